Context: an optimization exercise on an open-source flow, tuned for a short achievable clock period and few clock cycles per item. The choices shown serve that exercise and are no tape-out recipe.
Only simulation tests tie the RTL to the original design; equivalence was not proved.
The runs stand in the order in which they began. Some may have run side by side, so a run need not build on the results above it, and the first need not be the original design.
Not every run is shown, and edits may drop behaviour that the tests do not exercise.
Power and IR drop assume default switching activity.

File: run.sh
#!/bin/bash
# synth_recipe.tcl (not shown) runs the flow's synth.tcl, then flattens the netlist and writes it again
# the make line also repeats each setting of config.mk as NAME=value (left out here)
make -C /OpenROAD-flow-scripts/flow DESIGN_CONFIG=/design/flow/config.mk WORK_HOME=/design/flow/orfs CLKGATE_MAP_FILE= SYNTH_SCRIPT=/design/flow/synth_recipe.tcl finish
File: config.mk
export PLATFORM = sky130hd
export DESIGN_NAME = top
export DESIGN_NICKNAME = top
export VERILOG_FILES = /design/flow/design.v
export SDC_FILE = /design/flow/constraint.sdc
export NUM_CORES = 4
export LEC_CHECK = 0
export CAP_MARGIN = 20
export CORE_MARGIN = 2
export CORE_UTILIZATION = 40
export SLEW_MARGIN = 20
File: constraint.sdc
create_clock -name core_clock -period 10.0 [get_ports {clk}]
set_input_delay 2.0000 -clock core_clock [delete_from_list [all_inputs] [get_ports {clk}]]
set_output_delay 2.0000 -clock core_clock [all_outputs]
set_load 0.01 [all_outputs]
File: design.v
module regfile(
  input   wire    clk   ,
  input   wire    rstn  ,
  input   wire    [4:0]   index_rs1   ,
  input   wire    [4:0]   index_rs2   ,
  output  wire    [63:0]  gpr_data_rs1   ,
  output  wire    [63:0]  gpr_data_rs2   ,
  input   wire               wr_en    ,
  input   wire    [4:0]   index_rd    ,
  input   wire    [63:0]   data_rd    
);
  reg  [63:0]  gpr [31:0] ;
  integer i;
  always@(posedge clk) begin
    if(!rstn) begin
      for( i=0; i<32; i=i+1) begin
        gpr[i] <= 64'b0;
      end
    end
    else if( wr_en && (index_rd != 0) ) begin
      gpr[index_rd] <= data_rd;
    end
  end
  assign  gpr_data_rs1 = gpr[index_rs1];
  assign  gpr_data_rs2 = gpr[index_rs2];
endmodule
module imm_gen (
  input   wire  [31:0]  instr  ,
  input   wire          I_type ,
  input   wire          S_type ,
  input   wire          U_type ,
  input   wire          B_type ,
  input   wire          J_type ,
  output  wire  [63:0]  imm   
);
  assign imm = ( {64{I_type}} & { {53{instr[31]}},instr[30:20] } ) | 
               ( {64{S_type}} & { {53{instr[31]}},instr[30:25],instr[11:7] } ) |
               ( {64{B_type}} & { {52{instr[31]}},instr[7], instr[30:25],instr[11:8],1'b0 } ) |
               ( {64{U_type}} & { {33{instr[31]}},instr[30:12], 12'b0 } ) |
               ( {64{J_type}} & { {44{instr[31]}},instr[19:12], instr[20], instr[30:21], 1'b0 } ) ; 
endmodule
module decoder (
  input   wire    [31:0]  instr         ,
  output  wire            I_type        ,
  output  wire            S_type        ,
  output  wire            B_type        ,
  output  wire            U_type        ,
  output  wire            J_type        ,
  output  wire            need_rs1      ,
  output  wire            need_rs2      ,
  output  wire            add_pc_en     ,
  output  wire            add_rs1_en    ,
  output  wire            add_zero_en   ,
  output  wire            imm_en    ,
  output  wire            rs2_en    ,
  output  wire            addop_en      ,
  output  wire              iop_en      ,
  output  wire             iwop_en      ,
  output  wire              rop_en      ,
  output  wire             rwop_en      ,
  output  wire              mop_en      ,
  output  wire             mwop_en      ,
  output  wire              jal_en      ,
  output  wire             jalr_en      ,
  output  wire            branch_en     ,
  output  wire            load_en       ,
  output  wire            store_en      ,
  output  wire            wb_alu_en     ,
  output  wire            ebreak_en
);
  wire  [6:0]   opcode  =   instr[6:0]    ;
  wire  [2:0]   funct3  =   instr[14:12]  ;
  wire  [6:0]   funct7  =   instr[31:25]  ;
  wire  opcode1_0__11  = ( opcode[1:0]== 2'b11  ) ;
  wire  opcode4_2__000 = ( opcode[4:2]== 3'b000 ) ;
  wire  opcode4_2__001 = ( opcode[4:2]== 3'b001 ) ;
  wire  opcode4_2__010 = ( opcode[4:2]== 3'b010 ) ;
  wire  opcode4_2__011 = ( opcode[4:2]== 3'b011 ) ;
  wire  opcode4_2__100 = ( opcode[4:2]== 3'b100 ) ;
  wire  opcode4_2__101 = ( opcode[4:2]== 3'b101 ) ;
  wire  opcode4_2__110 = ( opcode[4:2]== 3'b110 ) ;
  wire  opcode4_2__111 = ( opcode[4:2]== 3'b111 ) ;
  wire  opcode6_5__00  = ( opcode[6:5]== 2'b00 ) ;
  wire  opcode6_5__01  = ( opcode[6:5]== 2'b01 ) ;
  wire  opcode6_5__10  = ( opcode[6:5]== 2'b10 ) ;
  wire  opcode6_5__11  = ( opcode[6:5]== 2'b11 ) ;
  wire       lui_en  = opcode6_5__01 & opcode4_2__101 & opcode1_0__11 ;
  wire     auipc_en  = opcode6_5__00 & opcode4_2__101 & opcode1_0__11 ;
assign       jal_en  = opcode6_5__11 & opcode4_2__011 & opcode1_0__11 ;
assign      jalr_en  = opcode6_5__11 & opcode4_2__001 & opcode1_0__11 ;
assign    branch_en  = opcode6_5__11 & opcode4_2__000 & opcode1_0__11 ;
assign      load_en  = opcode6_5__00 & opcode4_2__000 & opcode1_0__11 ;
assign     store_en  = opcode6_5__01 & opcode4_2__000 & opcode1_0__11 ;
  wire      addi_en  = opcode6_5__00 & opcode4_2__100 & opcode1_0__11 & ( funct3 == 3'b000 );
  wire       add_en  = opcode6_5__01 & opcode4_2__100 & opcode1_0__11 & ( funct3 == 3'b000 ) & ( funct7[5] == 1'b0 ) & ( funct7[0] == 1'b0 ) ;
assign       iop_en  = opcode6_5__00 & opcode4_2__100 & opcode1_0__11 & ( funct3 != 3'b000 );
assign       rop_en  = opcode6_5__01 & opcode4_2__100 & opcode1_0__11 & ( funct7[0] == 1'b0) & !add_en  ;
assign       mop_en  = opcode6_5__01 & opcode4_2__100 & opcode1_0__11 & ( funct7[0] == 1'b1);
assign      iwop_en  = opcode6_5__00 & opcode4_2__110 & opcode1_0__11 ;
assign      rwop_en  = opcode6_5__01 & opcode4_2__110 & opcode1_0__11 & ( funct7[0] == 1'b0 );
assign      mwop_en  = opcode6_5__01 & opcode4_2__110 & opcode1_0__11 & ( funct7[0] == 1'b1 );
assign    ebreak_en  = opcode6_5__11 & opcode4_2__100 & opcode1_0__11 & instr[20] & ( {instr[31:21], instr[19:7]} == 0 ) ;
assign  add_pc_en = auipc_en | jal_en | branch_en;
assign  add_rs1_en = jalr_en | load_en | store_en | addi_en | add_en;
assign  add_zero_en = lui_en ;
assign  imm_en = lui_en | auipc_en | jal_en  | jalr_en | branch_en | 
                load_en | store_en | addi_en | iop_en  | iwop_en   ;
assign  rs2_en = add_en | rop_en | rwop_en ;
assign addop_en = add_pc_en | add_rs1_en | add_zero_en ;
  wire     op_en =  rop_en |  iop_en ;
  wire    wop_en = rwop_en | iwop_en ;
  assign  wb_alu_en = lui_en  | auipc_en | addi_en |  add_en | 
                      iop_en  | rop_en   | mop_en  | iwop_en | 
                      rwop_en | mwop_en  ;
assign  need_rs1 = jalr_en | branch_en | load_en | store_en | addi_en | iop_en  |
                   add_en  | rop_en    | iwop_en | rwop_en  | mop_en  | mwop_en ;
assign  need_rs2 = branch_en | store_en | add_en  | rop_en | 
                     rwop_en | mop_en   | mwop_en ;
  assign  U_type = lui_en | auipc_en ;
  assign  J_type = jal_en ;
  assign  I_type = jalr_en | load_en | iop_en | iwop_en | addi_en ;
  assign  B_type = branch_en ;
  assign  S_type = store_en  ;
endmodule
module alu(
  input   wire              add_pc_en    ,
  input   wire              add_rs1_en   ,
  input   wire              add_zero_en  ,
  input   wire              imm_en       ,
  input   wire              rs2_en       ,
  input   wire    [63:0]    pc           ,
  input   wire    [63:0]    data_rs1     ,
  input   wire    [63:0]    imm          ,
  input   wire    [63:0]    data_rs2     ,
  input   wire              mop_en       ,
  input   wire             mwop_en       ,
  input   wire              iop_en       ,
  input   wire              rop_en       ,
  input   wire             iwop_en       ,
  input   wire             rwop_en       ,
  input   wire            addop_en       ,
  input   wire             funct7_5      ,
  input   wire    [2:0]    funct3        ,
  input   wire             branch_en     ,
  output  wire    [63:0]   alu_result    ,
  output  wire             br_result 
);
  wire  [31:0]  wdata_rs1 = data_rs1[31:0];
  wire  [31:0]  wdata_rs2 = data_rs2[31:0];
  wire  [63:0]  opdata_1;
  wire  [63:0]  opdata_2;
  wire  [31:0]  wopdata_2 = opdata_2[31:0] ;
  assign  opdata_1 =     ( { 64{add_rs1_en } } & data_rs1  ) |
                         ( { 64{add_pc_en  } } & pc        ) |
                         ( { 64{add_zero_en} } & 64'b0     ) ;
  assign  opdata_2 =     ( { 64{rs2_en } } & data_rs2  ) |
                         ( { 64{imm_en } } & imm       ) ;
  wire   funct3_000 = funct3 == 3'b000; 
  wire   funct3_001 = funct3 == 3'b001; 
  wire   funct3_010 = funct3 == 3'b010; 
  wire   funct3_011 = funct3 == 3'b011; 
  wire   funct3_100 = funct3 == 3'b100; 
  wire   funct3_101 = funct3 == 3'b101; 
  wire   funct3_110 = funct3 == 3'b110; 
  wire   funct3_111 = funct3 == 3'b111; 
  wire    [63:0]  sum = $signed(opdata_1) + $signed(opdata_2) ;
  wire   [63:0]  riop_sub  = (  $signed(data_rs1) - $signed(opdata_2)      )  ;
  wire   [63:0]  riop_sll  = (  data_rs1 <<    opdata_2[5:0]               )  ;
  wire   [63:0]  riop_slt  = (  { 63'b0, (  $signed(data_rs1) <    $signed(opdata_2)) }  )  ;
  wire   [63:0]  riop_sltu = (  { 63'b0, ($unsigned(data_rs1) <  $unsigned(opdata_2)) }  )  ;
  wire   [63:0]  riop_xor  = (  data_rs1 ^   opdata_2                      )  ;
  wire   [63:0]  riop_srl  = (  data_rs1 >>  opdata_2[5:0]                 )  ;
  wire   [63:0]  riop_sra  = (  $signed(data_rs1) >>> opdata_2[5:0]                 )  ;
  wire   [63:0]  riop_or   = (  data_rs1 | opdata_2                        )  ;
  wire   [63:0]  riop_and  = (  data_rs1 & opdata_2                        )  ;
  wire   [63:0]  riop_result = ( { 64{ funct3_000 } } &  riop_sub ) |
                               ( { 64{ funct3_001 } } &  riop_sll ) |
                               ( { 64{ funct3_010 } } &  riop_slt ) |
                               ( { 64{ funct3_011 } } &  riop_sltu) |
                               ( { 64{ funct3_100 } } &  riop_xor ) |
                               ( { 64{ funct3_101 & !funct7_5 } } &  riop_srl ) |
                               ( { 64{ funct3_101 &  funct7_5 } } &  riop_sra ) |
                               ( { 64{ funct3_110 } } &  riop_or  ) |
                               ( { 64{ funct3_111 } } &  riop_and ) ;
  wire   [31:0]  riwop_add  = ( $signed(wdata_rs1) + $signed(wopdata_2) ) ;
  wire   [31:0]  riwop_sub  = ( $signed(wdata_rs1) - $signed(wopdata_2) ) ;
  wire   [31:0]  riwop_sll  = ( wdata_rs1 <<  wopdata_2[4:0] ) ;
  wire   [31:0]  riwop_srl  = ( wdata_rs1 >>  wopdata_2[4:0] ) ;
  wire   [31:0]  riwop_sra  = ( $signed(wdata_rs1) >>> wopdata_2[4:0] ) ;
  wire  addiw_en = iwop_en & funct3_000 ;
  wire  addw_en  = rwop_en & funct3_000 & !funct7_5;
  wire  subw_en  = rwop_en & funct3_000 &  funct7_5;
  wire   [31:0]  riwop_result = ( { 32{ addiw_en | addw_en } } & riwop_add ) |
                                ( { 32{  subw_en } } & riwop_sub ) |
                                ( { 32{ funct3_001 } } & riwop_sll ) |
                                ( { 32{ funct3_101 & !funct7_5} } & riwop_srl ) |
                                ( { 32{ funct3_101 &  funct7_5} } & riwop_sra ) ;
  assign  alu_result =  ( {64{addop_en}} & sum ) | 
                        ( {64{  iop_en |  rop_en }} & riop_result ) | 
                        ( {64{ iwop_en | rwop_en }} & { {32{ riwop_result[31]}}, riwop_result } ) ;
  assign  br_result = ( funct3_000 & (   $signed(data_rs1) ==   $signed(data_rs2) ) ) |
                      ( funct3_001 & (   $signed(data_rs1) !=   $signed(data_rs2) ) ) |
                      ( funct3_100 & (   $signed(data_rs1) <    $signed(data_rs2) ) ) |
                      ( funct3_101 & (   $signed(data_rs1) >=   $signed(data_rs2) ) ) |
                      ( funct3_110 & ( $unsigned(data_rs1) <  $unsigned(data_rs2) ) ) |
                      ( funct3_111 & ( $unsigned(data_rs1) >= $unsigned(data_rs2) ) ) ;
endmodule
module memory(
  input   wire          load_en     ,
  input   wire          store_en    ,
  input   wire  [2:0]   funct3      ,
  input   wire  [63:0]  store_data  ,
  input   wire  [63:0]  address     ,
  output  wire  [63:0]  load_data   ,
  output  wire  [63:0]  mm_addr     ,
  output  wire  [63:0]  mm_wdata    ,
  output  wire  [3:0]   mm_wlen     ,
  output  wire          mm_wen      ,
  output  wire          mm_ren      ,
  input   wire  [63:0]  mm_rdata      
);
  wire    funct3_000  =  ( funct3 == 3'b000 ) ;
  wire    funct3_001  =  ( funct3 == 3'b001 ) ;
  wire    funct3_010  =  ( funct3 == 3'b010 ) ;
  wire    funct3_011  =  ( funct3 == 3'b011 ) ;
  wire    funct3_100  =  ( funct3 == 3'b100 ) ;
  wire    funct3_101  =  ( funct3 == 3'b101 ) ;
  wire    funct3_110  =  ( funct3 == 3'b110 ) ;
  wire    funct3_111  =  ( funct3 == 3'b111 ) ;
  wire  [63:0]  memory_rdata = mm_rdata ;
  assign  mm_wlen = ( {4{ funct3_000 }} & 4'd1 ) |   
                    ( {4{ funct3_001 }} & 4'd2 ) |   
                    ( {4{ funct3_010 }} & 4'd4 ) |   
                    ( {4{ funct3_011 }} & 4'd8 ) ;   
  assign  mm_addr  = address   ;
  assign  mm_wdata = store_data;
  assign  mm_wen   = store_en  ;
  assign  mm_ren   = load_en   ;
  assign  load_data = ( {64{ funct3_000 }} & { {56{memory_rdata[7] }},memory_rdata[7:0] } ) |    
                      ( {64{ funct3_001 }} & { {48{memory_rdata[15]}},memory_rdata[15:0]} ) |    
                      ( {64{ funct3_010 }} & { {32{memory_rdata[31]}},memory_rdata[31:0]} ) |    
                      ( {64{ funct3_011 }} &                          memory_rdata        ) |    
                      ( {64{ funct3_100 }} & { {56{          1'b0  }},memory_rdata[7:0] } ) |    
                      ( {64{ funct3_101 }} & { {48{          1'b0  }},memory_rdata[15:0]} ) |    
                      ( {64{ funct3_110 }} & { {32{          1'b0  }},memory_rdata[31:0]} ) ;    
endmodule
module hazard (
  input   wire    [4:0]  index_rs1       ,
  input   wire    [4:0]  index_rs2       ,
  input   wire    [4:0]  index_rd        ,
  input   wire           need_rs1        ,
  input   wire           need_rs2        ,
  input   wire           load_en         ,
  output  wire           hazard_nop      ,
  output  wire           hazard_stop        
);
  wire    hazard_rs1 = ( index_rd == index_rs1 ) & need_rs1 ;
  wire    hazard_rs2 = ( index_rd == index_rs2 ) & need_rs2 ;
  assign  hazard_nop  = load_en & ( hazard_rs1 | hazard_rs2 ) ;
  assign  hazard_stop = hazard_nop ;
endmodule
module flush (
  input   wire    jump_en   ,
  output  wire    flush_nop     
);
  assign  flush_nop = jump_en ;
endmodule
module forward(
  input   wire  [4:0]   idu_index_rs1   ,
  input   wire  [4:0]   idu_index_rs2   ,
  input   wire  [4:0]   exu_index_rd    ,
  input   wire  [4:0]   mmu_index_rd    ,
  input   wire  [63:0]  exu_alu_result  ,
  input   wire  [63:0]  mmu_wb_data     ,
  input   wire          exu_wb_en       ,
  input   wire          mmu_wb_en       ,
  output  wire          fwd_en_1          ,
  output  wire          fwd_en_2          ,
  output  wire  [63:0]  fwd_data_rs1     ,
  output  wire  [63:0]  fwd_data_rs2        
);
  wire   ex_forward_1 = exu_wb_en & ( exu_index_rd !=0 ) & ( exu_index_rd == idu_index_rs1 ) ;
  wire   ex_forward_2 = exu_wb_en & ( exu_index_rd !=0 ) & ( exu_index_rd == idu_index_rs2 ) ;
  wire   mm_forward_1 = mmu_wb_en & ( mmu_index_rd !=0 ) & !( exu_wb_en & ( exu_index_rd != 0 ) & ( exu_index_rd == idu_index_rs1 )) & ( mmu_index_rd == idu_index_rs1 ) ;
  wire   mm_forward_2 = mmu_wb_en & ( mmu_index_rd !=0 ) & !( exu_wb_en & ( exu_index_rd != 0 ) & ( exu_index_rd == idu_index_rs2 )) & ( mmu_index_rd == idu_index_rs2 ) ;
  assign fwd_en_1   = ex_forward_1 | mm_forward_1;
  assign fwd_data_rs1 = ex_forward_1 ? exu_alu_result :
                  ( mm_forward_1 ? mmu_wb_data : 64'b0 ) ;
  assign fwd_en_2   = ex_forward_2 | mm_forward_2;
  assign fwd_data_rs2 = ex_forward_2 ? exu_alu_result :
                  ( mm_forward_2 ? mmu_wb_data : 64'b0 ) ;
endmodule
module ifu(
  input   wire          clk              ,
  input   wire          rstn             ,
  input   wire          jump_en          ,
  input   wire  [63:0]  jump_pc          ,
  output  wire  [63:0]  snxt_pc          ,
  output  wire  [63:0]  dnxt_pc          ,
  output  reg   [63:0]    pc             ,
  input   wire  [31:0]    instr          ,
  output  reg   [63:0]    ifu_pc         ,
  output  reg   [31:0]    ifu_instr      ,
  output  reg   [63:0]    ifu_snxt_pc    ,
  output  reg             ifu_valid      ,
  input   wire            hazard_stop     ,
  input   wire            flush_nop
);
assign  snxt_pc = pc + 4;
assign  dnxt_pc = (jump_en) ? jump_pc : snxt_pc ;
always@(posedge clk) begin
  if(!rstn)
    pc <= 64'h80000000 ;
  else if( hazard_stop & ( !jump_en ) )
    pc <= pc ;
  else
    pc <= dnxt_pc;
end
always@(posedge clk) begin
  if(!rstn) begin
    ifu_pc          <= 64'b0;
    ifu_instr       <= 32'b0;
    ifu_snxt_pc     <= 64'b0;
    ifu_valid       <=  1'b0;
  end else if (flush_nop) begin
    ifu_pc          <= pc     ;
    ifu_instr       <= 32'h13 ;
    ifu_snxt_pc     <= snxt_pc;
    ifu_valid       <=  1'b0  ;
  end else if (hazard_stop) begin
    ifu_pc          <= ifu_pc   ;
    ifu_instr       <= ifu_instr;
    ifu_snxt_pc     <= ifu_snxt_pc;
    ifu_valid       <= ifu_valid  ;
  end else begin
    ifu_pc          <= pc     ;
    ifu_instr       <= instr  ;
    ifu_snxt_pc     <= snxt_pc;
    ifu_valid       <=  1'b1  ;
  end
end
endmodule
module idu(
  input   wire              clk     ,
  input   wire              rstn    ,
  input   wire              flush_nop        ,
  input   wire              hazard_nop       ,
  output  wire              need_rs1         ,
  output  wire              need_rs2         ,
  input   wire    [31:0]    ifu_instr        ,
  input   wire    [63:0]    ifu_pc           ,
  input   wire    [63:0]    ifu_snxt_pc      ,
  input   wire              ifu_valid        ,
  input   wire    [63:0]    mmu_wb_data      ,
  input   wire    [4:0]     mmu_index_rd     ,
  input   wire              mmu_wb_en        ,
  output  reg     [4:0]     idu_index_rs1    ,
  output  reg     [4:0]     idu_index_rs2    ,
  output  reg     [4:0]     idu_index_rd     ,
  output  reg     [31:0]    idu_instr        ,
  output  reg     [2:0]     idu_funct3       ,
  output  reg     [6:0]     idu_funct7       ,
  output  reg               idu_valid        ,
  output  reg     [63:0]    idu_snxt_pc      ,
  output  reg     [63:0]    idu_pc           ,
  output  reg     [63:0]    idu_data_rs1     ,
  output  reg     [63:0]    idu_imm          ,
  output  reg     [63:0]    idu_data_rs2     ,
  output  reg               idu_add_pc_en    ,
  output  reg               idu_add_rs1_en   ,
  output  reg               idu_add_zero_en  ,
  output  reg               idu_imm_en       ,
  output  reg               idu_rs2_en       ,
  output  reg               idu_addop_en     ,
  output  reg               idu_iop_en       ,
  output  reg               idu_rop_en       ,
  output  reg               idu_mop_en       ,
  output  reg               idu_iwop_en      ,
  output  reg               idu_rwop_en      ,
  output  reg               idu_mwop_en      ,
  output  reg               idu_jal_en       ,
  output  reg               idu_jalr_en      ,
  output  reg               idu_branch_en    ,
  output  reg               idu_load_en      ,
  output  reg               idu_store_en     ,
  output  reg               idu_wb_alu_en    ,
  output  reg               idu_ebreak_en      
);
wire  [4:0]   index_rs1 = ifu_instr[19:15];
wire  [4:0]   index_rs2 = ifu_instr[24:20];
wire  [4:0]   index_rd  = ifu_instr[11: 7];
wire  [63:0]  gpr_data_rs1 ;
wire  [63:0]  gpr_data_rs2 ;
wire  [63:0]  data_rs1 ;
wire  [63:0]  data_rs2 ;
wire  wbfwd_en1 = mmu_wb_en & ( mmu_index_rd == index_rs1 ) & ( mmu_index_rd != 0 );
wire  wbfwd_en2 = mmu_wb_en & ( mmu_index_rd == index_rs2 ) & ( mmu_index_rd != 0 );
regfile regfile_inst (
  .clk  ( clk  ) ,
  .rstn ( rstn ) ,
  .index_rs1 ( index_rs1 ) ,
  .index_rs2 ( index_rs2 ) ,
  .gpr_data_rs1  ( gpr_data_rs1 ) ,
  .gpr_data_rs2  ( gpr_data_rs2 ) ,
  .wr_en     ( mmu_wb_en    ) ,
  .index_rd  ( mmu_index_rd ) ,
  .data_rd   ( mmu_wb_data  ) 
);
assign  data_rs1 = wbfwd_en1 ? mmu_wb_data : gpr_data_rs1;
assign  data_rs2 = wbfwd_en2 ? mmu_wb_data : gpr_data_rs2;
wire            I_type        ;
wire            S_type        ;
wire            B_type        ;
wire            U_type        ;
wire            J_type        ;
wire            add_pc_en     ;
wire            add_rs1_en    ;
wire            add_zero_en   ;
wire            imm_en        ;
wire            rs2_en        ;
wire            addop_en      ;
wire              iop_en      ;
wire             iwop_en      ;
wire              rop_en      ;
wire             rwop_en      ;
wire              mop_en      ;
wire             mwop_en      ;
wire              jal_en      ;
wire             jalr_en      ;
wire            branch_en     ;
wire            load_en       ;
wire            store_en      ;
wire            wb_alu_en     ;
wire            ebreak_en     ; 
decoder decoder_inst (
  .instr        ( ifu_instr    ) ,
  .need_rs1     ( need_rs1         ) ,
  .need_rs2     ( need_rs2         ) ,
  .I_type       ( I_type       ) ,
  .S_type       ( S_type       ) ,
  .B_type       ( B_type       ) ,
  .U_type       ( U_type       ) ,
  .J_type       ( J_type       ) ,
  .add_pc_en    ( add_pc_en    ) ,
  .add_rs1_en   ( add_rs1_en   ) ,
  .add_zero_en  ( add_zero_en  ) ,
  .imm_en       ( imm_en       ) ,
  .rs2_en       ( rs2_en       ) ,
  .addop_en     ( addop_en     ) ,
  .  iop_en     (   iop_en     ) ,
  . iwop_en     (  iwop_en     ) ,
  .  rop_en     (   rop_en     ) ,
  . rwop_en     (  rwop_en     ) ,
  .  mop_en     (   mop_en     ) ,
  . mwop_en     (  mwop_en     ) ,
  .  jal_en     (   jal_en     ) ,
  . jalr_en     (  jalr_en     ) ,
  .branch_en    ( branch_en    ) ,
  .load_en      ( load_en      ) ,
  .store_en     ( store_en     ) ,
  .wb_alu_en    ( wb_alu_en    ) ,
  .ebreak_en    ( ebreak_en    )    
);
wire  [63:0]  imm;
imm_gen imm_gen_inst (
    .instr   ( ifu_instr   )  , 
    .I_type  ( I_type  )  , 
    .S_type  ( S_type  )  , 
    .U_type  ( U_type  )  , 
    .B_type  ( B_type  )  , 
    .J_type  ( J_type  )  , 
    .imm     ( imm     )
);
always@(posedge clk) begin
  if(!rstn) begin
      idu_index_rs1    <=  'b0 ; 
      idu_index_rs2    <=  'b0 ; 
      idu_index_rd     <=  'b0 ; 
      idu_instr        <=  'b0 ; 
      idu_funct3       <=  'b0 ; 
      idu_funct7       <=  'b0 ; 
      idu_valid        <=  'b0 ; 
      idu_snxt_pc      <=  'b0 ; 
      idu_pc           <=  'b0 ; 
      idu_data_rs1     <=  'b0 ; 
      idu_imm          <=  'b0 ; 
      idu_data_rs2     <=  'b0 ; 
      idu_add_pc_en    <=  'b0 ; 
      idu_add_rs1_en   <=  'b0 ; 
      idu_add_zero_en  <=  'b0 ; 
      idu_imm_en       <=  'b0 ; 
      idu_rs2_en       <=  'b0 ; 
      idu_addop_en     <=  'b0 ; 
      idu_iop_en       <=  'b0 ; 
      idu_rop_en       <=  'b0 ; 
      idu_mop_en       <=  'b0 ; 
      idu_iwop_en      <=  'b0 ; 
      idu_rwop_en      <=  'b0 ; 
      idu_mwop_en      <=  'b0 ; 
      idu_jal_en       <=  'b0 ; 
      idu_jalr_en      <=  'b0 ; 
      idu_branch_en    <=  'b0 ; 
      idu_load_en      <=  'b0 ; 
      idu_store_en     <=  'b0 ; 
      idu_wb_alu_en    <=  'b0 ; 
      idu_ebreak_en    <=  'b0 ; 
  end
  else if ( flush_nop | hazard_nop ) begin
      idu_index_rs1    <=  'b0 ; 
      idu_index_rs2    <=  'b0 ; 
      idu_index_rd     <=  'b0 ; 
      idu_instr        <=  'b0 ; 
      idu_funct3       <=  'b0 ; 
      idu_funct7       <=  'b0 ; 
      idu_valid        <=  'b0 ; 
      idu_snxt_pc      <=  'b0 ; 
      idu_pc           <=  'b0 ; 
      idu_data_rs1     <=  'b0 ; 
      idu_imm          <=  'b0 ; 
      idu_data_rs2     <=  'b0 ; 
      idu_add_pc_en    <=  'b0 ; 
      idu_add_rs1_en   <=  'b0 ; 
      idu_add_zero_en  <=  'b0 ; 
      idu_imm_en       <=  'b0 ; 
      idu_rs2_en       <=  'b0 ; 
      idu_addop_en     <=  'b0 ; 
      idu_iop_en       <=  'b0 ; 
      idu_rop_en       <=  'b0 ; 
      idu_mop_en       <=  'b0 ; 
      idu_iwop_en      <=  'b0 ; 
      idu_rwop_en      <=  'b0 ; 
      idu_mwop_en      <=  'b0 ; 
      idu_jal_en       <=  'b0 ; 
      idu_jalr_en      <=  'b0 ; 
      idu_branch_en    <=  'b0 ; 
      idu_load_en      <=  'b0 ; 
      idu_store_en     <=  'b0 ; 
      idu_wb_alu_en    <=  'b0 ; 
      idu_ebreak_en    <=  'b0 ; 
  end
  else begin
      idu_index_rs1    <= index_rs1         ; 
      idu_index_rs2    <= index_rs2         ; 
      idu_index_rd     <= index_rd          ; 
      idu_instr        <= ifu_instr         ; 
      idu_funct3       <= ifu_instr[14:12]  ; 
      idu_funct7       <= ifu_instr[31:25]  ; 
      idu_valid        <= ifu_valid         ; 
      idu_snxt_pc      <= ifu_snxt_pc       ; 
      idu_pc           <= ifu_pc            ; 
      idu_data_rs1     <= data_rs1          ; 
      idu_imm          <= imm               ; 
      idu_data_rs2     <= data_rs2         ; 
      idu_add_pc_en    <= add_pc_en         ; 
      idu_add_rs1_en   <= add_rs1_en        ; 
      idu_add_zero_en  <= add_zero_en       ; 
      idu_imm_en       <= imm_en            ; 
      idu_rs2_en       <= rs2_en            ; 
      idu_addop_en     <= addop_en          ; 
      idu_iop_en       <= iop_en            ; 
      idu_rop_en       <= rop_en            ; 
      idu_mop_en       <= mop_en            ; 
      idu_iwop_en      <= iwop_en           ; 
      idu_rwop_en      <= rwop_en           ; 
      idu_mwop_en      <= mwop_en           ; 
      idu_jal_en       <= jal_en            ; 
      idu_jalr_en      <= jalr_en           ; 
      idu_branch_en    <= branch_en         ; 
      idu_load_en      <= load_en           ; 
      idu_store_en     <= store_en          ; 
      idu_wb_alu_en    <= wb_alu_en         ; 
      idu_ebreak_en    <= ebreak_en         ; 
  end
end
endmodule
module exu(
  input   wire                   clk         ,
  input   wire                  rstn         ,
  input   wire             flush_nop         ,
  input   wire             fwd_en_1          ,
  input   wire             fwd_en_2          ,
  input   wire  [63:0]     fwd_data_rs1      ,
  input   wire  [63:0]     fwd_data_rs2      ,
  input   wire  [63:0]     idu_snxt_pc       ,
  input   wire  [63:0]     idu_pc            ,
  input   wire  [63:0]     idu_data_rs1      ,
  input   wire  [63:0]     idu_data_rs2      ,
  input   wire  [63:0]     idu_imm           ,
  input   wire             idu_add_pc_en     ,
  input   wire             idu_add_rs1_en    ,
  input   wire             idu_add_zero_en   ,
  input   wire             idu_imm_en        ,
  input   wire             idu_rs2_en        ,
  input   wire             idu_addop_en      ,
  input   wire             idu_iop_en        ,
  input   wire             idu_iwop_en       ,
  input   wire             idu_rop_en        ,
  input   wire             idu_rwop_en       ,
  input   wire             idu_mop_en        ,
  input   wire             idu_mwop_en       ,
  input   wire             idu_jal_en        ,
  input   wire             idu_jalr_en       ,
  input   wire             idu_branch_en     ,
  input   wire             idu_load_en       ,
  input   wire             idu_store_en      ,
  input   wire             idu_wb_alu_en     ,
  input   wire             idu_ebreak_en     ,
  input   wire  [4:0]      idu_index_rd      ,
  input   wire  [4:0]      idu_index_rs1     ,
  input   wire  [4:0]      idu_index_rs2     ,
  input   wire  [31:0]     idu_instr         ,
  input   wire             idu_valid         ,
  input   wire  [6:0]      idu_funct7        ,
  input   wire  [2:0]      idu_funct3        ,
  output  reg              exu_jal_en        ,
  output  reg              exu_jalr_en       ,
  output  reg              exu_branch_en     ,
  output  reg              exu_br_result     ,
  output  reg   [63:0]     exu_snxt_pc       ,
  output  reg   [63:0]     exu_alu_result    ,
  output  reg              exu_load_en       ,
  output  reg              exu_store_en      ,
  output  reg   [2:0]      exu_funct3        ,
  output  reg   [63:0]     exu_data_rs2      ,
  output  reg              exu_wb_alu_en     ,
  output  reg              exu_wb_spc_en     ,
  output  reg              exu_wb_en         ,
  output  reg              exu_ebreak_en     ,
  output  reg   [4:0]      exu_index_rd      ,
  output  reg   [63:0]     exu_pc            ,
  output  reg   [31:0]     exu_instr         ,
  output  reg              exu_valid            
);
  wire   wb_spc_en = idu_jal_en | idu_jalr_en ;
  wire   wb_en     = idu_wb_alu_en | wb_spc_en | idu_load_en ;
  wire  [63:0] data_rs1 =  fwd_en_1 ? fwd_data_rs1 : idu_data_rs1 ;
  wire  [63:0] data_rs2 =  fwd_en_2 ? fwd_data_rs2 : idu_data_rs2 ;
  wire  [63:0] alu_result ;
  wire          br_result ;
alu alu_inst(
  .add_pc_en    ( idu_add_pc_en    )  ,
  .add_rs1_en   ( idu_add_rs1_en   )  ,
  .add_zero_en  ( idu_add_zero_en  )  ,
  .imm_en       ( idu_imm_en       )  ,
  .rs2_en       ( idu_rs2_en       )  ,
  .pc           ( idu_pc           )  ,
  .data_rs1     ( data_rs1         )  ,
  .imm          ( idu_imm          )  ,
  .data_rs2     ( data_rs2         )  ,
  .mop_en       ( idu_mop_en       )  ,
  .mwop_en      ( idu_mwop_en      )  ,
  .iop_en       ( idu_iop_en       )  ,
  .rop_en       ( idu_rop_en       )  ,
  .iwop_en      ( idu_iwop_en      )  ,
  .rwop_en      ( idu_rwop_en      )  ,
  .addop_en     ( idu_addop_en     )  ,
  .funct7_5     ( idu_funct7[5]    )  ,
  .funct3       ( idu_funct3       )  ,
  .branch_en    ( idu_branch_en    )  ,
  .alu_result   ( alu_result       )  ,
  .br_result    ( br_result        )   
);
always@(posedge clk) begin
  if(!rstn) begin
     exu_jal_en      <=   'b0  ;      
     exu_jalr_en     <=   'b0  ;   
     exu_branch_en   <=   'b0  ;   
     exu_br_result   <=   'b0  ;   
     exu_snxt_pc     <=   'b0  ;   
     exu_alu_result  <=   'b0  ;   
     exu_load_en     <=   'b0  ;   
     exu_store_en    <=   'b0  ;   
     exu_funct3      <=   'b0  ;   
     exu_data_rs2    <=   'b0  ;   
     exu_wb_alu_en   <=   'b0  ;   
     exu_wb_spc_en   <=   'b0  ;   
     exu_wb_en       <=   'b0  ;   
     exu_ebreak_en   <=   'b0  ;   
     exu_index_rd    <=   'b0  ;   
     exu_pc          <=   'b0  ;   
     exu_instr       <=   'b0  ;   
     exu_valid       <=   'b0  ;   
  end else if (flush_nop) begin
     exu_jal_en      <=   'b0  ;      
     exu_jalr_en     <=   'b0  ;   
     exu_branch_en   <=   'b0  ;   
     exu_br_result   <=   'b0  ;   
     exu_snxt_pc     <=   'b0  ;   
     exu_alu_result  <=   'b0  ;   
     exu_load_en     <=   'b0  ;   
     exu_store_en    <=   'b0  ;   
     exu_funct3      <=   'b0  ;   
     exu_data_rs2    <=   'b0  ;   
     exu_wb_alu_en   <=   'b0  ;   
     exu_wb_spc_en   <=   'b0  ;   
     exu_wb_en       <=   'b0  ;   
     exu_ebreak_en   <=   'b0  ;   
     exu_index_rd    <=   'b0  ;   
     exu_pc          <=   'b0  ;   
     exu_instr       <=   'b0  ;   
     exu_valid       <=   'b0  ;   
  end else begin
     exu_jal_en      <=   idu_jal_en      ;      
     exu_jalr_en     <=   idu_jalr_en     ;   
     exu_branch_en   <=   idu_branch_en   ;   
     exu_br_result   <=   br_result       ;   
     exu_snxt_pc     <=   idu_snxt_pc     ;   
     exu_alu_result  <=   alu_result      ;   
     exu_load_en     <=   idu_load_en     ;   
     exu_store_en    <=   idu_store_en    ;   
     exu_funct3      <=   idu_funct3      ;   
     exu_data_rs2    <=   data_rs2        ;   
     exu_wb_alu_en   <=   idu_wb_alu_en   ;   
     exu_wb_spc_en   <=   wb_spc_en       ;   
     exu_wb_en       <=   wb_en           ;   
     exu_ebreak_en   <=   idu_ebreak_en   ;   
     exu_index_rd    <=   idu_index_rd    ;   
     exu_pc          <=   idu_pc          ;   
     exu_instr       <=   idu_instr       ;   
     exu_valid       <=   idu_valid       ;   
  end
end
endmodule
module mmu(
  input   wire            clk                 ,
  input   wire            rstn                ,
  input   wire            exu_jal_en          ,
  input   wire            exu_jalr_en         ,
  input   wire            exu_branch_en       ,
  input   wire            exu_br_result       ,
  input   wire    [63:0]  exu_snxt_pc         ,
  input   wire    [63:0]  exu_alu_result      ,
  input   wire            exu_load_en         ,
  input   wire            exu_store_en        ,
  input   wire    [2:0]   exu_funct3          ,
  input   wire    [63:0]  exu_data_rs2        ,
  input   wire            exu_wb_alu_en       ,
  input   wire            exu_wb_spc_en       ,
  input   wire            exu_wb_en           ,
  input   wire            exu_ebreak_en       ,
  input   wire    [4:0]   exu_index_rd        ,
  input   wire    [63:0]  exu_pc              ,
  input   wire    [31:0]  exu_instr           ,
  input   wire            exu_valid           ,
  output  wire            jump_en             ,
  output  wire    [63:0]  jump_pc             ,
  output  reg     [4:0]   mmu_index_rd        ,
  output  reg             mmu_wb_en           ,
  output  wire    [63:0]  mmu_wb_data         ,
  output  reg             mmu_valid           ,
  output  reg             mmu_ebreak_en       ,
  output  reg     [63:0]  mmu_pc              ,
  output  reg     [31:0]  mmu_instr           ,
  output  wire    [63:0]  mm_addr             , 
  output  wire    [63:0]  mm_wdata            , 
  output  wire    [3:0]   mm_wlen             , 
  output  wire            mm_wen              , 
  output  wire            mm_ren              , 
  input   wire    [63:0]  mm_rdata            
);
  assign  jump_en = exu_jal_en | exu_jalr_en | ( exu_branch_en & exu_br_result ) ;
  assign  jump_pc = exu_alu_result;
  wire  [63:0]     address = exu_alu_result ;
  wire  [63:0]  store_data = exu_data_rs2   ;
  wire  [63:0]  load_data ;
memory memory_inst(
  .load_en     ( exu_load_en     )  ,
  .store_en    ( exu_store_en    )  ,
  .funct3      ( exu_funct3      )  ,
  .store_data  (     store_data  )  ,
  .address     (     address     )  ,
  .load_data   (     load_data   )  ,
  .mm_addr     ( mm_addr         )  ,
  .mm_wdata    ( mm_wdata        )  ,
  .mm_wlen     ( mm_wlen         )  ,
  .mm_wen      ( mm_wen          )  ,
  .mm_ren      ( mm_ren          )  ,
  .mm_rdata    ( mm_rdata        )    
);
  reg     [63:0]  mmu_alu_result      ;
  reg     [63:0]  mmu_snxt_pc         ;
  reg     [63:0]  mmu_load_data       ;
  reg       mmu_wb_alu_en       ;
  reg       mmu_wb_spc_en       ;
  reg       mmu_load_en         ;
  always@(posedge clk) begin
    if(!rstn) begin
       mmu_alu_result    <=   'b0 ;  
       mmu_snxt_pc       <=   'b0 ; 
       mmu_load_data     <=   'b0 ; 
       mmu_wb_alu_en     <=   'b0 ; 
       mmu_wb_spc_en     <=   'b0 ; 
       mmu_load_en       <=   'b0 ; 
       mmu_index_rd      <=   'b0 ;
       mmu_wb_en         <=   'b0 ;
       mmu_valid         <=   'b0 ;
       mmu_ebreak_en     <=   'b0 ;
       mmu_pc            <=   'b0 ;
       mmu_instr         <=   'b0 ;
    end else begin
       mmu_alu_result    <=   exu_alu_result  ;  
       mmu_snxt_pc       <=   exu_snxt_pc     ; 
       mmu_load_data     <=   load_data   ; 
       mmu_wb_alu_en     <=   exu_wb_alu_en   ; 
       mmu_wb_spc_en     <=   exu_wb_spc_en   ; 
       mmu_load_en       <=   exu_load_en     ; 
       mmu_index_rd      <=   exu_index_rd    ;
       mmu_wb_en         <=   exu_wb_en       ;
       mmu_valid         <=   exu_valid       ;
       mmu_ebreak_en     <=   exu_ebreak_en   ;
       mmu_pc            <=   exu_pc          ;
       mmu_instr         <=   exu_instr       ;
    end
  end 
  assign  mmu_wb_data = ( {64{ mmu_wb_alu_en }} &  mmu_alu_result ) | 
                        ( {64{ mmu_wb_spc_en }} &  mmu_snxt_pc    ) |
                        ( {64{ mmu_load_en   }} &  mmu_load_data  ) ;
endmodule
module top(
  input wire    clk   ,
  input wire    rstn  ,
  output  wire  [63:0]    pc        ,
  input   wire  [31:0]    instr     ,
  output  reg             this_ebreak ,
  output  reg             this_valid,
  output  reg   [63:0]    this_pc   ,
  output  reg   [31:0]    this_instr,
  output  wire  [63:0]    mm_addr,
  output  wire  [63:0]    mm_wdata,
  output  wire  [3:0]     mm_wlen,
  output  wire            mm_wen,
  output  wire            mm_ren,
  input   wire  [63:0]    mm_rdata
);
wire            jump_en          ; 
wire  [63:0]    jump_pc          ; 
wire  [63:0]    ifu_pc           ; 
wire  [31:0]    ifu_instr        ; 
wire  [63:0]    ifu_snxt_pc      ; 
wire            ifu_valid        ; 
wire  [63:0]    snxt_pc          ; 
wire  [63:0]    dnxt_pc          ; 
wire            hazard_stop      ; 
wire            flush_nop        ;       
ifu ifu_inst(
  .clk         ( clk          )   ,
  .rstn        ( rstn         )   ,
  .jump_en     ( jump_en      )   ,
  .jump_pc     ( jump_pc      )   ,
  .snxt_pc     ( snxt_pc      )   ,
  .dnxt_pc     ( dnxt_pc      )   ,
  .pc          ( pc           )   ,
  .instr       ( instr        )   ,
  .ifu_pc      ( ifu_pc       )   ,
  .ifu_instr   ( ifu_instr    )   ,
  .ifu_snxt_pc ( ifu_snxt_pc  )   ,
  .ifu_valid   ( ifu_valid    )   ,
  .hazard_stop ( hazard_stop  )   ,
  .flush_nop   ( flush_nop    )      
);
wire              hazard_nop       ; 
wire              need_rs1         ;
wire              need_rs2         ;
wire    [63:0]    mmu_wb_data      ; 
wire    [4:0]     mmu_index_rd     ; 
wire              mmu_wb_en        ; 
wire    [4:0]     idu_index_rs1    ; 
wire    [4:0]     idu_index_rs2    ; 
wire    [4:0]     idu_index_rd     ; 
wire    [31:0]    idu_instr        ; 
wire    [2:0]     idu_funct3       ; 
wire    [6:0]     idu_funct7       ; 
wire              idu_valid        ; 
wire    [63:0]    idu_snxt_pc      ; 
wire    [63:0]    idu_pc           ; 
wire    [63:0]    idu_data_rs1     ; 
wire    [63:0]    idu_imm          ; 
wire    [63:0]    idu_data_rs2    ; 
wire              idu_add_pc_en    ; 
wire              idu_add_rs1_en   ; 
wire              idu_add_zero_en  ; 
wire              idu_imm_en       ; 
wire              idu_rs2_en       ; 
wire              idu_addop_en     ; 
wire              idu_iop_en       ; 
wire              idu_rop_en       ; 
wire              idu_mop_en       ; 
wire              idu_iwop_en      ; 
wire              idu_rwop_en      ; 
wire              idu_mwop_en      ; 
wire              idu_jal_en       ; 
wire              idu_jalr_en      ; 
wire              idu_branch_en    ; 
wire              idu_load_en      ; 
wire              idu_store_en     ; 
wire              idu_wb_alu_en    ; 
wire              idu_ebreak_en    ; 
idu idu_inst(
  .clk              ( clk              ) ,
  .rstn             ( rstn             ) ,
  .flush_nop        ( flush_nop        ) ,
  .hazard_nop       ( hazard_nop       ) ,
  .need_rs1         ( need_rs1         ) ,
  .need_rs2         ( need_rs2         ) ,
  .ifu_instr        ( ifu_instr        ) ,
  .ifu_pc           ( ifu_pc           ) ,
  .ifu_snxt_pc      ( ifu_snxt_pc      ) ,
  .ifu_valid        ( ifu_valid        ) ,
  .mmu_wb_data      ( mmu_wb_data      ) ,
  .mmu_index_rd     ( mmu_index_rd     ) ,
  .mmu_wb_en        ( mmu_wb_en        ) ,
  .idu_index_rs1    ( idu_index_rs1    ) ,
  .idu_index_rs2    ( idu_index_rs2    ) ,
  .idu_index_rd     ( idu_index_rd     ) ,
  .idu_instr        ( idu_instr        ) ,
  .idu_funct3       ( idu_funct3       ) ,
  .idu_funct7       ( idu_funct7       ) ,
  .idu_snxt_pc      ( idu_snxt_pc      ) ,
  .idu_pc           ( idu_pc           ) ,
  .idu_data_rs1     ( idu_data_rs1     ) ,
  .idu_imm          ( idu_imm          ) ,
  .idu_data_rs2     ( idu_data_rs2     ) ,
  .idu_add_pc_en    ( idu_add_pc_en    ) ,
  .idu_add_rs1_en   ( idu_add_rs1_en   ) ,
  .idu_add_zero_en  ( idu_add_zero_en  ) ,
  .idu_imm_en       ( idu_imm_en       ) ,
  .idu_rs2_en       ( idu_rs2_en       ) ,
  .idu_addop_en     ( idu_addop_en     ) ,
  .idu_iop_en       ( idu_iop_en       ) ,
  .idu_rop_en       ( idu_rop_en       ) ,
  .idu_mop_en       ( idu_mop_en       ) ,
  .idu_iwop_en      ( idu_iwop_en      ) ,
  .idu_rwop_en      ( idu_rwop_en      ) ,
  .idu_mwop_en      ( idu_mwop_en      ) ,
  .idu_jal_en       ( idu_jal_en       ) ,
  .idu_jalr_en      ( idu_jalr_en      ) ,
  .idu_branch_en    ( idu_branch_en    ) ,
  .idu_load_en      ( idu_load_en      ) ,
  .idu_store_en     ( idu_store_en     ) ,
  .idu_wb_alu_en    ( idu_wb_alu_en    ) ,
  .idu_ebreak_en    ( idu_ebreak_en    ) ,
  .idu_valid        ( idu_valid        ) 
);
wire             fwd_en_1         ; 
wire             fwd_en_2         ; 
wire  [63:0]     fwd_data_rs1     ; 
wire  [63:0]     fwd_data_rs2     ; 
wire             exu_jal_en       ; 
wire             exu_jalr_en      ; 
wire             exu_branch_en    ; 
wire             exu_br_result    ; 
wire  [63:0]     exu_snxt_pc      ; 
reg   [63:0]     exu_alu_result   ; 
reg              exu_load_en      ; 
reg              exu_store_en     ; 
reg   [2:0]      exu_funct3       ; 
reg   [63:0]     exu_data_rs2     ; 
reg              exu_wb_alu_en    ; 
reg              exu_wb_spc_en    ; 
reg              exu_wb_en        ; 
reg              exu_ebreak_en    ; 
reg   [4:0]      exu_index_rd     ; 
reg   [63:0]     exu_pc           ; 
reg   [31:0]     exu_instr        ; 
reg              exu_valid        ; 
exu exu_inst(
  .      clk        (       clk        )  ,
  .     rstn        (      rstn        )  ,
  .flush_nop        ( flush_nop        )  ,
  .fwd_en_1         ( fwd_en_1         )  ,
  .fwd_en_2         ( fwd_en_2         )  ,
  .fwd_data_rs1     ( fwd_data_rs1     )  ,
  .fwd_data_rs2     ( fwd_data_rs2     )  ,
  .idu_snxt_pc      ( idu_snxt_pc      )  ,
  .idu_pc           ( idu_pc           )  ,
  .idu_data_rs1     ( idu_data_rs1     )  ,
  .idu_data_rs2     ( idu_data_rs2     )  ,
  .idu_imm          ( idu_imm          )  ,
  .idu_add_pc_en    ( idu_add_pc_en    )  ,
  .idu_add_rs1_en   ( idu_add_rs1_en   )  ,
  .idu_add_zero_en  ( idu_add_zero_en  )  ,
  .idu_imm_en       ( idu_imm_en       )  ,
  .idu_rs2_en       ( idu_rs2_en       )  ,
  .idu_addop_en     ( idu_addop_en     )  ,
  .idu_iop_en       ( idu_iop_en       )  ,
  .idu_iwop_en      ( idu_iwop_en      )  ,
  .idu_rop_en       ( idu_rop_en       )  ,
  .idu_rwop_en      ( idu_rwop_en      )  ,
  .idu_mop_en       ( idu_mop_en       )  ,
  .idu_mwop_en      ( idu_mwop_en      )  ,
  .idu_jal_en       ( idu_jal_en       )  ,
  .idu_jalr_en      ( idu_jalr_en      )  ,
  .idu_branch_en    ( idu_branch_en    )  ,
  .idu_load_en      ( idu_load_en      )  ,
  .idu_store_en     ( idu_store_en     )  ,
  .idu_wb_alu_en    ( idu_wb_alu_en    )  ,
  .idu_ebreak_en    ( idu_ebreak_en    )  ,
  .idu_index_rd     ( idu_index_rd     )  ,
  .idu_index_rs1    ( idu_index_rs1    )  ,
  .idu_index_rs2    ( idu_index_rs2    )  ,
  .idu_instr        ( idu_instr        )  ,
  .idu_valid        ( idu_valid        )  ,
  .idu_funct7       ( idu_funct7       )  ,
  .idu_funct3       ( idu_funct3       )  ,
  .exu_jal_en       ( exu_jal_en       )  ,
  .exu_jalr_en      ( exu_jalr_en      )  ,
  .exu_branch_en    ( exu_branch_en    )  ,
  .exu_br_result    ( exu_br_result    )  ,
  .exu_snxt_pc      ( exu_snxt_pc      )  ,
  .exu_alu_result   ( exu_alu_result   )  ,
  .exu_load_en      ( exu_load_en      )  ,
  .exu_store_en     ( exu_store_en     )  ,
  .exu_funct3       ( exu_funct3       )  ,
  .exu_data_rs2     ( exu_data_rs2     )  ,
  .exu_wb_alu_en    ( exu_wb_alu_en    )  ,
  .exu_wb_spc_en    ( exu_wb_spc_en    )  ,
  .exu_wb_en        ( exu_wb_en        )  ,
  .exu_ebreak_en    ( exu_ebreak_en    )  ,
  .exu_index_rd     ( exu_index_rd     )  ,
  .exu_pc           ( exu_pc           )  ,
  .exu_instr        ( exu_instr        )  ,
  .exu_valid        ( exu_valid        )    
);
wire            mmu_valid          ; 
wire            mmu_ebreak_en      ; 
wire    [63:0]  mmu_pc             ; 
wire    [31:0]  mmu_instr          ; 
mmu mmu_inst(
  .clk                ( clk                ) ,
  .rstn               ( rstn               ) ,
  .exu_jal_en         ( exu_jal_en         ) ,
  .exu_jalr_en        ( exu_jalr_en        ) ,
  .exu_branch_en      ( exu_branch_en      ) ,
  .exu_br_result      ( exu_br_result      ) ,
  .exu_snxt_pc        ( exu_snxt_pc        ) ,
  .exu_alu_result     ( exu_alu_result     ) ,
  .exu_load_en        ( exu_load_en        ) ,
  .exu_store_en       ( exu_store_en       ) ,
  .exu_funct3         ( exu_funct3         ) ,
  .exu_data_rs2       ( exu_data_rs2       ) ,
  .exu_wb_spc_en      ( exu_wb_spc_en      ) ,
  .exu_wb_alu_en      ( exu_wb_alu_en      ) ,
  .exu_wb_en          ( exu_wb_en          ) ,
  .exu_ebreak_en      ( exu_ebreak_en      ) ,
  .exu_index_rd       ( exu_index_rd       ) ,
  .exu_pc             ( exu_pc             ) ,
  .exu_instr          ( exu_instr          ) ,
  .exu_valid          ( exu_valid          ) ,
  .jump_en            ( jump_en            ) ,
  .jump_pc            ( jump_pc            ) ,
  .mmu_index_rd       ( mmu_index_rd       ) ,
  .mmu_wb_en          ( mmu_wb_en          ) ,
  .mmu_wb_data        ( mmu_wb_data        ) ,
  .mmu_valid          ( mmu_valid          ) ,
  .mmu_ebreak_en      ( mmu_ebreak_en      ) ,
  .mmu_pc             ( mmu_pc             ) ,
  .mmu_instr          ( mmu_instr          ) ,
  .mm_addr            ( mm_addr            ) , 
  .mm_wdata           ( mm_wdata           ) , 
  .mm_wlen            ( mm_wlen            ) , 
  .mm_wen             ( mm_wen             ) , 
  .mm_ren             ( mm_ren             ) , 
  .mm_rdata           ( mm_rdata           ) 
);
  always@(posedge clk) begin
    if(!rstn) begin
      this_valid <=  1'b0;
      this_pc    <= 64'b0;
      this_instr <= 32'b0;
      this_ebreak<=  1'b0;
    end
    else begin
      this_valid   <= mmu_valid     ;
      this_pc      <= mmu_pc        ;
      this_instr   <= mmu_instr     ;
      this_ebreak  <= mmu_ebreak_en ;
    end
  end
hazard hazard_inst(
  .index_rs1      ( ifu_instr[19:15] ) ,
  .index_rs2      ( ifu_instr[24:20] ) ,
  .index_rd       ( idu_index_rd     ) ,
  .load_en        ( idu_load_en      ) ,
  .need_rs1       ( need_rs1         ) ,
  .need_rs2       ( need_rs2         ) ,
  .hazard_nop     ( hazard_nop       ) ,
  .hazard_stop    ( hazard_stop      )
);
flush flush_inst(
  .jump_en    ( jump_en    )  ,
  .flush_nop  ( flush_nop  )  
);
forward  forward_inst(
  .idu_index_rs1   ( idu_index_rs1   )  ,
  .idu_index_rs2   ( idu_index_rs2   )  ,
  .exu_index_rd    ( exu_index_rd    )  ,
  .mmu_index_rd    ( mmu_index_rd    )  ,
  .exu_alu_result  ( exu_alu_result  )  ,
  .mmu_wb_data     ( mmu_wb_data     )  ,
  .exu_wb_en       ( exu_wb_en       )  ,
  .mmu_wb_en       ( mmu_wb_en       )  ,
  .fwd_en_1        ( fwd_en_1        )  ,
  .fwd_en_2        ( fwd_en_2        )  ,
  .fwd_data_rs1    ( fwd_data_rs1    )  ,
  .fwd_data_rs2    ( fwd_data_rs2    )    
);
endmodule
==> results of run 1 <==
## path summary, 6_finish.rpt
kind,to,slack (ps),depth (start not counted)
worst max-delay path,exu_inst.exu_alu_result[44],1280,20
worst min-delay path,this_pc[30],420,1
worst min register to register,this_pc[30],420,1
worst max register to register,exu_inst.exu_alu_result[44],1280,20
## synthesized netlist by cell type, drive strengths merged (321+ instances only)
cell type | number | share of area
mux4 | 1281 | 0.17
dfxtp | 1245 | 0.15
ha | 321 | 0.023
and3 | 368 | 0.013
o21ai | 511 | 0.015
nand2 | 943 | 0.021
clkbuf | 1089 | 0.024
edfxtp | 2048 | 0.36
a21oi | 665 | 0.019
and2 | 344 | 0.013
buf | 400 | 0.010
nor2 | 2894 | 0.063
## routing by layer
metal | vias to the layer above | global-route usage | share of wire
met5 | - | 0 | 0.00059
met4 | 68 | 0.2897 | 0.092
met3 | 2620 | 0.1159 | 0.12
met2 | 10280 | 0.5637 | 0.44
met1 | 69070 | 0.4536 | 0.35
li1 | 54670 | - | -
## through the flow
| step | setup WS, ps | power, uW | cell area (sq um) | std cells | util |
|---|---|---|---|---|---|
| 2_1_floorplan | 3252 | 17430 | 171700 | 15000 | - |
| 5_1_grt | 1189 | 33300 | 193700 | 20760 | 0.4535 |
| 4_1_cts | 1630 | 32510 | 193600 | 20730 | 0.4533 |
| 3_5_place_dp | 1651 | 19180 | 181700 | 20080 | 0.4256 |
| 6_report | 1283 | 32620 | 193800 | 20820 | 0.4539 |
| 3_3_place_gp | 1712 | 19170 | 181700 | 20080 | 0.4255 |
## logic make-up (layout without fill, tap and decap cells)
kind of cell	count (synthesis)	count (layout)	synth area share
AO/OA/AOI/OAI	2415	2415	0.09251
XOR/XNOR	276	276	0.01410
adder cells (fa/ha/maj)	324	324	0.02377
buffers and inverters	1803	1845	0.04104
flip-flops	3293	3293	0.5039
multiplexers	1733	1733	0.1961
other	1	152	0.00002187
AND/OR/NAND/NOR	5094	5094	0.1285
## state kept, by name, summed over array words and instances, names as in the netlist, 5 cells and up
name / count
ifu_inst.ifu_snxt_pc: 64
mmu_inst.mmu_alu_result: 64
this_pc: 64
idu_inst.idu_data_rs1: 64
idu_inst.idu_snxt_pc: 62
ifu_inst.ifu_instr: 32
mmu_inst.mmu_load_data: 64
mmu_inst.mmu_snxt_pc: 64
idu_inst.regfile_inst.gpr: 2048
exu_inst.exu_snxt_pc: 62
exu_inst.exu_pc: 64
ifu_inst.pc: 64
ifu_inst.ifu_pc: 62
mmu_inst.mmu_instr: 32
exu_inst.exu_alu_result: 64
idu_inst.idu_instr: 25
this_instr: 32
mmu_inst.mmu_pc: 62
exu_inst.exu_data_rs2: 64
idu_inst.idu_pc: 64
idu_inst.idu_data_rs2: 64
idu_inst.idu_imm: 32
exu_inst.exu_instr: 32
idu_inst.idu_funct7: 5
## power by group through the flow
stage | sequential, uW | clock (uW) | combinational, uW
5_1_grt | 15000 | 14100 | 4190
6_report | 15000 | 13600 | 4100
3_5_place_dp | 15200 | 0 | 3940
4_1_cts | 15000 | 13600 | 3950
2_1_floorplan | 15100 | 0 | 2310
3_3_place_gp | 15200 | 0 | 3950
## cell type report
class	instances	area, sq um
flip-flops and latches	3293	86480
inverters	314	1196
fillers	39010	233200
clock inverters	172	1733
multi-input cells	9906	79110
repair buffers	879	7868
diodes	88	220.2
well taps	5687	7116
clock buffers	480	10080
## cell usage in the layout (no fill, tap or decap), types with 88 or more instances in the layout
| master | n |
|---|---|
| nor2_1 | 2879 |
| edfxtp_1 | 2048 |
| mux4_2 | 1281 |
| dfxtp_1 | 1221 |
| nand2_1 | 878 |
| a21oi_1 | 661 |
| o21ai_0 | 480 |
| buf_4 | 463 |
| clkdlybuf4s50_1 | 392 |
| clkbuf_16 | 369 |
| and3_1 | 366 |
| and2_1 | 339 |
| ha_1 | 321 |
| inv_1 | 302 |
| mux2i_1 | 291 |
| a211oi_1 | 187 |
| xnor2_1 | 156 |
| mux2_2 | 149 |
| nor3_1 | 138 |
| o211ai_1 | 131 |
| nand3_1 | 120 |
| xor2_1 | 120 |
| a21o_1 | 118 |
| a22o_1 | 97 |
| diode_2 | 88 |
## worst max-delay path: stages, from the launching register on
cell and delay (ps):
dfxtp_1 470, xor2_1 120, nor2_2 730, nand3_2 830
nand2_1 620, o221a_2 440, ha_1 340, o21ai_0 250
a21oi_1 590, o32ai_1 190, buf_4 190, o221ai_1 500
a21oi_1 250, o31ai_1 410, buf_4 270, a211oi_1 130
xnor2_1 200, a222oi_1 370, a21o_1 890, nor2_8 190
or4_1 570
==> impl_metrics.env, run 1 <==
export IMPL_grt_ovfl_total=0
export IMPL_grt_start_max_net_pins=212
export IMPL_syn_avg_cell_area_sq_um=11.48
export IMPL_worstMarginPinSlew_ps=1367
export IMPL_cp_max_fo=27
export IMPL_numCtsBuffers=360
export IMPL_drive_gt1_frac=0.1801
export IMPL_fin_skew_ps=81.11
export IMPL_internal_power_uw=23850
export IMPL_worstPathArrival_ps=9570
export IMPL_rows=240
export IMPL_io_buffers=393
export IMPL_cts_buffer_depth=4
export IMPL_min_path_type="flop to flop"
export IMPL_post_drt_wl_per_cell_microns=40.14
export IMPL_tns_ps=0
export IMPL_cp_start_kind="flop"
export IMPL_seqPwrFrac=0.459
export IMPL_io_pins=394
export IMPL_final_max_slew_viol_count=0
export IMPL_clock_fmax_ghz=0.1147
export IMPL_worstSetupPathType="flop to flop"
export IMPL_cts_repair_resized=0
export IMPL_pwr_share_clk=0.415
export IMPL_clockRootBuffer="clkbuf_16"
export IMPL_status="finished clean"
export IMPL_numClockSinks=3293
export IMPL_cts_tree="done"
export IMPL_ys_async_sr_fraction=0
export IMPL_rsz0062_at_grt="no"
export IMPL_coreArea_sq_um=427000
export IMPL_firstDrtPassIters=9
export IMPL_leakagePower_uw=0.06886
export IMPL_antenna_found_initial=124
export IMPL_period_needed_ps=8717
export IMPL_setup_viol=0
export IMPL_crit_required_ps=10850
export IMPL_ys_seq_elements=3293
export IMPL_r2r_start="exu_inst.exu_instr[7]"
export IMPL_switching_share=0.2688
export IMPL_nets=15180
export IMPL_fin_hold_ws_ps=419.3
export IMPL_vias=136700
export IMPL_die_w_microns=658.8
export IMPL_initialDrtViolationCount=22150
export IMPL_critPathLaunch="exu_inst.exu_instr[7]"
export IMPL_gr_usage_all_layers=0.3762
export IMPL_maxCapViolCount=0
export IMPL_ys_seq_area_frac=0.5039
export IMPL_drc=0
export IMPL_die_h_microns=658.8
export IMPL_cts_hold_buf=0
export IMPL_place_detailed_hpwl_microns=557700
export IMPL_start_util=0.4016
export IMPL_insertion_delay_ps=1040
export IMPL_grt_pass1_wl_microns=1121000
export IMPL_synth_edf_count=2048
export IMPL_syn_area_sq_um=171500
export IMPL_ys_types=103
export IMPL_detail_route_antenna_nets=0
export IMPL_p_sw_uw=8769
export IMPL_p_per_area_nw_per_um2=168.3
export IMPL_fp_dieArea_sq_um=434000
export IMPL_end_kind="flop"
export IMPL_finalHoldViolCount=0
export IMPL_fin_crit_sh=0.8717
export IMPL_pwr_share_comb=0.126
export IMPL_syn_inst=14940
export IMPL_grt_pass1_vias=129500
export IMPL_cts_setup_buffers=0
export IMPL_htreeDepth=5
export IMPL_wl_microns=835700
export IMPL_synth_main_ff_cell="edfxtp_1"
export IMPL_vdd_drop_max_mv=0.1452
export IMPL_cts_reportedPaths_clkPinSlew_ps=70
export IMPL_viasPerCell=6.567
export IMPL_finalWeightedCongestion=1.052
export IMPL_relSlewSlack=0.07891
export IMPL_synthToLayoutAreaGrowth_pct=13.01
export IMPL_synth_warnings=6
export IMPL_hp_start="mmu_inst.mmu_pc[30]"
Testbench counts, summed over its fixed seeds: cycles 76,007, instrs 58,905.
==> run 2, diff against run 1 <==
==> design.v (replaced) <==
module top(
  input  wire         clk,
  input  wire         rstn,
  output wire [63:0]  pc,
  input  wire [31:0]  instr,
  output wire         this_ebreak,
  output wire         this_valid,
  output wire [63:0]  this_pc,
  output wire [31:0]  this_instr,
  output wire [63:0]  mm_addr,
  output wire [63:0]  mm_wdata,
  output wire [3:0]   mm_wlen,
  output wire         mm_wen,
  output wire         mm_ren,
  input  wire [63:0]  mm_rdata
);
  reg  [63:0] f_pc;
  reg         d_valid;
  reg  [31:0] d_instr;
  reg  [63:0] d_pc;
  reg  [63:0] d_pc4;
  reg         e_valid;
  reg  [31:0] e_instr;
  reg  [63:0] e_pc;
  reg         e_ebreak;
  reg  [63:0] e_a;         
  reg  [63:0] e_b;         
  reg  [63:0] e_sd;        
  reg  [63:0] e_pc4;
  reg  [63:0] e_alt;       
  reg         e_fa_m, e_fa_w;    
  reg         e_fb_m, e_fb_w;    
  reg         e_fs_m, e_fs_w;    
  reg  [4:0]  e_rd;
  reg         e_wen;
  reg         e_load;
  reg         e_store;
  reg         e_branch;
  reg         e_pred;      
  reg         e_jalr;
  reg  [2:0]  e_f3;
  reg         e_s_add, e_s_sub, e_s_slt, e_s_sltu, e_s_xor, e_s_or, e_s_and;
  reg         e_s_sll, e_s_sr, e_s_link;
  reg         e_sra, e_word;
  reg  [63:0] m_res;
  reg  [4:0]  m_rd;
  reg         m_wen;
  reg         m_load;
  reg  [2:0]  m_f3;
  reg         m_ren;
  reg         m_sten;
  reg  [3:0]  m_wlen;
  reg  [63:0] m_sd;
  reg  [63:0] w_res;
  reg  [4:0]  w_rd;
  reg         w_wen;
  reg  [63:0] gpr [1:31];
  wire [6:0] op  = d_instr[6:0];
  wire [2:0] f3  = d_instr[14:12];
  wire       f7b = d_instr[30];
  wire [4:0] rs1 = d_instr[19:15];
  wire [4:0] rs2 = d_instr[24:20];
  wire [4:0] rd  = d_instr[11:7];
  wire op_lui    = op == 7'b0110111;
  wire op_auipc  = op == 7'b0010111;
  wire op_jal    = op == 7'b1101111;
  wire op_jalr   = op == 7'b1100111;
  wire op_branch = op == 7'b1100011;
  wire op_load   = op == 7'b0000011;
  wire op_store  = op == 7'b0100011;
  wire op_imm    = op == 7'b0010011;
  wire op_reg    = op == 7'b0110011;
  wire op_immw   = op == 7'b0011011;
  wire op_regw   = op == 7'b0111011;
  wire op_ebreak = d_instr == 32'h00100073;
  wire use_rs1 = op_jalr | op_branch | op_load | op_store | op_imm | op_reg | op_immw | op_regw;
  wire use_rs2 = op_branch | op_store | op_reg | op_regw;
  wire use_imm = op_lui | op_auipc | op_jalr | op_load | op_store | op_imm | op_immw;
  wire wen     = op_lui | op_auipc | op_jal | op_jalr | op_load | op_imm | op_reg | op_immw | op_regw;
  wire [63:0] imm_i = {{52{d_instr[31]}}, d_instr[31:20]};
  wire [63:0] imm_s = {{52{d_instr[31]}}, d_instr[31:25], d_instr[11:7]};
  wire [63:0] imm_b = {{51{d_instr[31]}}, d_instr[31], d_instr[7], d_instr[30:25], d_instr[11:8], 1'b0};
  wire [63:0] imm_u = {{32{d_instr[31]}}, d_instr[31:12], 12'b0};
  wire [63:0] imm_j = {{43{d_instr[31]}}, d_instr[31], d_instr[19:12], d_instr[20], d_instr[30:21], 1'b0};
  wire [63:0] imm = op_store              ? imm_s :
                    (op_lui | op_auipc)   ? imm_u :
                                            imm_i;
  wire [63:0] bj_imm = op_jal ? imm_j : imm_b;
  wire [63:0] d_tgt  = d_pc + bj_imm;
  wire is_alu  = op_imm | op_reg | op_immw | op_regw;
  wire regop   = op_reg | op_regw;
  wire s_add   = op_lui | op_auipc | op_load | op_store |
                 (is_alu & f3 == 3'd0 & !(regop & f7b));
  wire s_sub   = is_alu & f3 == 3'd0 & regop & f7b;
  wire s_sll   = is_alu & f3 == 3'd1;
  wire s_slt   = is_alu & f3 == 3'd2;
  wire s_sltu  = is_alu & f3 == 3'd3;
  wire s_xor   = is_alu & f3 == 3'd4;
  wire s_sr    = is_alu & f3 == 3'd5;
  wire s_or    = is_alu & f3 == 3'd6;
  wire s_and   = is_alu & f3 == 3'd7;
  wire s_link  = op_jal | op_jalr;
  wire word    = op_immw | op_regw;
  wire [63:0] rf1 = (rs1 == 5'd0) ? 64'd0 : gpr[rs1];
  wire [63:0] rf2 = (rs2 == 5'd0) ? 64'd0 : gpr[rs2];
  wire        wb1 = w_wen & (w_rd == rs1);
  wire        wb2 = w_wen & (w_rd == rs2);
  wire [63:0] rv1 = wb1 ? w_res : rf1;
  wire [63:0] rv2 = wb2 ? w_res : rf2;
  wire fa_m = use_rs1 & e_wen & (e_rd == rs1);
  wire fa_w = use_rs1 & m_wen & (m_rd == rs1) & !fa_m;
  wire fs_m = e_wen & (e_rd == rs2);
  wire fs_w = m_wen & (m_rd == rs2) & !fs_m;
  wire stall = d_valid & e_load & e_wen &
               ((use_rs1 & e_rd == rs1) | (use_rs2 & e_rd == rs2));
  wire [63:0] a  = e_fa_m ? m_res : e_fa_w ? w_res : e_a;
  wire [63:0] b  = e_fb_m ? m_res : e_fb_w ? w_res : e_b;
  wire [63:0] sd = e_fs_m ? m_res : e_fs_w ? w_res : e_sd;
  wire [63:0] sum  = a + b;
  wire [63:0] diff = a - b;
  wire        lt   = $signed(a) < $signed(b);
  wire        ltu  = a < b;
  wire [5:0]  shamt = {e_word ? 1'b0 : b[5], b[4:0]};
  wire [63:0] sl    = a << shamt;
  wire [63:0] sr_in = e_word ? {(e_sra ? {32{a[31]}} : 32'd0), a[31:0]} : a;
  wire        sr_fill = e_sra & (e_word ? a[31] : a[63]);
  wire [127:0] sr_w = {{64{sr_fill}}, sr_in} >> shamt;
  wire [63:0] sr    = sr_w[63:0];
  wire [63:0] r =
      ({64{e_s_add }} & sum) |
      ({64{e_s_sub }} & diff) |
      ({64{e_s_slt }} & {63'd0, lt}) |
      ({64{e_s_sltu}} & {63'd0, ltu}) |
      ({64{e_s_xor }} & (a ^ b)) |
      ({64{e_s_or  }} & (a | b)) |
      ({64{e_s_and }} & (a & b)) |
      ({64{e_s_sll }} & sl) |
      ({64{e_s_sr  }} & sr) |
      ({64{e_s_link}} & e_pc4);
  wire [63:0] ex_res = e_word ? {{32{r[31]}}, r[31:0]} : r;
  wire        beq  = a == sd;
  wire        blt  = $signed(a) < $signed(sd);
  wire        bltu = a < sd;
  reg         taken;
  always @(*) begin
    case (e_f3)
      3'd0: taken = beq;
      3'd1: taken = !beq;
      3'd4: taken = blt;
      3'd5: taken = !blt;
      3'd6: taken = bltu;
      default: taken = !bltu;
    endcase
  end
  wire ex_redir = e_jalr | (e_branch & (taken != e_pred));
  wire [63:0] ex_tgt = e_jalr ? sum : e_alt;
  wire back_br  = op_branch & d_instr[31];
  wire id_redir = d_valid & (op_jal | back_br) & !stall & !ex_redir;
  wire d_go     = d_valid & !stall & !ex_redir;    
  wire [63:0] f_pc4 = f_pc + 64'd4;
  always @(posedge clk) begin
    if (!rstn) begin
      f_pc    <= 64'h80000000;
      d_valid <= 1'b0;
    end else begin
      if (ex_redir)      f_pc <= ex_tgt;
      else if (stall)    f_pc <= f_pc;
      else if (id_redir) f_pc <= d_tgt;
      else               f_pc <= f_pc4;
      if (ex_redir | id_redir) d_valid <= 1'b0;
      else if (!stall)         d_valid <= 1'b1;
    end
  end
  always @(posedge clk) begin
    if (!stall) begin
      d_instr <= instr;
      d_pc    <= f_pc;
      d_pc4   <= f_pc4;
    end
  end
  always @(posedge clk) begin
    if (!rstn) begin
      e_valid  <= 1'b0;
      e_ebreak <= 1'b0;
      e_wen    <= 1'b0;
      e_load   <= 1'b0;
      e_store  <= 1'b0;
      e_branch <= 1'b0;
      e_jalr   <= 1'b0;
    end else begin
      e_valid  <= d_go;
      e_ebreak <= d_go & op_ebreak;
      e_wen    <= d_go & wen & (rd != 5'd0);
      e_load   <= d_go & op_load;
      e_store  <= d_go & op_store;
      e_branch <= d_go & op_branch;
      e_jalr   <= d_go & op_jalr;
    end
  end
  always @(posedge clk) begin
    e_instr  <= d_instr;
    e_pc     <= d_pc;
    e_pc4    <= d_pc4;
    e_a      <= op_auipc ? d_pc : op_lui ? 64'd0 : rv1;
    e_b      <= use_imm ? imm : rv2;
    e_sd     <= rv2;
    e_alt    <= back_br ? d_pc4 : d_tgt;
    e_pred   <= back_br;
    e_fa_m   <= fa_m;
    e_fa_w   <= fa_w;
    e_fb_m   <= fs_m & !use_imm;
    e_fb_w   <= fs_w & !use_imm;
    e_fs_m   <= fs_m;
    e_fs_w   <= fs_w;
    e_rd     <= rd;
    e_f3     <= f3;
    e_s_add  <= s_add;
    e_s_sub  <= s_sub;
    e_s_slt  <= s_slt;
    e_s_sltu <= s_sltu;
    e_s_xor  <= s_xor;
    e_s_or   <= s_or;
    e_s_and  <= s_and;
    e_s_sll  <= s_sll;
    e_s_sr   <= s_sr;
    e_s_link <= s_link;
    e_sra    <= f7b;
    e_word   <= word;
  end
  always @(posedge clk) begin
    if (!rstn) begin
      m_wen  <= 1'b0;
      m_ren  <= 1'b0;
      m_sten <= 1'b0;
      m_load <= 1'b0;
    end else begin
      m_wen  <= e_wen;
      m_ren  <= e_load;
      m_sten <= e_store;
      m_load <= e_load;
    end
  end
  always @(posedge clk) begin
    m_res  <= ex_res;
    m_rd   <= e_rd;
    m_f3   <= e_f3;
    m_sd   <= sd;
    m_wlen <= (e_f3[1:0] == 2'd0) ? 4'd1 :
              (e_f3[1:0] == 2'd1) ? 4'd2 :
              (e_f3[1:0] == 2'd2) ? 4'd4 : 4'd8;
  end
  reg [63:0] ld;
  always @(*) begin
    case (m_f3)
      3'd0: ld = {{56{mm_rdata[7]}},  mm_rdata[7:0]};
      3'd1: ld = {{48{mm_rdata[15]}}, mm_rdata[15:0]};
      3'd2: ld = {{32{mm_rdata[31]}}, mm_rdata[31:0]};
      3'd4: ld = {56'd0, mm_rdata[7:0]};
      3'd5: ld = {48'd0, mm_rdata[15:0]};
      3'd6: ld = {32'd0, mm_rdata[31:0]};
      default: ld = mm_rdata;
    endcase
  end
  always @(posedge clk) begin
    if (!rstn) w_wen <= 1'b0;
    else       w_wen <= m_wen;
    w_res <= m_load ? ld : m_res;
    w_rd  <= m_rd;
  end
  integer i;
  always @(posedge clk) begin
    if (!rstn) begin
      for (i = 1; i < 32; i = i + 1) gpr[i] <= 64'd0;
    end else if (w_wen) begin
      gpr[w_rd] <= w_res;
    end
  end
  assign pc          = f_pc;
  assign this_valid  = e_valid;
  assign this_pc     = e_pc;
  assign this_instr  = e_instr;
  assign this_ebreak = e_ebreak;
  assign mm_addr     = m_res;
  assign mm_wdata    = m_sd;
  assign mm_wlen     = m_wlen;
  assign mm_wen      = m_sten;
  assign mm_ren      = m_ren;
endmodule
--- a/config.mk
+++ b/config.mk
@@ -5,7 +5,12 @@
 export SDC_FILE = /design/flow/constraint.sdc
 export NUM_CORES = 4
 export LEC_CHECK = 0
+export ABC_AREA = 0
+export ABC_CLOCK_PERIOD_IN_PS = 3000
 export CAP_MARGIN = 20
 export CORE_MARGIN = 2
 export CORE_UTILIZATION = 40
+export GPL_TIMING_DRIVEN = 1
+export SETUP_SLACK_MARGIN = 5
 export SLEW_MARGIN = 20
+export TNS_END_PERCENT = 100
==> impl_metrics.env, run 2 <==
export IMPL_nets=13810
export IMPL_fin_skew_ps=78.70
export IMPL_max_stage_delay_ps=600
export IMPL_grt_start_max_net_pins=113
export IMPL_drive_gt1_frac=0.2272
export IMPL_fp_dieArea_sq_um=416400
export IMPL_crit_buf_inv=6
export IMPL_clockRootBuffer="clkbuf_16"
export IMPL_r2r_end="f_pc[51]"
export IMPL_wl_microns=829000
export IMPL_wl_met2_microns=360800
export IMPL_rsz0062_at_grt="yes"
export IMPL_syn_avg_cell_area_sq_um=12.39
export IMPL_leakagePower_uw=0.06920
export IMPL_ys_async_sr_fraction=0
export IMPL_yosys_cell_count_top_type="edfxtp_1"
export IMPL_grt_pass1_vias=121300
export IMPL_fin_util=0.4653
export IMPL_syn_inst=13270
export IMPL_min_path_cells=0
export IMPL_yosys_top_cells_area="edfxtp_1, mux4_2, dfxtp_1, and2_1, mux2i_1"
export IMPL_cp_start_kind="flop"
export IMPL_crit_required_ps=10840
export IMPL_fin_crit_sh=0.5285
export IMPL_crit_slowest_cell="or4_4"
export IMPL_crit_top_cell="buf_12"
export IMPL_holdPathEnd="e_pc4[41]"
export IMPL_io_pins=394
export IMPL_mostFrequentLayoutCell="edfxtp_1"
export IMPL_hp_start="d_pc4[41]"
export IMPL_finalInstanceArea_sq_um=190600
export IMPL_insertion_delay_ps=1020
export IMPL_gr_usage_all_layers=0.3881
export IMPL_firstDrtPassIters=8
export IMPL_top_layer_used="met5"
export IMPL_detail_route_antenna_nets=0
export IMPL_cts_reportedPaths_clkPinSlew_ps=70
export IMPL_r2r_start="e_fa_w"
export IMPL_vias=127100
export IMPL_tns_ps=0
export IMPL_synth_main_ff_cell="edfxtp_1"
export IMPL_initialDrtViolationCount=21620
export IMPL_finalHoldViolCount=0
export IMPL_pre_cts_ws_ps=2869
export IMPL_ys_types=87
export IMPL_place_detailed_hpwl_microns=560200
export IMPL_setup_viol=0
export IMPL_die_w_microns=645.3
export IMPL_die_h_microns=645.3
export IMPL_cts_buffer_depth=4
export IMPL_io_buffers=393
export IMPL_numClockSinks=2933
export IMPL_ys_seq_elements=2933
export IMPL_final_max_slew_viol_count=0
export IMPL_synth_warnings=1
export IMPL_grt_ovfl_total=0
export IMPL_synth_common_cells="edfxtp_1, and2_1, mux4_2"
export IMPL_final_cell_mix="edfxtp_1, and2_1, mux4_2"
export IMPL_ff2ff_path_depth=20
export IMPL_placed_cell_area_sq_um=175200
export IMPL_reg2reg_slack_ps=4720
export IMPL_cp_max_fo=8
export IMPL_grt_pass1_wl_microns=1096000
export IMPL_drc=0
export IMPL_synthToLayoutAreaGrowth_pct=15.86
export IMPL_worstSetupPathType="flop to flop"
export IMPL_start_util=0.4016
export IMPL_wl_met3_microns=103000
export IMPL_cp_cell_sequence="buf_12 > buf_12 > mux2i_4 > o21a_1 > inv_2 > ha_1 > nand4_1 > or4_4 > or4_4 > or3_4 > a211o_4 > and3_4 > mux2i_4 > buf_12 > buf_8 > and2_4 > buf_12 > a221oi_2 > o211ai_1 > o211a_1"
export IMPL_nFillCells=36360
export IMPL_rows=235
export IMPL_clock_fmax_ghz=0.1892
export IMPL_critPathTopFamily="simple AND/OR/NAND/NOR gates"
export IMPL_worstMarginPinSlew_ps=1442
export IMPL_m1WireLength_microns=290700
export IMPL_numCtsBuffers=329
export IMPL_antenna_found_initial=140
export IMPL_htreeDepth=5
export IMPL_vdd_drop_max_mv=0.1489
export IMPL_netlist_area_leader_share=0.4027
export IMPL_ys_seq_area_frac=0.4912
export IMPL_post_drt_wl_per_cell_microns=43.20
export IMPL_synth_edf_count=2206
export IMPL_cts_hold_buf=0
export IMPL_cts_tree="done"
export IMPL_timing_final_ws_setup_ps=4715
export IMPL_finalWeightedCongestion=1.125
export IMPL_syn_area_sq_um=164500
export IMPL_worstPathArrival_ps=6130
export IMPL_p_per_area_nw_per_um2=181.6
export IMPL_largest_register_ffs=2048
export IMPL_min_path_type="flop to flop"
export IMPL_end_kind="flop"
export IMPL_coreArea_sq_um=409600
export IMPL_status="finished clean"
export IMPL_maxCapViolCount=0
export IMPL_viasPerCell=6.625
export IMPL_relSlewSlack=0.03860
export IMPL_top_register="gpr"
export IMPL_synth_top_area_cell="edfxtp_1"
export IMPL_period_needed_ps=5285
==> run 2: cell types whose count changed in the layout (fill, tap and decap cells not counted), moves of 146 or more <==
cell      before   now
and2_1       339  2022
and3_1       366    30
dfxtp_1     1221   683
edfxtp_1    2048  2206
mux2i_1      291   486
nor2_1      2879   526
o21a_1        25   171
==> run 2: report_power, final <==
group          leakage [uW]  internal, uW  switching (uW)  total [uW]
logic                0.0351          2720            5740        8460
clock network       0.00512          6760            5400       12200
registers            0.0290         13600             423       14000
total                0.0692         23100           11600       34600
==> run 2: layout make-up <==
cell class                      instances  area, sq um  area share
Clock inverter                        173         1413    0.007412
Clock buffer                          421         8954     0.04698
Timing Repair Buffer                 1049        10430     0.05470
Antenna cell                           86        215.2    0.001129
Sequential cell                      2933        80910      0.4245
Tap cell                             5451         6820     0.03578
Inverter                              299         1137    0.005967
Multi-Input combinational cell       8776        80720      0.4235
==> run 2: kinds of logic after synthesis <==
group,after synthesis,synth area share
multiplexers,1947,0.2172
AO/OA/AOI/OAI,2239,0.08695
AND/OR/NAND/NOR,4017,0.1301
flip-flops,2933,0.4912
buffers and inverters,1564,0.03666
XOR/XNOR,250,0.01331
adder cells (fa/ha/maj),323,0.02470
==> run 2: worst max-delay path by stage <==
stage               start          to  slack (ps)  depth (start not counted)
3_5_place_dp   d_instr[5]    f_pc[61]        2870                         20
5_1_grt            e_fa_w    f_pc[51]        4660                         22
2_1_floorplan        rstn  gpr[30][0]        3920                          6
4_1_cts            e_fa_w     f_pc[6]        4710                         19
6_report           e_fa_w    f_pc[51]        4720                         20
3_3_place_gp       e_fa_m    f_pc[58]        2830                         18
==> run 2: layer usage <==
metal / vias to the layer above / global-route usage
met5: - / 0.003585
met4: 56 / 0.2838
met3: 2408 / 0.1147
met2: 9743 / 0.5820
met1: 64890 / 0.4761
li1: 50020 / -
==> run 2: repair_timing <==
action	CTS	global route
gates cloned	12	7
pin swaps	60	75
resized for setup	365	254
setup buffers	106	67
endpoints found under the setup margin	177	132
==> run 2: through the flow <==
stage	std cells	total power, uW	hold WS [ps]
finish	19190	34620	359.1
global route	19120	35090	378.1
CTS	19030	33990	370.2
detailed placement	18310	21780	354.3
global placement	18310	21840	351.1
floorplan	13270	18150	346.2
Testbench counts for the RTL of run 2, summed over its fixed seeds: cycles 68,616, instrs 58,905.
==> run 3, diff against run 2 <==
--- a/design.v
+++ b/design.v
@@ -15,10 +15,6 @@
   input  wire [63:0]  mm_rdata
 );
   reg  [63:0] f_pc;
-  reg         d_valid;
-  reg  [31:0] d_instr;
-  reg  [63:0] d_pc;
-  reg  [63:0] d_pc4;
   reg         e_valid;
   reg  [31:0] e_instr;
   reg  [63:0] e_pc;
@@ -55,12 +51,12 @@
   reg  [4:0]  w_rd;
   reg         w_wen;
   reg  [63:0] gpr [1:31];
-  wire [6:0] op  = d_instr[6:0];
-  wire [2:0] f3  = d_instr[14:12];
-  wire       f7b = d_instr[30];
-  wire [4:0] rs1 = d_instr[19:15];
-  wire [4:0] rs2 = d_instr[24:20];
-  wire [4:0] rd  = d_instr[11:7];
+  wire [6:0] op  = instr[6:0];
+  wire [2:0] f3  = instr[14:12];
+  wire       f7b = instr[30];
+  wire [4:0] rs1 = instr[19:15];
+  wire [4:0] rs2 = instr[24:20];
+  wire [4:0] rd  = instr[11:7];
   wire op_lui    = op == 7'b0110111;
   wire op_auipc  = op == 7'b0010111;
   wire op_jal    = op == 7'b1101111;
@@ -72,21 +68,24 @@
   wire op_reg    = op == 7'b0110011;
   wire op_immw   = op == 7'b0011011;
   wire op_regw   = op == 7'b0111011;
-  wire op_ebreak = d_instr == 32'h00100073;
+  wire op_ebreak = instr == 32'h00100073;
   wire use_rs1 = op_jalr | op_branch | op_load | op_store | op_imm | op_reg | op_immw | op_regw;
   wire use_rs2 = op_branch | op_store | op_reg | op_regw;
   wire use_imm = op_lui | op_auipc | op_jalr | op_load | op_store | op_imm | op_immw;
   wire wen     = op_lui | op_auipc | op_jal | op_jalr | op_load | op_imm | op_reg | op_immw | op_regw;
-  wire [63:0] imm_i = {{52{d_instr[31]}}, d_instr[31:20]};
-  wire [63:0] imm_s = {{52{d_instr[31]}}, d_instr[31:25], d_instr[11:7]};
-  wire [63:0] imm_b = {{51{d_instr[31]}}, d_instr[31], d_instr[7], d_instr[30:25], d_instr[11:8], 1'b0};
-  wire [63:0] imm_u = {{32{d_instr[31]}}, d_instr[31:12], 12'b0};
-  wire [63:0] imm_j = {{43{d_instr[31]}}, d_instr[31], d_instr[19:12], d_instr[20], d_instr[30:21], 1'b0};
+  wire [63:0] imm_i = {{52{instr[31]}}, instr[31:20]};
+  wire [63:0] imm_s = {{52{instr[31]}}, instr[31:25], instr[11:7]};
+  wire [63:0] imm_b = {{51{instr[31]}}, instr[31], instr[7], instr[30:25], instr[11:8], 1'b0};
+  wire [63:0] imm_u = {{32{instr[31]}}, instr[31:12], 12'b0};
+  wire [63:0] imm_j = {{43{instr[31]}}, instr[31], instr[19:12], instr[20], instr[30:21], 1'b0};
   wire [63:0] imm = op_store              ? imm_s :
                     (op_lui | op_auipc)   ? imm_u :
                                             imm_i;
+  wire [63:0] f_pc4  = f_pc + 64'd4;
   wire [63:0] bj_imm = op_jal ? imm_j : imm_b;
-  wire [63:0] d_tgt  = d_pc + bj_imm;
+  wire [63:0] f_tgt  = f_pc + bj_imm;
+  wire        back_br = op_branch & instr[31];
+  wire        f_pred  = op_jal | back_br;
   wire is_alu  = op_imm | op_reg | op_immw | op_regw;
   wire regop   = op_reg | op_regw;
   wire s_add   = op_lui | op_auipc | op_load | op_store |
@@ -111,7 +110,7 @@
   wire fa_w = use_rs1 & m_wen & (m_rd == rs1) & !fa_m;
   wire fs_m = e_wen & (e_rd == rs2);
   wire fs_w = m_wen & (m_rd == rs2) & !fs_m;
-  wire stall = d_valid & e_load & e_wen &
+  wire stall = e_load & e_wen &
                ((use_rs1 & e_rd == rs1) | (use_rs2 & e_rd == rs2));
   wire [63:0] a  = e_fa_m ? m_res : e_fa_w ? w_res : e_a;
   wire [63:0] b  = e_fb_m ? m_res : e_fb_w ? w_res : e_b;
@@ -138,9 +137,31 @@
       ({64{e_s_sr  }} & sr) |
       ({64{e_s_link}} & e_pc4);
   wire [63:0] ex_res = e_word ? {{32{r[31]}}, r[31:0]} : r;
-  wire        beq  = a == sd;
-  wire        blt  = $signed(a) < $signed(sd);
-  wire        bltu = a < sd;
+  wire [63:0] ca0 = e_a,  ca1 = m_res, ca2 = w_res;
+  wire [63:0] cb0 = e_sd, cb1 = m_res, cb2 = w_res;
+  wire [2:0] pa = {e_fa_w, e_fa_m, !(e_fa_m | e_fa_w)};
+  wire [2:0] pb = {e_fs_w, e_fs_m, !(e_fs_m | e_fs_w)};
+  wire eq00 = ca0 == cb0, eq01 = ca0 == cb1, eq02 = ca0 == cb2;
+  wire eq10 = ca1 == cb0, eq12 = ca1 == cb2, eq20 = ca2 == cb0;
+  wire lu00 = ca0 < cb0, lu01 = ca0 < cb1, lu02 = ca0 < cb2;
+  wire lu10 = ca1 < cb0, lu12 = ca1 < cb2;
+  wire lu20 = ca2 < cb0, lu21 = ca2 < cb1;
+  wire ls00 = (ca0[63] ^ cb0[63]) ? ca0[63] : lu00;
+  wire ls01 = (ca0[63] ^ cb1[63]) ? ca0[63] : lu01;
+  wire ls02 = (ca0[63] ^ cb2[63]) ? ca0[63] : lu02;
+  wire ls10 = (ca1[63] ^ cb0[63]) ? ca1[63] : lu10;
+  wire ls12 = (ca1[63] ^ cb2[63]) ? ca1[63] : lu12;
+  wire ls20 = (ca2[63] ^ cb0[63]) ? ca2[63] : lu20;
+  wire ls21 = (ca2[63] ^ cb1[63]) ? ca2[63] : lu21;
+  wire beq  = (pa[0] & pb[0] & eq00) | (pa[0] & pb[1] & eq01) | (pa[0] & pb[2] & eq02) |
+              (pa[1] & pb[0] & eq10) | (pa[1] & pb[1])        | (pa[1] & pb[2] & eq12) |
+              (pa[2] & pb[0] & eq20) | (pa[2] & pb[1] & eq12) | (pa[2] & pb[2]);
+  wire bltu = (pa[0] & pb[0] & lu00) | (pa[0] & pb[1] & lu01) | (pa[0] & pb[2] & lu02) |
+              (pa[1] & pb[0] & lu10) |                          (pa[1] & pb[2] & lu12) |
+              (pa[2] & pb[0] & lu20) | (pa[2] & pb[1] & lu21);
+  wire blt  = (pa[0] & pb[0] & ls00) | (pa[0] & pb[1] & ls01) | (pa[0] & pb[2] & ls02) |
+              (pa[1] & pb[0] & ls10) |                          (pa[1] & pb[2] & ls12) |
+              (pa[2] & pb[0] & ls20) | (pa[2] & pb[1] & ls21);
   reg         taken;
   always @(*) begin
     case (e_f3)
@@ -154,28 +175,15 @@
   end
   wire ex_redir = e_jalr | (e_branch & (taken != e_pred));
   wire [63:0] ex_tgt = e_jalr ? sum : e_alt;
-  wire back_br  = op_branch & d_instr[31];
-  wire id_redir = d_valid & (op_jal | back_br) & !stall & !ex_redir;
-  wire d_go     = d_valid & !stall & !ex_redir;    
-  wire [63:0] f_pc4 = f_pc + 64'd4;
-  always @(posedge clk) begin
-    if (!rstn) begin
-      f_pc    <= 64'h80000000;
-      d_valid <= 1'b0;
+  wire f_go = !stall & !ex_redir;    
+  always @(posedge clk) begin
+    if (!rstn) begin
+      f_pc <= 64'h80000000;
     end else begin
-      if (ex_redir)      f_pc <= ex_tgt;
-      else if (stall)    f_pc <= f_pc;
-      else if (id_redir) f_pc <= d_tgt;
-      else               f_pc <= f_pc4;
-      if (ex_redir | id_redir) d_valid <= 1'b0;
-      else if (!stall)         d_valid <= 1'b1;
-    end
-  end
-  always @(posedge clk) begin
-    if (!stall) begin
-      d_instr <= instr;
-      d_pc    <= f_pc;
-      d_pc4   <= f_pc4;
+      if (ex_redir)    f_pc <= ex_tgt;
+      else if (stall)  f_pc <= f_pc;
+      else if (f_pred) f_pc <= f_tgt;
+      else             f_pc <= f_pc4;
     end
   end
   always @(posedge clk) begin
@@ -188,23 +196,23 @@
       e_branch <= 1'b0;
       e_jalr   <= 1'b0;
     end else begin
-      e_valid  <= d_go;
-      e_ebreak <= d_go & op_ebreak;
-      e_wen    <= d_go & wen & (rd != 5'd0);
-      e_load   <= d_go & op_load;
-      e_store  <= d_go & op_store;
-      e_branch <= d_go & op_branch;
-      e_jalr   <= d_go & op_jalr;
-    end
-  end
-  always @(posedge clk) begin
-    e_instr  <= d_instr;
-    e_pc     <= d_pc;
-    e_pc4    <= d_pc4;
-    e_a      <= op_auipc ? d_pc : op_lui ? 64'd0 : rv1;
+      e_valid  <= f_go;
+      e_ebreak <= f_go & op_ebreak;
+      e_wen    <= f_go & wen & (rd != 5'd0);
+      e_load   <= f_go & op_load;
+      e_store  <= f_go & op_store;
+      e_branch <= f_go & op_branch;
+      e_jalr   <= f_go & op_jalr;
+    end
+  end
+  always @(posedge clk) begin
+    e_instr  <= instr;
+    e_pc     <= f_pc;
+    e_pc4    <= f_pc4;
+    e_a      <= op_auipc ? f_pc : op_lui ? 64'd0 : rv1;
     e_b      <= use_imm ? imm : rv2;
     e_sd     <= rv2;
-    e_alt    <= back_br ? d_pc4 : d_tgt;
+    e_alt    <= back_br ? f_pc4 : f_tgt;
     e_pred   <= back_br;
     e_fa_m   <= fa_m;
     e_fa_w   <= fa_w;
==> flow/run.sh (new file) <==
#!/bin/bash
set -euo pipefail
bash standard.sh finish SETUP_SLACK_MARGIN=6.5 > standard_flow.log 2>&1
==> standard.sh (new file) <==
#!/bin/bash
# synth_recipe.tcl (not shown) runs the flow's synth.tcl, then flattens the netlist and writes it again
# the make line also repeats each setting of config.mk as NAME=value (left out here)
make -C /OpenROAD-flow-scripts/flow DESIGN_CONFIG=/design/flow/config.mk WORK_HOME=/design/flow/orfs CLKGATE_MAP_FILE= SYNTH_SCRIPT=/design/flow/synth_recipe.tcl "${@:-finish}"
--- a/config.mk
+++ b/config.mk
@@ -10,7 +10,5 @@
 export CAP_MARGIN = 20
 export CORE_MARGIN = 2
 export CORE_UTILIZATION = 40
-export GPL_TIMING_DRIVEN = 1
 export SETUP_SLACK_MARGIN = 5
 export SLEW_MARGIN = 20
-export TNS_END_PERCENT = 100
removed: run.sh
==> impl_metrics.env, run 3 <==
export IMPL_synth_common_cells="nor3_1, edfxtp_1, mux4_2"
export IMPL_ys_types=113
export IMPL_syn_area_sq_um=164200
export IMPL_grt_pass1_wl_microns=1130000
export IMPL_numClockSinks=2763
export IMPL_ys_seq_elements=2763
export IMPL_seqPwrFrac=0.365
export IMPL_final_cell_mix="nor3_1, edfxtp_1, mux4_2"
export IMPL_grt_start_max_net_pins=154
export IMPL_cp_max_fo=11
export IMPL_synthToLayoutAreaGrowth_pct=26.69
export IMPL_grt_pass1_vias=135200
export IMPL_maxCapViolCount=0
export IMPL_die_h_microns=644.8
export IMPL_p_per_area_nw_per_um2=175.7
export IMPL_ys_seq_area_frac=0.4616
export IMPL_timing_final_ws_setup_ps=5013
export IMPL_worstMarginPinSlew_ps=1322
export IMPL_io_buffers=393
export IMPL_syn_avg_cell_area_sq_um=11.66
export IMPL_firstDrtPassIters=8
export IMPL_grt_ovfl_total=0
export IMPL_yosys_cell_count_top_type="nor3_1"
export IMPL_cts_reportedPaths_clkPinSlew_ps=60
export IMPL_end_kind="flop"
export IMPL_crit_required_ps=10960
export IMPL_insertion_delay_ps=1060
export IMPL_fin_skew_ps=93.49
export IMPL_clock_fmax_ghz=0.2005
export IMPL_htreeDepth=5
export IMPL_place_detailed_hpwl_microns=497700
export IMPL_internal_power_uw=23780
export IMPL_switching_share=0.3495
export IMPL_synth_edf_count=2048
export IMPL_clockRootBuffer="clkbuf_16"
export IMPL_detail_route_antenna_nets=0
export IMPL_cp_cell_sequence="buf_12 > buf_4 > buf_8 > buf_16 > mux2i_1 > o21a_1 > ha_1 > nand4_1 > o211ai_1 > nor4_2 > or2_4 > o22a_4 > o21ai_4 > nor3b_4 > or3_4 > nand4_1 > o221ai_1"
export IMPL_finalHoldViolCount=0
export IMPL_rows=235
export IMPL_vdd_drop_max_mv=0.1696
export IMPL_tns_ps=0
export IMPL_pwr_share_comb=0.304
export IMPL_fin_crit_sh=0.4987
export IMPL_critPathTopFamily="simple AND/OR/NAND/NOR gates"
export IMPL_cts_buffer_depth=4
export IMPL_final_max_slew_viol_count=0
export IMPL_start_util=0.4013
export IMPL_vias=142700
export IMPL_netlist_area_leader_share=0.3745
export IMPL_pwr_share_clk=0.331
export IMPL_placed_cell_area_sq_um=175100
export IMPL_rsz0062_at_grt="yes"
export IMPL_ys_async_sr_fraction=0
export IMPL_coreArea_sq_um=409300
export IMPL_syn_inst=14080
export IMPL_post_drt_wl_per_cell_microns=40.85
export IMPL_finalInstanceArea_sq_um=208100
export IMPL_die_w_microns=644.8
export IMPL_fp_dieArea_sq_um=415700
export IMPL_cts_tree="done"
export IMPL_period_needed_ps=4987
export IMPL_antenna_found_initial=86
export IMPL_worstPathArrival_ps=5940
export IMPL_min_path_type="flop to flop"
export IMPL_status="finished clean"
export IMPL_largest_register_ffs=2048
export IMPL_top_register="gpr"
export IMPL_mostFrequentLayoutCell="nor3_1"
export IMPL_leakagePower_uw=0.07386
export IMPL_yosys_top_cells_area="edfxtp_1, mux4_2, dfxtp_1, nor3_1, ha_1"
export IMPL_setup_viol=0
export IMPL_drc=0
export IMPL_viasPerCell=6.928
export IMPL_crit_top_cell="nand4_1"
export IMPL_finalWeightedCongestion=1.111
export IMPL_pre_cts_ws_ps=2811
export IMPL_cp_start_kind="flop"
export IMPL_worstSetupPathType="flop to flop"
export IMPL_synth_top_area_cell="edfxtp_1"
export IMPL_relSlewSlack=0.1124
export IMPL_synth_main_ff_cell="edfxtp_1"
export IMPL_drive_gt1_frac=0.3344
export IMPL_numCtsBuffers=324
export IMPL_wl_microns=841500
export IMPL_max_stage_delay_ps=490
export IMPL_synth_warnings=1
export IMPL_p_sw_uw=12780
export IMPL_gr_usage_all_layers=0.3895
export IMPL_crit_buf_inv=4
export IMPL_nets=15500
export IMPL_crit_slowest_cell="ha_1"
export IMPL_io_pins=394
export IMPL_initialDrtViolationCount=23350
-- run 3: metal layers --
metal	GRT usage	wire length (microns)	vias up
met3	0.1286	118300	2965
met5	0	249	-
li1	-	-	56150
met1	0.4764	284600	71750
met2	0.5608	354800	11830
met4	0.3171	83640	34
-- run 3: kinds of logic after synthesis --
family,count (synthesis),synth area share
DFF,2763,0.4616
and+or+nand+nor,4207,0.1223
adders and majority gates,643,0.04912
xor gates and xnor gates,243,0.01296
buffers and inverters,1903,0.04506
muxes,1886,0.2140
AOI/OAI and AO/OA,2438,0.09490
-- run 3: metrics by stage --
step / power [uW] / hold slack [ps] / util / cells
after floorplan: 18390 / 363.9 / - / 14080
after global placement: 21890 / 385.2 / 0.4275 / 18870
after detailed placement: 21910 / 385.3 / 0.4278 / 18870
after CTS: 35510 / 393.9 / 0.4969 / 20300
after global routing: 37140 / 397.2 / 0.5081 / 20560
final: 36560 / 395.1 / 0.5083 / 20600
-- run 3: worst paths after layout --
path         slack, ps    start  endpoint  cells past startpoint
max               5010   e_fb_w  f_pc[62]                     17
min                400  m_rd[3]   w_rd[3]                      0
max reg2reg       5010   e_fb_w  f_pc[62]                     17
min reg2reg        400  m_rd[3]   w_rd[3]                      0
-- run 3: repair_timing --
action | 4_1_cts | 5_1_grt
gates resized for setup | 3456 | 452
endpoints found under the hold margin | 0 | 0
cloned | 183 | 46
hold buffers | 0 | 0
buffers inserted | 645 | 141
endpoints found under the setup margin | 3106 | 1090
pin swaps | 311 | 184
-- run 3: final cells by class --
class                   count  area, sq um
fillers                 35280       201200
multi-input cells        9438        89600
flip-flops and latches   2763        76450
repair buffers           1754        22360
clock buffers             428         8931
well taps                5451         6820
inverters                 459         1927
clock inverters           167         1551
diodes                    118        295.3
repair inverters           23        126.4
-- run 3: power by group through the flow --
stage | Clock (uW) | Combinational [uW] | Sequential [uW]
after floorplan | 0 | 5040 | 13400
after global placement | 0 | 8350 | 13500
after detailed placement | 0 | 8350 | 13600
after CTS | 12100 | 10200 | 13300
after global routing | 12500 | 11300 | 13400
final | 12100 | 11100 | 13300
Testbench counts for the RTL of run 3, summed over its fixed seeds: cycles 62,377, instrs 58,905.
==> run 4, diff against run 3 <==
--- a/design.v
+++ b/design.v
@@ -24,9 +24,12 @@
   reg  [63:0] e_sd;        
   reg  [63:0] e_pc4;
   reg  [63:0] e_alt;       
-  reg         e_fa_m, e_fa_w;    
-  reg         e_fb_m, e_fb_w;    
-  reg         e_fs_m, e_fs_w;    
+  reg         e_fa_m;      
+  reg         e_fb_m;      
+  reg         e_fs_m;      
+  reg         e_inv;       
+  reg  [5:0]  e_sh;        
+  reg         e_bsign;     
   reg  [4:0]  e_rd;
   reg         e_wen;
   reg         e_load;
@@ -35,7 +38,8 @@
   reg         e_pred;      
   reg         e_jalr;
   reg  [2:0]  e_f3;
-  reg         e_s_add, e_s_sub, e_s_slt, e_s_sltu, e_s_xor, e_s_or, e_s_and;
+  reg         e_arith;     
+  reg         e_s_add, e_s_slt, e_s_sltu, e_s_xor, e_s_or, e_s_and;
   reg         e_s_sll, e_s_sr, e_s_link;
   reg         e_sra, e_word;
   reg  [63:0] m_res;
@@ -47,7 +51,10 @@
   reg         m_sten;
   reg  [3:0]  m_wlen;
   reg  [63:0] m_sd;
+  reg         m_jalr;
+  reg  [63:0] m_jtgt;
   reg  [63:0] w_res;
+  wire [63:0] w_next;
   reg  [4:0]  w_rd;
   reg         w_wen;
   reg  [63:0] gpr [1:31];
@@ -82,15 +89,27 @@
                     (op_lui | op_auipc)   ? imm_u :
                                             imm_i;
   wire [63:0] f_pc4  = f_pc + 64'd4;
-  wire [63:0] bj_imm = op_jal ? imm_j : imm_b;
-  wire [63:0] f_tgt  = f_pc + bj_imm;
+  wire [13:0] tb_lo  = {1'b0, f_pc[12:0]} + {1'b0, imm_b[12:0]};
+  wire [50:0] pb_hi  = f_pc[63:13];
+  wire [50:0] pb_hip = pb_hi + 51'd1;
+  wire [50:0] pb_him = pb_hi - 51'd1;
+  wire [50:0] tb_hi  = instr[31] ? (tb_lo[13] ? pb_hi  : pb_him)
+                                 : (tb_lo[13] ? pb_hip : pb_hi);
+  wire [63:0] tgt_b  = {tb_hi, tb_lo[12:0]};
+  wire [21:0] tj_lo  = {1'b0, f_pc[20:0]} + {1'b0, imm_j[20:0]};
+  wire [42:0] pj_hi  = f_pc[63:21];
+  wire [42:0] pj_hip = pj_hi + 43'd1;
+  wire [42:0] pj_him = pj_hi - 43'd1;
+  wire [42:0] tj_hi  = instr[31] ? (tj_lo[21] ? pj_hi  : pj_him)
+                                 : (tj_lo[21] ? pj_hip : pj_hi);
+  wire [63:0] tgt_j  = {tj_hi, tj_lo[20:0]};
   wire        back_br = op_branch & instr[31];
   wire        f_pred  = op_jal | back_br;
+  wire [63:0] f_tgt   = op_jal ? tgt_j : tgt_b;
   wire is_alu  = op_imm | op_reg | op_immw | op_regw;
   wire regop   = op_reg | op_regw;
-  wire s_add   = op_lui | op_auipc | op_load | op_store |
-                 (is_alu & f3 == 3'd0 & !(regop & f7b));
   wire s_sub   = is_alu & f3 == 3'd0 & regop & f7b;
+  wire s_add   = op_lui | op_auipc | op_load | op_store | (is_alu & f3 == 3'd0);
   wire s_sll   = is_alu & f3 == 3'd1;
   wire s_slt   = is_alu & f3 == 3'd2;
   wire s_sltu  = is_alu & f3 == 3'd3;
@@ -104,84 +123,78 @@
   wire [63:0] rf2 = (rs2 == 5'd0) ? 64'd0 : gpr[rs2];
   wire        wb1 = w_wen & (w_rd == rs1);
   wire        wb2 = w_wen & (w_rd == rs2);
-  wire [63:0] rv1 = wb1 ? w_res : rf1;
-  wire [63:0] rv2 = wb2 ? w_res : rf2;
+  wire        mb1 = m_wen & (m_rd == rs1);
+  wire        mb2 = m_wen & (m_rd == rs2);
+  wire [63:0] rv1 = mb1 ? w_next : wb1 ? w_res : rf1;
+  wire [63:0] rv2 = mb2 ? w_next : wb2 ? w_res : rf2;
   wire fa_m = use_rs1 & e_wen & (e_rd == rs1);
-  wire fa_w = use_rs1 & m_wen & (m_rd == rs1) & !fa_m;
   wire fs_m = e_wen & (e_rd == rs2);
-  wire fs_w = m_wen & (m_rd == rs2) & !fs_m;
+  wire inv  = s_sub | s_slt | s_sltu | op_branch;
   wire stall = e_load & e_wen &
                ((use_rs1 & e_rd == rs1) | (use_rs2 & e_rd == rs2));
-  wire [63:0] a  = e_fa_m ? m_res : e_fa_w ? w_res : e_a;
-  wire [63:0] b  = e_fb_m ? m_res : e_fb_w ? w_res : e_b;
-  wire [63:0] sd = e_fs_m ? m_res : e_fs_w ? w_res : e_sd;
-  wire [63:0] sum  = a + b;
-  wire [63:0] diff = a - b;
-  wire        lt   = $signed(a) < $signed(b);
-  wire        ltu  = a < b;
-  wire [5:0]  shamt = {e_word ? 1'b0 : b[5], b[4:0]};
+  wire [63:0] a  = e_fa_m ? m_res : e_a;
+  wire [63:0] bx = e_fb_m ? (m_res ^ {64{e_inv}}) : e_b;   
+  wire [63:0] b  = bx ^ {64{e_inv}};                        
+  wire [63:0] sd = e_fs_m ? m_res : e_sd;
+  wire [64:0] s00 = {1'b0, e_a}   + {1'b0, e_b} + {64'd0, e_inv};
+  wire [64:0] s10 = {1'b0, m_res} + {1'b0, e_b} + {64'd0, e_inv};
+  wire [64:0] s01 = e_inv ? ({1'b0, e_a} + {1'b0, ~m_res} + 65'd1) : ({1'b0, e_a} + {1'b0, m_res});
+  wire [64:0] s11 = e_inv ? {1'b1, 64'd0} : {m_res[63], m_res[62:0], 1'b0};
+  wire [64:0] sx  = e_fa_m ? (e_fb_m ? s11 : s10) : (e_fb_m ? s01 : s00);
+  wire [63:0] sum = sx[63:0];
+  wire        bsign = e_fb_m ? m_res[63] : e_bsign;
+  wire        ltu = !sx[64];
+  wire        lt  = (a[63] ^ bsign) ? a[63] : sum[63];
+  wire lu00 = !s00[64], lu10 = !s10[64], lu01 = !s01[64];
+  wire ls00 = (e_a[63]   ^ e_bsign)  ? e_a[63]   : s00[63];
+  wire ls10 = (m_res[63] ^ e_bsign)  ? m_res[63] : s10[63];
+  wire ls01 = (e_a[63]   ^ m_res[63]) ? e_a[63]  : s01[63];
+  wire [5:0]  shb   = e_fb_m ? m_res[5:0] : e_sh;
+  wire [5:0]  shamt = {e_word ? 1'b0 : shb[5], shb[4:0]};
   wire [63:0] sl    = a << shamt;
   wire [63:0] sr_in = e_word ? {(e_sra ? {32{a[31]}} : 32'd0), a[31:0]} : a;
   wire        sr_fill = e_sra & (e_word ? a[31] : a[63]);
   wire [127:0] sr_w = {{64{sr_fill}}, sr_in} >> shamt;
   wire [63:0] sr    = sr_w[63:0];
-  wire [63:0] r =
-      ({64{e_s_add }} & sum) |
-      ({64{e_s_sub }} & diff) |
-      ({64{e_s_slt }} & {63'd0, lt}) |
-      ({64{e_s_sltu}} & {63'd0, ltu}) |
+  wire [63:0] r_oth =
       ({64{e_s_xor }} & (a ^ b)) |
       ({64{e_s_or  }} & (a | b)) |
       ({64{e_s_and }} & (a & b)) |
       ({64{e_s_sll }} & sl) |
       ({64{e_s_sr  }} & sr) |
       ({64{e_s_link}} & e_pc4);
-  wire [63:0] ex_res = e_word ? {{32{r[31]}}, r[31:0]} : r;
-  wire [63:0] ca0 = e_a,  ca1 = m_res, ca2 = w_res;
-  wire [63:0] cb0 = e_sd, cb1 = m_res, cb2 = w_res;
-  wire [2:0] pa = {e_fa_w, e_fa_m, !(e_fa_m | e_fa_w)};
-  wire [2:0] pb = {e_fs_w, e_fs_m, !(e_fs_m | e_fs_w)};
-  wire eq00 = ca0 == cb0, eq01 = ca0 == cb1, eq02 = ca0 == cb2;
-  wire eq10 = ca1 == cb0, eq12 = ca1 == cb2, eq20 = ca2 == cb0;
-  wire lu00 = ca0 < cb0, lu01 = ca0 < cb1, lu02 = ca0 < cb2;
-  wire lu10 = ca1 < cb0, lu12 = ca1 < cb2;
-  wire lu20 = ca2 < cb0, lu21 = ca2 < cb1;
-  wire ls00 = (ca0[63] ^ cb0[63]) ? ca0[63] : lu00;
-  wire ls01 = (ca0[63] ^ cb1[63]) ? ca0[63] : lu01;
-  wire ls02 = (ca0[63] ^ cb2[63]) ? ca0[63] : lu02;
-  wire ls10 = (ca1[63] ^ cb0[63]) ? ca1[63] : lu10;
-  wire ls12 = (ca1[63] ^ cb2[63]) ? ca1[63] : lu12;
-  wire ls20 = (ca2[63] ^ cb0[63]) ? ca2[63] : lu20;
-  wire ls21 = (ca2[63] ^ cb1[63]) ? ca2[63] : lu21;
-  wire beq  = (pa[0] & pb[0] & eq00) | (pa[0] & pb[1] & eq01) | (pa[0] & pb[2] & eq02) |
-              (pa[1] & pb[0] & eq10) | (pa[1] & pb[1])        | (pa[1] & pb[2] & eq12) |
-              (pa[2] & pb[0] & eq20) | (pa[2] & pb[1] & eq12) | (pa[2] & pb[2]);
-  wire bltu = (pa[0] & pb[0] & lu00) | (pa[0] & pb[1] & lu01) | (pa[0] & pb[2] & lu02) |
-              (pa[1] & pb[0] & lu10) |                          (pa[1] & pb[2] & lu12) |
-              (pa[2] & pb[0] & lu20) | (pa[2] & pb[1] & lu21);
-  wire blt  = (pa[0] & pb[0] & ls00) | (pa[0] & pb[1] & ls01) | (pa[0] & pb[2] & ls02) |
-              (pa[1] & pb[0] & ls10) |                          (pa[1] & pb[2] & ls12) |
-              (pa[2] & pb[0] & ls20) | (pa[2] & pb[1] & ls21);
-  reg         taken;
-  always @(*) begin
-    case (e_f3)
-      3'd0: taken = beq;
-      3'd1: taken = !beq;
-      3'd4: taken = blt;
-      3'd5: taken = !blt;
-      3'd6: taken = bltu;
-      default: taken = !bltu;
+  wire [63:0] r_oth_w = e_word ? {{32{r_oth[31]}}, r_oth[31:0]} : r_oth;
+  wire [63:0] r_ar    = e_s_add ? sum : {63'd0, e_s_slt ? lt : ltu};
+  wire [63:0] r_ar_w  = e_word ? {{32{r_ar[31]}}, r_ar[31:0]} : r_ar;
+  wire [63:0] ex_res  = e_arith ? r_ar_w : r_oth_w;
+  wire eq00 = &(e_a ^ e_b);
+  wire eq10 = &(m_res ^ e_b);
+  wire eq01 = e_a == m_res;
+  function br_taken(input [2:0] f, input eq, input lts, input ltu_);
+    case (f)
+      3'd0: br_taken = eq;
+      3'd1: br_taken = !eq;
+      3'd4: br_taken = lts;
+      3'd5: br_taken = !lts;
+      3'd6: br_taken = ltu_;
+      default: br_taken = !ltu_;
     endcase
-  end
-  wire ex_redir = e_jalr | (e_branch & (taken != e_pred));
-  wire [63:0] ex_tgt = e_jalr ? sum : e_alt;
-  wire f_go = !stall & !ex_redir;    
+  endfunction
+  wire tk00 = br_taken(e_f3, eq00, ls00, lu00);
+  wire tk10 = br_taken(e_f3, eq10, ls10, lu10);
+  wire tk01 = br_taken(e_f3, eq01, ls01, lu01);
+  wire tk11 = br_taken(e_f3, 1'b1, 1'b0, 1'b0);
+  wire taken = e_fa_m ? (e_fb_m ? tk11 : tk10) : (e_fb_m ? tk01 : tk00);
+  wire ex_redir = e_branch & (taken != e_pred);
+  wire [63:0] ex_tgt = m_jalr ? m_jtgt : e_alt;
+  wire redir = m_jalr | ex_redir;
+  wire f_go = !stall & !redir & !e_jalr;
   always @(posedge clk) begin
     if (!rstn) begin
       f_pc <= 64'h80000000;
     end else begin
-      if (ex_redir)    f_pc <= ex_tgt;
-      else if (stall)  f_pc <= f_pc;
+      if (redir)       f_pc <= ex_tgt;
+      else if (stall | e_jalr) f_pc <= f_pc;
       else if (f_pred) f_pc <= f_tgt;
       else             f_pc <= f_pc4;
     end
@@ -210,20 +223,20 @@
     e_pc     <= f_pc;
     e_pc4    <= f_pc4;
     e_a      <= op_auipc ? f_pc : op_lui ? 64'd0 : rv1;
-    e_b      <= use_imm ? imm : rv2;
+    e_b      <= (use_imm ? imm : rv2) ^ {64{inv}};
+    e_bsign  <= use_imm ? imm[63] : rv2[63];
+    e_inv    <= inv;
+    e_sh     <= use_imm ? imm[5:0] : rv2[5:0];
     e_sd     <= rv2;
-    e_alt    <= back_br ? f_pc4 : f_tgt;
+    e_alt    <= back_br ? f_pc4 : tgt_b;
     e_pred   <= back_br;
     e_fa_m   <= fa_m;
-    e_fa_w   <= fa_w;
     e_fb_m   <= fs_m & !use_imm;
-    e_fb_w   <= fs_w & !use_imm;
     e_fs_m   <= fs_m;
-    e_fs_w   <= fs_w;
     e_rd     <= rd;
     e_f3     <= f3;
-    e_s_add  <= s_add;
-    e_s_sub  <= s_sub;
+    e_s_add  <= s_add | s_sub;
+    e_arith  <= s_add | s_sub | s_slt | s_sltu;
     e_s_slt  <= s_slt;
     e_s_sltu <= s_sltu;
     e_s_xor  <= s_xor;
@@ -238,11 +251,13 @@
   always @(posedge clk) begin
     if (!rstn) begin
       m_wen  <= 1'b0;
+      m_jalr <= 1'b0;
       m_ren  <= 1'b0;
       m_sten <= 1'b0;
       m_load <= 1'b0;
     end else begin
       m_wen  <= e_wen;
+      m_jalr <= e_jalr;
       m_ren  <= e_load;
       m_sten <= e_store;
       m_load <= e_load;
@@ -250,6 +265,7 @@
   end
   always @(posedge clk) begin
     m_res  <= ex_res;
+    m_jtgt <= sum;
     m_rd   <= e_rd;
     m_f3   <= e_f3;
     m_sd   <= sd;
@@ -269,10 +285,11 @@
       default: ld = mm_rdata;
     endcase
   end
+  assign w_next = m_load ? ld : m_res;
   always @(posedge clk) begin
     if (!rstn) w_wen <= 1'b0;
     else       w_wen <= m_wen;
-    w_res <= m_load ? ld : m_res;
+    w_res <= w_next;
     w_rd  <= m_rd;
   end
   integer i;
==> flow/run.sh (replaced) <==
#!/bin/bash
set -euo pipefail
bash standard.sh finish SETUP_SLACK_MARGIN=6.5 MATCH_CELL_FOOTPRINT=0 \
  "BUFFER_PORTS_ARGS=-buffer_cell sky130_fd_sc_hd__buf_8" > standard_flow.log 2>&1
--- a/config.mk
+++ b/config.mk
@@ -7,8 +7,8 @@
 export LEC_CHECK = 0
 export ABC_AREA = 0
 export ABC_CLOCK_PERIOD_IN_PS = 3000
-export CAP_MARGIN = 20
+export CAP_MARGIN = 40
 export CORE_MARGIN = 2
 export CORE_UTILIZATION = 40
 export SETUP_SLACK_MARGIN = 5
-export SLEW_MARGIN = 20
+export SLEW_MARGIN = 40
==> impl_metrics.env, run 4 <==
export IMPL_crit_top_cell="buf_4"
export IMPL_timing_final_ws_setup_ps=4980
export IMPL_netlist_area_leader_share=0.3561
export IMPL_nets=16620
export IMPL_drive_gt1_frac=0.3460
export IMPL_end_kind="flop"
export IMPL_ys_seq_area_frac=0.4469
export IMPL_final_max_slew_viol_count=0
export IMPL_coreArea_sq_um=430300
export IMPL_worstSetupPathType="flop to flop"
export IMPL_cts_hold_buf=0
export IMPL_vdd_drop_max_mv=0.1414
export IMPL_critPathTopFamily="compound AO/OA/AOI/OAI gates"
export IMPL_clockRootBuffer="clkbuf_16"
export IMPL_busiest_layer="met2"
export IMPL_detail_route_antenna_nets=0
export IMPL_synth_edf_count=2048
export IMPL_grt_ovfl_total=0
export IMPL_initialDrtViolationCount=23580
export IMPL_mostFrequentLayoutCell="edfxtp_1"
export IMPL_period_needed_ps=5020
export IMPL_grt_start_max_net_pins=107
export IMPL_syn_inst=15020
export IMPL_syn_area_sq_um=172700
export IMPL_rsz0062_at_grt="yes"
export IMPL_min_path_type="flop to flop"
export IMPL_finalHoldViolCount=0
export IMPL_clock_fmax_ghz=0.1992
export IMPL_met1_usage=0.4789
export IMPL_grt_met3_usage=0.1053
export IMPL_io_pins=394
export IMPL_worstPathArrival_ps=5950
export IMPL_synth_top_family_by_area="multiplexers"
export IMPL_cp_cell_sequence="inv_8 > fa_2 > o21ai_4 > a21oi_4 > or4_4 > a2111oi_4 > buf_4 > o211ai_1 > buf_4 > or3b_4 > and3_4 > a211o_1 > nand4_1 > a22o_4 > buf_4 > mux2_4 > o311ai_0 > a31oi_1"
export IMPL_numCtsBuffers=329
export IMPL_htreeDepth=5
export IMPL_rows=241
export IMPL_maxCapViolCount=0
export IMPL_ys_async_sr_fraction=0
export IMPL_ys_types=102
export IMPL_final_cell_mix="edfxtp_1, and2_1, mux4_2"
export IMPL_synth_main_ff_cell="edfxtp_1"
export IMPL_switching_share=0.3462
export IMPL_synthToLayoutAreaGrowth_pct=29.89
export IMPL_io_buffers=393
export IMPL_internal_power_uw=24350
export IMPL_seqPwrFrac=0.379
export IMPL_firstDrtPassIters=8
export IMPL_cp_max_fo=17
export IMPL_fin_util=0.5214
export IMPL_yosys_cell_count_top_type="edfxtp_1"
export IMPL_insertion_delay_ps=1080
export IMPL_yosys_top_cells_area="edfxtp_1, mux4_2, dfxtp_1, and2_1, ha_1"
export IMPL_p_per_area_nw_per_um2=166.0
export IMPL_cts_buffer_depth=4
export IMPL_synthAdderAreaFrac=0.03870
export IMPL_fin_crit_sh=0.5020
export IMPL_met2_usage=0.6228
export IMPL_syn_avg_cell_area_sq_um=11.50
export IMPL_die_h_microns=661.1
export IMPL_crit_buf_inv=4
export IMPL_cp_start_kind="flop"
export IMPL_pwr_share_clk=0.330
export IMPL_relSlewSlack=0.3156
export IMPL_fin_skew_ps=92.73
export IMPL_start_util=0.4014
export IMPL_cts_reportedPaths_clkPinSlew_ps=60
export IMPL_muxShareOfSynthArea=0.2005
export IMPL_grt_pass1_wl_microns=1220000
export IMPL_place_detailed_hpwl_microns=577300
export IMPL_cts_tree="done"
export IMPL_synth_top_area_cell="edfxtp_1"
export IMPL_fp_dieArea_sq_um=437100
export IMPL_vias=147900
export IMPL_synth_xor_area_share=0.02505
export IMPL_synth_warnings=1
export IMPL_post_drt_wl_per_cell_microns=41.82
export IMPL_placed_cell_area_sq_um=187100
export IMPL_synth_compound_area_frac=0.1072
export IMPL_p_sw_uw=12890
export IMPL_grt_pass1_vias=139600
export IMPL_crit_slowest_cell="mux2_4"
export IMPL_power_uw=37240
export IMPL_finalInstanceArea_sq_um=224300
export IMPL_yosys_area_share_simple=0.1428
export IMPL_crit_required_ps=10930
export IMPL_max_stage_delay_ps=480
export IMPL_largest_register_ffs=2048
export IMPL_tns_ps=0
export IMPL_pre_cts_ws_ps=3439
export IMPL_ys_seq_elements=2832
export IMPL_setup_viol=0
export IMPL_synth_common_cells="edfxtp_1, and2_1, mux4_2"
export IMPL_numClockSinks=2832
export IMPL_die_w_microns=661.1
export IMPL_viasPerCell=6.683
export IMPL_pwr_share_comb=0.291
export IMPL_antenna_found_initial=127
export IMPL_status="finished clean"
export IMPL_gr_usage_all_layers=0.4093
export IMPL_finalWeightedCongestion=1.050
export IMPL_wl_microns=925400
export IMPL_top_register="gpr"
export IMPL_leakagePower_uw=0.08406
export IMPL_drc=0
export IMPL_worstMarginPinSlew_ps=1016
==> run 4: cell count changes in the layout (fill, tap and decap cells not counted), sizes merged, moves of 64 or more <==
cell	before	now
a31oi	51	128
clkbuf	474	562
ha	640	519
clkdlybuf4s50	67	0
nor3	2091	151
nor2	586	904
o211ai	96	219
mux2i	462	303
buf	1586	1868
o21ai	724	845
o31ai	39	103
dfxtp	715	784
and2	36	2023
xnor2	154	346
==> run 4: cell type report <==
| type | count | area (sq um) |
|---|---|---|
| diodes | 157 | 392.9 |
| clock buffers | 428 | 8941 |
| clock inverters | 170 | 1623 |
| fillers | 36360 | 205900 |
| inverters | 394 | 1548 |
| multi-input cells | 10430 | 99950 |
| flip-flops and latches | 2832 | 77730 |
| well taps | 5710 | 7144 |
| repair buffers | 2003 | 27020 |
==> run 4: path summary, 6_finish.rpt <==
| path | endpoint | cells after the start | slack (ps) | start |
|---|---|---|---|---|
| setup / recovery | f_pc[2] | 18 | 4980 | e_inv |
| hold / removal | w_rd[2] | 0 | 430 | m_rd[2] |
| setup reg to reg | f_pc[2] | 18 | 4980 | e_inv |
| hold reg to reg | w_rd[2] | 0 | 430 | m_rd[2] |
==> run 4: timing repair <==
item,4_1_cts,5_1_grt
buffers inserted,601,383
gates resized for setup,2288,838
gates cloned,179,29
setup endpoints to repair,2678,1339
endpoints found under the hold margin,0,0
pin swaps,320,395
==> run 4: through the flow <==
step / hold slack, ps / std cells
3_3_place_gp: 416.3 / 20150
4_1_cts: 417.4 / 21560
5_1_grt: 437.1 / 22090
2_1_floorplan: 364.4 / 15020
6_report: 428.1 / 22130
3_5_place_dp: 416.9 / 20180
==> run 4: per-layer routing <==
layer | up-vias | wire (microns)
li1 | 58490 | -
met1 | 74460 | 308700
met2 | 11560 | 403000
met3 | 3337 | 107400
met4 | 30 | 106100
met5 | - | 203
==> run 4: power groups by stage <==
stage | registers (uW) | logic (uW) | clock network, uW
2_1_floorplan | 13700 | 4600 | 0
3_3_place_gp | 14200 | 7950 | 0
3_5_place_dp | 14300 | 7940 | 0
4_1_cts | 14000 | 9600 | 12300
5_1_grt | 14100 | 10900 | 12700
6_report | 14100 | 10800 | 12300
==> run 4: logic make-up (layout without fill, tap and decap cells) <==
logic type	count (synthesis)	after routing
buffers and inverters	1757	2995
other	0	157
and+or+nand+nor	4682	4688
xor gates and xnor gates	494	494
muxes	1788	1790
AOI/OAI and AO/OA	2933	2933
DFF	2832	2832
adders and majority gates	529	529
Testbench counts for the RTL of run 4, summed over its fixed seeds: cycles 62,579, instrs 58,905.
==> run 5, diff against run 4 <==
--- a/design.v
+++ b/design.v
@@ -38,7 +38,7 @@
   reg         e_pred;      
   reg         e_jalr;
   reg  [2:0]  e_f3;
-  reg         e_arith;     
+  reg  [3:0]  e_q, e_qn, e_qw;   
   reg         e_s_add, e_s_slt, e_s_sltu, e_s_xor, e_s_or, e_s_and;
   reg         e_s_sll, e_s_sr, e_s_link;
   reg         e_sra, e_word;
@@ -51,8 +51,12 @@
   reg         m_sten;
   reg  [3:0]  m_wlen;
   reg  [63:0] m_sd;
-  reg         m_jalr;
-  reg  [63:0] m_jtgt;
+  reg         m_redir;
+  reg  [63:0] m_tgt;
+  reg         m_valid;
+  reg  [63:0] m_pc;
+  reg  [31:0] m_instr;
+  reg         m_ebreak;
   reg  [63:0] w_res;
   wire [63:0] w_next;
   reg  [4:0]  w_rd;
@@ -130,6 +134,8 @@
   wire fa_m = use_rs1 & e_wen & (e_rd == rs1);
   wire fs_m = e_wen & (e_rd == rs2);
   wire inv  = s_sub | s_slt | s_sltu | op_branch;
+  wire fb_m = fs_m & !use_imm;
+  wire [3:0] fcase = {fa_m & fb_m, !fa_m & fb_m, fa_m & !fb_m, !fa_m & !fb_m};
   wire stall = e_load & e_wen &
                ((use_rs1 & e_rd == rs1) | (use_rs2 & e_rd == rs2));
   wire [63:0] a  = e_fa_m ? m_res : e_a;
@@ -141,7 +147,7 @@
   wire [64:0] s01 = e_inv ? ({1'b0, e_a} + {1'b0, ~m_res} + 65'd1) : ({1'b0, e_a} + {1'b0, m_res});
   wire [64:0] s11 = e_inv ? {1'b1, 64'd0} : {m_res[63], m_res[62:0], 1'b0};
   wire [64:0] sx  = e_fa_m ? (e_fb_m ? s11 : s10) : (e_fb_m ? s01 : s00);
-  wire [63:0] sum = sx[63:0];
+  wire [63:0] sum = sx[63:0];    
   wire        bsign = e_fb_m ? m_res[63] : e_bsign;
   wire        ltu = !sx[64];
   wire        lt  = (a[63] ^ bsign) ? a[63] : sum[63];
@@ -164,9 +170,14 @@
       ({64{e_s_sr  }} & sr) |
       ({64{e_s_link}} & e_pc4);
   wire [63:0] r_oth_w = e_word ? {{32{r_oth[31]}}, r_oth[31:0]} : r_oth;
-  wire [63:0] r_ar    = e_s_add ? sum : {63'd0, e_s_slt ? lt : ltu};
-  wire [63:0] r_ar_w  = e_word ? {{32{r_ar[31]}}, r_ar[31:0]} : r_ar;
-  wire [63:0] ex_res  = e_arith ? r_ar_w : r_oth_w;
+  wire [31:0] r_lo = ({32{e_q[0]}} & s00[31:0]) | ({32{e_q[1]}} & s10[31:0]) |
+                     ({32{e_q[2]}} & s01[31:0]) | ({32{e_q[3]}} & s11[31:0]);
+  wire [31:0] r_hi = ({32{e_qn[0]}} & s00[63:32]) | ({32{e_qn[1]}} & s10[63:32]) |
+                     ({32{e_qn[2]}} & s01[63:32]) | ({32{e_qn[3]}} & s11[63:32]) |
+                     ({32{e_qw[0] & s00[31]}}) | ({32{e_qw[1] & s10[31]}}) |
+                     ({32{e_qw[2] & s01[31]}}) | ({32{e_qw[3] & s11[31]}});
+  wire        r_cmp = (e_s_slt & lt) | (e_s_sltu & ltu);
+  wire [63:0] ex_res = {r_hi, r_lo} | r_oth_w | {63'd0, r_cmp};
   wire eq00 = &(e_a ^ e_b);
   wire eq10 = &(m_res ^ e_b);
   wire eq01 = e_a == m_res;
@@ -185,16 +196,16 @@
   wire tk01 = br_taken(e_f3, eq01, ls01, lu01);
   wire tk11 = br_taken(e_f3, 1'b1, 1'b0, 1'b0);
   wire taken = e_fa_m ? (e_fb_m ? tk11 : tk10) : (e_fb_m ? tk01 : tk00);
-  wire ex_redir = e_branch & (taken != e_pred);
-  wire [63:0] ex_tgt = m_jalr ? m_jtgt : e_alt;
-  wire redir = m_jalr | ex_redir;
-  wire f_go = !stall & !redir & !e_jalr;
+  wire redir  = m_redir;
+  wire e_live = !redir;                       
+  wire ex_mis = e_branch & (taken != e_pred);
+  wire f_go = !stall & !redir;
   always @(posedge clk) begin
     if (!rstn) begin
       f_pc <= 64'h80000000;
     end else begin
-      if (redir)       f_pc <= ex_tgt;
-      else if (stall | e_jalr) f_pc <= f_pc;
+      if (redir)       f_pc <= m_tgt;
+      else if (stall)  f_pc <= f_pc;
       else if (f_pred) f_pc <= f_tgt;
       else             f_pc <= f_pc4;
     end
@@ -231,12 +242,14 @@
     e_alt    <= back_br ? f_pc4 : tgt_b;
     e_pred   <= back_br;
     e_fa_m   <= fa_m;
-    e_fb_m   <= fs_m & !use_imm;
+    e_fb_m   <= fb_m;
     e_fs_m   <= fs_m;
     e_rd     <= rd;
     e_f3     <= f3;
     e_s_add  <= s_add | s_sub;
-    e_arith  <= s_add | s_sub | s_slt | s_sltu;
+    e_q      <= {4{s_add | s_sub}} & fcase;
+    e_qn     <= {4{(s_add | s_sub) & !word}} & fcase;
+    e_qw     <= {4{(s_add | s_sub) &  word}} & fcase;
     e_s_slt  <= s_slt;
     e_s_sltu <= s_sltu;
     e_s_xor  <= s_xor;
@@ -250,22 +263,28 @@
   end
   always @(posedge clk) begin
     if (!rstn) begin
-      m_wen  <= 1'b0;
-      m_jalr <= 1'b0;
-      m_ren  <= 1'b0;
-      m_sten <= 1'b0;
-      m_load <= 1'b0;
+      m_wen    <= 1'b0;
+      m_redir  <= 1'b0;
+      m_ren    <= 1'b0;
+      m_sten   <= 1'b0;
+      m_load   <= 1'b0;
+      m_valid  <= 1'b0;
+      m_ebreak <= 1'b0;
     end else begin
-      m_wen  <= e_wen;
-      m_jalr <= e_jalr;
-      m_ren  <= e_load;
-      m_sten <= e_store;
-      m_load <= e_load;
+      m_wen    <= e_wen & e_live;
+      m_redir  <= (e_jalr | ex_mis) & e_live;
+      m_ren    <= e_load & e_live;
+      m_sten   <= e_store & e_live;
+      m_load   <= e_load & e_live;
+      m_valid  <= e_valid & e_live;
+      m_ebreak <= e_ebreak & e_live;
     end
   end
   always @(posedge clk) begin
     m_res  <= ex_res;
-    m_jtgt <= sum;
+    m_tgt   <= e_jalr ? sum : e_alt;
+    m_pc    <= e_pc;
+    m_instr <= e_instr;
     m_rd   <= e_rd;
     m_f3   <= e_f3;
     m_sd   <= sd;
@@ -301,10 +320,10 @@
     end
   end
   assign pc          = f_pc;
-  assign this_valid  = e_valid;
-  assign this_pc     = e_pc;
-  assign this_instr  = e_instr;
-  assign this_ebreak = e_ebreak;
+  assign this_valid  = m_valid;
+  assign this_pc     = m_pc;
+  assign this_instr  = m_instr;
+  assign this_ebreak = m_ebreak;
   assign mm_addr     = m_res;
   assign mm_wdata    = m_sd;
   assign mm_wlen     = m_wlen;
==> impl_metrics.env, run 5 <==
export IMPL_min_path_type="flop to flop"
export IMPL_netlist_area_leader_share=0.3485
export IMPL_antenna_found_initial=123
export IMPL_place_detailed_hpwl_microns=597600
export IMPL_ys_seq_area_frac=0.4490
export IMPL_start_util=0.4022
export IMPL_crit_buf_inv=3
export IMPL_synth_common_cells="edfxtp_1, and2_1, mux4_2"
export IMPL_setup_viol=0
export IMPL_insertion_delay_ps=1070
export IMPL_end_kind="flop"
export IMPL_die_w_microns=668.2
export IMPL_firstDrtPassIters=16
export IMPL_gr_usage_all_layers=0.4335
export IMPL_p_per_area_nw_per_um2=162.1
export IMPL_status="finished clean"
export IMPL_yosys_cell_count_top_type="edfxtp_1"
export IMPL_top_register="gpr"
export IMPL_yosys_area_share_simple=0.1404
export IMPL_grt_start_max_net_pins=106
export IMPL_crit_slowest_cell="o211ai_1"
export IMPL_relSlewSlack=0.2458
export IMPL_drc=0
export IMPL_coreArea_sq_um=438700
export IMPL_crit_top_cell="o211ai_1"
export IMPL_fin_util=0.5350
export IMPL_synth_edf_count=2048
export IMPL_io_pins=394
export IMPL_post_drt_wl_per_cell_microns=43.87
export IMPL_syn_inst=15470
export IMPL_die_h_microns=668.2
export IMPL_numCtsBuffers=338
export IMPL_synth_main_ff_cell="edfxtp_1"
export IMPL_rows=243
export IMPL_worstSetupPathType="flop to flop"
export IMPL_clock_fmax_ghz=0.2253
export IMPL_synth_warnings=1
export IMPL_worstPathArrival_ps=5300
export IMPL_vdd_drop_max_mv=0.1610
export IMPL_max_stage_delay_ps=660
export IMPL_worstMarginPinSlew_ps=1120
export IMPL_htreeDepth=5
export IMPL_fin_skew_ps=103.2
export IMPL_cp_start_kind="flop"
export IMPL_numClockSinks=2933
export IMPL_grt_ovfl_total=0
export IMPL_mostFrequentLayoutCell="edfxtp_1"
export IMPL_cp_cell_sequence="ha_4 > inv_2 > fa_2 > a21oi_4 > o211ai_1 > a21oi_2 > nor4_4 > buf_6 > nor3_4 > o21ai_2 > a31oi_4 > o21ai_4 > a311oi_2 > mux2i_1 > xnor2_2 > buf_4 > o211ai_1"
export IMPL_grt_pass1_vias=147800
export IMPL_period_needed_ps=4439
export IMPL_fp_dieArea_sq_um=446400
export IMPL_initialDrtViolationCount=27940
export IMPL_final_cell_mix="edfxtp_1, and2_1, mux4_2"
export IMPL_leakagePower_uw=0.08923
export IMPL_maxCapViolCount=0
export IMPL_critPathTopFamily="compound AO/OA/AOI/OAI gates"
export IMPL_synth_top_area_cell="edfxtp_1"
export IMPL_wl_microns=1011000
export IMPL_ys_seq_elements=2933
export IMPL_final_max_slew_viol_count=0
export IMPL_grt_pass1_wl_microns=1315000
export IMPL_syn_avg_cell_area_sq_um=11.40
export IMPL_fin_crit_sh=0.4439
export IMPL_nets=17370
export IMPL_vias=160800
export IMPL_cts_buffer_depth=4
export IMPL_cts_hold_buf=0
export IMPL_drive_gt1_frac=0.3725
export IMPL_rsz0062_at_grt="yes"
export IMPL_finalWeightedCongestion=1.075
export IMPL_ys_async_sr_fraction=0
export IMPL_syn_area_sq_um=176400
export IMPL_clockRootBuffer="clkbuf_16"
export IMPL_finalHoldViolCount=0
export IMPL_detail_route_antenna_nets=0
export IMPL_ys_types=101
export IMPL_cts_tree="done"
export IMPL_tns_ps=0
export IMPL_synth_xor_area_share=0.02541
export IMPL_yosys_top_cells_area="edfxtp_1, mux4_2, dfxtp_1, and2_1, ha_1"
export IMPL_synth_compound_area_frac=0.1140
export IMPL_muxShareOfSynthArea=0.1944
export IMPL_io_buffers=393
export IMPL_synthToLayoutAreaGrowth_pct=33.03
export IMPL_crit_required_ps=10860
export IMPL_viasPerCell=6.979
export IMPL_synth_top_family_by_area="multiplexers"
export IMPL_cts_reportedPaths_clkPinSlew_ps=70
export IMPL_cp_max_fo=6
export IMPL_largest_register_ffs=2048
export IMPL_synthAdderAreaFrac=0.03782
-- run 5: logic make-up after synthesis --
| group | count (synthesis) |
|---|---|
| multiplexers | 1931 |
| AO/OA/AOI/OAI | 3103 |
| buffers and inverters | 1811 |
| AND/OR/NAND/NOR | 4656 |
| flip-flops | 2933 |
| XOR/XNOR | 512 |
| adder cells (fa/ha/maj) | 528 |
-- run 5: cell type report --
type / count / area, sq um
repair buffers: 2303 / 30610
repair inverters: 1 / 11.26
inverters: 428 / 1705
clock inverters: 180 / 2069
diodes: 130 / 325.3
fillers: 36640 / 204000
clock buffers: 442 / 9205
flip-flops and latches: 2933 / 79920
well taps: 5880 / 7357
multi-input cells: 10740 / 103500
-- run 5: power breakdown --
| part | internal (uW) | leakage, uW | total (uW) | switching (uW) |
|---|---|---|---|---|
| combinational | 4210 | 0.0553 | 10600 | 6370 |
| clock | 7310 | 0.00546 | 13000 | 5710 |
| sequential | 13500 | 0.0285 | 14400 | 913 |
| total | 25100 | 0.0892 | 38100 | 13000 |
-- run 5: final timing paths --
| kind | start | to | cells after the start | slack (ps) |
|---|---|---|---|---|
| max | m_res[0] | m_tgt[40] | 17 | 5560 |
| min | e_instr[21] | m_instr[21] | 0 | 320 |
| max reg2reg | m_res[0] | m_tgt[40] | 17 | 5560 |
| min reg2reg | e_instr[21] | m_instr[21] | 0 | 320 |
-- run 5: metal layers --
| metal | vias up | GRT usage | part of all wire |
|---|---|---|---|
| met4 | 36 | 0.4183 | 0.12 |
| li1 | 60860 | - | - |
| met2 | 15560 | 0.6235 | 0.41 |
| met1 | 79400 | 0.4947 | 0.31 |
| met5 | - | 0 | 0.00055 |
| met3 | 4934 | 0.1572 | 0.15 |
-- run 5: through the flow --
| stage | hold slack, ps | setup slack, ps | instances | area (sq um) | power [uW] |
|---|---|---|---|---|---|
| 3_3_place_gp | 310.2 | 3495 | 20790 | 190300 | 22180 |
| 3_5_place_dp | 312.1 | 3630 | 20820 | 191400 | 22220 |
| 4_1_cts | 324.5 | 5675 | 22480 | 225000 | 36460 |
| 5_1_grt | 327.4 | 5653 | 22950 | 234500 | 38470 |
| 2_1_floorplan | 309.6 | 5217 | 15470 | 180400 | 18680 |
| 6_report | 323.1 | 5561 | 23040 | 234700 | 38060 |
-- run 5: repair_timing --
action / in CTS / in global routing
cloned: 221 / 46
gates resized for setup: 2673 / 1082
setup endpoints to repair: 3498 / 686
setup buffers: 818 / 382
pin swaps: 480 / 575
Testbench counts for the RTL of run 5, summed over its fixed seeds: cycles 64,493, instrs 58,905.
==> run 6, diff against run 5 <==
--- a/design.v
+++ b/design.v
@@ -38,6 +38,7 @@
   reg         e_pred;      
   reg         e_jalr;
   reg  [2:0]  e_f3;
+  reg  [3:0]  e_ql, e_qu;   
   reg  [3:0]  e_q, e_qn, e_qw;   
   reg         e_s_add, e_s_slt, e_s_sltu, e_s_xor, e_s_or, e_s_and;
   reg         e_s_sll, e_s_sr, e_s_link;
@@ -51,6 +52,7 @@
   reg         m_sten;
   reg  [3:0]  m_wlen;
   reg  [63:0] m_sd;
+  reg  [63:0] m_addr;      
   reg         m_redir;
   reg  [63:0] m_tgt;
   reg         m_valid;
@@ -176,7 +178,7 @@
                      ({32{e_qn[2]}} & s01[63:32]) | ({32{e_qn[3]}} & s11[63:32]) |
                      ({32{e_qw[0] & s00[31]}}) | ({32{e_qw[1] & s10[31]}}) |
                      ({32{e_qw[2] & s01[31]}}) | ({32{e_qw[3] & s11[31]}});
-  wire        r_cmp = (e_s_slt & lt) | (e_s_sltu & ltu);
+  wire        r_cmp = |(e_ql & {1'b0, ls01, ls10, ls00}) | |(e_qu & {1'b0, lu01, lu10, lu00});
   wire [63:0] ex_res = {r_hi, r_lo} | r_oth_w | {63'd0, r_cmp};
   wire eq00 = &(e_a ^ e_b);
   wire eq10 = &(m_res ^ e_b);
@@ -250,6 +252,8 @@
     e_q      <= {4{s_add | s_sub}} & fcase;
     e_qn     <= {4{(s_add | s_sub) & !word}} & fcase;
     e_qw     <= {4{(s_add | s_sub) &  word}} & fcase;
+    e_ql     <= {4{s_slt}} & fcase;
+    e_qu     <= {4{s_sltu}} & fcase;
     e_s_slt  <= s_slt;
     e_s_sltu <= s_sltu;
     e_s_xor  <= s_xor;
@@ -283,6 +287,7 @@
   always @(posedge clk) begin
     m_res  <= ex_res;
     m_tgt   <= e_jalr ? sum : e_alt;
+    m_addr  <= sum;
     m_pc    <= e_pc;
     m_instr <= e_instr;
     m_rd   <= e_rd;
@@ -324,7 +329,7 @@
   assign this_pc     = m_pc;
   assign this_instr  = m_instr;
   assign this_ebreak = m_ebreak;
-  assign mm_addr     = m_res;
+  assign mm_addr     = m_addr;
   assign mm_wdata    = m_sd;
   assign mm_wlen     = m_wlen;
   assign mm_wen      = m_sten;
==> impl_metrics.env, run 6 <==
export IMPL_numClockSinks=3001
export IMPL_finalHoldViolCount=0
export IMPL_p_per_area_nw_per_um2=170.6
export IMPL_final_cell_mix="edfxtp_1, and2_1, mux4_2"
export IMPL_syn_inst=15440
export IMPL_final_max_slew_viol_count=0
export IMPL_drc=0
export IMPL_cts_buffer_depth=4
export IMPL_leakagePower_uw=0.08999
export IMPL_viasPerCell=6.777
export IMPL_period_needed_ps=4443
export IMPL_maxCapViolCount=0
export IMPL_netlist_area_leader_share=0.3454
export IMPL_grt_ovfl_total=0
export IMPL_cts_hold_buf=0
export IMPL_instances_no_fill=23140
export IMPL_firstDrtPassIters=9
export IMPL_initialDrtViolationCount=26570
export IMPL_finalWeightedCongestion=1.081
export IMPL_numCtsBuffers=349
export IMPL_clockRootBuffer="clkbuf_16"
export IMPL_relSlewSlack=0.2797
export IMPL_cp_start_kind="flop"
export IMPL_yosys_top_cells_area="edfxtp_1, mux4_2, dfxtp_1, and2_1, ha_1"
export IMPL_largest_register_ffs=2048
export IMPL_worstMarginPinSlew_ps=1071
export IMPL_gr_usage_all_layers=0.4071
export IMPL_tns_ps=0
export IMPL_fin_hold_ws_ps=318.1
export IMPL_cts_reportedPaths_clkPinSlew_ps=70
export IMPL_end_kind="flop"
export IMPL_cts_tree="done"
export IMPL_status="finished clean"
export IMPL_insertion_delay_ps=1030
export IMPL_wl_microns=958100
export IMPL_place_detailed_hpwl_microns=576900
export IMPL_power_uw=40420
export IMPL_io_pins=394
export IMPL_synth_top_area_cell="edfxtp_1"
export IMPL_fin_crit_sh=0.4443
export IMPL_grt_pass1_vias=145400
export IMPL_grt_start_max_net_pins=117
export IMPL_synth_main_ff_cell="edfxtp_1"
export IMPL_die_h_microns=671.2
export IMPL_syn_area_sq_um=178100
export IMPL_clock_fmax_ghz=0.2251
export IMPL_fin_skew_ps=83.03
export IMPL_worstSetupPathType="flop to flop"
export IMPL_rsz0062_at_grt="yes"
export IMPL_detail_route_antenna_nets=0
export IMPL_rows=245
export IMPL_grt_pass1_wl_microns=1263000
export IMPL_cp_max_fo=7
export IMPL_vdd_drop_max_mv=0.1456
export IMPL_nFillCells=37110
export IMPL_synth_warnings=1
export IMPL_die_w_microns=671.2
export IMPL_mostFrequentLayoutCell="edfxtp_1"
export IMPL_coreArea_sq_um=444200
export IMPL_place_inst=20870
export IMPL_syn_avg_cell_area_sq_um=11.53
export IMPL_regArea_sq_um=81160
export IMPL_synthToLayoutAreaGrowth_pct=33.02
export IMPL_reg2reg_slack_ps=5560
export IMPL_setup_viol=0
export IMPL_ys_seq_area_frac=0.4525
export IMPL_min_path_type="flop to flop"
export IMPL_synth_edf_count=2048
export IMPL_ys_async_sr_fraction=0
export IMPL_synth_common_cells="edfxtp_1, and2_1, mux4_2"
export IMPL_nets=17350
export IMPL_multiInputGateArea_sq_um=104300
export IMPL_ys_types=105
export IMPL_yosys_cell_count_top_type="edfxtp_1"
export IMPL_io_buffers=393
export IMPL_top_register="gpr"
export IMPL_fin_util=0.5333
export IMPL_post_drt_wl_per_cell_microns=41.40
export IMPL_ys_seq_elements=3001
export IMPL_htreeDepth=5
export IMPL_start_util=0.4009
export IMPL_fp_dieArea_sq_um=450500
export IMPL_antenna_found_initial=139
export IMPL_crit_required_ps=10890
export IMPL_vias=156800
export IMPL_worstPathArrival_ps=5340
export IMPL_drive_gt1_frac=0.3814
## run 6: changes by cell type in the layout (fill, tap and decap cells not counted), moves of 32 or more
cell and change:
nand3_1 -43, a21o_1 -42, mux2i_2 +43, o21ai_2 +40, a21oi_1 -32, dfxtp_1 +104
buf_4 +62, diode_2 +74
## run 6: worst max-delay path: stages (launching register included)
cell	delay [ps]
dfxtp_4	420
buf_6	170
buf_12	130
buf_6	120
mux2i_4	240
buf_6	200
buf_8	120
mux2i_1	80
o21ai_2	240
mux2i_2	150
mux2i_2	250
nor2_1	60
or3_4	440
a311o_1	450
a22oi_2	230
nand4_4	170
buf_12	210
buf_4	150
a211oi_4	200
o211ai_1	160
## run 6: metrics by stage
| step | setup WS, ps | cell area [sq um] |
|---|---|---|
| 2_1_floorplan | 5374 | 182700 |
| 3_3_place_gp | 3420 | 192500 |
| 3_5_place_dp | 3356 | 193300 |
| 4_1_cts | 5700 | 227700 |
| 5_1_grt | 5580 | 236700 |
| 6_report | 5557 | 236900 |
## run 6: worst paths after layout
check | startpoint | endpoint | depth (start not counted)
setup / recovery | m_res[0] | m_res[62] | 19
hold / removal | e_pc[24] | m_pc[24] | 0
setup reg to reg | m_res[0] | m_res[62] | 19
hold reg to reg | e_pc[24] | m_pc[24] | 0
## run 6: cells by family (layout without fill, tap and decap cells)
logic type                 Yosys count  after routing  share of synthesized area
other                                0            204                          0
AOI/OAI and AO/OA                 3013           3014                     0.1094
buffers and inverters             1802           3356                    0.03907
DFF                               3001           3001                     0.4525
xor gates and xnor gates           513            513                    0.02523
muxes                             1998           2002                     0.1990
and+or+nand+nor                   4587           4597                     0.1373
adders and majority gates          529            529                    0.03752
## run 6: metal layers
metal	wire length, microns	global-route usage	up-vias
li1	-	-	60780
met5	375	0.002764	-
met3	128500	0.1236	3917
met2	406900	0.5991	13850
met4	102700	0.3459	52
met1	319600	0.4875	78250
## run 6: cell type report
| cell class | count | area share |
|---|---|---|
| tap | 5928 | 0.03131 |
| clock buffer | 432 | 0.03954 |
| multi-input combinational | 10660 | 0.4405 |
| antenna | 204 | 0.002155 |
| timing repair inverter | 1 | 0.00004754 |
| sequential | 3001 | 0.3426 |
| timing repair buffer | 2285 | 0.1251 |
| clock inverter | 210 | 0.01156 |
| inverter | 428 | 0.007168 |
## run 6: repair_timing
| action | CTS | global route |
|---|---|---|
| pin swaps | 505 | 591 |
| endpoints found under the hold margin | 0 | 0 |
| gates resized for setup | 2546 | 1053 |
| cloned | 204 | 22 |
| buffers inserted | 844 | 359 |
| endpoints found under the setup margin | 3721 | 1384 |
## run 6: where the power goes
| group | total, uW | switching, uW | internal [uW] |
|---|---|---|---|
| clock network | 13800 | 5860 | 7980 |
| registers | 14700 | 804 | 13900 |
| logic | 11800 | 6990 | 4840 |
Testbench counts for the RTL of run 6, summed over its fixed seeds: cycles 64,493, instrs 58,905.
==> run 7, diff against run 6 <==
--- a/design.v
+++ b/design.v
@@ -111,7 +111,6 @@
   wire [63:0] tgt_j  = {tj_hi, tj_lo[20:0]};
   wire        back_br = op_branch & instr[31];
   wire        f_pred  = op_jal | back_br;
-  wire [63:0] f_tgt   = op_jal ? tgt_j : tgt_b;
   wire is_alu  = op_imm | op_reg | op_immw | op_regw;
   wire regop   = op_reg | op_regw;
   wire s_sub   = is_alu & f3 == 3'd0 & regop & f7b;
@@ -133,6 +132,14 @@
   wire        mb2 = m_wen & (m_rd == rs2);
   wire [63:0] rv1 = mb1 ? w_next : wb1 ? w_res : rf1;
   wire [63:0] rv2 = mb2 ? w_next : wb2 ? w_res : rf2;
+  wire        rd1 = !mb1 & !wb1;                
+  wire        rd2 = !mb2 & !wb2;
+  wire [63:0] by1 = mb1 ? w_next : w_res;       
+  wire [63:0] by2 = mb2 ? w_next : w_res;
+  wire        a_rf = !op_auipc & !op_lui & rd1;
+  wire [63:0] a_ot = op_auipc ? f_pc : op_lui ? 64'd0 : by1;
+  wire        b_rf = !use_imm & rd2;
+  wire [63:0] b_ot = (use_imm ? imm : by2) ^ {64{inv}};
   wire fa_m = use_rs1 & e_wen & (e_rd == rs1);
   wire fs_m = e_wen & (e_rd == rs2);
   wire inv  = s_sub | s_slt | s_sltu | op_branch;
@@ -202,14 +209,14 @@
   wire e_live = !redir;                       
   wire ex_mis = e_branch & (taken != e_pred);
   wire f_go = !stall & !redir;
+  wire        use_j = !redir & !stall & op_jal;
+  wire        use_b = !redir & !stall & back_br;
+  wire [63:0] pc_ot = redir ? m_tgt : stall ? f_pc : f_pc4;
   always @(posedge clk) begin
     if (!rstn) begin
       f_pc <= 64'h80000000;
     end else begin
-      if (redir)       f_pc <= m_tgt;
-      else if (stall)  f_pc <= f_pc;
-      else if (f_pred) f_pc <= f_tgt;
-      else             f_pc <= f_pc4;
+      f_pc <= ({64{use_j}} & tgt_j) | ({64{use_b}} & tgt_b) | ({64{!use_j & !use_b}} & pc_ot);
     end
   end
   always @(posedge clk) begin
@@ -235,12 +242,12 @@
     e_instr  <= instr;
     e_pc     <= f_pc;
     e_pc4    <= f_pc4;
-    e_a      <= op_auipc ? f_pc : op_lui ? 64'd0 : rv1;
-    e_b      <= (use_imm ? imm : rv2) ^ {64{inv}};
+    e_a      <= a_rf ? rf1 : a_ot;
+    e_b      <= b_rf ? (rf2 ^ {64{inv}}) : b_ot;
     e_bsign  <= use_imm ? imm[63] : rv2[63];
     e_inv    <= inv;
     e_sh     <= use_imm ? imm[5:0] : rv2[5:0];
-    e_sd     <= rv2;
+    e_sd     <= rd2 ? rf2 : by2;
     e_alt    <= back_br ? f_pc4 : tgt_b;
     e_pred   <= back_br;
     e_fa_m   <= fa_m;
==> impl_metrics.env, run 7 <==
export IMPL_place_detailed_hpwl_microns=627400
export IMPL_drc=0
export IMPL_fin_hold_ws_ps=304.8
export IMPL_htreeDepth=5
export IMPL_synthToLayoutAreaGrowth_pct=31.87
export IMPL_ys_types=112
export IMPL_synth_top_area_cell="edfxtp_1"
export IMPL_setup_viol=0
export IMPL_hp_start="e_instr[26]"
export IMPL_mostFrequentLayoutCell="edfxtp_1"
export IMPL_cp_start_kind="flop"
export IMPL_coreArea_sq_um=445400
export IMPL_ff2ff_path_depth=15
export IMPL_final_cell_mix="edfxtp_1, and2_1, mux4_2"
export IMPL_ys_async_sr_fraction=0
export IMPL_start_util=0.4016
export IMPL_numCtsBuffers=342
export IMPL_fp_dieArea_sq_um=452600
export IMPL_p_per_area_nw_per_um2=169.6
export IMPL_leakagePower_uw=0.08814
export IMPL_synth_main_ff_cell="edfxtp_1"
export IMPL_vdd_drop_max_mv=0.1361
export IMPL_final_max_slew_viol_count=0
export IMPL_fin_skew_ps=88.35
export IMPL_r2r_start="e_fa_m"
export IMPL_initialDrtViolationCount=27100
export IMPL_syn_inst=15710
export IMPL_status="finished clean"
export IMPL_cts_reportedPaths_clkPinSlew_ps=70
export IMPL_muxShareOfSynthArea=0.1993
export IMPL_finalHoldViolCount=0
export IMPL_worstSetupPathType="flop to flop"
export IMPL_synth_top_family_by_area="multiplexers"
export IMPL_clockRootBuffer="clkbuf_16"
export IMPL_tns_ps=0
export IMPL_end_kind="flop"
export IMPL_relSlewSlack=0.2789
export IMPL_r2r_end="m_res[52]"
export IMPL_fin_util=0.5296
export IMPL_pre_cts_ws_ps=3527
export IMPL_holdPathEnd="m_instr[26]"
export IMPL_post_drt_wl_per_cell_microns=43.89
export IMPL_grt_ovfl_total=0
export IMPL_netlist_area_leader_share=0.3438
export IMPL_synthAdderAreaFrac=0.03445
export IMPL_io_buffers=393
export IMPL_yosys_cell_count_top_type="edfxtp_1"
export IMPL_antenna_found_initial=160
export IMPL_reg2reg_slack_ps=5640
export IMPL_cp_max_fo=6
export IMPL_viasPerCell=6.901
export IMPL_period_needed_ps=4358
export IMPL_grt_pass1_wl_microns=1338000
export IMPL_worstPathArrival_ps=5250
export IMPL_finalWeightedCongestion=1.050
export IMPL_ys_seq_area_frac=0.4504
export IMPL_nets=17490
export IMPL_min_path_cells=0
export IMPL_drive_gt1_frac=0.3723
export IMPL_synth_xor_area_share=0.02780
export IMPL_yosys_area_share_simple=0.1436
export IMPL_detail_route_antenna_nets=0
export IMPL_die_h_microns=672.8
export IMPL_ys_seq_elements=3001
export IMPL_numClockSinks=3001
export IMPL_crit_required_ps=10890
export IMPL_vias=160900
export IMPL_instances_no_fill=23310
export IMPL_cts_hold_buf=0
export IMPL_cts_tree="done"
export IMPL_grt_pass1_vias=149700
export IMPL_synth_warnings=1
export IMPL_grt_start_max_net_pins=87
export IMPL_top_register="gpr"
export IMPL_rsz0062_at_grt="yes"
export IMPL_io_pins=394
export IMPL_largest_register_ffs=2048
export IMPL_maxCapViolCount=0
export IMPL_fin_crit_sh=0.4358
export IMPL_timing_final_ws_setup_ps=5642
export IMPL_die_w_microns=672.8
export IMPL_worstMarginPinSlew_ps=1082
export IMPL_syn_area_sq_um=178900
export IMPL_cts_buffer_depth=4
export IMPL_clock_fmax_ghz=0.2295
export IMPL_firstDrtPassIters=17
export IMPL_insertion_delay_ps=1070
export IMPL_synth_compound_area_frac=0.1060
export IMPL_syn_avg_cell_area_sq_um=11.39
export IMPL_synth_common_cells="edfxtp_1, and2_1, mux4_2"
export IMPL_place_inst=21120
export IMPL_min_path_type="flop to flop"
export IMPL_synth_edf_count=2048
export IMPL_yosys_top_cells_area="edfxtp_1, mux4_2, dfxtp_1, and2_1, mux2i_1"
export IMPL_wl_microns=1023000
export IMPL_gr_usage_all_layers=0.4345
export IMPL_rows=245
run 7: worst max-delay path by stage:
stage | endpoint | depth (start not counted) | start
global placement | e_a[26] | 11 | instr[15]
global route | m_res[52] | 15 | e_fa_m
detailed placement | e_b[12] | 12 | instr[20]
CTS | m_tgt[32] | 16 | e_inv
finish | m_res[52] | 15 | e_fa_m
floorplan | f_pc[30] | 13 | instr[21]
run 7: critical path, stage by stage (launching register included):
cell	delay [ps]
dfxtp_4	390
buf_12	160
buf_6	140
buf_8	190
mux2i_1	220
buf_4	190
inv_1	110
mux2i_4	390
mux2i_2	220
mux2_2	330
nand2_1	70
o21ai_0	220
o211ai_1	250
nand4_1	280
a222oi_1	830
o2111ai_2	210
run 7: what timing repair did:
item                       4_1_cts  5_1_grt
setup endpoints to repair     1980      848
resized for setup             2726      967
pin swaps                      452      532
gates cloned                   167       38
setup buffers                  853      302
run 7: layer usage:
metal / part of all wire / GRT usage / vias to the layer above
li1: - / - / 61430
met1: 0.32 / 0.4921 / 79520
met2: 0.41 / 0.6214 / 14930
met3: 0.14 / 0.1660 / 4944
met4: 0.12 / 0.4231 / 52
met5: 0.00072 / 0.004464 / -
run 7: logic make-up after synthesis:
kind of cell	after synthesis
mux	2062
buf+inv	1756
simple gates	4870
compound gates	2966
fa+ha+maj	488
flops	3001
xor+xnor	567
run 7: per-stage QoR:
step	total power (uW)	cell area [sq um]
after global placement	23440	192400
after detailed placement	23480	193300
final	40000	235900
after CTS	38470	227400
after floorplan	19100	182600
after global routing	40390	235600
run 7: layout make-up:
cell class | instances | area, sq um
Multi-Input combinational cell | 10970 | 104800
Fill cell | 37420 | 209500
Inverter | 365 | 1480
Timing Repair Buffer | 2219 | 28950
Tap cell | 5928 | 7417
Antenna cell | 202 | 505.5
Clock buffer | 461 | 9507
Clock inverter | 165 | 1918
Sequential cell | 3001 | 81320
run 7: report_power, final:
part           leakage [uW]  internal [uW]  switching, uW
registers            0.0291          14000            925
clock network       0.00555           7500           5750
logic                0.0535           4770           7110
Testbench counts for the RTL of run 7, summed over its fixed seeds: cycles 64,493, instrs 58,905.
==> run 8, diff against run 7 <==
--- a/design.v
+++ b/design.v
@@ -28,6 +28,7 @@
   reg         e_fb_m;      
   reg         e_fs_m;      
   reg         e_inv;       
+  reg         e_zok;       
   reg  [5:0]  e_sh;        
   reg         e_bsign;     
   reg  [4:0]  e_rd;
@@ -53,8 +54,9 @@
   reg  [3:0]  m_wlen;
   reg  [63:0] m_sd;
   reg  [63:0] m_addr;      
+  reg         m_isjalr;
   reg         m_redir;
-  reg  [63:0] m_tgt;
+  reg  [63:0] m_alt;       
   reg         m_valid;
   reg  [63:0] m_pc;
   reg  [31:0] m_instr;
@@ -109,7 +111,11 @@
   wire [42:0] tj_hi  = instr[31] ? (tj_lo[21] ? pj_hi  : pj_him)
                                  : (tj_lo[21] ? pj_hip : pj_hi);
   wire [63:0] tgt_j  = {tj_hi, tj_lo[20:0]};
-  wire        back_br = op_branch & instr[31];
+  wire [63:0] zt    = (e_a ^ e_b) ^ {e_a[62:0] | e_b[62:0], 1'b0};
+  wire        zsum  = ~|zt;
+  wire        zbr   = op_branch & (f3[2:1] == 2'b00) & (rs2 == 5'd0) &
+                      e_zok & e_wen & (e_rd == rs1);
+  wire        back_br = zbr ? (zsum ^ f3[0]) : (op_branch & instr[31]);
   wire        f_pred  = op_jal | back_br;
   wire is_alu  = op_imm | op_reg | op_immw | op_regw;
   wire regop   = op_reg | op_regw;
@@ -145,8 +151,9 @@
   wire inv  = s_sub | s_slt | s_sltu | op_branch;
   wire fb_m = fs_m & !use_imm;
   wire [3:0] fcase = {fa_m & fb_m, !fa_m & fb_m, fa_m & !fb_m, !fa_m & !fb_m};
-  wire stall = e_load & e_wen &
-               ((use_rs1 & e_rd == rs1) | (use_rs2 & e_rd == rs2));
+  wire stall = (e_load & e_wen &
+                ((use_rs1 & e_rd == rs1) | (use_rs2 & e_rd == rs2))) |
+               ((s_sll | s_sr) & regop & fs_m);
   wire [63:0] a  = e_fa_m ? m_res : e_a;
   wire [63:0] bx = e_fb_m ? (m_res ^ {64{e_inv}}) : e_b;   
   wire [63:0] b  = bx ^ {64{e_inv}};                        
@@ -164,8 +171,7 @@
   wire ls00 = (e_a[63]   ^ e_bsign)  ? e_a[63]   : s00[63];
   wire ls10 = (m_res[63] ^ e_bsign)  ? m_res[63] : s10[63];
   wire ls01 = (e_a[63]   ^ m_res[63]) ? e_a[63]  : s01[63];
-  wire [5:0]  shb   = e_fb_m ? m_res[5:0] : e_sh;
-  wire [5:0]  shamt = {e_word ? 1'b0 : shb[5], shb[4:0]};
+  wire [5:0]  shamt = e_sh;
   wire [63:0] sl    = a << shamt;
   wire [63:0] sr_in = e_word ? {(e_sra ? {32{a[31]}} : 32'd0), a[31:0]} : a;
   wire        sr_fill = e_sra & (e_word ? a[31] : a[63]);
@@ -211,6 +217,7 @@
   wire f_go = !stall & !redir;
   wire        use_j = !redir & !stall & op_jal;
   wire        use_b = !redir & !stall & back_br;
+  wire [63:0] m_tgt = m_isjalr ? m_addr : m_alt;
   wire [63:0] pc_ot = redir ? m_tgt : stall ? f_pc : f_pc4;
   always @(posedge clk) begin
     if (!rstn) begin
@@ -246,7 +253,8 @@
     e_b      <= b_rf ? (rf2 ^ {64{inv}}) : b_ot;
     e_bsign  <= use_imm ? imm[63] : rv2[63];
     e_inv    <= inv;
-    e_sh     <= use_imm ? imm[5:0] : rv2[5:0];
+    e_zok    <= (op_lui | op_auipc | (op_imm & f3 == 3'd0) | (op_reg & f3 == 3'd0 & !f7b)) & fcase[0];
+    e_sh     <= {!word & (use_imm ? imm[5] : rv2[5]), use_imm ? imm[4:0] : rv2[4:0]};
     e_sd     <= rd2 ? rf2 : by2;
     e_alt    <= back_br ? f_pc4 : tgt_b;
     e_pred   <= back_br;
@@ -293,7 +301,8 @@
   end
   always @(posedge clk) begin
     m_res  <= ex_res;
-    m_tgt   <= e_jalr ? sum : e_alt;
+    m_alt   <= e_alt;
+    m_isjalr <= e_jalr;
     m_addr  <= sum;
     m_pc    <= e_pc;
     m_instr <= e_instr;
==> impl_metrics.env, run 8 <==
export IMPL_vdd_drop_max_mv=0.1517
export IMPL_start_util=0.4017
export IMPL_fp_dieArea_sq_um=456100
export IMPL_clock_fmax_ghz=0.2223
export IMPL_mostFrequentLayoutCell="edfxtp_1"
export IMPL_fin_skew_ps=90.32
export IMPL_p_per_area_nw_per_um2=167.7
export IMPL_wl_microns=1012000
export IMPL_ys_seq_elements=3002
export IMPL_ys_types=105
export IMPL_place_detailed_hpwl_microns=626000
export IMPL_period_needed_ps=4498
export IMPL_worstSetupPathType="flop to flop"
export IMPL_synth_top_area_cell="edfxtp_1"
export IMPL_yosys_cell_count_top_type="edfxtp_1"
export IMPL_finalHoldViolCount=0
export IMPL_netlist_area_leader_share=0.3411
export IMPL_leakagePower_uw=0.08827
export IMPL_critPathLaunch="m_res[19]"
export IMPL_coreArea_sq_um=448800
export IMPL_top_register="gpr"
export IMPL_firstDrtPassIters=13
export IMPL_detail_route_antenna_nets=0
export IMPL_cp_max_fo=8
export IMPL_syn_area_sq_um=180300
export IMPL_synth_common_cells="edfxtp_1, and2_1, mux4_2"
export IMPL_end_kind="flop"
export IMPL_io_buffers=393
export IMPL_ys_seq_area_frac=0.4471
export IMPL_drive_gt1_frac=0.3669
export IMPL_tns_ps=0
export IMPL_setup_viol=0
export IMPL_final_max_slew_viol_count=0
export IMPL_gr_usage_all_layers=0.4241
export IMPL_numClockSinks=3002
export IMPL_vias=160700
export IMPL_status="finished clean"
export IMPL_synth_edf_count=2048
export IMPL_cp_cell_sequence="buf_6 > inv_4 > ha_4 > buf_4 > nand2_1 > nor3_2 > nand4_1 > nor4_1 > buf_4 > a21oi_1 > and3_1 > o211a_1 > nor4_4 > buf_6 > or3_1 > nand3_1"
export IMPL_htreeDepth=5
export IMPL_cp_start_kind="flop"
export IMPL_viasPerCell=6.873
export IMPL_fin_util=0.5238
export IMPL_grt_pass1_vias=146700
export IMPL_post_drt_wl_per_cell_microns=43.29
export IMPL_cts_reportedPaths_clkPinSlew_ps=60
export IMPL_worstPathArrival_ps=5390
export IMPL_synth_main_ff_cell="edfxtp_1"
export IMPL_grt_ovfl_total=0
export IMPL_cts_tree="done"
export IMPL_rsz0062_at_grt="yes"
export IMPL_largest_register_ffs=2048
export IMPL_insertion_delay_ps=1060
export IMPL_min_path_type="flop to flop"
export IMPL_grt_start_max_net_pins=100
export IMPL_die_w_microns=675.3
export IMPL_cts_buffer_depth=4
export IMPL_antenna_found_initial=171
export IMPL_rows=246
export IMPL_fin_hold_ws_ps=308.6
export IMPL_die_h_microns=675.3
export IMPL_worstMarginPinSlew_ps=1048
export IMPL_hp_start="e_pc[22]"
export IMPL_yosys_top_cells_area="edfxtp_1, mux4_2, dfxtp_1, and2_1, ha_1"
export IMPL_ys_async_sr_fraction=0
export IMPL_numCtsBuffers=339
export IMPL_clockRootBuffer="clkbuf_16"
export IMPL_crit_required_ps=10890
export IMPL_drc=0
export IMPL_nets=17540
export IMPL_max_stage_delay_ps=700
export IMPL_grt_pass1_wl_microns=1312000
export IMPL_r2r_start="m_res[19]"
export IMPL_cts_hold_buf=0
export IMPL_synth_warnings=1
export IMPL_relSlewSlack=0.2986
export IMPL_finalWeightedCongestion=1.104
export IMPL_synthToLayoutAreaGrowth_pct=30.39
export IMPL_final_cell_mix="edfxtp_1, and2_1, mux4_2"
export IMPL_syn_avg_cell_area_sq_um=11.43
export IMPL_syn_inst=15780
export IMPL_maxCapViolCount=0
export IMPL_crit_slowest_cell="nor3_2"
export IMPL_fin_crit_sh=0.4498
export IMPL_initialDrtViolationCount=27940
export IMPL_io_pins=394
-- run 8: kinds of logic (layout without fill, tap and decap cells) --
family | count (synthesis) | after routing | synth area share
compound gates | 2877 | 2877 | 0.1013
xor+xnor | 615 | 615 | 0.02988
fa+ha+maj | 551 | 551 | 0.03855
buf+inv | 1925 | 3314 | 0.04118
flops | 3002 | 3002 | 0.4471
mux | 2048 | 2048 | 0.2025
other cells | 0 | 250 | 0
simple gates | 4757 | 4770 | 0.1395
-- run 8: final cells by class --
cell class | instances | area, sq um
clock inverters | 177 | 1764
repair buffers | 2177 | 27740
diodes | 250 | 625.6
multi-input cells | 10860 | 104300
well taps | 5952 | 7447
fillers | 38040 | 213700
inverters | 510 | 1993
clock buffers | 450 | 9612
flip-flops and latches | 3002 | 81560
-- run 8: worst paths after layout --
check | endpoint | slack, ps | cells past startpoint
max | m_redir | 5500 | 16
min | m_pc[22] | 310 | 0
max reg2reg | m_redir | 5500 | 16
min reg2reg | m_pc[22] | 310 | 0
-- run 8: metal layers --
metal | GRT usage | routed length, microns
met5 | 0 | 1889
met2 | 0.6091 | 418300
met3 | 0.1673 | 151000
met4 | 0.3995 | 121400
met1 | 0.4800 | 319500
-- run 8: metrics by stage --
stage | instances | total power, uW | worst slack, ps | cell area, sq um
after CTS | 22640 | 37820 | 5612 | 223800
after global routing | 23260 | 39820 | 5570 | 234800
after floorplan | 15780 | 19180 | 5280 | 183800
final | 23380 | 39430 | 5502 | 235100
after detailed placement | 21240 | 23560 | 3506 | 195100
after global placement | 21230 | 23520 | 3394 | 194400
-- run 8: critical path: cells and delay by family, from the launching register on --
kind / cells / cell delay [ps]
simple gates: 8 / 2470
compound gates: 2 / 380
fa+ha+maj: 1 / 310
buf+inv: 5 / 820
flops: 1 / 320
-- run 8: report_power, final --
part	total (uW)	leakage [uW]	internal (uW)	switching, uW
clock	13200	0.00558	7440	5720
combinational	11200	0.0536	4480	6720
sequential	15100	0.0291	14000	1080
total	39400	0.0883	25900	13500
-- run 8: what timing repair did --
action                                 in CTS  in global routing
setup endpoints to repair                2618                823
resized for setup                        2261               1252
setup buffers                             639                424
gates cloned                              130                 56
pin swaps                                 339                596
endpoints found under the hold margin       0                  0
Testbench counts for the RTL of run 8, summed over its fixed seeds: cycles 62,611, instrs 58,905.
==> run 9, diff against run 8 <==
--- a/design.v
+++ b/design.v
@@ -23,7 +23,9 @@
   reg  [63:0] e_b;         
   reg  [63:0] e_sd;        
   reg  [63:0] e_pc4;
-  reg  [63:0] e_alt;       
+  reg  [63:0] e_tb;        
+  reg  [3:0]  e_cb;        
+  reg         e_mEQ, e_mNE, e_mLT, e_mGE, e_mLTU, e_mGEU;
   reg         e_fa_m;      
   reg         e_fb_m;      
   reg         e_fs_m;      
@@ -196,24 +198,14 @@
   wire eq00 = &(e_a ^ e_b);
   wire eq10 = &(m_res ^ e_b);
   wire eq01 = e_a == m_res;
-  function br_taken(input [2:0] f, input eq, input lts, input ltu_);
-    case (f)
-      3'd0: br_taken = eq;
-      3'd1: br_taken = !eq;
-      3'd4: br_taken = lts;
-      3'd5: br_taken = !lts;
-      3'd6: br_taken = ltu_;
-      default: br_taken = !ltu_;
-    endcase
-  endfunction
-  wire tk00 = br_taken(e_f3, eq00, ls00, lu00);
-  wire tk10 = br_taken(e_f3, eq10, ls10, lu10);
-  wire tk01 = br_taken(e_f3, eq01, ls01, lu01);
-  wire tk11 = br_taken(e_f3, 1'b1, 1'b0, 1'b0);
-  wire taken = e_fa_m ? (e_fb_m ? tk11 : tk10) : (e_fb_m ? tk01 : tk00);
   wire redir  = m_redir;
   wire e_live = !redir;                       
-  wire ex_mis = e_branch & (taken != e_pred);
+  function br_mis(input eq, input lts, input ltu_);
+    br_mis = (e_mEQ & eq) | (e_mNE & !eq) | (e_mLT & lts) | (e_mGE & !lts) |
+             (e_mLTU & ltu_) | (e_mGEU & !ltu_);
+  endfunction
+  wire ex_mis = (e_cb[0] & br_mis(eq00, ls00, lu00)) | (e_cb[1] & br_mis(eq10, ls10, lu10)) |
+                (e_cb[2] & br_mis(eq01, ls01, lu01)) | (e_cb[3] & br_mis(1'b1, 1'b0, 1'b0));
   wire f_go = !stall & !redir;
   wire        use_j = !redir & !stall & op_jal;
   wire        use_b = !redir & !stall & back_br;
@@ -234,6 +226,7 @@
       e_load   <= 1'b0;
       e_store  <= 1'b0;
       e_branch <= 1'b0;
+      e_cb     <= 4'd0;
       e_jalr   <= 1'b0;
     end else begin
       e_valid  <= f_go;
@@ -242,6 +235,7 @@
       e_load   <= f_go & op_load;
       e_store  <= f_go & op_store;
       e_branch <= f_go & op_branch;
+      e_cb     <= {4{f_go & op_branch}} & fcase;
       e_jalr   <= f_go & op_jalr;
     end
   end
@@ -253,10 +247,16 @@
     e_b      <= b_rf ? (rf2 ^ {64{inv}}) : b_ot;
     e_bsign  <= use_imm ? imm[63] : rv2[63];
     e_inv    <= inv;
+    e_mEQ    <= (f3 == 3'd0 & !back_br) | (f3 == 3'd1 &  back_br);
+    e_mNE    <= (f3 == 3'd0 &  back_br) | (f3 == 3'd1 & !back_br);
+    e_mLT    <= (f3 == 3'd4 & !back_br) | (f3 == 3'd5 &  back_br);
+    e_mGE    <= (f3 == 3'd4 &  back_br) | (f3 == 3'd5 & !back_br);
+    e_mLTU   <= (f3 == 3'd6 & !back_br) | (f3 == 3'd7 &  back_br);
+    e_mGEU   <= (f3 == 3'd6 &  back_br) | (f3 == 3'd7 & !back_br);
     e_zok    <= (op_lui | op_auipc | (op_imm & f3 == 3'd0) | (op_reg & f3 == 3'd0 & !f7b)) & fcase[0];
     e_sh     <= {!word & (use_imm ? imm[5] : rv2[5]), use_imm ? imm[4:0] : rv2[4:0]};
     e_sd     <= rd2 ? rf2 : by2;
-    e_alt    <= back_br ? f_pc4 : tgt_b;
+    e_tb     <= tgt_b;
     e_pred   <= back_br;
     e_fa_m   <= fa_m;
     e_fb_m   <= fb_m;
@@ -301,7 +301,7 @@
   end
   always @(posedge clk) begin
     m_res  <= ex_res;
-    m_alt   <= e_alt;
+    m_alt   <= e_pred ? e_pc4 : e_tb;
     m_isjalr <= e_jalr;
     m_addr  <= sum;
     m_pc    <= e_pc;
==> impl_metrics.env, run 9 <==
export IMPL_post_drt_wl_per_cell_microns=42.86
export IMPL_syn_inst=15890
export IMPL_insertion_delay_ps=1060
export IMPL_fin_crit_sh=0.4399
export IMPL_vdd_drop_max_mv=0.1615
export IMPL_ys_seq_area_frac=0.4466
export IMPL_relSlewSlack=0.1983
export IMPL_rows=246
export IMPL_end_kind="flop"
export IMPL_synth_main_ff_cell="edfxtp_1"
export IMPL_top_register="gpr"
export IMPL_clockRootBuffer="clkbuf_16"
export IMPL_pre_cts_ws_ps=3734
export IMPL_final_cell_mix="edfxtp_1, and2_1, mux4_2"
export IMPL_die_h_microns=676.5
export IMPL_htreeDepth=5
export IMPL_multiInputGateArea_sq_um=103700
export IMPL_reg2reg_slack_ps=5600
export IMPL_mostFrequentLayoutCell="edfxtp_1"
export IMPL_synth_edf_count=2048
export IMPL_synth_warnings=1
export IMPL_detail_route_antenna_nets=0
export IMPL_cp_max_fo=8
export IMPL_maxCapViolCount=0
export IMPL_grt_ovfl_total=0
export IMPL_p_per_area_nw_per_um2=168.7
export IMPL_worstMarginPinSlew_ps=1203
export IMPL_ys_async_sr_fraction=0
export IMPL_die_w_microns=676.5
export IMPL_yosys_cell_count_top_type="edfxtp_1"
export IMPL_final_max_slew_viol_count=0
export IMPL_wl_microns=1005000
export IMPL_leakagePower_uw=0.08810
export IMPL_ys_seq_elements=3012
export IMPL_ys_types=88
export IMPL_grt_start_max_net_pins=70
export IMPL_drive_gt1_frac=0.3551
export IMPL_synthToLayoutAreaGrowth_pct=29.65
export IMPL_viasPerCell=6.815
export IMPL_numCtsBuffers=341
export IMPL_drc=0
export IMPL_antenna_found_initial=166
export IMPL_io_pins=394
export IMPL_setup_viol=0
export IMPL_synth_compound_area_frac=0.1016
export IMPL_synth_top_family_by_area="multiplexers"
export IMPL_power_uw=39580
export IMPL_largest_register_ffs=2048
export IMPL_synth_common_cells="edfxtp_1, and2_1, mux4_2"
export IMPL_synth_top_area_cell="edfxtp_1"
export IMPL_synthAdderAreaFrac=0.03829
export IMPL_min_path_type="flop to flop"
export IMPL_cp_start_kind="flop"
export IMPL_finalWeightedCongestion=1.059
export IMPL_fin_skew_ps=120.6
export IMPL_netlist_area_leader_share=0.3399
export IMPL_grt_pass1_vias=148600
export IMPL_io_buffers=393
export IMPL_fp_dieArea_sq_um=457700
export IMPL_cts_tree="done"
export IMPL_firstDrtPassIters=9
export IMPL_initialDrtViolationCount=26890
export IMPL_nets=17610
export IMPL_synth_xor_area_share=0.03074
export IMPL_place_detailed_hpwl_microns=632300
export IMPL_tns_ps=0
export IMPL_numClockSinks=3012
export IMPL_period_needed_ps=4399
export IMPL_worstPathArrival_ps=5240
export IMPL_cts_hold_buf=0
export IMPL_clock_fmax_ghz=0.2273
export IMPL_syn_avg_cell_area_sq_um=11.38
export IMPL_yosys_area_share_simple=0.1398
export IMPL_grt_pass1_wl_microns=1321000
export IMPL_crit_required_ps=10840
export IMPL_nFillCells=38200
export IMPL_cts_buffer_depth=4
export IMPL_start_util=0.4023
export IMPL_rsz0062_at_grt="yes"
export IMPL_muxShareOfSynthArea=0.2025
export IMPL_finalHoldViolCount=0
export IMPL_gr_usage_all_layers=0.4202
export IMPL_status="finished clean"
export IMPL_regArea_sq_um=81700
export IMPL_timing_final_ws_setup_ps=5601
export IMPL_vias=159800
export IMPL_worstSetupPathType="flop to flop"
export IMPL_syn_area_sq_um=180900
export IMPL_yosys_top_cells_area="edfxtp_1, mux4_2, dfxtp_1, and2_1, ha_1"
export IMPL_coreArea_sq_um=449700
export IMPL_cts_reportedPaths_clkPinSlew_ps=60
-- run 9: cell count changes in the layout (fill, tap and decap cells not counted), sizes merged, moves of 44 or more --
cell | previous run | this run
buf | 2041 | 1997
o21a | 82 | 30
o31ai | 39 | 90
a31oi | 57 | 109
nor2 | 726 | 976
o22ai | 166 | 122
o21ai | 710 | 666
nor3b | 65 | 7
-- run 9: per-layer routing --
metal,routed length (microns),part of all wire,GRT usage
met5,523,0.00052,0
met4,111900,0.11,0.3756
met3,146100,0.15,0.1540
met2,414200,0.41,0.5992
met1,332100,0.33,0.4953
-- run 9: cell type report --
class / count / area share
multi-input cells: 10980 / 0.4420
flip-flops and latches: 3012 / 0.3483
repair buffers: 2141 / 0.1192
clock buffers: 459 / 0.04057
well taps: 5952 / 0.03175
inverters: 487 / 0.008102
clock inverters: 171 / 0.007446
diodes: 242 / 0.002582
-- run 9: worst max-delay path, stage by stage, from the launching register on --
cell and delay [ps]:
dfxtp_2 400, ha_1 1000, nand4_1 400, buf_6 290, nor4_2 570, nand4_1 160, nor2_1 380, mux2i_1 310
o221ai_1 180, o41ai_2 320, a41oi_1 150
-- run 9: final timing paths --
| path | startpoint | to | depth (start not counted) |
|---|---|---|---|
| min reg2reg | e_pc[41] | m_pc[41] | 0 |
| max reg2reg | e_b[63] | m_redir | 10 |
| min | e_pc[41] | m_pc[41] | 0 |
| max | e_b[63] | m_redir | 10 |
-- run 9: report_power, final --
group | internal, uW | switching (uW)
Combinational | 4540 | 6790
Clock | 7320 | 5710
Sequential | 14100 | 1150
Total | 25900 | 13700
-- run 9: cells by family after synthesis --
family                   count (synthesis)
AO/OA/AOI/OAI                         2884
adder cells (fa/ha/maj)                549
buffers and inverters                 1903
multiplexers                          2025
AND/OR/NAND/NOR                       4886
XOR/XNOR                               635
flip-flops                            3012
-- run 9: timing repair --
action,4_1_cts,5_1_grt
setup endpoints to repair,2739,747
cloned,159,36
pin swaps,340,425
resized for setup,2385,864
setup buffers,654,359
-- run 9: through the flow --
step / instance area (sq um) / util / hold WS [ps] / cells
2_1_floorplan: 184700 / - / 309.6 / 15890
3_3_place_gp: 194800 / 0.4333 / 310.0 / 21330
3_5_place_dp: 196100 / 0.4360 / 312.1 / 21360
4_1_cts: 225900 / 0.5025 / 321.4 / 22810
5_1_grt: 234300 / 0.5211 / 323.1 / 23350
6_report: 234600 / 0.5216 / 320.3 / 23450
Testbench counts for the RTL of run 9, summed over its fixed seeds: cycles 62,611, instrs 58,905.
==> run 10, diff against run 9 <==
--- a/design.v
+++ b/design.v
@@ -23,7 +23,8 @@
   reg  [63:0] e_b;         
   reg  [63:0] e_sd;        
   reg  [63:0] e_pc4;
-  reg  [63:0] e_tb;        
+  reg  [63:0] e_bjimm;     
+  reg         e_fix;       
   reg  [3:0]  e_cb;        
   reg         e_mEQ, e_mNE, e_mLT, e_mGE, e_mLTU, e_mGEU;
   reg         e_fa_m;      
@@ -59,6 +60,8 @@
   reg         m_isjalr;
   reg         m_redir;
   reg  [63:0] m_alt;       
+  reg         m_mis;       
+  reg  [63:0] m_ftgt;      
   reg         m_valid;
   reg  [63:0] m_pc;
   reg  [31:0] m_instr;
@@ -100,19 +103,11 @@
                                             imm_i;
   wire [63:0] f_pc4  = f_pc + 64'd4;
   wire [13:0] tb_lo  = {1'b0, f_pc[12:0]} + {1'b0, imm_b[12:0]};
-  wire [50:0] pb_hi  = f_pc[63:13];
-  wire [50:0] pb_hip = pb_hi + 51'd1;
-  wire [50:0] pb_him = pb_hi - 51'd1;
-  wire [50:0] tb_hi  = instr[31] ? (tb_lo[13] ? pb_hi  : pb_him)
-                                 : (tb_lo[13] ? pb_hip : pb_hi);
-  wire [63:0] tgt_b  = {tb_hi, tb_lo[12:0]};
   wire [21:0] tj_lo  = {1'b0, f_pc[20:0]} + {1'b0, imm_j[20:0]};
-  wire [42:0] pj_hi  = f_pc[63:21];
-  wire [42:0] pj_hip = pj_hi + 43'd1;
-  wire [42:0] pj_him = pj_hi - 43'd1;
-  wire [42:0] tj_hi  = instr[31] ? (tj_lo[21] ? pj_hi  : pj_him)
-                                 : (tj_lo[21] ? pj_hip : pj_hi);
-  wire [63:0] tgt_j  = {tj_hi, tj_lo[20:0]};
+  wire [63:0] tgt_bf = {f_pc[63:13], tb_lo[12:0]};
+  wire [63:0] tgt_jf = {f_pc[63:21], tj_lo[20:0]};
+  wire        bmf    = tb_lo[13] ^ instr[31];
+  wire        jmf    = tj_lo[21] ^ instr[31];
   wire [63:0] zt    = (e_a ^ e_b) ^ {e_a[62:0] | e_b[62:0], 1'b0};
   wire        zsum  = ~|zt;
   wire        zbr   = op_branch & (f3[2:1] == 2'b00) & (rs2 == 5'd0) &
@@ -204,18 +199,19 @@
     br_mis = (e_mEQ & eq) | (e_mNE & !eq) | (e_mLT & lts) | (e_mGE & !lts) |
              (e_mLTU & ltu_) | (e_mGEU & !ltu_);
   endfunction
+  wire [63:0] e_tgt = e_pc + e_bjimm;
   wire ex_mis = (e_cb[0] & br_mis(eq00, ls00, lu00)) | (e_cb[1] & br_mis(eq10, ls10, lu10)) |
                 (e_cb[2] & br_mis(eq01, ls01, lu01)) | (e_cb[3] & br_mis(1'b1, 1'b0, 1'b0));
   wire f_go = !stall & !redir;
   wire        use_j = !redir & !stall & op_jal;
   wire        use_b = !redir & !stall & back_br;
-  wire [63:0] m_tgt = m_isjalr ? m_addr : m_alt;
+  wire [63:0] m_tgt = m_isjalr ? m_addr : m_mis ? m_alt : m_ftgt;
   wire [63:0] pc_ot = redir ? m_tgt : stall ? f_pc : f_pc4;
   always @(posedge clk) begin
     if (!rstn) begin
       f_pc <= 64'h80000000;
     end else begin
-      f_pc <= ({64{use_j}} & tgt_j) | ({64{use_b}} & tgt_b) | ({64{!use_j & !use_b}} & pc_ot);
+      f_pc <= ({64{use_j}} & tgt_jf) | ({64{use_b}} & tgt_bf) | ({64{!use_j & !use_b}} & pc_ot);
     end
   end
   always @(posedge clk) begin
@@ -227,6 +223,7 @@
       e_store  <= 1'b0;
       e_branch <= 1'b0;
       e_cb     <= 4'd0;
+      e_fix    <= 1'b0;
       e_jalr   <= 1'b0;
     end else begin
       e_valid  <= f_go;
@@ -236,6 +233,7 @@
       e_store  <= f_go & op_store;
       e_branch <= f_go & op_branch;
       e_cb     <= {4{f_go & op_branch}} & fcase;
+      e_fix    <= f_go & ((op_jal & jmf) | (back_br & bmf));
       e_jalr   <= f_go & op_jalr;
     end
   end
@@ -256,7 +254,7 @@
     e_zok    <= (op_lui | op_auipc | (op_imm & f3 == 3'd0) | (op_reg & f3 == 3'd0 & !f7b)) & fcase[0];
     e_sh     <= {!word & (use_imm ? imm[5] : rv2[5]), use_imm ? imm[4:0] : rv2[4:0]};
     e_sd     <= rd2 ? rf2 : by2;
-    e_tb     <= tgt_b;
+    e_bjimm  <= op_jal ? imm_j : imm_b;
     e_pred   <= back_br;
     e_fa_m   <= fa_m;
     e_fb_m   <= fb_m;
@@ -284,6 +282,7 @@
     if (!rstn) begin
       m_wen    <= 1'b0;
       m_redir  <= 1'b0;
+      m_mis    <= 1'b0;
       m_ren    <= 1'b0;
       m_sten   <= 1'b0;
       m_load   <= 1'b0;
@@ -291,7 +290,8 @@
       m_ebreak <= 1'b0;
     end else begin
       m_wen    <= e_wen & e_live;
-      m_redir  <= (e_jalr | ex_mis) & e_live;
+      m_redir  <= (e_jalr | ex_mis | e_fix) & e_live;
+      m_mis    <= ex_mis;
       m_ren    <= e_load & e_live;
       m_sten   <= e_store & e_live;
       m_load   <= e_load & e_live;
@@ -301,8 +301,9 @@
   end
   always @(posedge clk) begin
     m_res  <= ex_res;
-    m_alt   <= e_pred ? e_pc4 : e_tb;
+    m_alt   <= e_pred ? e_pc4 : e_tgt;
     m_isjalr <= e_jalr;
+    m_ftgt   <= e_tgt;
     m_addr  <= sum;
     m_pc    <= e_pc;
     m_instr <= e_instr;
==> impl_metrics.env, run 10 <==
export IMPL_max_stage_delay_ps=590
export IMPL_grt_ovfl_total=0
export IMPL_ys_seq_area_frac=0.4458
export IMPL_leakagePower_uw=0.08766
export IMPL_end_kind="flop"
export IMPL_finalInstanceArea_sq_um=232700
export IMPL_min_path_cells=0
export IMPL_yosys_cell_count_top_type="edfxtp_1"
export IMPL_yosys_top_cells_area="edfxtp_1, mux4_2, dfxtp_1, and2_1, ha_1"
export IMPL_fin_crit_sh=0.4564
export IMPL_finalHoldViolCount=0
export IMPL_clock_fmax_ghz=0.2191
export IMPL_synth_edf_count=2048
export IMPL_grt_start_max_net_pins=77
export IMPL_cts_hold_buf=0
export IMPL_top_register="gpr"
export IMPL_rows=247
export IMPL_detail_route_antenna_nets=0
export IMPL_crit_top_cell="nand2_1"
export IMPL_cts_buffer_depth=4
export IMPL_wl_microns=1040000
export IMPL_min_path_type="flop to flop"
export IMPL_antenna_found_initial=174
export IMPL_fp_dieArea_sq_um=460200
export IMPL_worstSetupPathDepth=14
export IMPL_nets=17340
export IMPL_synth_main_ff_cell="edfxtp_1"
export IMPL_start_util=0.4018
export IMPL_ys_types=105
export IMPL_io_buffers=393
export IMPL_vias=158300
export IMPL_die_h_microns=678.4
export IMPL_worstPathArrival_ps=5500
export IMPL_viasPerCell=6.825
export IMPL_drc=0
export IMPL_status="finished clean"
export IMPL_drive_gt1_frac=0.3524
export IMPL_final_cell_mix="edfxtp_1, and2_1, mux4_2"
export IMPL_fin_skew_ps=95.21
export IMPL_ff2ff_path_depth=14
export IMPL_largest_register_ffs=2048
export IMPL_syn_avg_cell_area_sq_um=11.55
export IMPL_instances_no_fill=23190
export IMPL_vdd_drop_max_mv=0.1449
export IMPL_synth_warnings=1
export IMPL_synthToLayoutAreaGrowth_pct=27.92
export IMPL_die_w_microns=678.4
export IMPL_numCtsBuffers=348
export IMPL_worstSetupPathType="flop to flop"
export IMPL_place_detailed_hpwl_microns=657100
export IMPL_grt_pass1_wl_microns=1358000
export IMPL_worstMarginPinSlew_ps=1099
export IMPL_tns_ps=0
export IMPL_ys_async_sr_fraction=0
export IMPL_insertion_delay_ps=1060
export IMPL_final_max_slew_viol_count=0
export IMPL_initialDrtViolationCount=26680
export IMPL_numClockSinks=3027
export IMPL_crit_buf_inv=4
export IMPL_syn_area_sq_um=181900
export IMPL_coreArea_sq_um=452800
export IMPL_gr_usage_all_layers=0.4362
export IMPL_cts_tree="done"
export IMPL_io_pins=394
export IMPL_cp_cell_sequence="buf_16 > buf_8 > inv_6 > buf_12 > mux2_2 > mux4_2 > nand2_1 > o21ai_2 > nand2_1 > o21ai_0 > a221oi_2 > o221ai_1 > a211o_1 > a221o_1"
export IMPL_critPathTopFamily="compound AO/OA/AOI/OAI gates"
export IMPL_relSlewSlack=0.2663
export IMPL_nFillCells=38820
export IMPL_synth_common_cells="edfxtp_1, and2_1, mux4_2"
export IMPL_mostFrequentLayoutCell="edfxtp_1"
export IMPL_placed_cell_area_sq_um=196400
export IMPL_firstDrtPassIters=7
export IMPL_rsz0062_at_grt="yes"
export IMPL_syn_inst=15750
export IMPL_setup_viol=0
export IMPL_post_drt_wl_per_cell_microns=44.84
export IMPL_cts_reportedPaths_clkPinSlew_ps=70
export IMPL_finalWeightedCongestion=1.089
export IMPL_clockRootBuffer="clkbuf_16"
export IMPL_grt_pass1_vias=148200
export IMPL_crit_required_ps=10930
export IMPL_place_inst=21200
export IMPL_ys_seq_elements=3027
export IMPL_crit_slowest_cell="mux4_2"
export IMPL_maxCapViolCount=0
export IMPL_cp_max_fo=20
export IMPL_netlist_area_leader_share=0.3380
export IMPL_cp_start_kind="flop"
export IMPL_period_needed_ps=4564
export IMPL_htreeDepth=5
export IMPL_p_per_area_nw_per_um2=176.6
export IMPL_synth_top_area_cell="edfxtp_1"
[run 10: changes by cell type in the layout (fill, tap and decap cells not counted), sizes merged, moves of 29 or more]
cell   change
a21oi     +37
o221a     +29
buf      -221
nor2     -268
xnor2     -83
a21o      +35
nor3b     +33
mux2     +124
a31oi     -51
ha        +58
o21ai     +81
and3      -31
diode     +49
[run 10: kinds of logic (layout without fill, tap and decap cells)]
| logic type | after synthesis | after routing | synth area share |
|---|---|---|---|
| compound gates | 2970 | 2970 | 0.1048 |
| xor+xnor | 527 | 527 | 0.02537 |
| fa+ha+maj | 608 | 608 | 0.04217 |
| buf+inv | 1864 | 3029 | 0.04035 |
| flops | 3027 | 3027 | 0.4458 |
| mux | 2152 | 2152 | 0.2075 |
| other cells | 0 | 291 | 0 |
| simple gates | 4601 | 4612 | 0.1340 |
[run 10: power breakdown]
group          switching, uW  leakage, uW  internal, uW
clock network           5820      0.00557          7330
registers               1230       0.0294         14200
logic                   7650       0.0527          4840
[run 10: worst register-to-register path, stage by stage, from the launching register on]
cell,delay [ps]
dfxtp_4,400
buf_16,190
buf_8,170
inv_6,220
buf_12,270
mux2_2,430
mux4_2,590
nand2_1,410
o21ai_2,280
nand2_1,130
o21ai_0,110
a221oi_2,460
o221ai_1,260
a211o_1,320
a221o_1,250
[run 10: path summary, 6_finish.rpt]
check / startpoint / end / slack [ps]
max reg2reg: e_fa_m / m_res[52] / 5440
max: e_fa_m / m_res[52] / 5440
min reg2reg: e_instr[21] / m_instr[21] / 320
min: e_instr[21] / m_instr[21] / 320
[run 10: area by class of cell]
cell class              instances  area, sq um  share of cell area
well taps                    5976         7477             0.03213
clock inverters               171         1683            0.007231
inverters                     483         1889            0.008118
multi-input cells           10870       104100              0.4471
clock buffers                 474         9679             0.04159
diodes                        291        728.2            0.003129
flip-flops and latches       3027        82070              0.3526
repair buffers               1900        25130              0.1080
repair inverters                1        11.26          0.00004838
[run 10: metal layers]
layer,global-route usage,wire [microns]
met4,0.4177,123700
met1,0.4816,330300
met5,0.004374,782
met2,0.6408,443500
met3,0.1668,141700
[run 10: timing repair]
action / in CTS / in global routing
endpoints found under the hold margin: 0 / 0
resized for setup: 2258 / 913
buffers inserted: 584 / 295
cloned: 149 / 18
setup endpoints to repair: 3103 / 1188
pin swaps: 329 / 375
[run 10: metrics by stage]
| step | setup slack (ps) | hold slack (ps) | util | power, uW |
|---|---|---|---|---|
| 2_1_floorplan | 5684 | 309.6 | - | 19830 |
| 3_3_place_gp | 3317 | 310.2 | 0.4320 | 24970 |
| 3_5_place_dp | 3495 | 312.1 | 0.4338 | 24990 |
| 4_1_cts | 5462 | 323.5 | 0.4964 | 39410 |
| 5_1_grt | 5534 | 327.8 | 0.5133 | 41530 |
| 6_report | 5436 | 322.8 | 0.5140 | 41090 |
Testbench counts for the RTL of run 10, summed over its fixed seeds: cycles 62,611, instrs 58,905.

==> static timing again, ports no longer ideal <==
Ports are ideal in the flow. The routed layouts listed here were re-timed in OpenROAD.
Step 1: set_driving_cell puts a clkbuf_16 on clk and a buf_2 on each other input, an assumption about the parent block.
Step 2 moves the port delays by t, midway between the first and last clock arrival at a register: inputs arrive t later, outputs are due t later. That takes back most of the time a late clock gives input paths.
Three values: ideal ports, drivers, drivers and shift; two values: the first two.
run | t, ns | setup slack, ns | slew at the worst register clock pin (ns)
run 1 | 1.125 | 1.283 / 1.283 / 1.283 | 0.07 / 0.07
run 2 | 1.087 | 4.715 / 4.715 / 3.953 | 0.07 / 0.07
run 3 | 1.101 | 5.013 / 5.013 / 4.009 | 0.08 / 0.08
run 4 | 1.127 | 4.980 / 4.980 / 4.082 | 0.07 / 0.07
run 5 | 1.120 | 5.561 / 5.476 / 4.356 | 0.07 / 0.07
run 6 | 1.145 | 5.557 / 5.544 / 4.399 | 0.07 / 0.07
run 7 | 1.145 | 5.642 / 5.624 / 4.479 | 0.07 / 0.07
run 8 | 1.146 | 5.502 / 5.502 / 4.387 | 0.07 / 0.07
run 9 | 1.119 | 5.601 / 5.601 / 4.560 | 0.08 / 0.08
run 10 | 1.127 | 5.436 / 5.436 / 4.560 | 0.08 / 0.08
After both steps every run listed still meets setup and hold. For run 5, which loses most, drivers alone change the setup slack by -0.085 ns; drivers and shift together by -1.205 ns.
